This design comes from an exercise in tuning for small area on the open sky130 flow, not from production work. The RTL was checked by simulation tests, not by an equivalence proof against the original design. Order is by start time. A run may have started before the one above it ended, and the first run may already hold edits. Not every run is shown, and edits may drop behaviour that the tests do not exercise. Power and IR drop assume default switching activity.

$ cat flow/config.mk
export PLATFORM = sky130hd
export DESIGN_NAME = kl10_edp
export DESIGN_NICKNAME = kl10_edp
export VERILOG_FILES = /design/flow/design.v
export SDC_FILE = /design/flow/constraint.sdc
export NUM_CORES = 4
export LEC_CHECK = 0
export CAP_MARGIN = 20
export CORE_MARGIN = 2
export CORE_UTILIZATION = 40
export SLEW_MARGIN = 20
$ cat flow/constraint.sdc
create_clock -name core_clock -period 7.0 [get_ports {clk}]
set_input_delay 1.4000 -clock core_clock [delete_from_list [all_inputs] [get_ports {clk}]]
set_output_delay 1.4000 -clock core_clock [all_outputs]
set_load 0.01 [all_outputs]
$ cat flow/design.v
module delay_line(input bit in, output bit out);
  always_comb out = in;
endmodule  
module mc10101(input bit a1, b1, c1, d1, abcd2,
	       output bit nqa, qa,
	       output bit nqb, qb,
	       output bit nqc, qc,
	       output bit nqd, qd);
always_comb begin
   {qa, qb, qc, qd} = {a1, b1, c1, d1} | {4{abcd2}};
   nqa = !qa;
   nqb = !qb;
   nqc = !qc;
   nqd = !qd;
end
endmodule  
module mc10105(input bit a1,a2, b1,b2,b3, c1,c2,
	       output bit qa, nqa,
	       output bit qb, nqb,
	       output bit qc, nqc);
  always_comb begin
    qa = a1 | a2;
    nqa = !qa;
    qb = b1 | b2 | b3;
    nqb = !qb;
    qc = c1 | c2;
    nqc = !qc;
  end
endmodule  
module mc10107(input bit a1, a2, b1, b2, c1, c2,
	       output bit qa, nqa,
	       output bit qb, nqb,
	       output bit qc, nqc);
  always_comb begin
    qa = a1 ^ a2;
    nqa = !qa;
    qb = b1 ^ b2;
    nqb = !qb;
    qc = c1 ^ c2;
    nqc = !qc;
  end
endmodule  
module mc10109(input bit a1, a2, a3, a4, b1, b2, b3, b4, b5,
	       output bit qa, nqa,
	       output bit qb, nqb);
  always_comb begin
    qa = a1 | a2 | a3 | a4;
    nqa = !qa;
    qb = b1 | b2 | b3 | b4 | b5;
    nqb = !qb;
  end
endmodule  
module mc10110(input bit a1, a2, a3, b1, b2, b3,
	       output bit qa1, qa2, qa3,
	       output bit qb1, qb2, qb3);
  always_comb begin
    qa1 = a1 | a2 | a3;
    qa2 = qa1;
    qa3 = qa1;
    qb1 = b1 | b2 | b3;
    qb2 = qb1;
    qb3 = qb1;
  end
endmodule  
module mc10141(input bit shft0in,
               input bit d0, d1, d2, d3,
               input bit shft3in,
               input bit op2, op1,
               input bit clk,
               output bit q0, q1, q2, q3);
  bit [0:3] value;
  always_comb {q0,q1,q2,q3} = value;
  always_ff @(posedge clk) begin
    unique case ({op2, op1})
      2'd0:     
        value <= {d0,d1,d2,d3};
      2'd2:   
      value <= {value[1:3], shft3in};
      2'd1:   
      value <= {shft0in, value[0:2]};
      2'd3:     
        ;
    endcase
  end
endmodule
module mc10158(input bit d00,d01, d10,d11, d20,d21, d30,d31,
	       sel,
	       output bit b0, b1, b2, b3);
  always_comb {b0,b1,b2,b3} = sel ? {d01,d11,d21,d31} : {d00,d10,d20,d30};
endmodule
module mc10160(input bit d0,d1,d2,d3,d4,d5,d6,d7,d8,d9,d10,d11,
	       output bit odd);
  always_comb odd = ^{d0,d1,d2,d3,d4,d5,d6,d7,d8,d9,d10,d11};
endmodule
module mc10164(input bit d0,d1,d2,d3,d4,d5,d6,d7,
	       sel4, sel2, sel1,
	       nen,
	       output bit b);
  always_comb
    unique case ({nen, sel4, sel2, sel1})
      4'b0000: b = d0;
      4'b0001: b = d1;
      4'b0010: b = d2;
      4'b0011: b = d3;
      4'b0100: b = d4;
      4'b0101: b = d5;
      4'b0110: b = d6;
      4'b0111: b = d7;
      default: b = '0;
    endcase
endmodule
module mc10174(input bit d00,d01,d02,d03, d10,d11,d12,d13,
	       sel2,sel1, nen,
	       output bit b0,b1);
  always_comb begin
    if (!nen) begin
      unique case ({sel2, sel1})
	2'b00: b0 = d00;
	2'b01: b0 = d01;
	2'b10: b0 = d02;
	2'b11: b0 = d03;
      endcase
      unique case ({sel2, sel1})
	2'b00: b1 = d10;
	2'b01: b1 = d11;
	2'b10: b1 = d12;
	2'b11: b1 = d13;
      endcase
    end else
      {b0,b1} = 0;
  end
endmodule
module mc10181(input bit s8,s4,s2,s1, boole, cin,
               input bit a8,a4,a2,a1, b8,b4,b2,b1,
               output bit f8,f4,f2,f1, cg, cp, cout);
  bit [3:0] G, P;
  bit notGG;
  bit [3:0] A;
  bit [3:0] B;
  always_comb begin
    A = {a8,a4,a2,a1};
    B = {b8,b4,b2,b1};
    G = ~(~({4{s8}} | B | A) | ~({4{s4}} | A | ~B));
    P = ~(~(~B | {4{s2}}) | ~({4{s1}} | B) | ~A);
    f8 = ~(G[3] ^ P[3] ^ (~(boole | G[2]) |
			  ~(boole | P[2] | G[1]) |
			  ~(boole | P[2] | P[1] | G[0]) |
			  ~(boole | P[2] | P[1] | P[0] | cin)));
    f4 = ~(G[2] ^ P[2] ^ (~(boole | G[1]) |
			  ~(boole | P[1] | G[0]) |
			  ~(boole | P[1] | P[0] | cin)));
    f2 = ~(G[1] ^ P[1] ^ (~(boole | G[0]) |
			  ~(boole | P[0] | cin)));
    f1 = ~(G[0] ^ P[0] ^ (~(boole | cin)));
    notGG = ~G[3]  |
            ~(P[3] | G[2]) |
            ~(P[3] | P[2]  | G[1]) |
            ~(P[3] | P[2]  | P[1]  | G[0]);
    cg = ~notGG;
    cp = P[3] | P[2] | P[1] | P[0];
    cout = ~(notGG | ~(P[3] | P[2] | P[1] | P[0] | cin));  
  end
endmodule  
module kl10_edp (
  input clk,
  input ad_cry_06_h,
  input ad_cry_12_h,
  input ad_cry_18_h,
  input ad_cry_24_h,
  input ad_cry_30_h,
  input ad_cry_36_b_h,
  input ad_cry_m02_a_h,
  input adx_cry_06_h,
  input adx_cry_12_h,
  input adx_cry_18_h,
  input adx_cry_24_h,
  input adx_cry_30_h,
  input apr_fm_adr_10_h,
  input apr_fm_adr_1_h,
  input apr_fm_adr_2_h,
  input apr_fm_adr_4_h,
  input apr_fm_block_1_h,
  input apr_fm_block_2_h,
  input apr_fm_block_4_h,
  input armm_00_h,
  input armm_01_h,
  input armm_02_h,
  input armm_03_h,
  input armm_04_h,
  input armm_05_h,
  input armm_06_h,
  input armm_07_h,
  input armm_08_h,
  input armm_09_h,
  input armm_10_h,
  input armm_11_h,
  input armm_12_h,
  input armm_13_h,
  input armm_14_h,
  input armm_15_h,
  input armm_16_h,
  input armm_17_h,
  input armm_18_h,
  input armm_19_h,
  input armm_20_h,
  input armm_21_h,
  input armm_22_h,
  input armm_23_h,
  input armm_24_h,
  input armm_25_h,
  input armm_26_h,
  input armm_27_h,
  input armm_28_h,
  input armm_29_h,
  input armm_30_h,
  input armm_31_h,
  input armm_32_h,
  input armm_33_h,
  input armm_34_h,
  input armm_35_h,
  input arx_36_h,
  input arx_37_h,
  input brx_36_h,
  input cache_data_00_b_h,
  input cache_data_01_b_h,
  input cache_data_02_b_h,
  input cache_data_03_b_h,
  input cache_data_04_b_h,
  input cache_data_05_b_h,
  input cache_data_06_b_h,
  input cache_data_07_b_h,
  input cache_data_08_b_h,
  input cache_data_09_b_h,
  input cache_data_10_b_h,
  input cache_data_11_b_h,
  input cache_data_12_b_h,
  input cache_data_13_b_h,
  input cache_data_14_b_h,
  input cache_data_15_b_h,
  input cache_data_16_b_h,
  input cache_data_17_b_h,
  input cache_data_18_b_h,
  input cache_data_19_b_h,
  input cache_data_20_b_h,
  input cache_data_21_b_h,
  input cache_data_22_b_h,
  input cache_data_23_b_h,
  input cache_data_24_b_h,
  input cache_data_25_b_h,
  input cache_data_26_b_h,
  input cache_data_27_b_h,
  input cache_data_28_b_h,
  input cache_data_29_b_h,
  input cache_data_30_b_h,
  input cache_data_31_b_h,
  input cache_data_32_b_h,
  input cache_data_33_b_h,
  input cache_data_34_b_h,
  input cache_data_35_b_h,
  input con_fm_write_00_17_l,
  input con_fm_write_18_35_l,
  input cram_ad_boole_00_h,
  input cram_ad_boole_06_h,
  input cram_ad_boole_12_h,
  input cram_ad_boole_18_h,
  input cram_ad_boole_24_h,
  input cram_ad_boole_30_h,
  input cram_ad_sel_1_00_h,
  input cram_ad_sel_1_06_h,
  input cram_ad_sel_1_12_h,
  input cram_ad_sel_1_18_h,
  input cram_ad_sel_1_24_h,
  input cram_ad_sel_1_30_h,
  input cram_ad_sel_2_00_h,
  input cram_ad_sel_2_06_h,
  input cram_ad_sel_2_12_h,
  input cram_ad_sel_2_18_h,
  input cram_ad_sel_2_24_h,
  input cram_ad_sel_2_30_h,
  input cram_ad_sel_4_00_h,
  input cram_ad_sel_4_06_h,
  input cram_ad_sel_4_12_h,
  input cram_ad_sel_4_18_h,
  input cram_ad_sel_4_24_h,
  input cram_ad_sel_4_30_h,
  input cram_ad_sel_8_00_h,
  input cram_ad_sel_8_06_h,
  input cram_ad_sel_8_12_h,
  input cram_ad_sel_8_18_h,
  input cram_ad_sel_8_24_h,
  input cram_ad_sel_8_30_h,
  input cram_ada_sel_1_00_h,
  input cram_ada_sel_1_06_h,
  input cram_ada_sel_1_12_h,
  input cram_ada_sel_1_18_h,
  input cram_ada_sel_1_24_h,
  input cram_ada_sel_1_30_h,
  input cram_ada_sel_2_00_h,
  input cram_ada_sel_2_06_h,
  input cram_ada_sel_2_12_h,
  input cram_ada_sel_2_18_h,
  input cram_ada_sel_2_24_h,
  input cram_ada_sel_2_30_h,
  input cram_adb_sel_1_00_h,
  input cram_adb_sel_1_06_h,
  input cram_adb_sel_1_12_h,
  input cram_adb_sel_1_18_h,
  input cram_adb_sel_1_24_h,
  input cram_adb_sel_1_30_h,
  input cram_adb_sel_2_00_h,
  input cram_adb_sel_2_06_h,
  input cram_adb_sel_2_12_h,
  input cram_adb_sel_2_18_h,
  input cram_adb_sel_2_24_h,
  input cram_adb_sel_2_30_h,
  input cram_arm_sel_4_a_h,
  input cram_arxm_sel_4_00_h,
  input cram_arxm_sel_4_06_h,
  input cram_br_load_a_h,
  input cram_brx_load_a_h,
  input cram_num_00_h,
  input cram_num_01_h,
  input cram_num_02_h,
  input cram_num_03_h,
  input cram_num_04_h,
  input cram_num_05_h,
  input cram_num_06_h,
  input cram_num_07_h,
  input cram_num_08_h,
  input cram_num_09_h,
  input cram_num_10_h,
  input cram_num_11_h,
  input cram_num_12_h,
  input cram_num_13_h,
  input cram_num_14_h,
  input cram_num_15_h,
  input cram_num_16_h,
  input cram_num_17_h,
  input cram_num_18_h,
  input cram_num_19_h,
  input cram_num_20_h,
  input cram_num_21_h,
  input cram_num_22_h,
  input cram_num_23_h,
  input cram_num_24_h,
  input cram_num_25_h,
  input cram_num_26_h,
  input cram_num_27_h,
  input cram_num_28_h,
  input cram_num_29_h,
  input cram_num_30_h,
  input cram_num_31_h,
  input cram_num_32_h,
  input cram_num_33_h,
  input cram_num_34_h,
  input cram_num_35_h,
  input ctl_ad_to_ebus_l_h,
  input ctl_ad_to_ebus_r_h,
  input ctl_adx_cry_36_h,
  input ctl_ar_00_08_load_l,
  input ctl_ar_00_11_clr_h,
  input ctl_ar_09_17_load_l,
  input ctl_ar_12_17_clr_h,
  input ctl_arl_sel_1_h,
  input ctl_arl_sel_2_h,
  input ctl_arl_sel_4_h,
  input ctl_arr_clr_h,
  input ctl_arr_load_a_l,
  input ctl_arr_load_b_l,
  input ctl_arr_sel_1_h,
  input ctl_arr_sel_2_h,
  input ctl_arx_load_h,
  input ctl_arxl_sel_1_h,
  input ctl_arxl_sel_2_h,
  input ctl_arxr_sel_1_h,
  input ctl_arxr_sel_2_h,
  input ctl_mq_sel_1_h,
  input ctl_mq_sel_2_h,
  input ctl_mqm_en_h,
  input ctl_mqm_sel_1_h,
  input ctl_mqm_sel_2_h,
  input diag_04_a_h,
  input diag_05_a_h,
  input diag_06_a_h,
  input diag_read_func_12x_h,
  input ebus_d00_e_h,
  input ebus_d01_e_h,
  input ebus_d02_e_h,
  input ebus_d03_e_h,
  input ebus_d04_e_h,
  input ebus_d05_e_h,
  input ebus_d06_e_h,
  input ebus_d07_e_h,
  input ebus_d08_e_h,
  input ebus_d09_e_h,
  input ebus_d10_e_h,
  input ebus_d11_e_h,
  input ebus_d12_e_h,
  input ebus_d13_e_h,
  input ebus_d14_e_h,
  input ebus_d15_e_h,
  input ebus_d16_e_h,
  input ebus_d17_e_h,
  input ebus_d18_e_h,
  input ebus_d19_e_h,
  input ebus_d20_e_h,
  input ebus_d21_e_h,
  input ebus_d22_e_h,
  input ebus_d23_e_h,
  input ebus_d24_e_h,
  input ebus_d25_e_h,
  input ebus_d26_e_h,
  input ebus_d27_e_h,
  input ebus_d28_e_h,
  input ebus_d29_e_h,
  input ebus_d30_e_h,
  input ebus_d31_e_h,
  input ebus_d32_e_h,
  input ebus_d33_e_h,
  input ebus_d34_e_h,
  input ebus_d35_e_h,
  input fm_00_h,
  input fm_01_h,
  input fm_02_h,
  input fm_03_h,
  input fm_04_h,
  input fm_05_h,
  input fm_06_h,
  input fm_07_h,
  input fm_08_h,
  input fm_09_h,
  input fm_10_h,
  input fm_11_h,
  input fm_12_h,
  input fm_13_h,
  input fm_14_h,
  input fm_15_h,
  input fm_16_h,
  input fm_17_h,
  input fm_18_h,
  input fm_19_h,
  input fm_20_h,
  input fm_21_h,
  input fm_22_h,
  input fm_23_h,
  input fm_24_h,
  input fm_25_h,
  input fm_26_h,
  input fm_27_h,
  input fm_28_h,
  input fm_29_h,
  input fm_30_h,
  input fm_31_h,
  input fm_32_h,
  input fm_33_h,
  input fm_34_h,
  input fm_35_h,
  input hi,
  input n_cram_ada_dis_00_l,
  input n_cram_ada_dis_06_l,
  input n_cram_ada_dis_12_l,
  input n_cram_ada_dis_18_l,
  input n_cram_ada_dis_24_l,
  input n_cram_ada_dis_30_l,
  input sh_00_h,
  input sh_01_h,
  input sh_02_h,
  input sh_03_h,
  input sh_04_h,
  input sh_05_h,
  input sh_06_h,
  input sh_07_h,
  input sh_08_h,
  input sh_09_h,
  input sh_10_h,
  input sh_11_h,
  input sh_12_h,
  input sh_13_h,
  input sh_14_h,
  input sh_15_h,
  input sh_16_h,
  input sh_17_h,
  input sh_18_h,
  input sh_19_h,
  input sh_20_h,
  input sh_21_h,
  input sh_22_h,
  input sh_23_h,
  input sh_24_h,
  input sh_25_h,
  input sh_26_h,
  input sh_27_h,
  input sh_28_h,
  input sh_29_h,
  input sh_30_h,
  input sh_31_h,
  input sh_32_h,
  input sh_33_h,
  input sh_34_h,
  input sh_35_h,
  input vma_held_or_pc_00_h,
  input vma_held_or_pc_01_h,
  input vma_held_or_pc_02_h,
  input vma_held_or_pc_03_h,
  input vma_held_or_pc_04_h,
  input vma_held_or_pc_05_h,
  input vma_held_or_pc_06_h,
  input vma_held_or_pc_07_h,
  input vma_held_or_pc_08_h,
  input vma_held_or_pc_09_h,
  input vma_held_or_pc_10_h,
  input vma_held_or_pc_11_h,
  input vma_held_or_pc_12_h,
  input vma_held_or_pc_13_h,
  input vma_held_or_pc_14_h,
  input vma_held_or_pc_15_h,
  input vma_held_or_pc_16_h,
  input vma_held_or_pc_17_h,
  input vma_held_or_pc_18_h,
  input vma_held_or_pc_19_h,
  input vma_held_or_pc_20_h,
  input vma_held_or_pc_21_h,
  input vma_held_or_pc_22_h,
  input vma_held_or_pc_23_h,
  input vma_held_or_pc_24_h,
  input vma_held_or_pc_25_h,
  input vma_held_or_pc_26_h,
  input vma_held_or_pc_27_h,
  input vma_held_or_pc_28_h,
  input vma_held_or_pc_29_h,
  input vma_held_or_pc_30_h,
  input vma_held_or_pc_31_h,
  input vma_held_or_pc_32_h,
  input vma_held_or_pc_33_h,
  input vma_held_or_pc_34_h,
  input vma_held_or_pc_35_h,
  output ad_00_a_h,
  output ad_00_a_l,
  output ad_00_h,
  output ad_01_h,
  output ad_02_h,
  output ad_03_h,
  output ad_04_a_h,
  output ad_04_h,
  output ad_05_a_h,
  output ad_05_h,
  output ad_06_a_h,
  output ad_06_a_l,
  output ad_06_h,
  output ad_07_h,
  output ad_08_h,
  output ad_09_h,
  output ad_10_a_h,
  output ad_10_h,
  output ad_11_a_h,
  output ad_11_h,
  output ad_12_a_h,
  output ad_12_a_l,
  output ad_12_h,
  output ad_13_h,
  output ad_14_h,
  output ad_15_h,
  output ad_16_a_h,
  output ad_16_h,
  output ad_17_a_h,
  output ad_17_h,
  output ad_18_a_h,
  output ad_18_a_l,
  output ad_18_h,
  output ad_19_h,
  output ad_20_h,
  output ad_21_h,
  output ad_22_a_h,
  output ad_22_h,
  output ad_23_a_h,
  output ad_23_h,
  output ad_24_a_h,
  output ad_24_a_l,
  output ad_24_h,
  output ad_25_h,
  output ad_26_h,
  output ad_27_h,
  output ad_28_a_h,
  output ad_28_h,
  output ad_29_a_h,
  output ad_29_h,
  output ad_30_a_h,
  output ad_30_a_l,
  output ad_30_h,
  output ad_31_h,
  output ad_32_h,
  output ad_33_h,
  output ad_34_a_h,
  output ad_34_h,
  output ad_35_a_h,
  output ad_35_h,
  output ad_cg_00_h,
  output ad_cg_02_h,
  output ad_cg_06_h,
  output ad_cg_08_h,
  output ad_cg_12_h,
  output ad_cg_14_h,
  output ad_cg_18_h,
  output ad_cg_20_h,
  output ad_cg_24_h,
  output ad_cg_26_h,
  output ad_cg_30_h,
  output ad_cg_32_h,
  output ad_cp_00_h,
  output ad_cp_02_h,
  output ad_cp_06_h,
  output ad_cp_08_h,
  output ad_cp_12_h,
  output ad_cp_14_h,
  output ad_cp_18_h,
  output ad_cp_20_h,
  output ad_cp_24_h,
  output ad_cp_26_h,
  output ad_cp_30_h,
  output ad_cp_32_h,
  output ad_cry_01_h,
  output ad_cry_01_l,
  output ad_cry_07_h,
  output ad_cry_07_l,
  output ad_cry_13_h,
  output ad_cry_13_l,
  output ad_cry_19_h,
  output ad_cry_19_l,
  output ad_cry_25_h,
  output ad_cry_25_l,
  output ad_cry_31_h,
  output ad_cry_31_l,
  output ad_ex_04_h,
  output ad_ex_05_h,
  output ad_ex_10_h,
  output ad_ex_11_h,
  output ad_ex_16_h,
  output ad_ex_17_h,
  output ad_ex_22_h,
  output ad_ex_23_h,
  output ad_ex_28_h,
  output ad_ex_29_h,
  output ad_ex_m01_h,
  output ad_ex_m02_h,
  output ad_overflow_00_l,
  output ad_overflow_06_l,
  output ad_overflow_12_l,
  output ad_overflow_18_l,
  output ad_overflow_24_l,
  output ad_overflow_30_l,
  output adx_00_a_h,
  output adx_00_h,
  output adx_04_h,
  output adx_05_h,
  output adx_06_a_h,
  output adx_06_h,
  output adx_10_h,
  output adx_11_h,
  output adx_12_a_h,
  output adx_12_h,
  output adx_16_h,
  output adx_17_h,
  output adx_18_a_h,
  output adx_18_h,
  output adx_22_h,
  output adx_23_h,
  output adx_24_a_h,
  output adx_24_h,
  output adx_28_h,
  output adx_29_h,
  output adx_30_a_h,
  output adx_30_h,
  output adx_34_h,
  output adx_35_h,
  output adx_cg_00_h,
  output adx_cg_03_h,
  output adx_cg_06_h,
  output adx_cg_09_h,
  output adx_cg_12_h,
  output adx_cg_15_h,
  output adx_cg_18_h,
  output adx_cg_21_h,
  output adx_cg_24_h,
  output adx_cg_27_h,
  output adx_cg_30_h,
  output adx_cg_33_h,
  output adx_cp_00_h,
  output adx_cp_03_h,
  output adx_cp_06_h,
  output adx_cp_09_h,
  output adx_cp_12_h,
  output adx_cp_15_h,
  output adx_cp_18_h,
  output adx_cp_21_h,
  output adx_cp_24_h,
  output adx_cp_27_h,
  output adx_cp_30_h,
  output adx_cp_33_h,
  output ar_00_a_h,
  output ar_00_b_h,
  output ar_00_c_h,
  output ar_00_d_h,
  output ar_00_h,
  output ar_01_a_h,
  output ar_01_b_h,
  output ar_01_c_h,
  output ar_01_h,
  output ar_02_a_h,
  output ar_02_b_h,
  output ar_02_c_h,
  output ar_03_a_h,
  output ar_03_b_h,
  output ar_03_c_h,
  output ar_04_a_h,
  output ar_04_b_h,
  output ar_04_c_h,
  output ar_05_a_h,
  output ar_05_b_h,
  output ar_05_c_h,
  output ar_06_a_h,
  output ar_06_b_h,
  output ar_06_c_h,
  output ar_06_d_h,
  output ar_06_h,
  output ar_07_a_h,
  output ar_07_b_h,
  output ar_07_c_h,
  output ar_07_h,
  output ar_08_a_h,
  output ar_08_b_h,
  output ar_08_c_h,
  output ar_09_a_h,
  output ar_09_b_h,
  output ar_09_c_h,
  output ar_10_a_h,
  output ar_10_b_h,
  output ar_10_c_h,
  output ar_11_a_h,
  output ar_11_b_h,
  output ar_11_c_h,
  output ar_12_a_h,
  output ar_12_b_h,
  output ar_12_c_h,
  output ar_12_d_h,
  output ar_12_h,
  output ar_13_a_h,
  output ar_13_b_h,
  output ar_13_c_h,
  output ar_13_h,
  output ar_14_a_h,
  output ar_14_b_h,
  output ar_14_c_h,
  output ar_15_a_h,
  output ar_15_b_h,
  output ar_15_c_h,
  output ar_16_a_h,
  output ar_16_b_h,
  output ar_16_c_h,
  output ar_17_a_h,
  output ar_17_b_h,
  output ar_17_c_h,
  output ar_18_a_h,
  output ar_18_b_h,
  output ar_18_c_h,
  output ar_18_d_h,
  output ar_18_h,
  output ar_19_a_h,
  output ar_19_b_h,
  output ar_19_c_h,
  output ar_19_h,
  output ar_20_a_h,
  output ar_20_b_h,
  output ar_20_c_h,
  output ar_21_a_h,
  output ar_21_b_h,
  output ar_21_c_h,
  output ar_22_a_h,
  output ar_22_b_h,
  output ar_22_c_h,
  output ar_23_a_h,
  output ar_23_b_h,
  output ar_23_c_h,
  output ar_24_a_h,
  output ar_24_b_h,
  output ar_24_c_h,
  output ar_24_d_h,
  output ar_24_h,
  output ar_25_a_h,
  output ar_25_b_h,
  output ar_25_c_h,
  output ar_25_h,
  output ar_26_a_h,
  output ar_26_b_h,
  output ar_26_c_h,
  output ar_27_a_h,
  output ar_27_b_h,
  output ar_27_c_h,
  output ar_28_a_h,
  output ar_28_b_h,
  output ar_28_c_h,
  output ar_29_a_h,
  output ar_29_b_h,
  output ar_29_c_h,
  output ar_30_a_h,
  output ar_30_b_h,
  output ar_30_c_h,
  output ar_30_d_h,
  output ar_30_h,
  output ar_31_a_h,
  output ar_31_b_h,
  output ar_31_c_h,
  output ar_31_h,
  output ar_32_a_h,
  output ar_32_b_h,
  output ar_32_c_h,
  output ar_33_a_h,
  output ar_33_b_h,
  output ar_33_c_h,
  output ar_34_a_h,
  output ar_34_b_h,
  output ar_34_c_h,
  output ar_35_a_h,
  output ar_35_b_h,
  output ar_35_c_h,
  output arx_00_a_h,
  output arx_00_b_h,
  output arx_00_h,
  output arx_01_a_h,
  output arx_01_b_h,
  output arx_01_h,
  output arx_02_h,
  output arx_03_h,
  output arx_04_h,
  output arx_05_h,
  output arx_06_a_h,
  output arx_06_b_h,
  output arx_06_h,
  output arx_07_a_h,
  output arx_07_b_h,
  output arx_07_h,
  output arx_08_h,
  output arx_09_h,
  output arx_10_h,
  output arx_11_h,
  output arx_12_a_h,
  output arx_12_b_h,
  output arx_12_h,
  output arx_13_a_h,
  output arx_13_b_h,
  output arx_13_h,
  output arx_14_h,
  output arx_15_h,
  output arx_16_h,
  output arx_17_h,
  output arx_18_a_h,
  output arx_18_b_h,
  output arx_18_h,
  output arx_19_a_h,
  output arx_19_b_h,
  output arx_19_h,
  output arx_20_h,
  output arx_21_h,
  output arx_22_h,
  output arx_23_h,
  output arx_24_a_h,
  output arx_24_b_h,
  output arx_24_h,
  output arx_25_a_h,
  output arx_25_b_h,
  output arx_25_h,
  output arx_26_h,
  output arx_27_h,
  output arx_28_h,
  output arx_29_h,
  output arx_30_a_h,
  output arx_30_b_h,
  output arx_30_h,
  output arx_31_a_h,
  output arx_31_b_h,
  output arx_31_h,
  output arx_32_h,
  output arx_33_h,
  output arx_34_h,
  output arx_35_h,
  output br_00_a_h,
  output br_06_a_h,
  output br_12_a_h,
  output br_18_a_h,
  output br_24_a_h,
  output br_30_a_h,
  output brx_00_h,
  output brx_06_h,
  output brx_12_h,
  output brx_18_h,
  output brx_24_h,
  output brx_30_h,
  output ebus_d00,
  output ebus_d01,
  output ebus_d02,
  output ebus_d03,
  output ebus_d04,
  output ebus_d05,
  output ebus_d06,
  output ebus_d07,
  output ebus_d08,
  output ebus_d09,
  output ebus_d10,
  output ebus_d11,
  output ebus_d12,
  output ebus_d13,
  output ebus_d14,
  output ebus_d15,
  output ebus_d16,
  output ebus_d17,
  output ebus_d18,
  output ebus_d19,
  output ebus_d20,
  output ebus_d21,
  output ebus_d22,
  output ebus_d23,
  output ebus_d24,
  output ebus_d25,
  output ebus_d26,
  output ebus_d27,
  output ebus_d28,
  output ebus_d29,
  output ebus_d30,
  output ebus_d31,
  output ebus_d32,
  output ebus_d33,
  output ebus_d34,
  output ebus_d35,
  output edp_fm_parity_00_05_h,
  output edp_fm_parity_06_11_h,
  output edp_fm_parity_12_17_h,
  output edp_fm_parity_18_23_h,
  output edp_fm_parity_24_29_h,
  output edp_fm_parity_30_35_h,
  output mq_00_h,
  output mq_04_h,
  output mq_05_h,
  output mq_06_h,
  output mq_10_h,
  output mq_11_h,
  output mq_12_h,
  output mq_16_h,
  output mq_17_h,
  output mq_18_h,
  output mq_22_h,
  output mq_23_h,
  output mq_24_h,
  output mq_28_h,
  output mq_29_h,
  output mq_30_h,
  output mq_34_h,
  output mq_35_h,
  output n_ad_00_05_eq_0_h,
  output n_ad_06_11_eq_0_h,
  output n_ad_12_17_eq_0_h,
  output n_ad_18_23_eq_0_h,
  output n_ad_24_29_eq_0_h,
  output n_ad_30_35_eq_0_h
);
  wire ad_cry_02_h;
  wire ad_cry_04_h;
  wire ad_cry_08_h;
  wire ad_cry_10_h;
  wire ad_cry_14_h;
  wire ad_cry_16_h;
  wire ad_cry_20_h;
  wire ad_cry_22_h;
  wire ad_cry_26_h;
  wire ad_cry_28_h;
  wire ad_cry_32_h;
  wire ad_cry_m02_h;
  wire ada_00_h;
  wire ada_01_h;
  wire ada_02_h;
  wire ada_03_h;
  wire ada_04_h;
  wire ada_05_h;
  wire ada_06_h;
  wire ada_07_h;
  wire ada_08_h;
  wire ada_09_h;
  wire ada_10_h;
  wire ada_11_h;
  wire ada_12_h;
  wire ada_13_h;
  wire ada_14_h;
  wire ada_15_h;
  wire ada_16_h;
  wire ada_17_h;
  wire ada_18_h;
  wire ada_19_h;
  wire ada_20_h;
  wire ada_21_h;
  wire ada_22_h;
  wire ada_23_h;
  wire ada_24_h;
  wire ada_25_h;
  wire ada_26_h;
  wire ada_27_h;
  wire ada_28_h;
  wire ada_29_h;
  wire ada_30_h;
  wire ada_31_h;
  wire ada_32_h;
  wire ada_33_h;
  wire ada_34_h;
  wire ada_35_h;
  wire adb_00_h;
  wire adb_01_h;
  wire adb_02_h;
  wire adb_03_h;
  wire adb_06_h;
  wire adb_07_h;
  wire adb_08_h;
  wire adb_09_h;
  wire adb_12_h;
  wire adb_13_h;
  wire adb_14_h;
  wire adb_15_h;
  wire adb_18_h;
  wire adb_19_h;
  wire adb_20_h;
  wire adb_21_h;
  wire adb_24_h;
  wire adb_25_h;
  wire adb_26_h;
  wire adb_27_h;
  wire adb_30_h;
  wire adb_31_h;
  wire adb_32_h;
  wire adb_33_h;
  wire adb_34_h;
  wire adb_35_h;
  wire adb_m01_h;
  wire adb_m02_h;
  wire adx_01_h;
  wire adx_02_h;
  wire adx_03_h;
  wire adx_07_h;
  wire adx_08_h;
  wire adx_09_h;
  wire adx_13_h;
  wire adx_14_h;
  wire adx_15_h;
  wire adx_19_h;
  wire adx_20_h;
  wire adx_21_h;
  wire adx_25_h;
  wire adx_26_h;
  wire adx_27_h;
  wire adx_31_h;
  wire adx_32_h;
  wire adx_33_h;
  wire adx_cry_03_h;
  wire adx_cry_09_h;
  wire adx_cry_15_h;
  wire adx_cry_21_h;
  wire adx_cry_27_h;
  wire adx_cry_33_h;
  wire adxa_00_h;
  wire adxa_01_h;
  wire adxa_02_h;
  wire adxa_03_h;
  wire adxa_04_h;
  wire adxa_05_h;
  wire adxa_06_h;
  wire adxa_07_h;
  wire adxa_08_h;
  wire adxa_09_h;
  wire adxa_10_h;
  wire adxa_11_h;
  wire adxa_12_h;
  wire adxa_13_h;
  wire adxa_14_h;
  wire adxa_15_h;
  wire adxa_16_h;
  wire adxa_17_h;
  wire adxa_18_h;
  wire adxa_19_h;
  wire adxa_20_h;
  wire adxa_21_h;
  wire adxa_22_h;
  wire adxa_23_h;
  wire adxa_24_h;
  wire adxa_25_h;
  wire adxa_26_h;
  wire adxa_27_h;
  wire adxa_28_h;
  wire adxa_29_h;
  wire adxa_30_h;
  wire adxa_31_h;
  wire adxa_32_h;
  wire adxa_33_h;
  wire adxa_34_h;
  wire adxa_35_h;
  wire adxb_00_h;
  wire adxb_01_h;
  wire adxb_02_h;
  wire adxb_03_h;
  wire adxb_04_h;
  wire adxb_05_h;
  wire adxb_06_h;
  wire adxb_07_h;
  wire adxb_08_h;
  wire adxb_09_h;
  wire adxb_10_h;
  wire adxb_11_h;
  wire adxb_12_h;
  wire adxb_13_h;
  wire adxb_14_h;
  wire adxb_15_h;
  wire adxb_16_h;
  wire adxb_17_h;
  wire adxb_18_h;
  wire adxb_19_h;
  wire adxb_20_h;
  wire adxb_21_h;
  wire adxb_22_h;
  wire adxb_23_h;
  wire adxb_24_h;
  wire adxb_25_h;
  wire adxb_26_h;
  wire adxb_27_h;
  wire adxb_28_h;
  wire adxb_29_h;
  wire adxb_30_h;
  wire adxb_31_h;
  wire adxb_32_h;
  wire adxb_33_h;
  wire adxb_34_h;
  wire adxb_35_h;
  wire ar_02_h;
  wire ar_03_h;
  wire ar_04_h;
  wire ar_05_h;
  wire ar_08_h;
  wire ar_09_h;
  wire ar_10_h;
  wire ar_11_h;
  wire ar_14_h;
  wire ar_15_h;
  wire ar_16_h;
  wire ar_17_h;
  wire ar_20_h;
  wire ar_21_h;
  wire ar_22_h;
  wire ar_23_h;
  wire ar_26_h;
  wire ar_27_h;
  wire ar_28_h;
  wire ar_29_h;
  wire ar_32_h;
  wire ar_33_h;
  wire ar_34_h;
  wire ar_35_h;
  wire arm_00_h;
  wire arm_01_h;
  wire arm_02_h;
  wire arm_03_h;
  wire arm_04_h;
  wire arm_05_h;
  wire arm_06_h;
  wire arm_07_h;
  wire arm_08_h;
  wire arm_09_h;
  wire arm_10_h;
  wire arm_11_h;
  wire arm_12_h;
  wire arm_13_h;
  wire arm_14_h;
  wire arm_15_h;
  wire arm_16_h;
  wire arm_17_h;
  wire arm_18_h;
  wire arm_19_h;
  wire arm_20_h;
  wire arm_21_h;
  wire arm_22_h;
  wire arm_23_h;
  wire arm_24_h;
  wire arm_25_h;
  wire arm_26_h;
  wire arm_27_h;
  wire arm_28_h;
  wire arm_29_h;
  wire arm_30_h;
  wire arm_31_h;
  wire arm_32_h;
  wire arm_33_h;
  wire arm_34_h;
  wire arm_35_h;
  wire arx_02_a_h;
  wire arx_03_a_h;
  wire arx_04_a_h;
  wire arx_05_a_h;
  wire arx_08_a_h;
  wire arx_09_a_h;
  wire arx_10_a_h;
  wire arx_11_a_h;
  wire arx_14_a_h;
  wire arx_15_a_h;
  wire arx_16_a_h;
  wire arx_17_a_h;
  wire arx_20_a_h;
  wire arx_21_a_h;
  wire arx_22_a_h;
  wire arx_23_a_h;
  wire arx_26_a_h;
  wire arx_27_a_h;
  wire arx_28_a_h;
  wire arx_29_a_h;
  wire arx_32_a_h;
  wire arx_33_a_h;
  wire arx_34_a_h;
  wire arx_35_a_h;
  wire arxm_00_h;
  wire arxm_01_h;
  wire arxm_02_h;
  wire arxm_03_h;
  wire arxm_04_h;
  wire arxm_05_h;
  wire arxm_06_h;
  wire arxm_07_h;
  wire arxm_08_h;
  wire arxm_09_h;
  wire arxm_10_h;
  wire arxm_11_h;
  wire arxm_12_h;
  wire arxm_13_h;
  wire arxm_14_h;
  wire arxm_15_h;
  wire arxm_16_h;
  wire arxm_17_h;
  wire arxm_18_h;
  wire arxm_19_h;
  wire arxm_20_h;
  wire arxm_21_h;
  wire arxm_22_h;
  wire arxm_23_h;
  wire arxm_24_h;
  wire arxm_25_h;
  wire arxm_26_h;
  wire arxm_27_h;
  wire arxm_28_h;
  wire arxm_29_h;
  wire arxm_30_h;
  wire arxm_31_h;
  wire arxm_32_h;
  wire arxm_33_h;
  wire arxm_34_h;
  wire arxm_35_h;
  wire br_00_h;
  wire br_01_h;
  wire br_02_h;
  wire br_03_h;
  wire br_04_h;
  wire br_05_h;
  wire br_06_h;
  wire br_07_h;
  wire br_08_h;
  wire br_09_h;
  wire br_10_h;
  wire br_11_h;
  wire br_12_h;
  wire br_13_h;
  wire br_14_h;
  wire br_15_h;
  wire br_16_h;
  wire br_17_h;
  wire br_18_h;
  wire br_19_h;
  wire br_20_h;
  wire br_21_h;
  wire br_22_h;
  wire br_23_h;
  wire br_24_h;
  wire br_25_h;
  wire br_26_h;
  wire br_27_h;
  wire br_28_h;
  wire br_29_h;
  wire br_30_h;
  wire br_31_h;
  wire br_32_h;
  wire br_33_h;
  wire br_34_h;
  wire br_35_h;
  wire brx_01_h;
  wire brx_02_h;
  wire brx_03_h;
  wire brx_04_h;
  wire brx_05_h;
  wire brx_07_h;
  wire brx_08_h;
  wire brx_09_h;
  wire brx_10_h;
  wire brx_11_h;
  wire brx_13_h;
  wire brx_14_h;
  wire brx_15_h;
  wire brx_16_h;
  wire brx_17_h;
  wire brx_19_h;
  wire brx_20_h;
  wire brx_21_h;
  wire brx_22_h;
  wire brx_23_h;
  wire brx_25_h;
  wire brx_26_h;
  wire brx_27_h;
  wire brx_28_h;
  wire brx_29_h;
  wire brx_31_h;
  wire brx_32_h;
  wire brx_33_h;
  wire brx_34_h;
  wire brx_35_h;
  wire edp_00_apr_fm_adr_10_h;
  wire edp_00_apr_fm_adr_1_h;
  wire edp_00_apr_fm_adr_2_h;
  wire edp_00_apr_fm_adr_4_h;
  wire edp_00_apr_fm_block_1_h;
  wire edp_00_apr_fm_block_2_h;
  wire edp_00_apr_fm_block_4_h;
  wire edp_06_apr_fm_adr_10_h;
  wire edp_06_apr_fm_adr_1_h;
  wire edp_06_apr_fm_adr_2_h;
  wire edp_06_apr_fm_adr_4_h;
  wire edp_06_apr_fm_block_1_h;
  wire edp_06_apr_fm_block_2_h;
  wire edp_06_apr_fm_block_4_h;
  wire edp_12_apr_fm_adr_10_h;
  wire edp_12_apr_fm_adr_1_h;
  wire edp_12_apr_fm_adr_2_h;
  wire edp_12_apr_fm_adr_4_h;
  wire edp_12_apr_fm_block_1_h;
  wire edp_12_apr_fm_block_2_h;
  wire edp_12_apr_fm_block_4_h;
  wire edp_18_apr_fm_adr_10_h;
  wire edp_18_apr_fm_adr_1_h;
  wire edp_18_apr_fm_adr_2_h;
  wire edp_18_apr_fm_adr_4_h;
  wire edp_18_apr_fm_block_1_h;
  wire edp_18_apr_fm_block_2_h;
  wire edp_18_apr_fm_block_4_h;
  wire edp_24_apr_fm_adr_10_h;
  wire edp_24_apr_fm_adr_1_h;
  wire edp_24_apr_fm_adr_2_h;
  wire edp_24_apr_fm_adr_4_h;
  wire edp_24_apr_fm_block_1_h;
  wire edp_24_apr_fm_block_2_h;
  wire edp_24_apr_fm_block_4_h;
  wire edp_30_apr_fm_adr_10_h;
  wire edp_30_apr_fm_adr_1_h;
  wire edp_30_apr_fm_adr_2_h;
  wire edp_30_apr_fm_adr_4_h;
  wire edp_30_apr_fm_block_1_h;
  wire edp_30_apr_fm_block_2_h;
  wire edp_30_apr_fm_block_4_h;
  wire mq_01_h;
  wire mq_02_h;
  wire mq_03_h;
  wire mq_07_h;
  wire mq_08_h;
  wire mq_09_h;
  wire mq_13_h;
  wire mq_14_h;
  wire mq_15_h;
  wire mq_19_h;
  wire mq_20_h;
  wire mq_21_h;
  wire mq_25_h;
  wire mq_26_h;
  wire mq_27_h;
  wire mq_31_h;
  wire mq_32_h;
  wire mq_33_h;
  wire mqm_00_h;
  wire mqm_01_h;
  wire mqm_02_h;
  wire mqm_03_h;
  wire mqm_04_h;
  wire mqm_05_h;
  wire mqm_06_h;
  wire mqm_07_h;
  wire mqm_08_h;
  wire mqm_09_h;
  wire mqm_10_h;
  wire mqm_11_h;
  wire mqm_12_h;
  wire mqm_13_h;
  wire mqm_14_h;
  wire mqm_15_h;
  wire mqm_16_h;
  wire mqm_17_h;
  wire mqm_18_h;
  wire mqm_19_h;
  wire mqm_20_h;
  wire mqm_21_h;
  wire mqm_22_h;
  wire mqm_23_h;
  wire mqm_24_h;
  wire mqm_25_h;
  wire mqm_26_h;
  wire mqm_27_h;
  wire mqm_28_h;
  wire mqm_29_h;
  wire mqm_30_h;
  wire mqm_31_h;
  wire mqm_32_h;
  wire mqm_33_h;
  wire mqm_34_h;
  wire mqm_35_h;
  wire s00_adb_04_h;
  wire s00_adb_05_h;
  wire s00_dp04_fm_write_l;
  wire s00_edp1_e52_11;
  wire s00_edp1_e52_5;
  wire s00_edp1_e52_6;
  wire s00_edp1_e52_9;
  wire s00_edp2_e20_11;
  wire s00_edp2_e20_5;
  wire s00_edp2_e20_6;
  wire s00_edp2_e20_9;
  wire s00_edp2_e24_14;
  wire s00_edp2_e38_15;
  wire s00_edp2_e38_5;
  wire s00_edp2_e38_6;
  wire s00_edp2_e38_9;
  wire s00_edp2_e60_5;
  wire s00_edp2_e60_6;
  wire s00_edp2_e60_9;
  wire s00_edp3_e33_10;
  wire s00_edp3_e33_3;
  wire s00_edp3_e7_2;
  wire s00_edp4_dl1_1;
  wire s00_edp4_dl1_2;
  wire s00_edp4_e11_14;
  wire s00_edp4_e29_2;
  wire s00_edp4_e38_14;
  wire s00_edp4_e59_14;
  wire s00_edp4_e59_5;
  wire s00_edp4_e59_6;
  wire s00_edp4_e59_9;
  wire s06_adb_04_h;
  wire s06_adb_05_h;
  wire s06_adb_10_h;
  wire s06_adb_11_h;
  wire s06_dp04_fm_write_l;
  wire s06_edp1_e52_11;
  wire s06_edp1_e52_5;
  wire s06_edp1_e52_6;
  wire s06_edp1_e52_9;
  wire s06_edp2_e20_11;
  wire s06_edp2_e20_5;
  wire s06_edp2_e20_6;
  wire s06_edp2_e20_9;
  wire s06_edp2_e24_14;
  wire s06_edp2_e38_15;
  wire s06_edp2_e38_5;
  wire s06_edp2_e38_6;
  wire s06_edp2_e38_9;
  wire s06_edp2_e60_5;
  wire s06_edp2_e60_6;
  wire s06_edp2_e60_9;
  wire s06_edp3_e33_10;
  wire s06_edp3_e33_3;
  wire s06_edp3_e7_2;
  wire s06_edp4_dl1_1;
  wire s06_edp4_dl1_2;
  wire s06_edp4_e11_14;
  wire s06_edp4_e29_2;
  wire s06_edp4_e38_14;
  wire s06_edp4_e59_14;
  wire s06_edp4_e59_5;
  wire s06_edp4_e59_6;
  wire s06_edp4_e59_9;
  wire s12_adb_10_h;
  wire s12_adb_11_h;
  wire s12_adb_16_h;
  wire s12_adb_17_h;
  wire s12_dp04_fm_write_l;
  wire s12_edp1_e52_11;
  wire s12_edp1_e52_5;
  wire s12_edp1_e52_6;
  wire s12_edp1_e52_9;
  wire s12_edp2_e20_11;
  wire s12_edp2_e20_5;
  wire s12_edp2_e20_6;
  wire s12_edp2_e20_9;
  wire s12_edp2_e24_14;
  wire s12_edp2_e38_15;
  wire s12_edp2_e38_5;
  wire s12_edp2_e38_6;
  wire s12_edp2_e38_9;
  wire s12_edp2_e60_5;
  wire s12_edp2_e60_6;
  wire s12_edp2_e60_9;
  wire s12_edp3_e33_10;
  wire s12_edp3_e33_3;
  wire s12_edp3_e7_2;
  wire s12_edp4_dl1_1;
  wire s12_edp4_dl1_2;
  wire s12_edp4_e11_14;
  wire s12_edp4_e29_2;
  wire s12_edp4_e38_14;
  wire s12_edp4_e59_14;
  wire s12_edp4_e59_5;
  wire s12_edp4_e59_6;
  wire s12_edp4_e59_9;
  wire s18_adb_16_h;
  wire s18_adb_17_h;
  wire s18_adb_22_h;
  wire s18_adb_23_h;
  wire s18_dp04_fm_write_l;
  wire s18_edp1_e52_11;
  wire s18_edp1_e52_5;
  wire s18_edp1_e52_6;
  wire s18_edp1_e52_9;
  wire s18_edp2_e20_11;
  wire s18_edp2_e20_5;
  wire s18_edp2_e20_6;
  wire s18_edp2_e20_9;
  wire s18_edp2_e24_14;
  wire s18_edp2_e38_15;
  wire s18_edp2_e38_5;
  wire s18_edp2_e38_6;
  wire s18_edp2_e38_9;
  wire s18_edp2_e60_5;
  wire s18_edp2_e60_6;
  wire s18_edp2_e60_9;
  wire s18_edp3_e33_10;
  wire s18_edp3_e33_3;
  wire s18_edp3_e7_2;
  wire s18_edp4_dl1_1;
  wire s18_edp4_dl1_2;
  wire s18_edp4_e11_14;
  wire s18_edp4_e29_2;
  wire s18_edp4_e38_14;
  wire s18_edp4_e59_14;
  wire s18_edp4_e59_5;
  wire s18_edp4_e59_6;
  wire s18_edp4_e59_9;
  wire s24_adb_22_h;
  wire s24_adb_23_h;
  wire s24_adb_28_h;
  wire s24_adb_29_h;
  wire s24_dp04_fm_write_l;
  wire s24_edp1_e52_11;
  wire s24_edp1_e52_5;
  wire s24_edp1_e52_6;
  wire s24_edp1_e52_9;
  wire s24_edp2_e20_11;
  wire s24_edp2_e20_5;
  wire s24_edp2_e20_6;
  wire s24_edp2_e20_9;
  wire s24_edp2_e24_14;
  wire s24_edp2_e38_15;
  wire s24_edp2_e38_5;
  wire s24_edp2_e38_6;
  wire s24_edp2_e38_9;
  wire s24_edp2_e60_5;
  wire s24_edp2_e60_6;
  wire s24_edp2_e60_9;
  wire s24_edp3_e33_10;
  wire s24_edp3_e33_3;
  wire s24_edp3_e7_2;
  wire s24_edp4_dl1_1;
  wire s24_edp4_dl1_2;
  wire s24_edp4_e11_14;
  wire s24_edp4_e29_2;
  wire s24_edp4_e38_14;
  wire s24_edp4_e59_14;
  wire s24_edp4_e59_5;
  wire s24_edp4_e59_6;
  wire s24_edp4_e59_9;
  wire s30_adb_28_h;
  wire s30_adb_29_h;
  wire s30_dp04_fm_write_l;
  wire s30_edp1_e52_11;
  wire s30_edp1_e52_5;
  wire s30_edp1_e52_6;
  wire s30_edp1_e52_9;
  wire s30_edp2_e20_11;
  wire s30_edp2_e20_5;
  wire s30_edp2_e20_6;
  wire s30_edp2_e20_9;
  wire s30_edp2_e24_14;
  wire s30_edp2_e38_15;
  wire s30_edp2_e38_5;
  wire s30_edp2_e38_6;
  wire s30_edp2_e38_9;
  wire s30_edp2_e60_5;
  wire s30_edp2_e60_6;
  wire s30_edp2_e60_9;
  wire s30_edp3_e33_10;
  wire s30_edp3_e33_3;
  wire s30_edp3_e7_2;
  wire s30_edp4_dl1_1;
  wire s30_edp4_dl1_2;
  wire s30_edp4_e11_14;
  wire s30_edp4_e29_2;
  wire s30_edp4_e38_14;
  wire s30_edp4_e59_14;
  wire s30_edp4_e59_5;
  wire s30_edp4_e59_6;
  wire s30_edp4_e59_9;
  mc10101 e52_00 (.a1(ctl_arl_sel_4_h), .abcd2(1'b0), .qa(s00_edp1_e52_5), .nqa(), .b1(ctl_arl_sel_2_h), .nqb(), .qb(s00_edp1_e52_6), .d1(ctl_arl_sel_1_h), .nqd(), .qd(s00_edp1_e52_9), .c1(ctl_ar_00_11_clr_h), .nqc(), .qc(s00_edp1_e52_11));
  mc10164 e53_00 (.d0(armm_00_h), .d1(cache_data_00_b_h), .d2(ad_00_h), .d3(ebus_d00_e_h), .d4(sh_00_h), .d5(ad_01_h), .d6(adx_00_h), .d7(ad_ex_m02_h), .sel4(s00_edp1_e52_5), .sel2(s00_edp1_e52_6), .sel1(s00_edp1_e52_9), .nen(s00_edp1_e52_11), .b(arm_00_h));
  mc10164 e46_00 (.d0(armm_01_h), .d1(cache_data_01_b_h), .d2(ad_01_h), .d3(ebus_d01_e_h), .d4(sh_01_h), .d5(ad_02_h), .d6(adx_01_h), .d7(ad_ex_m01_h), .sel4(s00_edp1_e52_5), .sel2(s00_edp1_e52_6), .sel1(s00_edp1_e52_9), .nen(s00_edp1_e52_11), .b(arm_01_h));
  mc10164 e47_00 (.d0(armm_02_h), .d1(cache_data_02_b_h), .d2(ad_02_h), .d3(ebus_d02_e_h), .d4(sh_02_h), .d5(ad_03_h), .d6(adx_02_h), .d7(ad_00_h), .sel4(s00_edp1_e52_5), .sel2(s00_edp1_e52_6), .sel1(s00_edp1_e52_9), .nen(s00_edp1_e52_11), .b(arm_02_h));
  mc10164 e41_00 (.d0(armm_03_h), .d1(cache_data_03_b_h), .d2(ad_03_h), .d3(ebus_d03_e_h), .d4(sh_03_h), .d5(ad_04_h), .d6(adx_03_h), .d7(ad_01_h), .sel4(s00_edp1_e52_5), .sel2(s00_edp1_e52_6), .sel1(s00_edp1_e52_9), .nen(s00_edp1_e52_11), .b(arm_03_h));
  mc10164 e40_00 (.d0(armm_04_h), .d1(cache_data_04_b_h), .d2(ad_04_h), .d3(ebus_d04_e_h), .d4(sh_04_h), .d5(ad_05_h), .d6(adx_04_h), .d7(ad_02_h), .sel4(s00_edp1_e52_5), .sel2(s00_edp1_e52_6), .sel1(s00_edp1_e52_9), .nen(s00_edp1_e52_11), .b(arm_04_h));
  mc10164 e54_00 (.d0(armm_05_h), .d1(cache_data_05_b_h), .d2(ad_05_h), .d3(ebus_d05_e_h), .d4(sh_05_h), .d5(ad_06_h), .d6(adx_05_h), .d7(ad_03_h), .sel4(s00_edp1_e52_5), .sel2(s00_edp1_e52_6), .sel1(s00_edp1_e52_9), .nen(s00_edp1_e52_11), .b(arm_05_h));
  mc10141 e51_00 (.shft0in(1'b0), .d0(1'b0), .d1(arm_03_h), .d2(arm_04_h), .d3(arm_05_h), .shft3in(1'b0), .op2(ctl_ar_00_08_load_l), .op1(ctl_ar_00_08_load_l), .clk(clk), .q0(), .q1(ar_03_h), .q2(ar_04_h), .q3(ar_05_h));
  mc10110 e28_00 (.a1(1'b0), .a2(1'b0), .a3(ar_02_h), .qa1(ar_02_a_h), .qa2(ar_02_b_h), .qa3(ar_02_c_h), .b1(1'b0), .b2(1'b0), .b3(ar_03_h), .qb1(ar_03_a_h), .qb2(ar_03_b_h), .qb3(ar_03_c_h));
  mc10141 e39_00 (.shft0in(1'b0), .d0(arm_00_h), .d1(arm_00_h), .d2(arm_01_h), .d3(arm_02_h), .shft3in(1'b0), .op2(ctl_ar_00_08_load_l), .op1(ctl_ar_00_08_load_l), .clk(clk), .q0(ar_00_d_h), .q1(ar_00_h), .q2(ar_01_h), .q3(ar_02_h));
  mc10110 e68_00 (.a1(1'b0), .a2(1'b0), .a3(ar_00_h), .qa1(ar_00_a_h), .qa2(ar_00_b_h), .qa3(ar_00_c_h), .b1(1'b0), .b2(1'b0), .b3(ar_01_h), .qb1(ar_01_a_h), .qb2(ar_01_b_h), .qb3(ar_01_c_h));
  mc10110 e62_00 (.a1(1'b0), .a2(1'b0), .a3(ar_04_h), .qa1(ar_04_a_h), .qa2(ar_04_b_h), .qa3(ar_04_c_h), .b1(1'b0), .b2(1'b0), .b3(ar_05_h), .qb1(ar_05_a_h), .qb2(ar_05_b_h), .qb3(ar_05_c_h));
  mc10101 e60_00 (.a1(cram_arxm_sel_4_00_h), .abcd2(1'b0), .qa(s00_edp2_e60_5), .nqa(), .b1(ctl_arxl_sel_2_h), .nqb(), .qb(s00_edp2_e60_6), .d1(ctl_arxl_sel_1_h), .nqd(), .qd(s00_edp2_e60_9), .c1(1'b0), .nqc(), .qc());
  mc10164 e55_00 (.d0(1'b0), .d1(cache_data_00_b_h), .d2(ad_00_h), .d3(mq_00_h), .d4(sh_00_h), .d5(adx_01_h), .d6(adx_00_h), .d7(ad_34_h), .sel4(s00_edp2_e60_5), .sel2(s00_edp2_e60_6), .sel1(s00_edp2_e60_9), .nen(1'b0), .b(arxm_00_h));
  mc10164 e56_00 (.d0(1'b0), .d1(cache_data_01_b_h), .d2(ad_01_h), .d3(mq_01_h), .d4(sh_01_h), .d5(adx_02_h), .d6(adx_01_h), .d7(ad_35_h), .sel4(s00_edp2_e60_5), .sel2(s00_edp2_e60_6), .sel1(s00_edp2_e60_9), .nen(1'b0), .b(arxm_01_h));
  mc10164 e49_00 (.d0(1'b0), .d1(cache_data_02_b_h), .d2(ad_02_h), .d3(mq_02_h), .d4(sh_02_h), .d5(adx_03_h), .d6(adx_02_h), .d7(adx_00_h), .sel4(s00_edp2_e60_5), .sel2(s00_edp2_e60_6), .sel1(s00_edp2_e60_9), .nen(1'b0), .b(arxm_02_h));
  mc10164 e42_00 (.d0(1'b0), .d1(cache_data_03_b_h), .d2(ad_03_h), .d3(mq_03_h), .d4(sh_03_h), .d5(adx_04_h), .d6(adx_03_h), .d7(adx_01_h), .sel4(s00_edp2_e60_5), .sel2(s00_edp2_e60_6), .sel1(s00_edp2_e60_9), .nen(1'b0), .b(arxm_03_h));
  mc10164 e31_00 (.d0(1'b0), .d1(cache_data_04_b_h), .d2(ad_04_h), .d3(mq_04_h), .d4(sh_04_h), .d5(adx_05_h), .d6(adx_04_h), .d7(adx_02_h), .sel4(s00_edp2_e60_5), .sel2(s00_edp2_e60_6), .sel1(s00_edp2_e60_9), .nen(1'b0), .b(arxm_04_h));
  mc10164 e30_00 (.d0(1'b0), .d1(cache_data_05_b_h), .d2(ad_05_h), .d3(mq_05_h), .d4(sh_05_h), .d5(adx_06_h), .d6(adx_05_h), .d7(adx_03_h), .sel4(s00_edp2_e60_5), .sel2(s00_edp2_e60_6), .sel1(s00_edp2_e60_9), .nen(1'b0), .b(arxm_05_h));
  mc10101 e38_00 (.a1(ctl_mqm_sel_2_h), .abcd2(1'b0), .nqa(), .qa(s00_edp2_e38_5), .b1(ctl_mqm_sel_1_h), .nqb(), .qb(s00_edp2_e38_6), .d1(ctl_mqm_en_h), .nqd(s00_edp2_e38_15), .qd(s00_edp2_e38_9), .c1(cram_br_load_a_h), .nqc(s00_edp4_e38_14), .qc());
  mc10174 e45_00 (.d00(adx_34_h), .d01(sh_00_h), .d02(ad_00_h), .d03(s00_edp2_e38_9), .d10(adx_35_h), .d11(sh_01_h), .d12(ad_01_h), .d13(s00_edp2_e38_9), .sel2(s00_edp2_e38_5), .sel1(s00_edp2_e38_6), .nen(s00_edp2_e38_15), .b0(mqm_00_h), .b1(mqm_01_h));
  mc10174 e48_00 (.d00(mq_00_h), .d01(sh_02_h), .d02(ad_02_h), .d03(s00_edp2_e38_9), .d10(mq_01_h), .d11(sh_03_h), .d12(ad_03_h), .d13(s00_edp2_e38_9), .sel2(s00_edp2_e38_5), .sel1(s00_edp2_e38_6), .nen(s00_edp2_e38_15), .b0(mqm_02_h), .b1(mqm_03_h));
  mc10174 e35_00 (.d00(mq_02_h), .d01(sh_04_h), .d02(ad_04_h), .d03(s00_edp2_e38_9), .d10(mq_03_h), .d11(sh_05_h), .d12(ad_05_h), .d13(s00_edp2_e38_9), .sel2(s00_edp2_e38_5), .sel1(s00_edp2_e38_6), .nen(s00_edp2_e38_15), .b0(mqm_04_h), .b1(mqm_05_h));
  mc10101 e20_00 (.a1(ctl_mq_sel_2_h), .abcd2(1'b0), .qa(s00_edp2_e20_5), .nqa(), .b1(ctl_mq_sel_1_h), .nqb(), .qb(s00_edp2_e20_6), .d1(mq_04_h), .nqd(), .qd(s00_edp2_e20_9), .c1(mq_06_h), .nqc(), .qc(s00_edp2_e20_11));
  mc10141 e13_00 (.shft0in(mqm_01_h), .d0(mqm_00_h), .d1(mqm_01_h), .d2(mqm_02_h), .d3(mqm_03_h), .shft3in(s00_edp2_e20_9), .op2(s00_edp2_e20_5), .op1(s00_edp2_e20_6), .q0(mq_00_h), .q1(mq_01_h), .q2(mq_02_h), .q3(), .clk(clk));
  mc10141 e15_00 (.shft0in(mqm_03_h), .d0(mqm_02_h), .d1(mqm_03_h), .d2(mqm_04_h), .d3(mqm_05_h), .shft3in(s00_edp2_e20_11), .op2(s00_edp2_e20_5), .op1(s00_edp2_e20_6), .q0(), .q1(mq_03_h), .q2(mq_04_h), .q3(mq_05_h), .clk(clk));
  mc10141 e25_00 (.shft0in(1'b0), .d0(arxm_00_h), .d1(arxm_00_h), .d2(arxm_01_h), .d3(arxm_02_h), .shft3in(1'b0), .op2(s00_edp2_e24_14), .op1(s00_edp2_e24_14), .q0(arx_00_b_h), .q1(arx_00_h), .q2(arx_01_h), .q3(arx_02_h), .clk(clk));
  mc10101 e24_00 (.a1(arx_00_h), .abcd2(1'b0), .nqa(), .qa(arx_00_a_h), .b1(arx_01_h), .nqb(), .qb(arx_01_a_h), .d1(arx_02_h), .nqd(), .qd(arx_02_a_h), .c1(ctl_arx_load_h), .nqc(s00_edp2_e24_14), .qc());
  mc10141 e32_00 (.shft0in(1'b0), .d0(arxm_01_h), .d1(arxm_03_h), .d2(arxm_04_h), .d3(arxm_05_h), .shft3in(1'b0), .op2(s00_edp2_e24_14), .op1(s00_edp2_e24_14), .q0(arx_01_b_h), .q1(arx_03_h), .q2(arx_04_h), .q3(arx_05_h), .clk(clk));
  mc10101 e11_00 (.a1(arx_03_h), .abcd2(1'b0), .nqa(), .qa(arx_03_a_h), .b1(arx_04_h), .nqb(), .qb(arx_04_a_h), .d1(arx_05_h), .nqd(), .qd(arx_05_a_h), .c1(cram_brx_load_a_h), .nqc(s00_edp4_e11_14), .qc());
  mc10101 e27_00 (.a1(ad_00_h), .abcd2(1'b0), .nqa(ad_00_a_l), .qa(ad_00_a_h), .c1(ad_04_h), .nqc(), .qc(ad_04_a_h), .d1(ad_05_h), .nqd(), .qd(ad_05_a_h), .b1(adx_00_h), .nqb(), .qb(adx_00_a_h));
  mc10107 e33_00 (.a1(ad_ex_m02_h), .a2(ad_ex_m01_h), .nqa(), .qa(s00_edp3_e33_3), .b1(ad_ex_m01_h), .b2(ad_00_h), .nqb(), .qb(s00_edp3_e33_10), .c1(s00_edp3_e33_10), .c2(ad_cry_m02_h), .nqc(ad_cry_01_l), .qc(ad_cry_01_h));
  mc10105 e29_00 (.c2(s00_edp3_e33_3), .c1(s00_edp3_e33_10), .nqc(ad_overflow_00_l), .qc(), .b1(s00_edp4_dl1_2), .b2(s00_edp4_e29_2), .b3(con_fm_write_00_17_l), .nqb(), .qb(s00_dp04_fm_write_l), .a1(1'b0), .a2(1'b0), .nqa(s00_edp4_dl1_1), .qa(s00_edp4_e29_2));
  mc10109 e7_00 (.b1(1'b0), .b2(ad_00_h), .b3(ad_01_h), .b4(ad_02_h), .b5(s00_edp3_e7_2), .nqb(), .qb(n_ad_00_05_eq_0_h), .a1(1'b0), .a2(ad_03_h), .a3(ad_04_h), .a4(ad_05_h), .qa(s00_edp3_e7_2), .nqa());
  mc10181 e1_00 (.a8(ada_00_h), .b8(adb_m02_h), .a4(ada_00_h), .b4(adb_m01_h), .a2(ada_00_h), .b2(adb_00_h), .a1(ada_01_h), .b1(adb_01_h), .cin(ad_cry_02_h), .s8(cram_ad_sel_8_00_h), .s4(cram_ad_sel_4_00_h), .s2(cram_ad_sel_2_00_h), .s1(cram_ad_sel_1_00_h), .boole(cram_ad_boole_00_h), .cout(ad_cry_m02_h), .f8(ad_ex_m02_h), .f4(ad_ex_m01_h), .f2(ad_00_h), .f1(ad_01_h), .cg(ad_cg_00_h), .cp(ad_cp_00_h));
  mc10181 e2_00 (.a8(ada_02_h), .b8(adb_02_h), .a4(ada_03_h), .b4(adb_03_h), .a2(ada_04_h), .b2(s00_adb_04_h), .a1(ada_05_h), .b1(s00_adb_05_h), .cin(ad_cry_06_h), .s8(cram_ad_sel_8_00_h), .s4(cram_ad_sel_4_00_h), .s2(cram_ad_sel_2_00_h), .s1(cram_ad_sel_1_00_h), .boole(cram_ad_boole_00_h), .cout(ad_cry_02_h), .f8(ad_02_h), .f4(ad_03_h), .f2(ad_04_h), .f1(ad_05_h), .cg(ad_cg_02_h), .cp(ad_cp_02_h));
  mc10181 e3_00 (.a8(adxa_00_h), .b8(adxb_00_h), .a4(adxa_00_h), .b4(adxb_00_h), .a2(adxa_01_h), .b2(adxb_01_h), .a1(adxa_02_h), .b1(adxb_02_h), .cin(adx_cry_03_h), .s8(cram_ad_sel_8_00_h), .s4(cram_ad_sel_4_00_h), .s2(cram_ad_sel_2_00_h), .s1(cram_ad_sel_1_00_h), .boole(cram_ad_boole_00_h), .cout(), .f8(), .f4(adx_00_h), .f2(adx_01_h), .f1(adx_02_h), .cg(adx_cg_00_h), .cp(adx_cp_00_h));
  mc10181 e4_00 (.a8(adxa_03_h), .b8(adxb_03_h), .a4(adxa_03_h), .b4(adxb_03_h), .a2(adxa_04_h), .b2(adxb_04_h), .a1(adxa_05_h), .b1(adxb_05_h), .cin(adx_cry_06_h), .s8(cram_ad_sel_8_00_h), .s4(cram_ad_sel_4_00_h), .s2(cram_ad_sel_2_00_h), .s1(cram_ad_sel_1_00_h), .boole(cram_ad_boole_00_h), .cout(adx_cry_03_h), .f8(), .f4(adx_03_h), .f2(adx_04_h), .f1(adx_05_h), .cg(adx_cg_03_h), .cp(adx_cp_03_h));
  mc10164 e22_00 (.d0(fm_00_h), .d1(br_01_h), .d2(br_00_h), .d3(ar_02_h), .d4(fm_00_h), .d5(br_00_h), .d6(br_00_h), .d7(ar_00_h), .sel4(hi), .sel2(cram_adb_sel_2_00_h), .sel1(cram_adb_sel_1_00_h), .nen(1'b0), .b(adb_m02_h));
  mc10164 e21_00 (.d0(fm_00_h), .d1(br_01_h), .d2(br_00_h), .d3(ar_02_h), .d4(fm_00_h), .d5(br_00_h), .d6(br_00_h), .d7(ar_01_h), .sel4(hi), .sel2(cram_adb_sel_2_00_h), .sel1(cram_adb_sel_1_00_h), .nen(1'b0), .b(adb_m01_h));
  mc10174 e14_00 (.d00(ar_00_h), .d01(arx_00_h), .d02(mq_00_h), .d03(vma_held_or_pc_00_h), .d10(ar_01_h), .d11(arx_01_h), .d12(mq_01_h), .d13(vma_held_or_pc_01_h), .sel2(cram_ada_sel_2_00_h), .sel1(cram_ada_sel_1_00_h), .nen(n_cram_ada_dis_00_l), .b0(ada_00_h), .b1(ada_01_h));
  mc10174 e16_00 (.d00(ar_02_h), .d01(arx_02_h), .d02(mq_02_h), .d03(vma_held_or_pc_02_h), .d10(ar_03_h), .d11(arx_03_h), .d12(mq_03_h), .d13(vma_held_or_pc_03_h), .sel2(cram_ada_sel_2_00_h), .sel1(cram_ada_sel_1_00_h), .nen(n_cram_ada_dis_00_l), .b0(ada_02_h), .b1(ada_03_h));
  mc10174 e18_00 (.d00(ar_04_h), .d01(arx_04_h), .d02(mq_04_h), .d03(vma_held_or_pc_04_h), .d10(ar_05_h), .d11(arx_05_h), .d12(mq_05_h), .d13(vma_held_or_pc_05_h), .sel2(cram_ada_sel_2_00_h), .sel1(cram_ada_sel_1_00_h), .nen(n_cram_ada_dis_00_l), .b0(ada_04_h), .b1(ada_05_h));
  mc10158 e17_00 (.d01(1'b0), .d00(1'b0), .d11(1'b0), .d10(arx_00_h), .d21(1'b0), .d20(arx_01_h), .d31(1'b0), .d30(arx_02_h), .sel(n_cram_ada_dis_00_l), .b0(), .b1(adxa_00_h), .b2(adxa_01_h), .b3(adxa_02_h));
  mc10158 e5_00 (.d01(1'b0), .d00(1'b0), .d11(1'b0), .d10(arx_03_h), .d21(1'b0), .d20(arx_04_h), .d31(1'b0), .d30(arx_05_h), .sel(n_cram_ada_dis_00_l), .b0(), .b1(adxa_03_h), .b2(adxa_04_h), .b3(adxa_05_h));
  mc10174 e23_00 (.d00(fm_00_h), .d01(br_01_h), .d02(br_00_h), .d03(ar_02_h), .d10(fm_01_h), .d11(fm_02_h), .d12(br_01_h), .d13(ar_03_h), .sel2(cram_adb_sel_2_00_h), .sel1(cram_adb_sel_1_00_h), .nen(1'b0), .b0(adb_00_h), .b1(adb_01_h));
  mc10174 e26_00 (.d00(fm_02_h), .d01(br_03_h), .d02(br_02_h), .d03(ar_04_h), .d10(fm_03_h), .d11(fm_04_h), .d12(br_03_h), .d13(ar_05_h), .sel2(cram_adb_sel_2_00_h), .sel1(cram_adb_sel_1_00_h), .nen(1'b0), .b0(adb_02_h), .b1(adb_03_h));
  mc10174 e19_00 (.d00(fm_04_h), .d01(br_05_h), .d02(br_04_h), .d03(ar_06_h), .d10(fm_05_h), .d11(br_06_a_h), .d12(br_05_h), .d13(ar_07_h), .sel2(cram_adb_sel_2_00_h), .sel1(cram_adb_sel_1_00_h), .nen(1'b0), .b0(s00_adb_04_h), .b1(s00_adb_05_h));
  mc10174 e9_00 (.d00(cram_num_00_h), .d01(brx_01_h), .d02(brx_00_h), .d03(arx_02_h), .d10(cram_num_01_h), .d11(brx_02_h), .d12(brx_01_h), .d13(arx_03_h), .sel2(cram_adb_sel_2_00_h), .sel1(cram_adb_sel_1_00_h), .nen(1'b0), .b0(adxb_00_h), .b1(adxb_01_h));
  mc10174 e12_00 (.d00(cram_num_02_h), .d01(brx_03_h), .d02(brx_02_h), .d03(arx_04_h), .d10(cram_num_03_h), .d11(brx_04_h), .d12(brx_03_h), .d13(arx_05_h), .sel2(cram_adb_sel_2_00_h), .sel1(cram_adb_sel_1_00_h), .nen(1'b0), .b0(adxb_02_h), .b1(adxb_03_h));
  mc10174 e6_00 (.d00(cram_num_04_h), .d01(brx_05_h), .d02(brx_04_h), .d03(arx_06_h), .d10(cram_num_05_h), .d11(brx_06_h), .d12(brx_05_h), .d13(arx_07_h), .sel2(cram_adb_sel_2_00_h), .sel1(cram_adb_sel_1_00_h), .nen(1'b0), .b0(adxb_04_h), .b1(adxb_05_h));
  delay_line dl1_00 (.in(s00_edp4_dl1_1), .out(s00_edp4_dl1_2));
  mc10101 e59_00 (.c1(diag_read_func_12x_h), .abcd2(ctl_ad_to_ebus_l_h), .nqc(s00_edp4_e59_14), .qc(), .a1(diag_04_a_h), .nqa(), .qa(s00_edp4_e59_5), .b1(diag_05_a_h), .nqb(), .qb(s00_edp4_e59_6), .d1(diag_06_a_h), .nqd(), .qd(s00_edp4_e59_9));
  mc10164 e57_00 (.d0(ar_00_h), .d1(br_00_h), .d2(mq_00_h), .d3(fm_00_h), .d4(brx_00_h), .d5(arx_00_h), .d6(adx_00_h), .d7(ad_00_h), .sel4(s00_edp4_e59_5), .sel2(s00_edp4_e59_6), .sel1(s00_edp4_e59_9), .nen(s00_edp4_e59_14), .b(ebus_d00));
  mc10164 e50_00 (.d0(ar_01_h), .d1(br_01_h), .d2(mq_01_h), .d3(fm_01_h), .d4(brx_01_h), .d5(arx_01_h), .d6(adx_01_h), .d7(ad_01_h), .sel4(s00_edp4_e59_5), .sel2(s00_edp4_e59_6), .sel1(s00_edp4_e59_9), .nen(s00_edp4_e59_14), .b(ebus_d01));
  mc10164 e43_00 (.d0(ar_02_h), .d1(br_02_h), .d2(mq_02_h), .d3(fm_02_h), .d4(brx_02_h), .d5(arx_02_h), .d6(adx_02_h), .d7(ad_02_h), .sel4(s00_edp4_e59_5), .sel2(s00_edp4_e59_6), .sel1(s00_edp4_e59_9), .nen(s00_edp4_e59_14), .b(ebus_d02));
  mc10164 e44_00 (.d0(ar_03_h), .d1(br_03_h), .d2(mq_03_h), .d3(fm_03_h), .d4(brx_03_h), .d5(arx_03_h), .d6(adx_03_h), .d7(ad_03_h), .sel4(s00_edp4_e59_5), .sel2(s00_edp4_e59_6), .sel1(s00_edp4_e59_9), .nen(s00_edp4_e59_14), .b(ebus_d03));
  mc10164 e36_00 (.d0(ar_04_h), .d1(br_04_h), .d2(mq_04_h), .d3(fm_04_h), .d4(brx_04_h), .d5(arx_04_h), .d6(adx_04_h), .d7(ad_04_h), .sel4(s00_edp4_e59_5), .sel2(s00_edp4_e59_6), .sel1(s00_edp4_e59_9), .nen(s00_edp4_e59_14), .b(ebus_d04));
  mc10164 e37_00 (.d0(ar_05_h), .d1(br_05_h), .d2(mq_05_h), .d3(fm_05_h), .d4(brx_05_h), .d5(arx_05_h), .d6(adx_05_h), .d7(ad_05_h), .sel4(s00_edp4_e59_5), .sel2(s00_edp4_e59_6), .sel1(s00_edp4_e59_9), .nen(s00_edp4_e59_14), .b(ebus_d05));
  mc10101 e66_00 (.a1(apr_fm_block_4_h), .abcd2(1'b0), .nqa(), .qa(edp_00_apr_fm_block_4_h), .b1(apr_fm_block_2_h), .nqb(), .qb(edp_00_apr_fm_block_2_h), .d1(apr_fm_block_1_h), .nqd(), .qd(edp_00_apr_fm_block_1_h), .c1(1'b0), .nqc(), .qc());
  mc10101 e67_00 (.a1(apr_fm_adr_10_h), .abcd2(1'b0), .nqa(), .qa(edp_00_apr_fm_adr_10_h), .b1(apr_fm_adr_4_h), .nqb(), .qb(edp_00_apr_fm_adr_4_h), .d1(apr_fm_adr_2_h), .nqd(), .qd(edp_00_apr_fm_adr_2_h), .c1(apr_fm_adr_1_h), .nqc(), .qc(edp_00_apr_fm_adr_1_h));
  mc10160 e64_00 (.d0(fm_00_h), .d1(fm_01_h), .d2(fm_02_h), .d3(fm_03_h), .d4(fm_04_h), .d5(fm_05_h), .d6(1'b0), .d7(1'b0), .d8(1'b0), .d9(1'b0), .d10(1'b0), .d11(1'b0), .odd(edp_fm_parity_00_05_h));
  mc10141 e61_00 (.shft0in(1'b0), .d0(ar_00_a_h), .d1(ar_00_a_h), .d2(ar_01_a_h), .d3(ar_02_a_h), .shft3in(1'b0), .op2(s00_edp4_e38_14), .op1(s00_edp4_e38_14), .q0(br_00_a_h), .q1(br_00_h), .q2(br_01_h), .q3(br_02_h), .clk(clk));
  mc10141 e63_00 (.shft0in(1'b0), .d0(ar_03_a_h), .d1(ar_04_a_h), .d2(ar_05_a_h), .d3(1'b0), .shft3in(1'b0), .op2(s00_edp4_e38_14), .op1(s00_edp4_e38_14), .q0(br_03_h), .q1(br_04_h), .q2(br_05_h), .q3(), .clk(clk));
  mc10141 e8_00 (.shft0in(1'b0), .d0(arx_00_a_h), .d1(arx_01_a_h), .d2(arx_02_a_h), .d3(1'b0), .shft3in(1'b0), .op2(s00_edp4_e11_14), .op1(s00_edp4_e11_14), .q0(brx_00_h), .q1(brx_01_h), .q2(brx_02_h), .q3(), .clk(clk));
  mc10141 e10_00 (.shft0in(1'b0), .d0(arx_03_a_h), .d1(arx_04_a_h), .d2(arx_05_a_h), .d3(1'b0), .shft3in(1'b0), .op2(s00_edp4_e11_14), .op1(s00_edp4_e11_14), .q0(brx_03_h), .q1(brx_04_h), .q2(brx_05_h), .q3(), .clk(clk));
  mc10101 e52_06 (.a1(ctl_arl_sel_4_h), .abcd2(1'b0), .qa(s06_edp1_e52_5), .nqa(), .b1(ctl_arl_sel_2_h), .nqb(), .qb(s06_edp1_e52_6), .d1(ctl_arl_sel_1_h), .nqd(), .qd(s06_edp1_e52_9), .c1(ctl_ar_00_11_clr_h), .nqc(), .qc(s06_edp1_e52_11));
  mc10164 e53_06 (.d0(armm_06_h), .d1(cache_data_06_b_h), .d2(ad_06_h), .d3(ebus_d06_e_h), .d4(sh_06_h), .d5(ad_07_h), .d6(adx_06_h), .d7(ad_ex_04_h), .sel4(s06_edp1_e52_5), .sel2(s06_edp1_e52_6), .sel1(s06_edp1_e52_9), .nen(s06_edp1_e52_11), .b(arm_06_h));
  mc10164 e46_06 (.d0(armm_07_h), .d1(cache_data_07_b_h), .d2(ad_07_h), .d3(ebus_d07_e_h), .d4(sh_07_h), .d5(ad_08_h), .d6(adx_07_h), .d7(ad_ex_05_h), .sel4(s06_edp1_e52_5), .sel2(s06_edp1_e52_6), .sel1(s06_edp1_e52_9), .nen(s06_edp1_e52_11), .b(arm_07_h));
  mc10164 e47_06 (.d0(armm_08_h), .d1(cache_data_08_b_h), .d2(ad_08_h), .d3(ebus_d08_e_h), .d4(sh_08_h), .d5(ad_09_h), .d6(adx_08_h), .d7(ad_06_h), .sel4(s06_edp1_e52_5), .sel2(s06_edp1_e52_6), .sel1(s06_edp1_e52_9), .nen(s06_edp1_e52_11), .b(arm_08_h));
  mc10164 e41_06 (.d0(armm_09_h), .d1(cache_data_09_b_h), .d2(ad_09_h), .d3(ebus_d09_e_h), .d4(sh_09_h), .d5(ad_10_h), .d6(adx_09_h), .d7(ad_07_h), .sel4(s06_edp1_e52_5), .sel2(s06_edp1_e52_6), .sel1(s06_edp1_e52_9), .nen(s06_edp1_e52_11), .b(arm_09_h));
  mc10164 e40_06 (.d0(armm_10_h), .d1(cache_data_10_b_h), .d2(ad_10_h), .d3(ebus_d10_e_h), .d4(sh_10_h), .d5(ad_11_h), .d6(adx_10_h), .d7(ad_08_h), .sel4(s06_edp1_e52_5), .sel2(s06_edp1_e52_6), .sel1(s06_edp1_e52_9), .nen(s06_edp1_e52_11), .b(arm_10_h));
  mc10164 e54_06 (.d0(armm_11_h), .d1(cache_data_11_b_h), .d2(ad_11_h), .d3(ebus_d11_e_h), .d4(sh_11_h), .d5(ad_12_h), .d6(adx_11_h), .d7(ad_09_h), .sel4(s06_edp1_e52_5), .sel2(s06_edp1_e52_6), .sel1(s06_edp1_e52_9), .nen(s06_edp1_e52_11), .b(arm_11_h));
  mc10141 e51_06 (.shft0in(1'b0), .d0(1'b0), .d1(arm_09_h), .d2(arm_10_h), .d3(arm_11_h), .shft3in(1'b0), .op2(ctl_ar_09_17_load_l), .op1(ctl_ar_09_17_load_l), .clk(clk), .q0(), .q1(ar_09_h), .q2(ar_10_h), .q3(ar_11_h));
  mc10110 e28_06 (.a1(1'b0), .a2(1'b0), .a3(ar_08_h), .qa1(ar_08_a_h), .qa2(ar_08_b_h), .qa3(ar_08_c_h), .b1(1'b0), .b2(1'b0), .b3(ar_09_h), .qb1(ar_09_a_h), .qb2(ar_09_b_h), .qb3(ar_09_c_h));
  mc10141 e39_06 (.shft0in(1'b0), .d0(arm_06_h), .d1(arm_06_h), .d2(arm_07_h), .d3(arm_08_h), .shft3in(1'b0), .op2(ctl_ar_00_08_load_l), .op1(ctl_ar_00_08_load_l), .clk(clk), .q0(ar_06_d_h), .q1(ar_06_h), .q2(ar_07_h), .q3(ar_08_h));
  mc10110 e68_06 (.a1(1'b0), .a2(1'b0), .a3(ar_06_h), .qa1(ar_06_a_h), .qa2(ar_06_b_h), .qa3(ar_06_c_h), .b1(1'b0), .b2(1'b0), .b3(ar_07_h), .qb1(ar_07_a_h), .qb2(ar_07_b_h), .qb3(ar_07_c_h));
  mc10110 e62_06 (.a1(1'b0), .a2(1'b0), .a3(ar_10_h), .qa1(ar_10_a_h), .qa2(ar_10_b_h), .qa3(ar_10_c_h), .b1(1'b0), .b2(1'b0), .b3(ar_11_h), .qb1(ar_11_a_h), .qb2(ar_11_b_h), .qb3(ar_11_c_h));
  mc10101 e60_06 (.a1(cram_arxm_sel_4_00_h), .abcd2(1'b0), .qa(s06_edp2_e60_5), .nqa(), .b1(ctl_arxl_sel_2_h), .nqb(), .qb(s06_edp2_e60_6), .d1(ctl_arxl_sel_1_h), .nqd(), .qd(s06_edp2_e60_9), .c1(1'b0), .nqc(), .qc());
  mc10164 e55_06 (.d0(1'b0), .d1(cache_data_06_b_h), .d2(ad_06_h), .d3(mq_06_h), .d4(sh_06_h), .d5(adx_07_h), .d6(adx_06_h), .d7(adx_04_h), .sel4(s06_edp2_e60_5), .sel2(s06_edp2_e60_6), .sel1(s06_edp2_e60_9), .nen(1'b0), .b(arxm_06_h));
  mc10164 e56_06 (.d0(1'b0), .d1(cache_data_07_b_h), .d2(ad_07_h), .d3(mq_07_h), .d4(sh_07_h), .d5(adx_08_h), .d6(adx_07_h), .d7(adx_05_h), .sel4(s06_edp2_e60_5), .sel2(s06_edp2_e60_6), .sel1(s06_edp2_e60_9), .nen(1'b0), .b(arxm_07_h));
  mc10164 e49_06 (.d0(1'b0), .d1(cache_data_08_b_h), .d2(ad_08_h), .d3(mq_08_h), .d4(sh_08_h), .d5(adx_09_h), .d6(adx_08_h), .d7(adx_06_h), .sel4(s06_edp2_e60_5), .sel2(s06_edp2_e60_6), .sel1(s06_edp2_e60_9), .nen(1'b0), .b(arxm_08_h));
  mc10164 e42_06 (.d0(1'b0), .d1(cache_data_09_b_h), .d2(ad_09_h), .d3(mq_09_h), .d4(sh_09_h), .d5(adx_10_h), .d6(adx_09_h), .d7(adx_07_h), .sel4(s06_edp2_e60_5), .sel2(s06_edp2_e60_6), .sel1(s06_edp2_e60_9), .nen(1'b0), .b(arxm_09_h));
  mc10164 e31_06 (.d0(1'b0), .d1(cache_data_10_b_h), .d2(ad_10_h), .d3(mq_10_h), .d4(sh_10_h), .d5(adx_11_h), .d6(adx_10_h), .d7(adx_08_h), .sel4(s06_edp2_e60_5), .sel2(s06_edp2_e60_6), .sel1(s06_edp2_e60_9), .nen(1'b0), .b(arxm_10_h));
  mc10164 e30_06 (.d0(1'b0), .d1(cache_data_11_b_h), .d2(ad_11_h), .d3(mq_11_h), .d4(sh_11_h), .d5(adx_12_h), .d6(adx_11_h), .d7(adx_09_h), .sel4(s06_edp2_e60_5), .sel2(s06_edp2_e60_6), .sel1(s06_edp2_e60_9), .nen(1'b0), .b(arxm_11_h));
  mc10101 e38_06 (.a1(ctl_mqm_sel_2_h), .abcd2(1'b0), .nqa(), .qa(s06_edp2_e38_5), .b1(ctl_mqm_sel_1_h), .nqb(), .qb(s06_edp2_e38_6), .d1(ctl_mqm_en_h), .nqd(s06_edp2_e38_15), .qd(s06_edp2_e38_9), .c1(cram_br_load_a_h), .nqc(s06_edp4_e38_14), .qc());
  mc10174 e45_06 (.d00(mq_04_h), .d01(sh_06_h), .d02(ad_06_h), .d03(s06_edp2_e38_9), .d10(mq_05_h), .d11(sh_07_h), .d12(ad_07_h), .d13(s06_edp2_e38_9), .sel2(s06_edp2_e38_5), .sel1(s06_edp2_e38_6), .nen(s06_edp2_e38_15), .b0(mqm_06_h), .b1(mqm_07_h));
  mc10174 e48_06 (.d00(mq_06_h), .d01(sh_08_h), .d02(ad_08_h), .d03(s06_edp2_e38_9), .d10(mq_07_h), .d11(sh_09_h), .d12(ad_09_h), .d13(s06_edp2_e38_9), .sel2(s06_edp2_e38_5), .sel1(s06_edp2_e38_6), .nen(s06_edp2_e38_15), .b0(mqm_08_h), .b1(mqm_09_h));
  mc10174 e35_06 (.d00(mq_08_h), .d01(sh_10_h), .d02(ad_10_h), .d03(s06_edp2_e38_9), .d10(mq_09_h), .d11(sh_11_h), .d12(ad_11_h), .d13(s06_edp2_e38_9), .sel2(s06_edp2_e38_5), .sel1(s06_edp2_e38_6), .nen(s06_edp2_e38_15), .b0(mqm_10_h), .b1(mqm_11_h));
  mc10101 e20_06 (.a1(ctl_mq_sel_2_h), .abcd2(1'b0), .qa(s06_edp2_e20_5), .nqa(), .b1(ctl_mq_sel_1_h), .nqb(), .qb(s06_edp2_e20_6), .d1(mq_10_h), .nqd(), .qd(s06_edp2_e20_9), .c1(mq_12_h), .nqc(), .qc(s06_edp2_e20_11));
  mc10141 e13_06 (.shft0in(mqm_07_h), .d0(mqm_06_h), .d1(mqm_07_h), .d2(mqm_08_h), .d3(mqm_09_h), .shft3in(s06_edp2_e20_9), .op2(s06_edp2_e20_5), .op1(s06_edp2_e20_6), .q0(mq_06_h), .q1(mq_07_h), .q2(mq_08_h), .q3(), .clk(clk));
  mc10141 e15_06 (.shft0in(mqm_09_h), .d0(mqm_08_h), .d1(mqm_09_h), .d2(mqm_10_h), .d3(mqm_11_h), .shft3in(s06_edp2_e20_11), .op2(s06_edp2_e20_5), .op1(s06_edp2_e20_6), .q0(), .q1(mq_09_h), .q2(mq_10_h), .q3(mq_11_h), .clk(clk));
  mc10141 e25_06 (.shft0in(1'b0), .d0(arxm_06_h), .d1(arxm_06_h), .d2(arxm_07_h), .d3(arxm_08_h), .shft3in(1'b0), .op2(s06_edp2_e24_14), .op1(s06_edp2_e24_14), .q0(arx_06_b_h), .q1(arx_06_h), .q2(arx_07_h), .q3(arx_08_h), .clk(clk));
  mc10101 e24_06 (.a1(arx_06_h), .abcd2(1'b0), .nqa(), .qa(arx_06_a_h), .b1(arx_07_h), .nqb(), .qb(arx_07_a_h), .d1(arx_08_h), .nqd(), .qd(arx_08_a_h), .c1(ctl_arx_load_h), .nqc(s06_edp2_e24_14), .qc());
  mc10141 e32_06 (.shft0in(1'b0), .d0(arxm_07_h), .d1(arxm_09_h), .d2(arxm_10_h), .d3(arxm_11_h), .shft3in(1'b0), .op2(s06_edp2_e24_14), .op1(s06_edp2_e24_14), .q0(arx_07_b_h), .q1(arx_09_h), .q2(arx_10_h), .q3(arx_11_h), .clk(clk));
  mc10101 e11_06 (.a1(arx_09_h), .abcd2(1'b0), .nqa(), .qa(arx_09_a_h), .b1(arx_10_h), .nqb(), .qb(arx_10_a_h), .d1(arx_11_h), .nqd(), .qd(arx_11_a_h), .c1(cram_brx_load_a_h), .nqc(s06_edp4_e11_14), .qc());
  mc10101 e27_06 (.a1(ad_06_h), .abcd2(1'b0), .nqa(ad_06_a_l), .qa(ad_06_a_h), .c1(ad_10_h), .nqc(), .qc(ad_10_a_h), .d1(ad_11_h), .nqd(), .qd(ad_11_a_h), .b1(adx_06_h), .nqb(), .qb(adx_06_a_h));
  mc10107 e33_06 (.a1(ad_ex_04_h), .a2(ad_ex_05_h), .nqa(), .qa(s06_edp3_e33_3), .b1(ad_ex_05_h), .b2(ad_06_h), .nqb(), .qb(s06_edp3_e33_10), .c1(s06_edp3_e33_10), .c2(ad_cry_04_h), .nqc(ad_cry_07_l), .qc(ad_cry_07_h));
  mc10105 e29_06 (.c2(s06_edp3_e33_3), .c1(s06_edp3_e33_10), .nqc(ad_overflow_06_l), .qc(), .b1(s06_edp4_dl1_2), .b2(s06_edp4_e29_2), .b3(con_fm_write_00_17_l), .nqb(), .qb(s06_dp04_fm_write_l), .a1(1'b0), .a2(1'b0), .nqa(s06_edp4_dl1_1), .qa(s06_edp4_e29_2));
  mc10109 e7_06 (.b1(1'b0), .b2(ad_06_h), .b3(ad_07_h), .b4(ad_08_h), .b5(s06_edp3_e7_2), .nqb(), .qb(n_ad_06_11_eq_0_h), .a1(1'b0), .a2(ad_09_h), .a3(ad_10_h), .a4(ad_11_h), .qa(s06_edp3_e7_2), .nqa());
  mc10181 e1_06 (.a8(ada_06_h), .b8(s06_adb_04_h), .a4(ada_06_h), .b4(s06_adb_05_h), .a2(ada_06_h), .b2(adb_06_h), .a1(ada_07_h), .b1(adb_07_h), .cin(ad_cry_08_h), .s8(cram_ad_sel_8_06_h), .s4(cram_ad_sel_4_06_h), .s2(cram_ad_sel_2_06_h), .s1(cram_ad_sel_1_06_h), .boole(cram_ad_boole_06_h), .cout(ad_cry_04_h), .f8(ad_ex_04_h), .f4(ad_ex_05_h), .f2(ad_06_h), .f1(ad_07_h), .cg(ad_cg_06_h), .cp(ad_cp_06_h));
  mc10181 e2_06 (.a8(ada_08_h), .b8(adb_08_h), .a4(ada_09_h), .b4(adb_09_h), .a2(ada_10_h), .b2(s06_adb_10_h), .a1(ada_11_h), .b1(s06_adb_11_h), .cin(ad_cry_12_h), .s8(cram_ad_sel_8_06_h), .s4(cram_ad_sel_4_06_h), .s2(cram_ad_sel_2_06_h), .s1(cram_ad_sel_1_06_h), .boole(cram_ad_boole_06_h), .cout(ad_cry_08_h), .f8(ad_08_h), .f4(ad_09_h), .f2(ad_10_h), .f1(ad_11_h), .cg(ad_cg_08_h), .cp(ad_cp_08_h));
  mc10181 e3_06 (.a8(adxa_06_h), .b8(adxb_06_h), .a4(adxa_06_h), .b4(adxb_06_h), .a2(adxa_07_h), .b2(adxb_07_h), .a1(adxa_08_h), .b1(adxb_08_h), .cin(adx_cry_09_h), .s8(cram_ad_sel_8_06_h), .s4(cram_ad_sel_4_06_h), .s2(cram_ad_sel_2_06_h), .s1(cram_ad_sel_1_06_h), .boole(cram_ad_boole_06_h), .cout(), .f8(), .f4(adx_06_h), .f2(adx_07_h), .f1(adx_08_h), .cg(adx_cg_06_h), .cp(adx_cp_06_h));
  mc10181 e4_06 (.a8(adxa_09_h), .b8(adxb_09_h), .a4(adxa_09_h), .b4(adxb_09_h), .a2(adxa_10_h), .b2(adxb_10_h), .a1(adxa_11_h), .b1(adxb_11_h), .cin(adx_cry_12_h), .s8(cram_ad_sel_8_06_h), .s4(cram_ad_sel_4_06_h), .s2(cram_ad_sel_2_06_h), .s1(cram_ad_sel_1_06_h), .boole(cram_ad_boole_06_h), .cout(adx_cry_09_h), .f8(), .f4(adx_09_h), .f2(adx_10_h), .f1(adx_11_h), .cg(adx_cg_09_h), .cp(adx_cp_09_h));
  mc10164 e22_06 (.d0(fm_06_h), .d1(br_07_h), .d2(br_06_h), .d3(ar_08_h), .d4(fm_06_h), .d5(br_06_h), .d6(br_06_h), .d7(ar_06_h), .sel4(1'b0), .sel2(cram_adb_sel_2_06_h), .sel1(cram_adb_sel_1_06_h), .nen(1'b0), .b(s06_adb_04_h));
  mc10164 e21_06 (.d0(fm_06_h), .d1(br_07_h), .d2(br_06_h), .d3(ar_08_h), .d4(fm_06_h), .d5(br_06_h), .d6(br_06_h), .d7(ar_07_h), .sel4(1'b0), .sel2(cram_adb_sel_2_06_h), .sel1(cram_adb_sel_1_06_h), .nen(1'b0), .b(s06_adb_05_h));
  mc10174 e14_06 (.d00(ar_06_h), .d01(arx_06_h), .d02(mq_06_h), .d03(vma_held_or_pc_06_h), .d10(ar_07_h), .d11(arx_07_h), .d12(mq_07_h), .d13(vma_held_or_pc_07_h), .sel2(cram_ada_sel_2_06_h), .sel1(cram_ada_sel_1_06_h), .nen(n_cram_ada_dis_06_l), .b0(ada_06_h), .b1(ada_07_h));
  mc10174 e16_06 (.d00(ar_08_h), .d01(arx_08_h), .d02(mq_08_h), .d03(vma_held_or_pc_08_h), .d10(ar_09_h), .d11(arx_09_h), .d12(mq_09_h), .d13(vma_held_or_pc_09_h), .sel2(cram_ada_sel_2_06_h), .sel1(cram_ada_sel_1_06_h), .nen(n_cram_ada_dis_06_l), .b0(ada_08_h), .b1(ada_09_h));
  mc10174 e18_06 (.d00(ar_10_h), .d01(arx_10_h), .d02(mq_10_h), .d03(vma_held_or_pc_10_h), .d10(ar_11_h), .d11(arx_11_h), .d12(mq_11_h), .d13(vma_held_or_pc_11_h), .sel2(cram_ada_sel_2_06_h), .sel1(cram_ada_sel_1_06_h), .nen(n_cram_ada_dis_06_l), .b0(ada_10_h), .b1(ada_11_h));
  mc10158 e17_06 (.d01(1'b0), .d00(1'b0), .d11(1'b0), .d10(arx_06_h), .d21(1'b0), .d20(arx_07_h), .d31(1'b0), .d30(arx_08_h), .sel(n_cram_ada_dis_06_l), .b0(), .b1(adxa_06_h), .b2(adxa_07_h), .b3(adxa_08_h));
  mc10158 e5_06 (.d01(1'b0), .d00(1'b0), .d11(1'b0), .d10(arx_09_h), .d21(1'b0), .d20(arx_10_h), .d31(1'b0), .d30(arx_11_h), .sel(n_cram_ada_dis_06_l), .b0(), .b1(adxa_09_h), .b2(adxa_10_h), .b3(adxa_11_h));
  mc10174 e23_06 (.d00(fm_06_h), .d01(br_07_h), .d02(br_06_h), .d03(ar_08_h), .d10(fm_07_h), .d11(fm_08_h), .d12(br_07_h), .d13(ar_09_h), .sel2(cram_adb_sel_2_06_h), .sel1(cram_adb_sel_1_06_h), .nen(1'b0), .b0(adb_06_h), .b1(adb_07_h));
  mc10174 e26_06 (.d00(fm_08_h), .d01(br_09_h), .d02(br_08_h), .d03(ar_10_h), .d10(fm_09_h), .d11(fm_10_h), .d12(br_09_h), .d13(ar_11_h), .sel2(cram_adb_sel_2_06_h), .sel1(cram_adb_sel_1_06_h), .nen(1'b0), .b0(adb_08_h), .b1(adb_09_h));
  mc10174 e19_06 (.d00(fm_10_h), .d01(br_11_h), .d02(br_10_h), .d03(ar_12_h), .d10(fm_11_h), .d11(br_12_a_h), .d12(br_11_h), .d13(ar_13_h), .sel2(cram_adb_sel_2_06_h), .sel1(cram_adb_sel_1_06_h), .nen(1'b0), .b0(s06_adb_10_h), .b1(s06_adb_11_h));
  mc10174 e9_06 (.d00(cram_num_06_h), .d01(brx_07_h), .d02(brx_06_h), .d03(arx_08_h), .d10(cram_num_07_h), .d11(brx_08_h), .d12(brx_07_h), .d13(arx_09_h), .sel2(cram_adb_sel_2_06_h), .sel1(cram_adb_sel_1_06_h), .nen(1'b0), .b0(adxb_06_h), .b1(adxb_07_h));
  mc10174 e12_06 (.d00(cram_num_08_h), .d01(brx_09_h), .d02(brx_08_h), .d03(arx_10_h), .d10(cram_num_09_h), .d11(brx_10_h), .d12(brx_09_h), .d13(arx_11_h), .sel2(cram_adb_sel_2_06_h), .sel1(cram_adb_sel_1_06_h), .nen(1'b0), .b0(adxb_08_h), .b1(adxb_09_h));
  mc10174 e6_06 (.d00(cram_num_10_h), .d01(brx_11_h), .d02(brx_10_h), .d03(arx_12_h), .d10(cram_num_11_h), .d11(brx_12_h), .d12(brx_11_h), .d13(arx_13_h), .sel2(cram_adb_sel_2_06_h), .sel1(cram_adb_sel_1_06_h), .nen(1'b0), .b0(adxb_10_h), .b1(adxb_11_h));
  delay_line dl1_06 (.in(s06_edp4_dl1_1), .out(s06_edp4_dl1_2));
  mc10101 e59_06 (.c1(diag_read_func_12x_h), .abcd2(ctl_ad_to_ebus_l_h), .nqc(s06_edp4_e59_14), .qc(), .a1(diag_04_a_h), .nqa(), .qa(s06_edp4_e59_5), .b1(diag_05_a_h), .nqb(), .qb(s06_edp4_e59_6), .d1(diag_06_a_h), .nqd(), .qd(s06_edp4_e59_9));
  mc10164 e57_06 (.d0(ar_06_h), .d1(br_06_h), .d2(mq_06_h), .d3(fm_06_h), .d4(brx_06_h), .d5(arx_06_h), .d6(adx_06_h), .d7(ad_06_h), .sel4(s06_edp4_e59_5), .sel2(s06_edp4_e59_6), .sel1(s06_edp4_e59_9), .nen(s06_edp4_e59_14), .b(ebus_d06));
  mc10164 e50_06 (.d0(ar_07_h), .d1(br_07_h), .d2(mq_07_h), .d3(fm_07_h), .d4(brx_07_h), .d5(arx_07_h), .d6(adx_07_h), .d7(ad_07_h), .sel4(s06_edp4_e59_5), .sel2(s06_edp4_e59_6), .sel1(s06_edp4_e59_9), .nen(s06_edp4_e59_14), .b(ebus_d07));
  mc10164 e43_06 (.d0(ar_08_h), .d1(br_08_h), .d2(mq_08_h), .d3(fm_08_h), .d4(brx_08_h), .d5(arx_08_h), .d6(adx_08_h), .d7(ad_08_h), .sel4(s06_edp4_e59_5), .sel2(s06_edp4_e59_6), .sel1(s06_edp4_e59_9), .nen(s06_edp4_e59_14), .b(ebus_d08));
  mc10164 e44_06 (.d0(ar_09_h), .d1(br_09_h), .d2(mq_09_h), .d3(fm_09_h), .d4(brx_09_h), .d5(arx_09_h), .d6(adx_09_h), .d7(ad_09_h), .sel4(s06_edp4_e59_5), .sel2(s06_edp4_e59_6), .sel1(s06_edp4_e59_9), .nen(s06_edp4_e59_14), .b(ebus_d09));
  mc10164 e36_06 (.d0(ar_10_h), .d1(br_10_h), .d2(mq_10_h), .d3(fm_10_h), .d4(brx_10_h), .d5(arx_10_h), .d6(adx_10_h), .d7(ad_10_h), .sel4(s06_edp4_e59_5), .sel2(s06_edp4_e59_6), .sel1(s06_edp4_e59_9), .nen(s06_edp4_e59_14), .b(ebus_d10));
  mc10164 e37_06 (.d0(ar_11_h), .d1(br_11_h), .d2(mq_11_h), .d3(fm_11_h), .d4(brx_11_h), .d5(arx_11_h), .d6(adx_11_h), .d7(ad_11_h), .sel4(s06_edp4_e59_5), .sel2(s06_edp4_e59_6), .sel1(s06_edp4_e59_9), .nen(s06_edp4_e59_14), .b(ebus_d11));
  mc10101 e66_06 (.a1(apr_fm_block_4_h), .abcd2(1'b0), .nqa(), .qa(edp_06_apr_fm_block_4_h), .b1(apr_fm_block_2_h), .nqb(), .qb(edp_06_apr_fm_block_2_h), .d1(apr_fm_block_1_h), .nqd(), .qd(edp_06_apr_fm_block_1_h), .c1(1'b0), .nqc(), .qc());
  mc10101 e67_06 (.a1(apr_fm_adr_10_h), .abcd2(1'b0), .nqa(), .qa(edp_06_apr_fm_adr_10_h), .b1(apr_fm_adr_4_h), .nqb(), .qb(edp_06_apr_fm_adr_4_h), .d1(apr_fm_adr_2_h), .nqd(), .qd(edp_06_apr_fm_adr_2_h), .c1(apr_fm_adr_1_h), .nqc(), .qc(edp_06_apr_fm_adr_1_h));
  mc10160 e64_06 (.d0(fm_06_h), .d1(fm_07_h), .d2(fm_08_h), .d3(fm_09_h), .d4(fm_10_h), .d5(fm_11_h), .d6(1'b0), .d7(1'b0), .d8(1'b0), .d9(1'b0), .d10(1'b0), .d11(1'b0), .odd(edp_fm_parity_06_11_h));
  mc10141 e61_06 (.shft0in(1'b0), .d0(ar_06_a_h), .d1(ar_06_a_h), .d2(ar_07_a_h), .d3(ar_08_a_h), .shft3in(1'b0), .op2(s06_edp4_e38_14), .op1(s06_edp4_e38_14), .q0(br_06_a_h), .q1(br_06_h), .q2(br_07_h), .q3(br_08_h), .clk(clk));
  mc10141 e63_06 (.shft0in(1'b0), .d0(ar_09_a_h), .d1(ar_10_a_h), .d2(ar_11_a_h), .d3(1'b0), .shft3in(1'b0), .op2(s06_edp4_e38_14), .op1(s06_edp4_e38_14), .q0(br_09_h), .q1(br_10_h), .q2(br_11_h), .q3(), .clk(clk));
  mc10141 e8_06 (.shft0in(1'b0), .d0(arx_06_a_h), .d1(arx_07_a_h), .d2(arx_08_a_h), .d3(1'b0), .shft3in(1'b0), .op2(s06_edp4_e11_14), .op1(s06_edp4_e11_14), .q0(brx_06_h), .q1(brx_07_h), .q2(brx_08_h), .q3(), .clk(clk));
  mc10141 e10_06 (.shft0in(1'b0), .d0(arx_09_a_h), .d1(arx_10_a_h), .d2(arx_11_a_h), .d3(1'b0), .shft3in(1'b0), .op2(s06_edp4_e11_14), .op1(s06_edp4_e11_14), .q0(brx_09_h), .q1(brx_10_h), .q2(brx_11_h), .q3(), .clk(clk));
  mc10101 e52_12 (.a1(ctl_arl_sel_4_h), .abcd2(1'b0), .qa(s12_edp1_e52_5), .nqa(), .b1(ctl_arl_sel_2_h), .nqb(), .qb(s12_edp1_e52_6), .d1(ctl_arl_sel_1_h), .nqd(), .qd(s12_edp1_e52_9), .c1(ctl_ar_12_17_clr_h), .nqc(), .qc(s12_edp1_e52_11));
  mc10164 e53_12 (.d0(armm_12_h), .d1(cache_data_12_b_h), .d2(ad_12_h), .d3(ebus_d12_e_h), .d4(sh_12_h), .d5(ad_13_h), .d6(adx_12_h), .d7(ad_ex_10_h), .sel4(s12_edp1_e52_5), .sel2(s12_edp1_e52_6), .sel1(s12_edp1_e52_9), .nen(s12_edp1_e52_11), .b(arm_12_h));
  mc10164 e46_12 (.d0(armm_13_h), .d1(cache_data_13_b_h), .d2(ad_13_h), .d3(ebus_d13_e_h), .d4(sh_13_h), .d5(ad_14_h), .d6(adx_13_h), .d7(ad_ex_11_h), .sel4(s12_edp1_e52_5), .sel2(s12_edp1_e52_6), .sel1(s12_edp1_e52_9), .nen(s12_edp1_e52_11), .b(arm_13_h));
  mc10164 e47_12 (.d0(armm_14_h), .d1(cache_data_14_b_h), .d2(ad_14_h), .d3(ebus_d14_e_h), .d4(sh_14_h), .d5(ad_15_h), .d6(adx_14_h), .d7(ad_12_h), .sel4(s12_edp1_e52_5), .sel2(s12_edp1_e52_6), .sel1(s12_edp1_e52_9), .nen(s12_edp1_e52_11), .b(arm_14_h));
  mc10164 e41_12 (.d0(armm_15_h), .d1(cache_data_15_b_h), .d2(ad_15_h), .d3(ebus_d15_e_h), .d4(sh_15_h), .d5(ad_16_h), .d6(adx_15_h), .d7(ad_13_h), .sel4(s12_edp1_e52_5), .sel2(s12_edp1_e52_6), .sel1(s12_edp1_e52_9), .nen(s12_edp1_e52_11), .b(arm_15_h));
  mc10164 e40_12 (.d0(armm_16_h), .d1(cache_data_16_b_h), .d2(ad_16_h), .d3(ebus_d16_e_h), .d4(sh_16_h), .d5(ad_17_h), .d6(adx_16_h), .d7(ad_14_h), .sel4(s12_edp1_e52_5), .sel2(s12_edp1_e52_6), .sel1(s12_edp1_e52_9), .nen(s12_edp1_e52_11), .b(arm_16_h));
  mc10164 e54_12 (.d0(armm_17_h), .d1(cache_data_17_b_h), .d2(ad_17_h), .d3(ebus_d17_e_h), .d4(sh_17_h), .d5(ad_18_h), .d6(adx_17_h), .d7(ad_15_h), .sel4(s12_edp1_e52_5), .sel2(s12_edp1_e52_6), .sel1(s12_edp1_e52_9), .nen(s12_edp1_e52_11), .b(arm_17_h));
  mc10141 e51_12 (.shft0in(1'b0), .d0(1'b0), .d1(arm_15_h), .d2(arm_16_h), .d3(arm_17_h), .shft3in(1'b0), .op2(ctl_ar_09_17_load_l), .op1(ctl_ar_09_17_load_l), .clk(clk), .q0(), .q1(ar_15_h), .q2(ar_16_h), .q3(ar_17_h));
  mc10110 e28_12 (.a1(1'b0), .a2(1'b0), .a3(ar_14_h), .qa1(ar_14_a_h), .qa2(ar_14_b_h), .qa3(ar_14_c_h), .b1(1'b0), .b2(1'b0), .b3(ar_15_h), .qb1(ar_15_a_h), .qb2(ar_15_b_h), .qb3(ar_15_c_h));
  mc10141 e39_12 (.shft0in(1'b0), .d0(arm_12_h), .d1(arm_12_h), .d2(arm_13_h), .d3(arm_14_h), .shft3in(1'b0), .op2(ctl_ar_09_17_load_l), .op1(ctl_ar_09_17_load_l), .clk(clk), .q0(ar_12_d_h), .q1(ar_12_h), .q2(ar_13_h), .q3(ar_14_h));
  mc10110 e68_12 (.a1(1'b0), .a2(1'b0), .a3(ar_12_h), .qa1(ar_12_a_h), .qa2(ar_12_b_h), .qa3(ar_12_c_h), .b1(1'b0), .b2(1'b0), .b3(ar_13_h), .qb1(ar_13_a_h), .qb2(ar_13_b_h), .qb3(ar_13_c_h));
  mc10110 e62_12 (.a1(1'b0), .a2(1'b0), .a3(ar_16_h), .qa1(ar_16_a_h), .qa2(ar_16_b_h), .qa3(ar_16_c_h), .b1(1'b0), .b2(1'b0), .b3(ar_17_h), .qb1(ar_17_a_h), .qb2(ar_17_b_h), .qb3(ar_17_c_h));
  mc10101 e60_12 (.a1(cram_arxm_sel_4_00_h), .abcd2(1'b0), .qa(s12_edp2_e60_5), .nqa(), .b1(ctl_arxl_sel_2_h), .nqb(), .qb(s12_edp2_e60_6), .d1(ctl_arxl_sel_1_h), .nqd(), .qd(s12_edp2_e60_9), .c1(1'b0), .nqc(), .qc());
  mc10164 e55_12 (.d0(1'b0), .d1(cache_data_12_b_h), .d2(ad_12_h), .d3(mq_12_h), .d4(sh_12_h), .d5(adx_13_h), .d6(adx_12_h), .d7(adx_10_h), .sel4(s12_edp2_e60_5), .sel2(s12_edp2_e60_6), .sel1(s12_edp2_e60_9), .nen(1'b0), .b(arxm_12_h));
  mc10164 e56_12 (.d0(1'b0), .d1(cache_data_13_b_h), .d2(ad_13_h), .d3(mq_13_h), .d4(sh_13_h), .d5(adx_14_h), .d6(adx_13_h), .d7(adx_11_h), .sel4(s12_edp2_e60_5), .sel2(s12_edp2_e60_6), .sel1(s12_edp2_e60_9), .nen(1'b0), .b(arxm_13_h));
  mc10164 e49_12 (.d0(1'b0), .d1(cache_data_14_b_h), .d2(ad_14_h), .d3(mq_14_h), .d4(sh_14_h), .d5(adx_15_h), .d6(adx_14_h), .d7(adx_12_h), .sel4(s12_edp2_e60_5), .sel2(s12_edp2_e60_6), .sel1(s12_edp2_e60_9), .nen(1'b0), .b(arxm_14_h));
  mc10164 e42_12 (.d0(1'b0), .d1(cache_data_15_b_h), .d2(ad_15_h), .d3(mq_15_h), .d4(sh_15_h), .d5(adx_16_h), .d6(adx_15_h), .d7(adx_13_h), .sel4(s12_edp2_e60_5), .sel2(s12_edp2_e60_6), .sel1(s12_edp2_e60_9), .nen(1'b0), .b(arxm_15_h));
  mc10164 e31_12 (.d0(1'b0), .d1(cache_data_16_b_h), .d2(ad_16_h), .d3(mq_16_h), .d4(sh_16_h), .d5(adx_17_h), .d6(adx_16_h), .d7(adx_14_h), .sel4(s12_edp2_e60_5), .sel2(s12_edp2_e60_6), .sel1(s12_edp2_e60_9), .nen(1'b0), .b(arxm_16_h));
  mc10164 e30_12 (.d0(1'b0), .d1(cache_data_17_b_h), .d2(ad_17_h), .d3(mq_17_h), .d4(sh_17_h), .d5(adx_18_h), .d6(adx_17_h), .d7(adx_15_h), .sel4(s12_edp2_e60_5), .sel2(s12_edp2_e60_6), .sel1(s12_edp2_e60_9), .nen(1'b0), .b(arxm_17_h));
  mc10101 e38_12 (.a1(ctl_mqm_sel_2_h), .abcd2(1'b0), .nqa(), .qa(s12_edp2_e38_5), .b1(ctl_mqm_sel_1_h), .nqb(), .qb(s12_edp2_e38_6), .d1(ctl_mqm_en_h), .nqd(s12_edp2_e38_15), .qd(s12_edp2_e38_9), .c1(cram_br_load_a_h), .nqc(s12_edp4_e38_14), .qc());
  mc10174 e45_12 (.d00(mq_10_h), .d01(sh_12_h), .d02(ad_12_h), .d03(s12_edp2_e38_9), .d10(mq_11_h), .d11(sh_13_h), .d12(ad_13_h), .d13(s12_edp2_e38_9), .sel2(s12_edp2_e38_5), .sel1(s12_edp2_e38_6), .nen(s12_edp2_e38_15), .b0(mqm_12_h), .b1(mqm_13_h));
  mc10174 e48_12 (.d00(mq_12_h), .d01(sh_14_h), .d02(ad_14_h), .d03(s12_edp2_e38_9), .d10(mq_13_h), .d11(sh_15_h), .d12(ad_15_h), .d13(s12_edp2_e38_9), .sel2(s12_edp2_e38_5), .sel1(s12_edp2_e38_6), .nen(s12_edp2_e38_15), .b0(mqm_14_h), .b1(mqm_15_h));
  mc10174 e35_12 (.d00(mq_14_h), .d01(sh_16_h), .d02(ad_16_h), .d03(s12_edp2_e38_9), .d10(mq_15_h), .d11(sh_17_h), .d12(ad_17_h), .d13(s12_edp2_e38_9), .sel2(s12_edp2_e38_5), .sel1(s12_edp2_e38_6), .nen(s12_edp2_e38_15), .b0(mqm_16_h), .b1(mqm_17_h));
  mc10101 e20_12 (.a1(ctl_mq_sel_2_h), .abcd2(1'b0), .qa(s12_edp2_e20_5), .nqa(), .b1(ctl_mq_sel_1_h), .nqb(), .qb(s12_edp2_e20_6), .d1(mq_16_h), .nqd(), .qd(s12_edp2_e20_9), .c1(mq_18_h), .nqc(), .qc(s12_edp2_e20_11));
  mc10141 e13_12 (.shft0in(mqm_13_h), .d0(mqm_12_h), .d1(mqm_13_h), .d2(mqm_14_h), .d3(mqm_15_h), .shft3in(s12_edp2_e20_9), .op2(s12_edp2_e20_5), .op1(s12_edp2_e20_6), .q0(mq_12_h), .q1(mq_13_h), .q2(mq_14_h), .q3(), .clk(clk));
  mc10141 e15_12 (.shft0in(mqm_15_h), .d0(mqm_14_h), .d1(mqm_15_h), .d2(mqm_16_h), .d3(mqm_17_h), .shft3in(s12_edp2_e20_11), .op2(s12_edp2_e20_5), .op1(s12_edp2_e20_6), .q0(), .q1(mq_15_h), .q2(mq_16_h), .q3(mq_17_h), .clk(clk));
  mc10141 e25_12 (.shft0in(1'b0), .d0(arxm_12_h), .d1(arxm_12_h), .d2(arxm_13_h), .d3(arxm_14_h), .shft3in(1'b0), .op2(s12_edp2_e24_14), .op1(s12_edp2_e24_14), .q0(arx_12_b_h), .q1(arx_12_h), .q2(arx_13_h), .q3(arx_14_h), .clk(clk));
  mc10101 e24_12 (.a1(arx_12_h), .abcd2(1'b0), .nqa(), .qa(arx_12_a_h), .b1(arx_13_h), .nqb(), .qb(arx_13_a_h), .d1(arx_14_h), .nqd(), .qd(arx_14_a_h), .c1(ctl_arx_load_h), .nqc(s12_edp2_e24_14), .qc());
  mc10141 e32_12 (.shft0in(1'b0), .d0(arxm_13_h), .d1(arxm_15_h), .d2(arxm_16_h), .d3(arxm_17_h), .shft3in(1'b0), .op2(s12_edp2_e24_14), .op1(s12_edp2_e24_14), .q0(arx_13_b_h), .q1(arx_15_h), .q2(arx_16_h), .q3(arx_17_h), .clk(clk));
  mc10101 e11_12 (.a1(arx_15_h), .abcd2(1'b0), .nqa(), .qa(arx_15_a_h), .b1(arx_16_h), .nqb(), .qb(arx_16_a_h), .d1(arx_17_h), .nqd(), .qd(arx_17_a_h), .c1(cram_brx_load_a_h), .nqc(s12_edp4_e11_14), .qc());
  mc10101 e27_12 (.a1(ad_12_h), .abcd2(1'b0), .nqa(ad_12_a_l), .qa(ad_12_a_h), .c1(ad_16_h), .nqc(), .qc(ad_16_a_h), .d1(ad_17_h), .nqd(), .qd(ad_17_a_h), .b1(adx_12_h), .nqb(), .qb(adx_12_a_h));
  mc10107 e33_12 (.a1(ad_ex_10_h), .a2(ad_ex_11_h), .nqa(), .qa(s12_edp3_e33_3), .b1(ad_ex_11_h), .b2(ad_12_h), .nqb(), .qb(s12_edp3_e33_10), .c1(s12_edp3_e33_10), .c2(ad_cry_10_h), .nqc(ad_cry_13_l), .qc(ad_cry_13_h));
  mc10105 e29_12 (.c2(s12_edp3_e33_3), .c1(s12_edp3_e33_10), .nqc(ad_overflow_12_l), .qc(), .b1(s12_edp4_dl1_2), .b2(s12_edp4_e29_2), .b3(con_fm_write_00_17_l), .nqb(), .qb(s12_dp04_fm_write_l), .a1(1'b0), .a2(1'b0), .nqa(s12_edp4_dl1_1), .qa(s12_edp4_e29_2));
  mc10109 e7_12 (.b1(1'b0), .b2(ad_12_h), .b3(ad_13_h), .b4(ad_14_h), .b5(s12_edp3_e7_2), .nqb(), .qb(n_ad_12_17_eq_0_h), .a1(1'b0), .a2(ad_15_h), .a3(ad_16_h), .a4(ad_17_h), .qa(s12_edp3_e7_2), .nqa());
  mc10181 e1_12 (.a8(ada_12_h), .b8(s12_adb_10_h), .a4(ada_12_h), .b4(s12_adb_11_h), .a2(ada_12_h), .b2(adb_12_h), .a1(ada_13_h), .b1(adb_13_h), .cin(ad_cry_14_h), .s8(cram_ad_sel_8_12_h), .s4(cram_ad_sel_4_12_h), .s2(cram_ad_sel_2_12_h), .s1(cram_ad_sel_1_12_h), .boole(cram_ad_boole_12_h), .cout(ad_cry_10_h), .f8(ad_ex_10_h), .f4(ad_ex_11_h), .f2(ad_12_h), .f1(ad_13_h), .cg(ad_cg_12_h), .cp(ad_cp_12_h));
  mc10181 e2_12 (.a8(ada_14_h), .b8(adb_14_h), .a4(ada_15_h), .b4(adb_15_h), .a2(ada_16_h), .b2(s12_adb_16_h), .a1(ada_17_h), .b1(s12_adb_17_h), .cin(ad_cry_18_h), .s8(cram_ad_sel_8_12_h), .s4(cram_ad_sel_4_12_h), .s2(cram_ad_sel_2_12_h), .s1(cram_ad_sel_1_12_h), .boole(cram_ad_boole_12_h), .cout(ad_cry_14_h), .f8(ad_14_h), .f4(ad_15_h), .f2(ad_16_h), .f1(ad_17_h), .cg(ad_cg_14_h), .cp(ad_cp_14_h));
  mc10181 e3_12 (.a8(adxa_12_h), .b8(adxb_12_h), .a4(adxa_12_h), .b4(adxb_12_h), .a2(adxa_13_h), .b2(adxb_13_h), .a1(adxa_14_h), .b1(adxb_14_h), .cin(adx_cry_15_h), .s8(cram_ad_sel_8_12_h), .s4(cram_ad_sel_4_12_h), .s2(cram_ad_sel_2_12_h), .s1(cram_ad_sel_1_12_h), .boole(cram_ad_boole_12_h), .cout(), .f8(), .f4(adx_12_h), .f2(adx_13_h), .f1(adx_14_h), .cg(adx_cg_12_h), .cp(adx_cp_12_h));
  mc10181 e4_12 (.a8(adxa_15_h), .b8(adxb_15_h), .a4(adxa_15_h), .b4(adxb_15_h), .a2(adxa_16_h), .b2(adxb_16_h), .a1(adxa_17_h), .b1(adxb_17_h), .cin(adx_cry_18_h), .s8(cram_ad_sel_8_12_h), .s4(cram_ad_sel_4_12_h), .s2(cram_ad_sel_2_12_h), .s1(cram_ad_sel_1_12_h), .boole(cram_ad_boole_12_h), .cout(adx_cry_15_h), .f8(), .f4(adx_15_h), .f2(adx_16_h), .f1(adx_17_h), .cg(adx_cg_15_h), .cp(adx_cp_15_h));
  mc10164 e22_12 (.d0(fm_12_h), .d1(br_13_h), .d2(br_12_h), .d3(ar_14_h), .d4(fm_12_h), .d5(br_12_h), .d6(br_12_h), .d7(ar_12_h), .sel4(1'b0), .sel2(cram_adb_sel_2_12_h), .sel1(cram_adb_sel_1_12_h), .nen(1'b0), .b(s12_adb_10_h));
  mc10164 e21_12 (.d0(fm_12_h), .d1(br_13_h), .d2(br_12_h), .d3(ar_14_h), .d4(fm_12_h), .d5(br_12_h), .d6(br_12_h), .d7(ar_13_h), .sel4(1'b0), .sel2(cram_adb_sel_2_12_h), .sel1(cram_adb_sel_1_12_h), .nen(1'b0), .b(s12_adb_11_h));
  mc10174 e14_12 (.d00(ar_12_h), .d01(arx_12_h), .d02(mq_12_h), .d03(vma_held_or_pc_12_h), .d10(ar_13_h), .d11(arx_13_h), .d12(mq_13_h), .d13(vma_held_or_pc_13_h), .sel2(cram_ada_sel_2_12_h), .sel1(cram_ada_sel_1_12_h), .nen(n_cram_ada_dis_12_l), .b0(ada_12_h), .b1(ada_13_h));
  mc10174 e16_12 (.d00(ar_14_h), .d01(arx_14_h), .d02(mq_14_h), .d03(vma_held_or_pc_14_h), .d10(ar_15_h), .d11(arx_15_h), .d12(mq_15_h), .d13(vma_held_or_pc_15_h), .sel2(cram_ada_sel_2_12_h), .sel1(cram_ada_sel_1_12_h), .nen(n_cram_ada_dis_12_l), .b0(ada_14_h), .b1(ada_15_h));
  mc10174 e18_12 (.d00(ar_16_h), .d01(arx_16_h), .d02(mq_16_h), .d03(vma_held_or_pc_16_h), .d10(ar_17_h), .d11(arx_17_h), .d12(mq_17_h), .d13(vma_held_or_pc_17_h), .sel2(cram_ada_sel_2_12_h), .sel1(cram_ada_sel_1_12_h), .nen(n_cram_ada_dis_12_l), .b0(ada_16_h), .b1(ada_17_h));
  mc10158 e17_12 (.d01(1'b0), .d00(1'b0), .d11(1'b0), .d10(arx_12_h), .d21(1'b0), .d20(arx_13_h), .d31(1'b0), .d30(arx_14_h), .sel(n_cram_ada_dis_12_l), .b0(), .b1(adxa_12_h), .b2(adxa_13_h), .b3(adxa_14_h));
  mc10158 e5_12 (.d01(1'b0), .d00(1'b0), .d11(1'b0), .d10(arx_15_h), .d21(1'b0), .d20(arx_16_h), .d31(1'b0), .d30(arx_17_h), .sel(n_cram_ada_dis_12_l), .b0(), .b1(adxa_15_h), .b2(adxa_16_h), .b3(adxa_17_h));
  mc10174 e23_12 (.d00(fm_12_h), .d01(br_13_h), .d02(br_12_h), .d03(ar_14_h), .d10(fm_13_h), .d11(fm_14_h), .d12(br_13_h), .d13(ar_15_h), .sel2(cram_adb_sel_2_12_h), .sel1(cram_adb_sel_1_12_h), .nen(1'b0), .b0(adb_12_h), .b1(adb_13_h));
  mc10174 e26_12 (.d00(fm_14_h), .d01(br_15_h), .d02(br_14_h), .d03(ar_16_h), .d10(fm_15_h), .d11(fm_16_h), .d12(br_15_h), .d13(ar_17_h), .sel2(cram_adb_sel_2_12_h), .sel1(cram_adb_sel_1_12_h), .nen(1'b0), .b0(adb_14_h), .b1(adb_15_h));
  mc10174 e19_12 (.d00(fm_16_h), .d01(br_17_h), .d02(br_16_h), .d03(ar_18_h), .d10(fm_17_h), .d11(br_18_a_h), .d12(br_17_h), .d13(ar_19_h), .sel2(cram_adb_sel_2_12_h), .sel1(cram_adb_sel_1_12_h), .nen(1'b0), .b0(s12_adb_16_h), .b1(s12_adb_17_h));
  mc10174 e9_12 (.d00(cram_num_12_h), .d01(brx_13_h), .d02(brx_12_h), .d03(arx_14_h), .d10(cram_num_13_h), .d11(brx_14_h), .d12(brx_13_h), .d13(arx_15_h), .sel2(cram_adb_sel_2_12_h), .sel1(cram_adb_sel_1_12_h), .nen(1'b0), .b0(adxb_12_h), .b1(adxb_13_h));
  mc10174 e12_12 (.d00(cram_num_14_h), .d01(brx_15_h), .d02(brx_14_h), .d03(arx_16_h), .d10(cram_num_15_h), .d11(brx_16_h), .d12(brx_15_h), .d13(arx_17_h), .sel2(cram_adb_sel_2_12_h), .sel1(cram_adb_sel_1_12_h), .nen(1'b0), .b0(adxb_14_h), .b1(adxb_15_h));
  mc10174 e6_12 (.d00(cram_num_16_h), .d01(brx_17_h), .d02(brx_16_h), .d03(arx_18_h), .d10(cram_num_17_h), .d11(brx_18_h), .d12(brx_17_h), .d13(arx_19_h), .sel2(cram_adb_sel_2_12_h), .sel1(cram_adb_sel_1_12_h), .nen(1'b0), .b0(adxb_16_h), .b1(adxb_17_h));
  delay_line dl1_12 (.in(s12_edp4_dl1_1), .out(s12_edp4_dl1_2));
  mc10101 e59_12 (.c1(diag_read_func_12x_h), .abcd2(ctl_ad_to_ebus_l_h), .nqc(s12_edp4_e59_14), .qc(), .a1(diag_04_a_h), .nqa(), .qa(s12_edp4_e59_5), .b1(diag_05_a_h), .nqb(), .qb(s12_edp4_e59_6), .d1(diag_06_a_h), .nqd(), .qd(s12_edp4_e59_9));
  mc10164 e57_12 (.d0(ar_12_h), .d1(br_12_h), .d2(mq_12_h), .d3(fm_12_h), .d4(brx_12_h), .d5(arx_12_h), .d6(adx_12_h), .d7(ad_12_h), .sel4(s12_edp4_e59_5), .sel2(s12_edp4_e59_6), .sel1(s12_edp4_e59_9), .nen(s12_edp4_e59_14), .b(ebus_d12));
  mc10164 e50_12 (.d0(ar_13_h), .d1(br_13_h), .d2(mq_13_h), .d3(fm_13_h), .d4(brx_13_h), .d5(arx_13_h), .d6(adx_13_h), .d7(ad_13_h), .sel4(s12_edp4_e59_5), .sel2(s12_edp4_e59_6), .sel1(s12_edp4_e59_9), .nen(s12_edp4_e59_14), .b(ebus_d13));
  mc10164 e43_12 (.d0(ar_14_h), .d1(br_14_h), .d2(mq_14_h), .d3(fm_14_h), .d4(brx_14_h), .d5(arx_14_h), .d6(adx_14_h), .d7(ad_14_h), .sel4(s12_edp4_e59_5), .sel2(s12_edp4_e59_6), .sel1(s12_edp4_e59_9), .nen(s12_edp4_e59_14), .b(ebus_d14));
  mc10164 e44_12 (.d0(ar_15_h), .d1(br_15_h), .d2(mq_15_h), .d3(fm_15_h), .d4(brx_15_h), .d5(arx_15_h), .d6(adx_15_h), .d7(ad_15_h), .sel4(s12_edp4_e59_5), .sel2(s12_edp4_e59_6), .sel1(s12_edp4_e59_9), .nen(s12_edp4_e59_14), .b(ebus_d15));
  mc10164 e36_12 (.d0(ar_16_h), .d1(br_16_h), .d2(mq_16_h), .d3(fm_16_h), .d4(brx_16_h), .d5(arx_16_h), .d6(adx_16_h), .d7(ad_16_h), .sel4(s12_edp4_e59_5), .sel2(s12_edp4_e59_6), .sel1(s12_edp4_e59_9), .nen(s12_edp4_e59_14), .b(ebus_d16));
  mc10164 e37_12 (.d0(ar_17_h), .d1(br_17_h), .d2(mq_17_h), .d3(fm_17_h), .d4(brx_17_h), .d5(arx_17_h), .d6(adx_17_h), .d7(ad_17_h), .sel4(s12_edp4_e59_5), .sel2(s12_edp4_e59_6), .sel1(s12_edp4_e59_9), .nen(s12_edp4_e59_14), .b(ebus_d17));
  mc10101 e66_12 (.a1(apr_fm_block_4_h), .abcd2(1'b0), .nqa(), .qa(edp_12_apr_fm_block_4_h), .b1(apr_fm_block_2_h), .nqb(), .qb(edp_12_apr_fm_block_2_h), .d1(apr_fm_block_1_h), .nqd(), .qd(edp_12_apr_fm_block_1_h), .c1(1'b0), .nqc(), .qc());
  mc10101 e67_12 (.a1(apr_fm_adr_10_h), .abcd2(1'b0), .nqa(), .qa(edp_12_apr_fm_adr_10_h), .b1(apr_fm_adr_4_h), .nqb(), .qb(edp_12_apr_fm_adr_4_h), .d1(apr_fm_adr_2_h), .nqd(), .qd(edp_12_apr_fm_adr_2_h), .c1(apr_fm_adr_1_h), .nqc(), .qc(edp_12_apr_fm_adr_1_h));
  mc10160 e64_12 (.d0(fm_12_h), .d1(fm_13_h), .d2(fm_14_h), .d3(fm_15_h), .d4(fm_16_h), .d5(fm_17_h), .d6(1'b0), .d7(1'b0), .d8(1'b0), .d9(1'b0), .d10(1'b0), .d11(1'b0), .odd(edp_fm_parity_12_17_h));
  mc10141 e61_12 (.shft0in(1'b0), .d0(ar_12_a_h), .d1(ar_12_a_h), .d2(ar_13_a_h), .d3(ar_14_a_h), .shft3in(1'b0), .op2(s12_edp4_e38_14), .op1(s12_edp4_e38_14), .q0(br_12_a_h), .q1(br_12_h), .q2(br_13_h), .q3(br_14_h), .clk(clk));
  mc10141 e63_12 (.shft0in(1'b0), .d0(ar_15_a_h), .d1(ar_16_a_h), .d2(ar_17_a_h), .d3(1'b0), .shft3in(1'b0), .op2(s12_edp4_e38_14), .op1(s12_edp4_e38_14), .q0(br_15_h), .q1(br_16_h), .q2(br_17_h), .q3(), .clk(clk));
  mc10141 e8_12 (.shft0in(1'b0), .d0(arx_12_a_h), .d1(arx_13_a_h), .d2(arx_14_a_h), .d3(1'b0), .shft3in(1'b0), .op2(s12_edp4_e11_14), .op1(s12_edp4_e11_14), .q0(brx_12_h), .q1(brx_13_h), .q2(brx_14_h), .q3(), .clk(clk));
  mc10141 e10_12 (.shft0in(1'b0), .d0(arx_15_a_h), .d1(arx_16_a_h), .d2(arx_17_a_h), .d3(1'b0), .shft3in(1'b0), .op2(s12_edp4_e11_14), .op1(s12_edp4_e11_14), .q0(brx_15_h), .q1(brx_16_h), .q2(brx_17_h), .q3(), .clk(clk));
  mc10101 e52_18 (.a1(cram_arm_sel_4_a_h), .abcd2(1'b0), .qa(s18_edp1_e52_5), .nqa(), .b1(ctl_arr_sel_2_h), .nqb(), .qb(s18_edp1_e52_6), .d1(ctl_arr_sel_1_h), .nqd(), .qd(s18_edp1_e52_9), .c1(ctl_arr_clr_h), .nqc(), .qc(s18_edp1_e52_11));
  mc10164 e53_18 (.d0(armm_18_h), .d1(cache_data_18_b_h), .d2(ad_18_h), .d3(ebus_d18_e_h), .d4(sh_18_h), .d5(ad_19_h), .d6(adx_18_h), .d7(ad_ex_16_h), .sel4(s18_edp1_e52_5), .sel2(s18_edp1_e52_6), .sel1(s18_edp1_e52_9), .nen(s18_edp1_e52_11), .b(arm_18_h));
  mc10164 e46_18 (.d0(armm_19_h), .d1(cache_data_19_b_h), .d2(ad_19_h), .d3(ebus_d19_e_h), .d4(sh_19_h), .d5(ad_20_h), .d6(adx_19_h), .d7(ad_ex_17_h), .sel4(s18_edp1_e52_5), .sel2(s18_edp1_e52_6), .sel1(s18_edp1_e52_9), .nen(s18_edp1_e52_11), .b(arm_19_h));
  mc10164 e47_18 (.d0(armm_20_h), .d1(cache_data_20_b_h), .d2(ad_20_h), .d3(ebus_d20_e_h), .d4(sh_20_h), .d5(ad_21_h), .d6(adx_20_h), .d7(ad_18_h), .sel4(s18_edp1_e52_5), .sel2(s18_edp1_e52_6), .sel1(s18_edp1_e52_9), .nen(s18_edp1_e52_11), .b(arm_20_h));
  mc10164 e41_18 (.d0(armm_21_h), .d1(cache_data_21_b_h), .d2(ad_21_h), .d3(ebus_d21_e_h), .d4(sh_21_h), .d5(ad_22_h), .d6(adx_21_h), .d7(ad_19_h), .sel4(s18_edp1_e52_5), .sel2(s18_edp1_e52_6), .sel1(s18_edp1_e52_9), .nen(s18_edp1_e52_11), .b(arm_21_h));
  mc10164 e40_18 (.d0(armm_22_h), .d1(cache_data_22_b_h), .d2(ad_22_h), .d3(ebus_d22_e_h), .d4(sh_22_h), .d5(ad_23_h), .d6(adx_22_h), .d7(ad_20_h), .sel4(s18_edp1_e52_5), .sel2(s18_edp1_e52_6), .sel1(s18_edp1_e52_9), .nen(s18_edp1_e52_11), .b(arm_22_h));
  mc10164 e54_18 (.d0(armm_23_h), .d1(cache_data_23_b_h), .d2(ad_23_h), .d3(ebus_d23_e_h), .d4(sh_23_h), .d5(ad_24_h), .d6(adx_23_h), .d7(ad_21_h), .sel4(s18_edp1_e52_5), .sel2(s18_edp1_e52_6), .sel1(s18_edp1_e52_9), .nen(s18_edp1_e52_11), .b(arm_23_h));
  mc10141 e51_18 (.shft0in(1'b0), .d0(1'b0), .d1(arm_21_h), .d2(arm_22_h), .d3(arm_23_h), .shft3in(1'b0), .op2(ctl_arr_load_a_l), .op1(ctl_arr_load_a_l), .clk(clk), .q0(), .q1(ar_21_h), .q2(ar_22_h), .q3(ar_23_h));
  mc10110 e28_18 (.a1(1'b0), .a2(1'b0), .a3(ar_20_h), .qa1(ar_20_a_h), .qa2(ar_20_b_h), .qa3(ar_20_c_h), .b1(1'b0), .b2(1'b0), .b3(ar_21_h), .qb1(ar_21_a_h), .qb2(ar_21_b_h), .qb3(ar_21_c_h));
  mc10141 e39_18 (.shft0in(1'b0), .d0(arm_18_h), .d1(arm_18_h), .d2(arm_19_h), .d3(arm_20_h), .shft3in(1'b0), .op2(ctl_arr_load_b_l), .op1(ctl_arr_load_b_l), .clk(clk), .q0(ar_18_d_h), .q1(ar_18_h), .q2(ar_19_h), .q3(ar_20_h));
  mc10110 e68_18 (.a1(1'b0), .a2(1'b0), .a3(ar_18_h), .qa1(ar_18_a_h), .qa2(ar_18_b_h), .qa3(ar_18_c_h), .b1(1'b0), .b2(1'b0), .b3(ar_19_h), .qb1(ar_19_a_h), .qb2(ar_19_b_h), .qb3(ar_19_c_h));
  mc10110 e62_18 (.a1(1'b0), .a2(1'b0), .a3(ar_22_h), .qa1(ar_22_a_h), .qa2(ar_22_b_h), .qa3(ar_22_c_h), .b1(1'b0), .b2(1'b0), .b3(ar_23_h), .qb1(ar_23_a_h), .qb2(ar_23_b_h), .qb3(ar_23_c_h));
  mc10101 e60_18 (.a1(cram_arxm_sel_4_06_h), .abcd2(1'b0), .qa(s18_edp2_e60_5), .nqa(), .b1(ctl_arxr_sel_2_h), .nqb(), .qb(s18_edp2_e60_6), .d1(ctl_arxr_sel_1_h), .nqd(), .qd(s18_edp2_e60_9), .c1(1'b0), .nqc(), .qc());
  mc10164 e55_18 (.d0(1'b0), .d1(cache_data_18_b_h), .d2(ad_18_h), .d3(mq_18_h), .d4(sh_18_h), .d5(adx_19_h), .d6(adx_18_h), .d7(adx_16_h), .sel4(s18_edp2_e60_5), .sel2(s18_edp2_e60_6), .sel1(s18_edp2_e60_9), .nen(1'b0), .b(arxm_18_h));
  mc10164 e56_18 (.d0(1'b0), .d1(cache_data_19_b_h), .d2(ad_19_h), .d3(mq_19_h), .d4(sh_19_h), .d5(adx_20_h), .d6(adx_19_h), .d7(adx_17_h), .sel4(s18_edp2_e60_5), .sel2(s18_edp2_e60_6), .sel1(s18_edp2_e60_9), .nen(1'b0), .b(arxm_19_h));
  mc10164 e49_18 (.d0(1'b0), .d1(cache_data_20_b_h), .d2(ad_20_h), .d3(mq_20_h), .d4(sh_20_h), .d5(adx_21_h), .d6(adx_20_h), .d7(adx_18_h), .sel4(s18_edp2_e60_5), .sel2(s18_edp2_e60_6), .sel1(s18_edp2_e60_9), .nen(1'b0), .b(arxm_20_h));
  mc10164 e42_18 (.d0(1'b0), .d1(cache_data_21_b_h), .d2(ad_21_h), .d3(mq_21_h), .d4(sh_21_h), .d5(adx_22_h), .d6(adx_21_h), .d7(adx_19_h), .sel4(s18_edp2_e60_5), .sel2(s18_edp2_e60_6), .sel1(s18_edp2_e60_9), .nen(1'b0), .b(arxm_21_h));
  mc10164 e31_18 (.d0(1'b0), .d1(cache_data_22_b_h), .d2(ad_22_h), .d3(mq_22_h), .d4(sh_22_h), .d5(adx_23_h), .d6(adx_22_h), .d7(adx_20_h), .sel4(s18_edp2_e60_5), .sel2(s18_edp2_e60_6), .sel1(s18_edp2_e60_9), .nen(1'b0), .b(arxm_22_h));
  mc10164 e30_18 (.d0(1'b0), .d1(cache_data_23_b_h), .d2(ad_23_h), .d3(mq_23_h), .d4(sh_23_h), .d5(adx_24_h), .d6(adx_23_h), .d7(adx_21_h), .sel4(s18_edp2_e60_5), .sel2(s18_edp2_e60_6), .sel1(s18_edp2_e60_9), .nen(1'b0), .b(arxm_23_h));
  mc10101 e38_18 (.a1(ctl_mqm_sel_2_h), .abcd2(1'b0), .nqa(), .qa(s18_edp2_e38_5), .b1(ctl_mqm_sel_1_h), .nqb(), .qb(s18_edp2_e38_6), .d1(ctl_mqm_en_h), .nqd(s18_edp2_e38_15), .qd(s18_edp2_e38_9), .c1(cram_br_load_a_h), .nqc(s18_edp4_e38_14), .qc());
  mc10174 e45_18 (.d00(mq_16_h), .d01(sh_18_h), .d02(ad_18_h), .d03(s18_edp2_e38_9), .d10(mq_17_h), .d11(sh_19_h), .d12(ad_19_h), .d13(s18_edp2_e38_9), .sel2(s18_edp2_e38_5), .sel1(s18_edp2_e38_6), .nen(s18_edp2_e38_15), .b0(mqm_18_h), .b1(mqm_19_h));
  mc10174 e48_18 (.d00(mq_18_h), .d01(sh_20_h), .d02(ad_20_h), .d03(s18_edp2_e38_9), .d10(mq_19_h), .d11(sh_21_h), .d12(ad_21_h), .d13(s18_edp2_e38_9), .sel2(s18_edp2_e38_5), .sel1(s18_edp2_e38_6), .nen(s18_edp2_e38_15), .b0(mqm_20_h), .b1(mqm_21_h));
  mc10174 e35_18 (.d00(mq_20_h), .d01(sh_22_h), .d02(ad_22_h), .d03(s18_edp2_e38_9), .d10(mq_21_h), .d11(sh_23_h), .d12(ad_23_h), .d13(s18_edp2_e38_9), .sel2(s18_edp2_e38_5), .sel1(s18_edp2_e38_6), .nen(s18_edp2_e38_15), .b0(mqm_22_h), .b1(mqm_23_h));
  mc10101 e20_18 (.a1(ctl_mq_sel_2_h), .abcd2(1'b0), .qa(s18_edp2_e20_5), .nqa(), .b1(ctl_mq_sel_1_h), .nqb(), .qb(s18_edp2_e20_6), .d1(mq_22_h), .nqd(), .qd(s18_edp2_e20_9), .c1(mq_24_h), .nqc(), .qc(s18_edp2_e20_11));
  mc10141 e13_18 (.shft0in(mqm_19_h), .d0(mqm_18_h), .d1(mqm_19_h), .d2(mqm_20_h), .d3(mqm_21_h), .shft3in(s18_edp2_e20_9), .op2(s18_edp2_e20_5), .op1(s18_edp2_e20_6), .q0(mq_18_h), .q1(mq_19_h), .q2(mq_20_h), .q3(), .clk(clk));
  mc10141 e15_18 (.shft0in(mqm_21_h), .d0(mqm_20_h), .d1(mqm_21_h), .d2(mqm_22_h), .d3(mqm_23_h), .shft3in(s18_edp2_e20_11), .op2(s18_edp2_e20_5), .op1(s18_edp2_e20_6), .q0(), .q1(mq_21_h), .q2(mq_22_h), .q3(mq_23_h), .clk(clk));
  mc10141 e25_18 (.shft0in(1'b0), .d0(arxm_18_h), .d1(arxm_18_h), .d2(arxm_19_h), .d3(arxm_20_h), .shft3in(1'b0), .op2(s18_edp2_e24_14), .op1(s18_edp2_e24_14), .q0(arx_18_b_h), .q1(arx_18_h), .q2(arx_19_h), .q3(arx_20_h), .clk(clk));
  mc10101 e24_18 (.a1(arx_18_h), .abcd2(1'b0), .nqa(), .qa(arx_18_a_h), .b1(arx_19_h), .nqb(), .qb(arx_19_a_h), .d1(arx_20_h), .nqd(), .qd(arx_20_a_h), .c1(ctl_arx_load_h), .nqc(s18_edp2_e24_14), .qc());
  mc10141 e32_18 (.shft0in(1'b0), .d0(arxm_19_h), .d1(arxm_21_h), .d2(arxm_22_h), .d3(arxm_23_h), .shft3in(1'b0), .op2(s18_edp2_e24_14), .op1(s18_edp2_e24_14), .q0(arx_19_b_h), .q1(arx_21_h), .q2(arx_22_h), .q3(arx_23_h), .clk(clk));
  mc10101 e11_18 (.a1(arx_21_h), .abcd2(1'b0), .nqa(), .qa(arx_21_a_h), .b1(arx_22_h), .nqb(), .qb(arx_22_a_h), .d1(arx_23_h), .nqd(), .qd(arx_23_a_h), .c1(cram_brx_load_a_h), .nqc(s18_edp4_e11_14), .qc());
  mc10101 e27_18 (.a1(ad_18_h), .abcd2(1'b0), .nqa(ad_18_a_l), .qa(ad_18_a_h), .c1(ad_22_h), .nqc(), .qc(ad_22_a_h), .d1(ad_23_h), .nqd(), .qd(ad_23_a_h), .b1(adx_18_h), .nqb(), .qb(adx_18_a_h));
  mc10107 e33_18 (.a1(ad_ex_16_h), .a2(ad_ex_17_h), .nqa(), .qa(s18_edp3_e33_3), .b1(ad_ex_17_h), .b2(ad_18_h), .nqb(), .qb(s18_edp3_e33_10), .c1(s18_edp3_e33_10), .c2(ad_cry_16_h), .nqc(ad_cry_19_l), .qc(ad_cry_19_h));
  mc10105 e29_18 (.c2(s18_edp3_e33_3), .c1(s18_edp3_e33_10), .nqc(ad_overflow_18_l), .qc(), .b1(s18_edp4_dl1_2), .b2(s18_edp4_e29_2), .b3(con_fm_write_18_35_l), .nqb(), .qb(s18_dp04_fm_write_l), .a1(1'b0), .a2(1'b0), .nqa(s18_edp4_dl1_1), .qa(s18_edp4_e29_2));
  mc10109 e7_18 (.b1(1'b0), .b2(ad_18_h), .b3(ad_19_h), .b4(ad_20_h), .b5(s18_edp3_e7_2), .nqb(), .qb(n_ad_18_23_eq_0_h), .a1(1'b0), .a2(ad_21_h), .a3(ad_22_h), .a4(ad_23_h), .qa(s18_edp3_e7_2), .nqa());
  mc10181 e1_18 (.a8(ada_18_h), .b8(s18_adb_16_h), .a4(ada_18_h), .b4(s18_adb_17_h), .a2(ada_18_h), .b2(adb_18_h), .a1(ada_19_h), .b1(adb_19_h), .cin(ad_cry_20_h), .s8(cram_ad_sel_8_18_h), .s4(cram_ad_sel_4_18_h), .s2(cram_ad_sel_2_18_h), .s1(cram_ad_sel_1_18_h), .boole(cram_ad_boole_18_h), .cout(ad_cry_16_h), .f8(ad_ex_16_h), .f4(ad_ex_17_h), .f2(ad_18_h), .f1(ad_19_h), .cg(ad_cg_18_h), .cp(ad_cp_18_h));
  mc10181 e2_18 (.a8(ada_20_h), .b8(adb_20_h), .a4(ada_21_h), .b4(adb_21_h), .a2(ada_22_h), .b2(s18_adb_22_h), .a1(ada_23_h), .b1(s18_adb_23_h), .cin(ad_cry_24_h), .s8(cram_ad_sel_8_18_h), .s4(cram_ad_sel_4_18_h), .s2(cram_ad_sel_2_18_h), .s1(cram_ad_sel_1_18_h), .boole(cram_ad_boole_18_h), .cout(ad_cry_20_h), .f8(ad_20_h), .f4(ad_21_h), .f2(ad_22_h), .f1(ad_23_h), .cg(ad_cg_20_h), .cp(ad_cp_20_h));
  mc10181 e3_18 (.a8(adxa_18_h), .b8(adxb_18_h), .a4(adxa_18_h), .b4(adxb_18_h), .a2(adxa_19_h), .b2(adxb_19_h), .a1(adxa_20_h), .b1(adxb_20_h), .cin(adx_cry_21_h), .s8(cram_ad_sel_8_18_h), .s4(cram_ad_sel_4_18_h), .s2(cram_ad_sel_2_18_h), .s1(cram_ad_sel_1_18_h), .boole(cram_ad_boole_18_h), .cout(), .f8(), .f4(adx_18_h), .f2(adx_19_h), .f1(adx_20_h), .cg(adx_cg_18_h), .cp(adx_cp_18_h));
  mc10181 e4_18 (.a8(adxa_21_h), .b8(adxb_21_h), .a4(adxa_21_h), .b4(adxb_21_h), .a2(adxa_22_h), .b2(adxb_22_h), .a1(adxa_23_h), .b1(adxb_23_h), .cin(adx_cry_24_h), .s8(cram_ad_sel_8_18_h), .s4(cram_ad_sel_4_18_h), .s2(cram_ad_sel_2_18_h), .s1(cram_ad_sel_1_18_h), .boole(cram_ad_boole_18_h), .cout(adx_cry_21_h), .f8(), .f4(adx_21_h), .f2(adx_22_h), .f1(adx_23_h), .cg(adx_cg_21_h), .cp(adx_cp_21_h));
  mc10164 e22_18 (.d0(fm_18_h), .d1(br_19_h), .d2(br_18_h), .d3(ar_20_h), .d4(fm_18_h), .d5(br_18_h), .d6(br_18_h), .d7(ar_18_h), .sel4(1'b0), .sel2(cram_adb_sel_2_18_h), .sel1(cram_adb_sel_1_18_h), .nen(1'b0), .b(s18_adb_16_h));
  mc10164 e21_18 (.d0(fm_18_h), .d1(br_19_h), .d2(br_18_h), .d3(ar_20_h), .d4(fm_18_h), .d5(br_18_h), .d6(br_18_h), .d7(ar_19_h), .sel4(1'b0), .sel2(cram_adb_sel_2_18_h), .sel1(cram_adb_sel_1_18_h), .nen(1'b0), .b(s18_adb_17_h));
  mc10174 e14_18 (.d00(ar_18_h), .d01(arx_18_h), .d02(mq_18_h), .d03(vma_held_or_pc_18_h), .d10(ar_19_h), .d11(arx_19_h), .d12(mq_19_h), .d13(vma_held_or_pc_19_h), .sel2(cram_ada_sel_2_18_h), .sel1(cram_ada_sel_1_18_h), .nen(n_cram_ada_dis_18_l), .b0(ada_18_h), .b1(ada_19_h));
  mc10174 e16_18 (.d00(ar_20_h), .d01(arx_20_h), .d02(mq_20_h), .d03(vma_held_or_pc_20_h), .d10(ar_21_h), .d11(arx_21_h), .d12(mq_21_h), .d13(vma_held_or_pc_21_h), .sel2(cram_ada_sel_2_18_h), .sel1(cram_ada_sel_1_18_h), .nen(n_cram_ada_dis_18_l), .b0(ada_20_h), .b1(ada_21_h));
  mc10174 e18_18 (.d00(ar_22_h), .d01(arx_22_h), .d02(mq_22_h), .d03(vma_held_or_pc_22_h), .d10(ar_23_h), .d11(arx_23_h), .d12(mq_23_h), .d13(vma_held_or_pc_23_h), .sel2(cram_ada_sel_2_18_h), .sel1(cram_ada_sel_1_18_h), .nen(n_cram_ada_dis_18_l), .b0(ada_22_h), .b1(ada_23_h));
  mc10158 e17_18 (.d01(1'b0), .d00(1'b0), .d11(1'b0), .d10(arx_18_h), .d21(1'b0), .d20(arx_19_h), .d31(1'b0), .d30(arx_20_h), .sel(n_cram_ada_dis_18_l), .b0(), .b1(adxa_18_h), .b2(adxa_19_h), .b3(adxa_20_h));
  mc10158 e5_18 (.d01(1'b0), .d00(1'b0), .d11(1'b0), .d10(arx_21_h), .d21(1'b0), .d20(arx_22_h), .d31(1'b0), .d30(arx_23_h), .sel(n_cram_ada_dis_18_l), .b0(), .b1(adxa_21_h), .b2(adxa_22_h), .b3(adxa_23_h));
  mc10174 e23_18 (.d00(fm_18_h), .d01(br_19_h), .d02(br_18_h), .d03(ar_20_h), .d10(fm_19_h), .d11(fm_20_h), .d12(br_19_h), .d13(ar_21_h), .sel2(cram_adb_sel_2_18_h), .sel1(cram_adb_sel_1_18_h), .nen(1'b0), .b0(adb_18_h), .b1(adb_19_h));
  mc10174 e26_18 (.d00(fm_20_h), .d01(br_21_h), .d02(br_20_h), .d03(ar_22_h), .d10(fm_21_h), .d11(fm_22_h), .d12(br_21_h), .d13(ar_23_h), .sel2(cram_adb_sel_2_18_h), .sel1(cram_adb_sel_1_18_h), .nen(1'b0), .b0(adb_20_h), .b1(adb_21_h));
  mc10174 e19_18 (.d00(fm_22_h), .d01(br_23_h), .d02(br_22_h), .d03(ar_24_h), .d10(fm_23_h), .d11(br_24_a_h), .d12(br_23_h), .d13(ar_25_h), .sel2(cram_adb_sel_2_18_h), .sel1(cram_adb_sel_1_18_h), .nen(1'b0), .b0(s18_adb_22_h), .b1(s18_adb_23_h));
  mc10174 e9_18 (.d00(cram_num_18_h), .d01(brx_19_h), .d02(brx_18_h), .d03(arx_20_h), .d10(cram_num_19_h), .d11(brx_20_h), .d12(brx_19_h), .d13(arx_21_h), .sel2(cram_adb_sel_2_18_h), .sel1(cram_adb_sel_1_18_h), .nen(1'b0), .b0(adxb_18_h), .b1(adxb_19_h));
  mc10174 e12_18 (.d00(cram_num_20_h), .d01(brx_21_h), .d02(brx_20_h), .d03(arx_22_h), .d10(cram_num_21_h), .d11(brx_22_h), .d12(brx_21_h), .d13(arx_23_h), .sel2(cram_adb_sel_2_18_h), .sel1(cram_adb_sel_1_18_h), .nen(1'b0), .b0(adxb_20_h), .b1(adxb_21_h));
  mc10174 e6_18 (.d00(cram_num_22_h), .d01(brx_23_h), .d02(brx_22_h), .d03(arx_24_h), .d10(cram_num_23_h), .d11(brx_24_h), .d12(brx_23_h), .d13(arx_25_h), .sel2(cram_adb_sel_2_18_h), .sel1(cram_adb_sel_1_18_h), .nen(1'b0), .b0(adxb_22_h), .b1(adxb_23_h));
  delay_line dl1_18 (.in(s18_edp4_dl1_1), .out(s18_edp4_dl1_2));
  mc10101 e59_18 (.c1(diag_read_func_12x_h), .abcd2(ctl_ad_to_ebus_r_h), .nqc(s18_edp4_e59_14), .qc(), .a1(diag_04_a_h), .nqa(), .qa(s18_edp4_e59_5), .b1(diag_05_a_h), .nqb(), .qb(s18_edp4_e59_6), .d1(diag_06_a_h), .nqd(), .qd(s18_edp4_e59_9));
  mc10164 e57_18 (.d0(ar_18_h), .d1(br_18_h), .d2(mq_18_h), .d3(fm_18_h), .d4(brx_18_h), .d5(arx_18_h), .d6(adx_18_h), .d7(ad_18_h), .sel4(s18_edp4_e59_5), .sel2(s18_edp4_e59_6), .sel1(s18_edp4_e59_9), .nen(s18_edp4_e59_14), .b(ebus_d18));
  mc10164 e50_18 (.d0(ar_19_h), .d1(br_19_h), .d2(mq_19_h), .d3(fm_19_h), .d4(brx_19_h), .d5(arx_19_h), .d6(adx_19_h), .d7(ad_19_h), .sel4(s18_edp4_e59_5), .sel2(s18_edp4_e59_6), .sel1(s18_edp4_e59_9), .nen(s18_edp4_e59_14), .b(ebus_d19));
  mc10164 e43_18 (.d0(ar_20_h), .d1(br_20_h), .d2(mq_20_h), .d3(fm_20_h), .d4(brx_20_h), .d5(arx_20_h), .d6(adx_20_h), .d7(ad_20_h), .sel4(s18_edp4_e59_5), .sel2(s18_edp4_e59_6), .sel1(s18_edp4_e59_9), .nen(s18_edp4_e59_14), .b(ebus_d20));
  mc10164 e44_18 (.d0(ar_21_h), .d1(br_21_h), .d2(mq_21_h), .d3(fm_21_h), .d4(brx_21_h), .d5(arx_21_h), .d6(adx_21_h), .d7(ad_21_h), .sel4(s18_edp4_e59_5), .sel2(s18_edp4_e59_6), .sel1(s18_edp4_e59_9), .nen(s18_edp4_e59_14), .b(ebus_d21));
  mc10164 e36_18 (.d0(ar_22_h), .d1(br_22_h), .d2(mq_22_h), .d3(fm_22_h), .d4(brx_22_h), .d5(arx_22_h), .d6(adx_22_h), .d7(ad_22_h), .sel4(s18_edp4_e59_5), .sel2(s18_edp4_e59_6), .sel1(s18_edp4_e59_9), .nen(s18_edp4_e59_14), .b(ebus_d22));
  mc10164 e37_18 (.d0(ar_23_h), .d1(br_23_h), .d2(mq_23_h), .d3(fm_23_h), .d4(brx_23_h), .d5(arx_23_h), .d6(adx_23_h), .d7(ad_23_h), .sel4(s18_edp4_e59_5), .sel2(s18_edp4_e59_6), .sel1(s18_edp4_e59_9), .nen(s18_edp4_e59_14), .b(ebus_d23));
  mc10101 e66_18 (.a1(apr_fm_block_4_h), .abcd2(1'b0), .nqa(), .qa(edp_18_apr_fm_block_4_h), .b1(apr_fm_block_2_h), .nqb(), .qb(edp_18_apr_fm_block_2_h), .d1(apr_fm_block_1_h), .nqd(), .qd(edp_18_apr_fm_block_1_h), .c1(1'b0), .nqc(), .qc());
  mc10101 e67_18 (.a1(apr_fm_adr_10_h), .abcd2(1'b0), .nqa(), .qa(edp_18_apr_fm_adr_10_h), .b1(apr_fm_adr_4_h), .nqb(), .qb(edp_18_apr_fm_adr_4_h), .d1(apr_fm_adr_2_h), .nqd(), .qd(edp_18_apr_fm_adr_2_h), .c1(apr_fm_adr_1_h), .nqc(), .qc(edp_18_apr_fm_adr_1_h));
  mc10160 e64_18 (.d0(fm_18_h), .d1(fm_19_h), .d2(fm_20_h), .d3(fm_21_h), .d4(fm_22_h), .d5(fm_23_h), .d6(1'b0), .d7(1'b0), .d8(1'b0), .d9(1'b0), .d10(1'b0), .d11(1'b0), .odd(edp_fm_parity_18_23_h));
  mc10141 e61_18 (.shft0in(1'b0), .d0(ar_18_a_h), .d1(ar_18_a_h), .d2(ar_19_a_h), .d3(ar_20_a_h), .shft3in(1'b0), .op2(s18_edp4_e38_14), .op1(s18_edp4_e38_14), .q0(br_18_a_h), .q1(br_18_h), .q2(br_19_h), .q3(br_20_h), .clk(clk));
  mc10141 e63_18 (.shft0in(1'b0), .d0(ar_21_a_h), .d1(ar_22_a_h), .d2(ar_23_a_h), .d3(1'b0), .shft3in(1'b0), .op2(s18_edp4_e38_14), .op1(s18_edp4_e38_14), .q0(br_21_h), .q1(br_22_h), .q2(br_23_h), .q3(), .clk(clk));
  mc10141 e8_18 (.shft0in(1'b0), .d0(arx_18_a_h), .d1(arx_19_a_h), .d2(arx_20_a_h), .d3(1'b0), .shft3in(1'b0), .op2(s18_edp4_e11_14), .op1(s18_edp4_e11_14), .q0(brx_18_h), .q1(brx_19_h), .q2(brx_20_h), .q3(), .clk(clk));
  mc10141 e10_18 (.shft0in(1'b0), .d0(arx_21_a_h), .d1(arx_22_a_h), .d2(arx_23_a_h), .d3(1'b0), .shft3in(1'b0), .op2(s18_edp4_e11_14), .op1(s18_edp4_e11_14), .q0(brx_21_h), .q1(brx_22_h), .q2(brx_23_h), .q3(), .clk(clk));
  mc10101 e52_24 (.a1(cram_arm_sel_4_a_h), .abcd2(1'b0), .qa(s24_edp1_e52_5), .nqa(), .b1(ctl_arr_sel_2_h), .nqb(), .qb(s24_edp1_e52_6), .d1(ctl_arr_sel_1_h), .nqd(), .qd(s24_edp1_e52_9), .c1(ctl_arr_clr_h), .nqc(), .qc(s24_edp1_e52_11));
  mc10164 e53_24 (.d0(armm_24_h), .d1(cache_data_24_b_h), .d2(ad_24_h), .d3(ebus_d24_e_h), .d4(sh_24_h), .d5(ad_25_h), .d6(adx_24_h), .d7(ad_ex_22_h), .sel4(s24_edp1_e52_5), .sel2(s24_edp1_e52_6), .sel1(s24_edp1_e52_9), .nen(s24_edp1_e52_11), .b(arm_24_h));
  mc10164 e46_24 (.d0(armm_25_h), .d1(cache_data_25_b_h), .d2(ad_25_h), .d3(ebus_d25_e_h), .d4(sh_25_h), .d5(ad_26_h), .d6(adx_25_h), .d7(ad_ex_23_h), .sel4(s24_edp1_e52_5), .sel2(s24_edp1_e52_6), .sel1(s24_edp1_e52_9), .nen(s24_edp1_e52_11), .b(arm_25_h));
  mc10164 e47_24 (.d0(armm_26_h), .d1(cache_data_26_b_h), .d2(ad_26_h), .d3(ebus_d26_e_h), .d4(sh_26_h), .d5(ad_27_h), .d6(adx_26_h), .d7(ad_24_h), .sel4(s24_edp1_e52_5), .sel2(s24_edp1_e52_6), .sel1(s24_edp1_e52_9), .nen(s24_edp1_e52_11), .b(arm_26_h));
  mc10164 e41_24 (.d0(armm_27_h), .d1(cache_data_27_b_h), .d2(ad_27_h), .d3(ebus_d27_e_h), .d4(sh_27_h), .d5(ad_28_h), .d6(adx_27_h), .d7(ad_25_h), .sel4(s24_edp1_e52_5), .sel2(s24_edp1_e52_6), .sel1(s24_edp1_e52_9), .nen(s24_edp1_e52_11), .b(arm_27_h));
  mc10164 e40_24 (.d0(armm_28_h), .d1(cache_data_28_b_h), .d2(ad_28_h), .d3(ebus_d28_e_h), .d4(sh_28_h), .d5(ad_29_h), .d6(adx_28_h), .d7(ad_26_h), .sel4(s24_edp1_e52_5), .sel2(s24_edp1_e52_6), .sel1(s24_edp1_e52_9), .nen(s24_edp1_e52_11), .b(arm_28_h));
  mc10164 e54_24 (.d0(armm_29_h), .d1(cache_data_29_b_h), .d2(ad_29_h), .d3(ebus_d29_e_h), .d4(sh_29_h), .d5(ad_30_h), .d6(adx_29_h), .d7(ad_27_h), .sel4(s24_edp1_e52_5), .sel2(s24_edp1_e52_6), .sel1(s24_edp1_e52_9), .nen(s24_edp1_e52_11), .b(arm_29_h));
  mc10141 e51_24 (.shft0in(1'b0), .d0(1'b0), .d1(arm_27_h), .d2(arm_28_h), .d3(arm_29_h), .shft3in(1'b0), .op2(ctl_arr_load_a_l), .op1(ctl_arr_load_a_l), .clk(clk), .q0(), .q1(ar_27_h), .q2(ar_28_h), .q3(ar_29_h));
  mc10110 e28_24 (.a1(1'b0), .a2(1'b0), .a3(ar_26_h), .qa1(ar_26_a_h), .qa2(ar_26_b_h), .qa3(ar_26_c_h), .b1(1'b0), .b2(1'b0), .b3(ar_27_h), .qb1(ar_27_a_h), .qb2(ar_27_b_h), .qb3(ar_27_c_h));
  mc10141 e39_24 (.shft0in(1'b0), .d0(arm_24_h), .d1(arm_24_h), .d2(arm_25_h), .d3(arm_26_h), .shft3in(1'b0), .op2(ctl_arr_load_b_l), .op1(ctl_arr_load_b_l), .clk(clk), .q0(ar_24_d_h), .q1(ar_24_h), .q2(ar_25_h), .q3(ar_26_h));
  mc10110 e68_24 (.a1(1'b0), .a2(1'b0), .a3(ar_24_h), .qa1(ar_24_a_h), .qa2(ar_24_b_h), .qa3(ar_24_c_h), .b1(1'b0), .b2(1'b0), .b3(ar_25_h), .qb1(ar_25_a_h), .qb2(ar_25_b_h), .qb3(ar_25_c_h));
  mc10110 e62_24 (.a1(1'b0), .a2(1'b0), .a3(ar_28_h), .qa1(ar_28_a_h), .qa2(ar_28_b_h), .qa3(ar_28_c_h), .b1(1'b0), .b2(1'b0), .b3(ar_29_h), .qb1(ar_29_a_h), .qb2(ar_29_b_h), .qb3(ar_29_c_h));
  mc10101 e60_24 (.a1(cram_arxm_sel_4_06_h), .abcd2(1'b0), .qa(s24_edp2_e60_5), .nqa(), .b1(ctl_arxr_sel_2_h), .nqb(), .qb(s24_edp2_e60_6), .d1(ctl_arxr_sel_1_h), .nqd(), .qd(s24_edp2_e60_9), .c1(1'b0), .nqc(), .qc());
  mc10164 e55_24 (.d0(1'b0), .d1(cache_data_24_b_h), .d2(ad_24_h), .d3(mq_24_h), .d4(sh_24_h), .d5(adx_25_h), .d6(adx_24_h), .d7(adx_22_h), .sel4(s24_edp2_e60_5), .sel2(s24_edp2_e60_6), .sel1(s24_edp2_e60_9), .nen(1'b0), .b(arxm_24_h));
  mc10164 e56_24 (.d0(1'b0), .d1(cache_data_25_b_h), .d2(ad_25_h), .d3(mq_25_h), .d4(sh_25_h), .d5(adx_26_h), .d6(adx_25_h), .d7(adx_23_h), .sel4(s24_edp2_e60_5), .sel2(s24_edp2_e60_6), .sel1(s24_edp2_e60_9), .nen(1'b0), .b(arxm_25_h));
  mc10164 e49_24 (.d0(1'b0), .d1(cache_data_26_b_h), .d2(ad_26_h), .d3(mq_26_h), .d4(sh_26_h), .d5(adx_27_h), .d6(adx_26_h), .d7(adx_24_h), .sel4(s24_edp2_e60_5), .sel2(s24_edp2_e60_6), .sel1(s24_edp2_e60_9), .nen(1'b0), .b(arxm_26_h));
  mc10164 e42_24 (.d0(1'b0), .d1(cache_data_27_b_h), .d2(ad_27_h), .d3(mq_27_h), .d4(sh_27_h), .d5(adx_28_h), .d6(adx_27_h), .d7(adx_25_h), .sel4(s24_edp2_e60_5), .sel2(s24_edp2_e60_6), .sel1(s24_edp2_e60_9), .nen(1'b0), .b(arxm_27_h));
  mc10164 e31_24 (.d0(1'b0), .d1(cache_data_28_b_h), .d2(ad_28_h), .d3(mq_28_h), .d4(sh_28_h), .d5(adx_29_h), .d6(adx_28_h), .d7(adx_26_h), .sel4(s24_edp2_e60_5), .sel2(s24_edp2_e60_6), .sel1(s24_edp2_e60_9), .nen(1'b0), .b(arxm_28_h));
  mc10164 e30_24 (.d0(1'b0), .d1(cache_data_29_b_h), .d2(ad_29_h), .d3(mq_29_h), .d4(sh_29_h), .d5(adx_30_h), .d6(adx_29_h), .d7(adx_27_h), .sel4(s24_edp2_e60_5), .sel2(s24_edp2_e60_6), .sel1(s24_edp2_e60_9), .nen(1'b0), .b(arxm_29_h));
  mc10101 e38_24 (.a1(ctl_mqm_sel_2_h), .abcd2(1'b0), .nqa(), .qa(s24_edp2_e38_5), .b1(ctl_mqm_sel_1_h), .nqb(), .qb(s24_edp2_e38_6), .d1(ctl_mqm_en_h), .nqd(s24_edp2_e38_15), .qd(s24_edp2_e38_9), .c1(cram_br_load_a_h), .nqc(s24_edp4_e38_14), .qc());
  mc10174 e45_24 (.d00(mq_22_h), .d01(sh_24_h), .d02(ad_24_h), .d03(s24_edp2_e38_9), .d10(mq_23_h), .d11(sh_25_h), .d12(ad_25_h), .d13(s24_edp2_e38_9), .sel2(s24_edp2_e38_5), .sel1(s24_edp2_e38_6), .nen(s24_edp2_e38_15), .b0(mqm_24_h), .b1(mqm_25_h));
  mc10174 e48_24 (.d00(mq_24_h), .d01(sh_26_h), .d02(ad_26_h), .d03(s24_edp2_e38_9), .d10(mq_25_h), .d11(sh_27_h), .d12(ad_27_h), .d13(s24_edp2_e38_9), .sel2(s24_edp2_e38_5), .sel1(s24_edp2_e38_6), .nen(s24_edp2_e38_15), .b0(mqm_26_h), .b1(mqm_27_h));
  mc10174 e35_24 (.d00(mq_26_h), .d01(sh_28_h), .d02(ad_28_h), .d03(s24_edp2_e38_9), .d10(mq_27_h), .d11(sh_29_h), .d12(ad_29_h), .d13(s24_edp2_e38_9), .sel2(s24_edp2_e38_5), .sel1(s24_edp2_e38_6), .nen(s24_edp2_e38_15), .b0(mqm_28_h), .b1(mqm_29_h));
  mc10101 e20_24 (.a1(ctl_mq_sel_2_h), .abcd2(1'b0), .qa(s24_edp2_e20_5), .nqa(), .b1(ctl_mq_sel_1_h), .nqb(), .qb(s24_edp2_e20_6), .d1(mq_28_h), .nqd(), .qd(s24_edp2_e20_9), .c1(mq_30_h), .nqc(), .qc(s24_edp2_e20_11));
  mc10141 e13_24 (.shft0in(mqm_25_h), .d0(mqm_24_h), .d1(mqm_25_h), .d2(mqm_26_h), .d3(mqm_27_h), .shft3in(s24_edp2_e20_9), .op2(s24_edp2_e20_5), .op1(s24_edp2_e20_6), .q0(mq_24_h), .q1(mq_25_h), .q2(mq_26_h), .q3(), .clk(clk));
  mc10141 e15_24 (.shft0in(mqm_27_h), .d0(mqm_26_h), .d1(mqm_27_h), .d2(mqm_28_h), .d3(mqm_29_h), .shft3in(s24_edp2_e20_11), .op2(s24_edp2_e20_5), .op1(s24_edp2_e20_6), .q0(), .q1(mq_27_h), .q2(mq_28_h), .q3(mq_29_h), .clk(clk));
  mc10141 e25_24 (.shft0in(1'b0), .d0(arxm_24_h), .d1(arxm_24_h), .d2(arxm_25_h), .d3(arxm_26_h), .shft3in(1'b0), .op2(s24_edp2_e24_14), .op1(s24_edp2_e24_14), .q0(arx_24_b_h), .q1(arx_24_h), .q2(arx_25_h), .q3(arx_26_h), .clk(clk));
  mc10101 e24_24 (.a1(arx_24_h), .abcd2(1'b0), .nqa(), .qa(arx_24_a_h), .b1(arx_25_h), .nqb(), .qb(arx_25_a_h), .d1(arx_26_h), .nqd(), .qd(arx_26_a_h), .c1(ctl_arx_load_h), .nqc(s24_edp2_e24_14), .qc());
  mc10141 e32_24 (.shft0in(1'b0), .d0(arxm_25_h), .d1(arxm_27_h), .d2(arxm_28_h), .d3(arxm_29_h), .shft3in(1'b0), .op2(s24_edp2_e24_14), .op1(s24_edp2_e24_14), .q0(arx_25_b_h), .q1(arx_27_h), .q2(arx_28_h), .q3(arx_29_h), .clk(clk));
  mc10101 e11_24 (.a1(arx_27_h), .abcd2(1'b0), .nqa(), .qa(arx_27_a_h), .b1(arx_28_h), .nqb(), .qb(arx_28_a_h), .d1(arx_29_h), .nqd(), .qd(arx_29_a_h), .c1(cram_brx_load_a_h), .nqc(s24_edp4_e11_14), .qc());
  mc10101 e27_24 (.a1(ad_24_h), .abcd2(1'b0), .nqa(ad_24_a_l), .qa(ad_24_a_h), .c1(ad_28_h), .nqc(), .qc(ad_28_a_h), .d1(ad_29_h), .nqd(), .qd(ad_29_a_h), .b1(adx_24_h), .nqb(), .qb(adx_24_a_h));
  mc10107 e33_24 (.a1(ad_ex_22_h), .a2(ad_ex_23_h), .nqa(), .qa(s24_edp3_e33_3), .b1(ad_ex_23_h), .b2(ad_24_h), .nqb(), .qb(s24_edp3_e33_10), .c1(s24_edp3_e33_10), .c2(ad_cry_22_h), .nqc(ad_cry_25_l), .qc(ad_cry_25_h));
  mc10105 e29_24 (.c2(s24_edp3_e33_3), .c1(s24_edp3_e33_10), .nqc(ad_overflow_24_l), .qc(), .b1(s24_edp4_dl1_2), .b2(s24_edp4_e29_2), .b3(con_fm_write_18_35_l), .nqb(), .qb(s24_dp04_fm_write_l), .a1(1'b0), .a2(1'b0), .nqa(s24_edp4_dl1_1), .qa(s24_edp4_e29_2));
  mc10109 e7_24 (.b1(1'b0), .b2(ad_24_h), .b3(ad_25_h), .b4(ad_26_h), .b5(s24_edp3_e7_2), .nqb(), .qb(n_ad_24_29_eq_0_h), .a1(1'b0), .a2(ad_27_h), .a3(ad_28_h), .a4(ad_29_h), .qa(s24_edp3_e7_2), .nqa());
  mc10181 e1_24 (.a8(ada_24_h), .b8(s24_adb_22_h), .a4(ada_24_h), .b4(s24_adb_23_h), .a2(ada_24_h), .b2(adb_24_h), .a1(ada_25_h), .b1(adb_25_h), .cin(ad_cry_26_h), .s8(cram_ad_sel_8_24_h), .s4(cram_ad_sel_4_24_h), .s2(cram_ad_sel_2_24_h), .s1(cram_ad_sel_1_24_h), .boole(cram_ad_boole_24_h), .cout(ad_cry_22_h), .f8(ad_ex_22_h), .f4(ad_ex_23_h), .f2(ad_24_h), .f1(ad_25_h), .cg(ad_cg_24_h), .cp(ad_cp_24_h));
  mc10181 e2_24 (.a8(ada_26_h), .b8(adb_26_h), .a4(ada_27_h), .b4(adb_27_h), .a2(ada_28_h), .b2(s24_adb_28_h), .a1(ada_29_h), .b1(s24_adb_29_h), .cin(ad_cry_30_h), .s8(cram_ad_sel_8_24_h), .s4(cram_ad_sel_4_24_h), .s2(cram_ad_sel_2_24_h), .s1(cram_ad_sel_1_24_h), .boole(cram_ad_boole_24_h), .cout(ad_cry_26_h), .f8(ad_26_h), .f4(ad_27_h), .f2(ad_28_h), .f1(ad_29_h), .cg(ad_cg_26_h), .cp(ad_cp_26_h));
  mc10181 e3_24 (.a8(adxa_24_h), .b8(adxb_24_h), .a4(adxa_24_h), .b4(adxb_24_h), .a2(adxa_25_h), .b2(adxb_25_h), .a1(adxa_26_h), .b1(adxb_26_h), .cin(adx_cry_27_h), .s8(cram_ad_sel_8_24_h), .s4(cram_ad_sel_4_24_h), .s2(cram_ad_sel_2_24_h), .s1(cram_ad_sel_1_24_h), .boole(cram_ad_boole_24_h), .cout(), .f8(), .f4(adx_24_h), .f2(adx_25_h), .f1(adx_26_h), .cg(adx_cg_24_h), .cp(adx_cp_24_h));
  mc10181 e4_24 (.a8(adxa_27_h), .b8(adxb_27_h), .a4(adxa_27_h), .b4(adxb_27_h), .a2(adxa_28_h), .b2(adxb_28_h), .a1(adxa_29_h), .b1(adxb_29_h), .cin(adx_cry_30_h), .s8(cram_ad_sel_8_24_h), .s4(cram_ad_sel_4_24_h), .s2(cram_ad_sel_2_24_h), .s1(cram_ad_sel_1_24_h), .boole(cram_ad_boole_24_h), .cout(adx_cry_27_h), .f8(), .f4(adx_27_h), .f2(adx_28_h), .f1(adx_29_h), .cg(adx_cg_27_h), .cp(adx_cp_27_h));
  mc10164 e22_24 (.d0(fm_24_h), .d1(br_25_h), .d2(br_24_h), .d3(ar_26_h), .d4(fm_24_h), .d5(br_24_h), .d6(br_24_h), .d7(ar_24_h), .sel4(1'b0), .sel2(cram_adb_sel_2_24_h), .sel1(cram_adb_sel_1_24_h), .nen(1'b0), .b(s24_adb_22_h));
  mc10164 e21_24 (.d0(fm_24_h), .d1(br_25_h), .d2(br_24_h), .d3(ar_26_h), .d4(fm_24_h), .d5(br_24_h), .d6(br_24_h), .d7(ar_25_h), .sel4(1'b0), .sel2(cram_adb_sel_2_24_h), .sel1(cram_adb_sel_1_24_h), .nen(1'b0), .b(s24_adb_23_h));
  mc10174 e14_24 (.d00(ar_24_h), .d01(arx_24_h), .d02(mq_24_h), .d03(vma_held_or_pc_24_h), .d10(ar_25_h), .d11(arx_25_h), .d12(mq_25_h), .d13(vma_held_or_pc_25_h), .sel2(cram_ada_sel_2_24_h), .sel1(cram_ada_sel_1_24_h), .nen(n_cram_ada_dis_24_l), .b0(ada_24_h), .b1(ada_25_h));
  mc10174 e16_24 (.d00(ar_26_h), .d01(arx_26_h), .d02(mq_26_h), .d03(vma_held_or_pc_26_h), .d10(ar_27_h), .d11(arx_27_h), .d12(mq_27_h), .d13(vma_held_or_pc_27_h), .sel2(cram_ada_sel_2_24_h), .sel1(cram_ada_sel_1_24_h), .nen(n_cram_ada_dis_24_l), .b0(ada_26_h), .b1(ada_27_h));
  mc10174 e18_24 (.d00(ar_28_h), .d01(arx_28_h), .d02(mq_28_h), .d03(vma_held_or_pc_28_h), .d10(ar_29_h), .d11(arx_29_h), .d12(mq_29_h), .d13(vma_held_or_pc_29_h), .sel2(cram_ada_sel_2_24_h), .sel1(cram_ada_sel_1_24_h), .nen(n_cram_ada_dis_24_l), .b0(ada_28_h), .b1(ada_29_h));
  mc10158 e17_24 (.d01(1'b0), .d00(1'b0), .d11(1'b0), .d10(arx_24_h), .d21(1'b0), .d20(arx_25_h), .d31(1'b0), .d30(arx_26_h), .sel(n_cram_ada_dis_24_l), .b0(), .b1(adxa_24_h), .b2(adxa_25_h), .b3(adxa_26_h));
  mc10158 e5_24 (.d01(1'b0), .d00(1'b0), .d11(1'b0), .d10(arx_27_h), .d21(1'b0), .d20(arx_28_h), .d31(1'b0), .d30(arx_29_h), .sel(n_cram_ada_dis_24_l), .b0(), .b1(adxa_27_h), .b2(adxa_28_h), .b3(adxa_29_h));
  mc10174 e23_24 (.d00(fm_24_h), .d01(br_25_h), .d02(br_24_h), .d03(ar_26_h), .d10(fm_25_h), .d11(fm_26_h), .d12(br_25_h), .d13(ar_27_h), .sel2(cram_adb_sel_2_24_h), .sel1(cram_adb_sel_1_24_h), .nen(1'b0), .b0(adb_24_h), .b1(adb_25_h));
  mc10174 e26_24 (.d00(fm_26_h), .d01(br_27_h), .d02(br_26_h), .d03(ar_28_h), .d10(fm_27_h), .d11(fm_28_h), .d12(br_27_h), .d13(ar_29_h), .sel2(cram_adb_sel_2_24_h), .sel1(cram_adb_sel_1_24_h), .nen(1'b0), .b0(adb_26_h), .b1(adb_27_h));
  mc10174 e19_24 (.d00(fm_28_h), .d01(br_29_h), .d02(br_28_h), .d03(ar_30_h), .d10(fm_29_h), .d11(br_30_a_h), .d12(br_29_h), .d13(ar_31_h), .sel2(cram_adb_sel_2_24_h), .sel1(cram_adb_sel_1_24_h), .nen(1'b0), .b0(s24_adb_28_h), .b1(s24_adb_29_h));
  mc10174 e9_24 (.d00(cram_num_24_h), .d01(brx_25_h), .d02(brx_24_h), .d03(arx_26_h), .d10(cram_num_25_h), .d11(brx_26_h), .d12(brx_25_h), .d13(arx_27_h), .sel2(cram_adb_sel_2_24_h), .sel1(cram_adb_sel_1_24_h), .nen(1'b0), .b0(adxb_24_h), .b1(adxb_25_h));
  mc10174 e12_24 (.d00(cram_num_26_h), .d01(brx_27_h), .d02(brx_26_h), .d03(arx_28_h), .d10(cram_num_27_h), .d11(brx_28_h), .d12(brx_27_h), .d13(arx_29_h), .sel2(cram_adb_sel_2_24_h), .sel1(cram_adb_sel_1_24_h), .nen(1'b0), .b0(adxb_26_h), .b1(adxb_27_h));
  mc10174 e6_24 (.d00(cram_num_28_h), .d01(brx_29_h), .d02(brx_28_h), .d03(arx_30_h), .d10(cram_num_29_h), .d11(brx_30_h), .d12(brx_29_h), .d13(arx_31_h), .sel2(cram_adb_sel_2_24_h), .sel1(cram_adb_sel_1_24_h), .nen(1'b0), .b0(adxb_28_h), .b1(adxb_29_h));
  delay_line dl1_24 (.in(s24_edp4_dl1_1), .out(s24_edp4_dl1_2));
  mc10101 e59_24 (.c1(diag_read_func_12x_h), .abcd2(ctl_ad_to_ebus_r_h), .nqc(s24_edp4_e59_14), .qc(), .a1(diag_04_a_h), .nqa(), .qa(s24_edp4_e59_5), .b1(diag_05_a_h), .nqb(), .qb(s24_edp4_e59_6), .d1(diag_06_a_h), .nqd(), .qd(s24_edp4_e59_9));
  mc10164 e57_24 (.d0(ar_24_h), .d1(br_24_h), .d2(mq_24_h), .d3(fm_24_h), .d4(brx_24_h), .d5(arx_24_h), .d6(adx_24_h), .d7(ad_24_h), .sel4(s24_edp4_e59_5), .sel2(s24_edp4_e59_6), .sel1(s24_edp4_e59_9), .nen(s24_edp4_e59_14), .b(ebus_d24));
  mc10164 e50_24 (.d0(ar_25_h), .d1(br_25_h), .d2(mq_25_h), .d3(fm_25_h), .d4(brx_25_h), .d5(arx_25_h), .d6(adx_25_h), .d7(ad_25_h), .sel4(s24_edp4_e59_5), .sel2(s24_edp4_e59_6), .sel1(s24_edp4_e59_9), .nen(s24_edp4_e59_14), .b(ebus_d25));
  mc10164 e43_24 (.d0(ar_26_h), .d1(br_26_h), .d2(mq_26_h), .d3(fm_26_h), .d4(brx_26_h), .d5(arx_26_h), .d6(adx_26_h), .d7(ad_26_h), .sel4(s24_edp4_e59_5), .sel2(s24_edp4_e59_6), .sel1(s24_edp4_e59_9), .nen(s24_edp4_e59_14), .b(ebus_d26));
  mc10164 e44_24 (.d0(ar_27_h), .d1(br_27_h), .d2(mq_27_h), .d3(fm_27_h), .d4(brx_27_h), .d5(arx_27_h), .d6(adx_27_h), .d7(ad_27_h), .sel4(s24_edp4_e59_5), .sel2(s24_edp4_e59_6), .sel1(s24_edp4_e59_9), .nen(s24_edp4_e59_14), .b(ebus_d27));
  mc10164 e36_24 (.d0(ar_28_h), .d1(br_28_h), .d2(mq_28_h), .d3(fm_28_h), .d4(brx_28_h), .d5(arx_28_h), .d6(adx_28_h), .d7(ad_28_h), .sel4(s24_edp4_e59_5), .sel2(s24_edp4_e59_6), .sel1(s24_edp4_e59_9), .nen(s24_edp4_e59_14), .b(ebus_d28));
  mc10164 e37_24 (.d0(ar_29_h), .d1(br_29_h), .d2(mq_29_h), .d3(fm_29_h), .d4(brx_29_h), .d5(arx_29_h), .d6(adx_29_h), .d7(ad_29_h), .sel4(s24_edp4_e59_5), .sel2(s24_edp4_e59_6), .sel1(s24_edp4_e59_9), .nen(s24_edp4_e59_14), .b(ebus_d29));
  mc10101 e66_24 (.a1(apr_fm_block_4_h), .abcd2(1'b0), .nqa(), .qa(edp_24_apr_fm_block_4_h), .b1(apr_fm_block_2_h), .nqb(), .qb(edp_24_apr_fm_block_2_h), .d1(apr_fm_block_1_h), .nqd(), .qd(edp_24_apr_fm_block_1_h), .c1(1'b0), .nqc(), .qc());
  mc10101 e67_24 (.a1(apr_fm_adr_10_h), .abcd2(1'b0), .nqa(), .qa(edp_24_apr_fm_adr_10_h), .b1(apr_fm_adr_4_h), .nqb(), .qb(edp_24_apr_fm_adr_4_h), .d1(apr_fm_adr_2_h), .nqd(), .qd(edp_24_apr_fm_adr_2_h), .c1(apr_fm_adr_1_h), .nqc(), .qc(edp_24_apr_fm_adr_1_h));
  mc10160 e64_24 (.d0(fm_24_h), .d1(fm_25_h), .d2(fm_26_h), .d3(fm_27_h), .d4(fm_28_h), .d5(fm_29_h), .d6(1'b0), .d7(1'b0), .d8(1'b0), .d9(1'b0), .d10(1'b0), .d11(1'b0), .odd(edp_fm_parity_24_29_h));
  mc10141 e61_24 (.shft0in(1'b0), .d0(ar_24_a_h), .d1(ar_24_a_h), .d2(ar_25_a_h), .d3(ar_26_a_h), .shft3in(1'b0), .op2(s24_edp4_e38_14), .op1(s24_edp4_e38_14), .q0(br_24_a_h), .q1(br_24_h), .q2(br_25_h), .q3(br_26_h), .clk(clk));
  mc10141 e63_24 (.shft0in(1'b0), .d0(ar_27_a_h), .d1(ar_28_a_h), .d2(ar_29_a_h), .d3(1'b0), .shft3in(1'b0), .op2(s24_edp4_e38_14), .op1(s24_edp4_e38_14), .q0(br_27_h), .q1(br_28_h), .q2(br_29_h), .q3(), .clk(clk));
  mc10141 e8_24 (.shft0in(1'b0), .d0(arx_24_a_h), .d1(arx_25_a_h), .d2(arx_26_a_h), .d3(1'b0), .shft3in(1'b0), .op2(s24_edp4_e11_14), .op1(s24_edp4_e11_14), .q0(brx_24_h), .q1(brx_25_h), .q2(brx_26_h), .q3(), .clk(clk));
  mc10141 e10_24 (.shft0in(1'b0), .d0(arx_27_a_h), .d1(arx_28_a_h), .d2(arx_29_a_h), .d3(1'b0), .shft3in(1'b0), .op2(s24_edp4_e11_14), .op1(s24_edp4_e11_14), .q0(brx_27_h), .q1(brx_28_h), .q2(brx_29_h), .q3(), .clk(clk));
  mc10101 e52_30 (.a1(cram_arm_sel_4_a_h), .abcd2(1'b0), .qa(s30_edp1_e52_5), .nqa(), .b1(ctl_arr_sel_2_h), .nqb(), .qb(s30_edp1_e52_6), .d1(ctl_arr_sel_1_h), .nqd(), .qd(s30_edp1_e52_9), .c1(ctl_arr_clr_h), .nqc(), .qc(s30_edp1_e52_11));
  mc10164 e53_30 (.d0(armm_30_h), .d1(cache_data_30_b_h), .d2(ad_30_h), .d3(ebus_d30_e_h), .d4(sh_30_h), .d5(ad_31_h), .d6(adx_30_h), .d7(ad_ex_28_h), .sel4(s30_edp1_e52_5), .sel2(s30_edp1_e52_6), .sel1(s30_edp1_e52_9), .nen(s30_edp1_e52_11), .b(arm_30_h));
  mc10164 e46_30 (.d0(armm_31_h), .d1(cache_data_31_b_h), .d2(ad_31_h), .d3(ebus_d31_e_h), .d4(sh_31_h), .d5(ad_32_h), .d6(adx_31_h), .d7(ad_ex_29_h), .sel4(s30_edp1_e52_5), .sel2(s30_edp1_e52_6), .sel1(s30_edp1_e52_9), .nen(s30_edp1_e52_11), .b(arm_31_h));
  mc10164 e47_30 (.d0(armm_32_h), .d1(cache_data_32_b_h), .d2(ad_32_h), .d3(ebus_d32_e_h), .d4(sh_32_h), .d5(ad_33_h), .d6(adx_32_h), .d7(ad_30_h), .sel4(s30_edp1_e52_5), .sel2(s30_edp1_e52_6), .sel1(s30_edp1_e52_9), .nen(s30_edp1_e52_11), .b(arm_32_h));
  mc10164 e41_30 (.d0(armm_33_h), .d1(cache_data_33_b_h), .d2(ad_33_h), .d3(ebus_d33_e_h), .d4(sh_33_h), .d5(ad_34_h), .d6(adx_33_h), .d7(ad_31_h), .sel4(s30_edp1_e52_5), .sel2(s30_edp1_e52_6), .sel1(s30_edp1_e52_9), .nen(s30_edp1_e52_11), .b(arm_33_h));
  mc10164 e40_30 (.d0(armm_34_h), .d1(cache_data_34_b_h), .d2(ad_34_h), .d3(ebus_d34_e_h), .d4(sh_34_h), .d5(ad_35_h), .d6(adx_34_h), .d7(ad_32_h), .sel4(s30_edp1_e52_5), .sel2(s30_edp1_e52_6), .sel1(s30_edp1_e52_9), .nen(s30_edp1_e52_11), .b(arm_34_h));
  mc10164 e54_30 (.d0(armm_35_h), .d1(cache_data_35_b_h), .d2(ad_35_h), .d3(ebus_d35_e_h), .d4(sh_35_h), .d5(adx_00_h), .d6(adx_35_h), .d7(ad_33_h), .sel4(s30_edp1_e52_5), .sel2(s30_edp1_e52_6), .sel1(s30_edp1_e52_9), .nen(s30_edp1_e52_11), .b(arm_35_h));
  mc10141 e51_30 (.shft0in(1'b0), .d0(1'b0), .d1(arm_33_h), .d2(arm_34_h), .d3(arm_35_h), .shft3in(1'b0), .op2(ctl_arr_load_a_l), .op1(ctl_arr_load_a_l), .clk(clk), .q0(), .q1(ar_33_h), .q2(ar_34_h), .q3(ar_35_h));
  mc10110 e28_30 (.a1(1'b0), .a2(1'b0), .a3(ar_32_h), .qa1(ar_32_a_h), .qa2(ar_32_b_h), .qa3(ar_32_c_h), .b1(1'b0), .b2(1'b0), .b3(ar_33_h), .qb1(ar_33_a_h), .qb2(ar_33_b_h), .qb3(ar_33_c_h));
  mc10141 e39_30 (.shft0in(1'b0), .d0(arm_30_h), .d1(arm_30_h), .d2(arm_31_h), .d3(arm_32_h), .shft3in(1'b0), .op2(ctl_arr_load_b_l), .op1(ctl_arr_load_b_l), .clk(clk), .q0(ar_30_d_h), .q1(ar_30_h), .q2(ar_31_h), .q3(ar_32_h));
  mc10110 e68_30 (.a1(1'b0), .a2(1'b0), .a3(ar_30_h), .qa1(ar_30_a_h), .qa2(ar_30_b_h), .qa3(ar_30_c_h), .b1(1'b0), .b2(1'b0), .b3(ar_31_h), .qb1(ar_31_a_h), .qb2(ar_31_b_h), .qb3(ar_31_c_h));
  mc10110 e62_30 (.a1(1'b0), .a2(1'b0), .a3(ar_34_h), .qa1(ar_34_a_h), .qa2(ar_34_b_h), .qa3(ar_34_c_h), .b1(1'b0), .b2(1'b0), .b3(ar_35_h), .qb1(ar_35_a_h), .qb2(ar_35_b_h), .qb3(ar_35_c_h));
  mc10101 e60_30 (.a1(cram_arxm_sel_4_06_h), .abcd2(1'b0), .qa(s30_edp2_e60_5), .nqa(), .b1(ctl_arxr_sel_2_h), .nqb(), .qb(s30_edp2_e60_6), .d1(ctl_arxr_sel_1_h), .nqd(), .qd(s30_edp2_e60_9), .c1(1'b0), .nqc(), .qc());
  mc10164 e55_30 (.d0(1'b0), .d1(cache_data_30_b_h), .d2(ad_30_h), .d3(mq_30_h), .d4(sh_30_h), .d5(adx_31_h), .d6(adx_30_h), .d7(adx_28_h), .sel4(s30_edp2_e60_5), .sel2(s30_edp2_e60_6), .sel1(s30_edp2_e60_9), .nen(1'b0), .b(arxm_30_h));
  mc10164 e56_30 (.d0(1'b0), .d1(cache_data_31_b_h), .d2(ad_31_h), .d3(mq_31_h), .d4(sh_31_h), .d5(adx_32_h), .d6(adx_31_h), .d7(adx_29_h), .sel4(s30_edp2_e60_5), .sel2(s30_edp2_e60_6), .sel1(s30_edp2_e60_9), .nen(1'b0), .b(arxm_31_h));
  mc10164 e49_30 (.d0(1'b0), .d1(cache_data_32_b_h), .d2(ad_32_h), .d3(mq_32_h), .d4(sh_32_h), .d5(adx_33_h), .d6(adx_32_h), .d7(adx_30_h), .sel4(s30_edp2_e60_5), .sel2(s30_edp2_e60_6), .sel1(s30_edp2_e60_9), .nen(1'b0), .b(arxm_32_h));
  mc10164 e42_30 (.d0(1'b0), .d1(cache_data_33_b_h), .d2(ad_33_h), .d3(mq_33_h), .d4(sh_33_h), .d5(adx_34_h), .d6(adx_33_h), .d7(adx_31_h), .sel4(s30_edp2_e60_5), .sel2(s30_edp2_e60_6), .sel1(s30_edp2_e60_9), .nen(1'b0), .b(arxm_33_h));
  mc10164 e31_30 (.d0(1'b0), .d1(cache_data_34_b_h), .d2(ad_34_h), .d3(mq_34_h), .d4(sh_34_h), .d5(adx_35_h), .d6(adx_34_h), .d7(adx_32_h), .sel4(s30_edp2_e60_5), .sel2(s30_edp2_e60_6), .sel1(s30_edp2_e60_9), .nen(1'b0), .b(arxm_34_h));
  mc10164 e30_30 (.d0(1'b0), .d1(cache_data_35_b_h), .d2(ad_35_h), .d3(mq_35_h), .d4(sh_35_h), .d5(mq_00_h), .d6(adx_35_h), .d7(adx_33_h), .sel4(s30_edp2_e60_5), .sel2(s30_edp2_e60_6), .sel1(s30_edp2_e60_9), .nen(1'b0), .b(arxm_35_h));
  mc10101 e38_30 (.a1(ctl_mqm_sel_2_h), .abcd2(1'b0), .nqa(), .qa(s30_edp2_e38_5), .b1(ctl_mqm_sel_1_h), .nqb(), .qb(s30_edp2_e38_6), .d1(ctl_mqm_en_h), .nqd(s30_edp2_e38_15), .qd(s30_edp2_e38_9), .c1(cram_br_load_a_h), .nqc(s30_edp4_e38_14), .qc());
  mc10174 e45_30 (.d00(mq_28_h), .d01(sh_30_h), .d02(ad_30_h), .d03(s30_edp2_e38_9), .d10(mq_29_h), .d11(sh_31_h), .d12(ad_31_h), .d13(s30_edp2_e38_9), .sel2(s30_edp2_e38_5), .sel1(s30_edp2_e38_6), .nen(s30_edp2_e38_15), .b0(mqm_30_h), .b1(mqm_31_h));
  mc10174 e48_30 (.d00(mq_30_h), .d01(sh_32_h), .d02(ad_32_h), .d03(s30_edp2_e38_9), .d10(mq_31_h), .d11(sh_33_h), .d12(ad_33_h), .d13(s30_edp2_e38_9), .sel2(s30_edp2_e38_5), .sel1(s30_edp2_e38_6), .nen(s30_edp2_e38_15), .b0(mqm_32_h), .b1(mqm_33_h));
  mc10174 e35_30 (.d00(mq_32_h), .d01(sh_34_h), .d02(ad_34_h), .d03(s30_edp2_e38_9), .d10(mq_33_h), .d11(sh_35_h), .d12(ad_35_h), .d13(s30_edp2_e38_9), .sel2(s30_edp2_e38_5), .sel1(s30_edp2_e38_6), .nen(s30_edp2_e38_15), .b0(mqm_34_h), .b1(mqm_35_h));
  mc10101 e20_30 (.a1(ctl_mq_sel_2_h), .abcd2(1'b0), .qa(s30_edp2_e20_5), .nqa(), .b1(ctl_mq_sel_1_h), .nqb(), .qb(s30_edp2_e20_6), .d1(mq_34_h), .nqd(), .qd(s30_edp2_e20_9), .c1(ad_cry_m02_a_h), .nqc(), .qc(s30_edp2_e20_11));
  mc10141 e13_30 (.shft0in(mqm_31_h), .d0(mqm_30_h), .d1(mqm_31_h), .d2(mqm_32_h), .d3(mqm_33_h), .shft3in(s30_edp2_e20_9), .op2(s30_edp2_e20_5), .op1(s30_edp2_e20_6), .q0(mq_30_h), .q1(mq_31_h), .q2(mq_32_h), .q3(), .clk(clk));
  mc10141 e15_30 (.shft0in(mqm_33_h), .d0(mqm_32_h), .d1(mqm_33_h), .d2(mqm_34_h), .d3(mqm_35_h), .shft3in(s30_edp2_e20_11), .op2(s30_edp2_e20_5), .op1(s30_edp2_e20_6), .q0(), .q1(mq_33_h), .q2(mq_34_h), .q3(mq_35_h), .clk(clk));
  mc10141 e25_30 (.shft0in(1'b0), .d0(arxm_30_h), .d1(arxm_30_h), .d2(arxm_31_h), .d3(arxm_32_h), .shft3in(1'b0), .op2(s30_edp2_e24_14), .op1(s30_edp2_e24_14), .q0(arx_30_b_h), .q1(arx_30_h), .q2(arx_31_h), .q3(arx_32_h), .clk(clk));
  mc10101 e24_30 (.a1(arx_30_h), .abcd2(1'b0), .nqa(), .qa(arx_30_a_h), .b1(arx_31_h), .nqb(), .qb(arx_31_a_h), .d1(arx_32_h), .nqd(), .qd(arx_32_a_h), .c1(ctl_arx_load_h), .nqc(s30_edp2_e24_14), .qc());
  mc10141 e32_30 (.shft0in(1'b0), .d0(arxm_31_h), .d1(arxm_33_h), .d2(arxm_34_h), .d3(arxm_35_h), .shft3in(1'b0), .op2(s30_edp2_e24_14), .op1(s30_edp2_e24_14), .q0(arx_31_b_h), .q1(arx_33_h), .q2(arx_34_h), .q3(arx_35_h), .clk(clk));
  mc10101 e11_30 (.a1(arx_33_h), .abcd2(1'b0), .nqa(), .qa(arx_33_a_h), .b1(arx_34_h), .nqb(), .qb(arx_34_a_h), .d1(arx_35_h), .nqd(), .qd(arx_35_a_h), .c1(cram_brx_load_a_h), .nqc(s30_edp4_e11_14), .qc());
  mc10101 e27_30 (.a1(ad_30_h), .abcd2(1'b0), .nqa(ad_30_a_l), .qa(ad_30_a_h), .c1(ad_34_h), .nqc(), .qc(ad_34_a_h), .d1(ad_35_h), .nqd(), .qd(ad_35_a_h), .b1(adx_30_h), .nqb(), .qb(adx_30_a_h));
  mc10107 e33_30 (.a1(ad_ex_28_h), .a2(ad_ex_29_h), .nqa(), .qa(s30_edp3_e33_3), .b1(ad_ex_29_h), .b2(ad_30_h), .nqb(), .qb(s30_edp3_e33_10), .c1(s30_edp3_e33_10), .c2(ad_cry_28_h), .nqc(ad_cry_31_l), .qc(ad_cry_31_h));
  mc10105 e29_30 (.c2(s30_edp3_e33_3), .c1(s30_edp3_e33_10), .nqc(ad_overflow_30_l), .qc(), .b1(s30_edp4_dl1_2), .b2(s30_edp4_e29_2), .b3(con_fm_write_18_35_l), .nqb(), .qb(s30_dp04_fm_write_l), .a1(1'b0), .a2(1'b0), .nqa(s30_edp4_dl1_1), .qa(s30_edp4_e29_2));
  mc10109 e7_30 (.b1(1'b0), .b2(ad_30_h), .b3(ad_31_h), .b4(ad_32_h), .b5(s30_edp3_e7_2), .nqb(), .qb(n_ad_30_35_eq_0_h), .a1(1'b0), .a2(ad_33_h), .a3(ad_34_h), .a4(ad_35_h), .qa(s30_edp3_e7_2), .nqa());
  mc10181 e1_30 (.a8(ada_30_h), .b8(s30_adb_28_h), .a4(ada_30_h), .b4(s30_adb_29_h), .a2(ada_30_h), .b2(adb_30_h), .a1(ada_31_h), .b1(adb_31_h), .cin(ad_cry_32_h), .s8(cram_ad_sel_8_30_h), .s4(cram_ad_sel_4_30_h), .s2(cram_ad_sel_2_30_h), .s1(cram_ad_sel_1_30_h), .boole(cram_ad_boole_30_h), .cout(ad_cry_28_h), .f8(ad_ex_28_h), .f4(ad_ex_29_h), .f2(ad_30_h), .f1(ad_31_h), .cg(ad_cg_30_h), .cp(ad_cp_30_h));
  mc10181 e2_30 (.a8(ada_32_h), .b8(adb_32_h), .a4(ada_33_h), .b4(adb_33_h), .a2(ada_34_h), .b2(adb_34_h), .a1(ada_35_h), .b1(adb_35_h), .cin(ad_cry_36_b_h), .s8(cram_ad_sel_8_30_h), .s4(cram_ad_sel_4_30_h), .s2(cram_ad_sel_2_30_h), .s1(cram_ad_sel_1_30_h), .boole(cram_ad_boole_30_h), .cout(ad_cry_32_h), .f8(ad_32_h), .f4(ad_33_h), .f2(ad_34_h), .f1(ad_35_h), .cg(ad_cg_32_h), .cp(ad_cp_32_h));
  mc10181 e3_30 (.a8(adxa_30_h), .b8(adxb_30_h), .a4(adxa_30_h), .b4(adxb_30_h), .a2(adxa_31_h), .b2(adxb_31_h), .a1(adxa_32_h), .b1(adxb_32_h), .cin(adx_cry_33_h), .s8(cram_ad_sel_8_30_h), .s4(cram_ad_sel_4_30_h), .s2(cram_ad_sel_2_30_h), .s1(cram_ad_sel_1_30_h), .boole(cram_ad_boole_30_h), .cout(), .f8(), .f4(adx_30_h), .f2(adx_31_h), .f1(adx_32_h), .cg(adx_cg_30_h), .cp(adx_cp_30_h));
  mc10181 e4_30 (.a8(adxa_33_h), .b8(adxb_33_h), .a4(adxa_33_h), .b4(adxb_33_h), .a2(adxa_34_h), .b2(adxb_34_h), .a1(adxa_35_h), .b1(adxb_35_h), .cin(ctl_adx_cry_36_h), .s8(cram_ad_sel_8_30_h), .s4(cram_ad_sel_4_30_h), .s2(cram_ad_sel_2_30_h), .s1(cram_ad_sel_1_30_h), .boole(cram_ad_boole_30_h), .cout(adx_cry_33_h), .f8(), .f4(adx_33_h), .f2(adx_34_h), .f1(adx_35_h), .cg(adx_cg_33_h), .cp(adx_cp_33_h));
  mc10164 e22_30 (.d0(fm_30_h), .d1(br_31_h), .d2(br_30_h), .d3(ar_32_h), .d4(fm_30_h), .d5(br_30_h), .d6(br_30_h), .d7(ar_30_h), .sel4(1'b0), .sel2(cram_adb_sel_2_30_h), .sel1(cram_adb_sel_1_30_h), .nen(1'b0), .b(s30_adb_28_h));
  mc10164 e21_30 (.d0(fm_30_h), .d1(br_31_h), .d2(br_30_h), .d3(ar_32_h), .d4(fm_30_h), .d5(br_30_h), .d6(br_30_h), .d7(ar_31_h), .sel4(1'b0), .sel2(cram_adb_sel_2_30_h), .sel1(cram_adb_sel_1_30_h), .nen(1'b0), .b(s30_adb_29_h));
  mc10174 e14_30 (.d00(ar_30_h), .d01(arx_30_h), .d02(mq_30_h), .d03(vma_held_or_pc_30_h), .d10(ar_31_h), .d11(arx_31_h), .d12(mq_31_h), .d13(vma_held_or_pc_31_h), .sel2(cram_ada_sel_2_30_h), .sel1(cram_ada_sel_1_30_h), .nen(n_cram_ada_dis_30_l), .b0(ada_30_h), .b1(ada_31_h));
  mc10174 e16_30 (.d00(ar_32_h), .d01(arx_32_h), .d02(mq_32_h), .d03(vma_held_or_pc_32_h), .d10(ar_33_h), .d11(arx_33_h), .d12(mq_33_h), .d13(vma_held_or_pc_33_h), .sel2(cram_ada_sel_2_30_h), .sel1(cram_ada_sel_1_30_h), .nen(n_cram_ada_dis_30_l), .b0(ada_32_h), .b1(ada_33_h));
  mc10174 e18_30 (.d00(ar_34_h), .d01(arx_34_h), .d02(mq_34_h), .d03(vma_held_or_pc_34_h), .d10(ar_35_h), .d11(arx_35_h), .d12(mq_35_h), .d13(vma_held_or_pc_35_h), .sel2(cram_ada_sel_2_30_h), .sel1(cram_ada_sel_1_30_h), .nen(n_cram_ada_dis_30_l), .b0(ada_34_h), .b1(ada_35_h));
  mc10158 e17_30 (.d01(1'b0), .d00(1'b0), .d11(1'b0), .d10(arx_30_h), .d21(1'b0), .d20(arx_31_h), .d31(1'b0), .d30(arx_32_h), .sel(n_cram_ada_dis_30_l), .b0(), .b1(adxa_30_h), .b2(adxa_31_h), .b3(adxa_32_h));
  mc10158 e5_30 (.d01(1'b0), .d00(1'b0), .d11(1'b0), .d10(arx_33_h), .d21(1'b0), .d20(arx_34_h), .d31(1'b0), .d30(arx_35_h), .sel(n_cram_ada_dis_30_l), .b0(), .b1(adxa_33_h), .b2(adxa_34_h), .b3(adxa_35_h));
  mc10174 e23_30 (.d00(fm_30_h), .d01(br_31_h), .d02(br_30_h), .d03(ar_32_h), .d10(fm_31_h), .d11(fm_32_h), .d12(br_31_h), .d13(ar_33_h), .sel2(cram_adb_sel_2_30_h), .sel1(cram_adb_sel_1_30_h), .nen(1'b0), .b0(adb_30_h), .b1(adb_31_h));
  mc10174 e26_30 (.d00(fm_32_h), .d01(br_33_h), .d02(br_32_h), .d03(ar_34_h), .d10(fm_33_h), .d11(fm_34_h), .d12(br_33_h), .d13(ar_35_h), .sel2(cram_adb_sel_2_30_h), .sel1(cram_adb_sel_1_30_h), .nen(1'b0), .b0(adb_32_h), .b1(adb_33_h));
  mc10174 e19_30 (.d00(fm_34_h), .d01(br_35_h), .d02(br_34_h), .d03(arx_00_h), .d10(fm_35_h), .d11(brx_00_h), .d12(br_35_h), .d13(arx_01_h), .sel2(cram_adb_sel_2_30_h), .sel1(cram_adb_sel_1_30_h), .nen(1'b0), .b0(adb_34_h), .b1(adb_35_h));
  mc10174 e9_30 (.d00(cram_num_30_h), .d01(brx_31_h), .d02(brx_30_h), .d03(arx_32_h), .d10(cram_num_31_h), .d11(brx_32_h), .d12(brx_31_h), .d13(arx_33_h), .sel2(cram_adb_sel_2_30_h), .sel1(cram_adb_sel_1_30_h), .nen(1'b0), .b0(adxb_30_h), .b1(adxb_31_h));
  mc10174 e12_30 (.d00(cram_num_32_h), .d01(brx_33_h), .d02(brx_32_h), .d03(arx_34_h), .d10(cram_num_33_h), .d11(brx_34_h), .d12(brx_33_h), .d13(arx_35_h), .sel2(cram_adb_sel_2_30_h), .sel1(cram_adb_sel_1_30_h), .nen(1'b0), .b0(adxb_32_h), .b1(adxb_33_h));
  mc10174 e6_30 (.d00(cram_num_34_h), .d01(brx_35_h), .d02(brx_34_h), .d03(arx_36_h), .d10(cram_num_35_h), .d11(brx_36_h), .d12(brx_35_h), .d13(arx_37_h), .sel2(cram_adb_sel_2_30_h), .sel1(cram_adb_sel_1_30_h), .nen(1'b0), .b0(adxb_34_h), .b1(adxb_35_h));
  delay_line dl1_30 (.in(s30_edp4_dl1_1), .out(s30_edp4_dl1_2));
  mc10101 e59_30 (.c1(diag_read_func_12x_h), .abcd2(ctl_ad_to_ebus_r_h), .nqc(s30_edp4_e59_14), .qc(), .a1(diag_04_a_h), .nqa(), .qa(s30_edp4_e59_5), .b1(diag_05_a_h), .nqb(), .qb(s30_edp4_e59_6), .d1(diag_06_a_h), .nqd(), .qd(s30_edp4_e59_9));
  mc10164 e57_30 (.d0(ar_30_h), .d1(br_30_h), .d2(mq_30_h), .d3(fm_30_h), .d4(brx_30_h), .d5(arx_30_h), .d6(adx_30_h), .d7(ad_30_h), .sel4(s30_edp4_e59_5), .sel2(s30_edp4_e59_6), .sel1(s30_edp4_e59_9), .nen(s30_edp4_e59_14), .b(ebus_d30));
  mc10164 e50_30 (.d0(ar_31_h), .d1(br_31_h), .d2(mq_31_h), .d3(fm_31_h), .d4(brx_31_h), .d5(arx_31_h), .d6(adx_31_h), .d7(ad_31_h), .sel4(s30_edp4_e59_5), .sel2(s30_edp4_e59_6), .sel1(s30_edp4_e59_9), .nen(s30_edp4_e59_14), .b(ebus_d31));
  mc10164 e43_30 (.d0(ar_32_h), .d1(br_32_h), .d2(mq_32_h), .d3(fm_32_h), .d4(brx_32_h), .d5(arx_32_h), .d6(adx_32_h), .d7(ad_32_h), .sel4(s30_edp4_e59_5), .sel2(s30_edp4_e59_6), .sel1(s30_edp4_e59_9), .nen(s30_edp4_e59_14), .b(ebus_d32));
  mc10164 e44_30 (.d0(ar_33_h), .d1(br_33_h), .d2(mq_33_h), .d3(fm_33_h), .d4(brx_33_h), .d5(arx_33_h), .d6(adx_33_h), .d7(ad_33_h), .sel4(s30_edp4_e59_5), .sel2(s30_edp4_e59_6), .sel1(s30_edp4_e59_9), .nen(s30_edp4_e59_14), .b(ebus_d33));
  mc10164 e36_30 (.d0(ar_34_h), .d1(br_34_h), .d2(mq_34_h), .d3(fm_34_h), .d4(brx_34_h), .d5(arx_34_h), .d6(adx_34_h), .d7(ad_34_h), .sel4(s30_edp4_e59_5), .sel2(s30_edp4_e59_6), .sel1(s30_edp4_e59_9), .nen(s30_edp4_e59_14), .b(ebus_d34));
  mc10164 e37_30 (.d0(ar_35_h), .d1(br_35_h), .d2(mq_35_h), .d3(fm_35_h), .d4(brx_35_h), .d5(arx_35_h), .d6(adx_35_h), .d7(ad_35_h), .sel4(s30_edp4_e59_5), .sel2(s30_edp4_e59_6), .sel1(s30_edp4_e59_9), .nen(s30_edp4_e59_14), .b(ebus_d35));
  mc10101 e66_30 (.a1(apr_fm_block_4_h), .abcd2(1'b0), .nqa(), .qa(edp_30_apr_fm_block_4_h), .b1(apr_fm_block_2_h), .nqb(), .qb(edp_30_apr_fm_block_2_h), .d1(apr_fm_block_1_h), .nqd(), .qd(edp_30_apr_fm_block_1_h), .c1(1'b0), .nqc(), .qc());
  mc10101 e67_30 (.a1(apr_fm_adr_10_h), .abcd2(1'b0), .nqa(), .qa(edp_30_apr_fm_adr_10_h), .b1(apr_fm_adr_4_h), .nqb(), .qb(edp_30_apr_fm_adr_4_h), .d1(apr_fm_adr_2_h), .nqd(), .qd(edp_30_apr_fm_adr_2_h), .c1(apr_fm_adr_1_h), .nqc(), .qc(edp_30_apr_fm_adr_1_h));
  mc10160 e64_30 (.d0(fm_30_h), .d1(fm_31_h), .d2(fm_32_h), .d3(fm_33_h), .d4(fm_34_h), .d5(fm_35_h), .d6(1'b0), .d7(1'b0), .d8(1'b0), .d9(1'b0), .d10(1'b0), .d11(1'b0), .odd(edp_fm_parity_30_35_h));
  mc10141 e61_30 (.shft0in(1'b0), .d0(ar_30_a_h), .d1(ar_30_a_h), .d2(ar_31_a_h), .d3(ar_32_a_h), .shft3in(1'b0), .op2(s30_edp4_e38_14), .op1(s30_edp4_e38_14), .q0(br_30_a_h), .q1(br_30_h), .q2(br_31_h), .q3(br_32_h), .clk(clk));
  mc10141 e63_30 (.shft0in(1'b0), .d0(ar_33_a_h), .d1(ar_34_a_h), .d2(ar_35_a_h), .d3(1'b0), .shft3in(1'b0), .op2(s30_edp4_e38_14), .op1(s30_edp4_e38_14), .q0(br_33_h), .q1(br_34_h), .q2(br_35_h), .q3(), .clk(clk));
  mc10141 e8_30 (.shft0in(1'b0), .d0(arx_30_a_h), .d1(arx_31_a_h), .d2(arx_32_a_h), .d3(1'b0), .shft3in(1'b0), .op2(s30_edp4_e11_14), .op1(s30_edp4_e11_14), .q0(brx_30_h), .q1(brx_31_h), .q2(brx_32_h), .q3(), .clk(clk));
  mc10141 e10_30 (.shft0in(1'b0), .d0(arx_33_a_h), .d1(arx_34_a_h), .d2(arx_35_a_h), .d3(1'b0), .shft3in(1'b0), .op2(s30_edp4_e11_14), .op1(s30_edp4_e11_14), .q0(brx_33_h), .q1(brx_34_h), .q2(brx_35_h), .q3(), .clk(clk));
endmodule
$ cat flow/run.sh
#!/bin/bash
# synth_recipe.tcl (not shown) runs the flow's synth.tcl, then flattens the netlist and writes it again
# the make line also repeats each setting of config.mk as NAME=value (left out here)
make -C /OpenROAD-flow-scripts/flow DESIGN_CONFIG=/design/flow/config.mk WORK_HOME=/design/flow/orfs CLKGATE_MAP_FILE= SYNTH_SCRIPT=/design/flow/synth_recipe.tcl finish
==> metrics.sh, run 1 <==
CRIT_FANOUT=12
VIAS_PER_CELL=6.75
YS_SEQ_ELEMENTS=192
DRT_DRC_VIOLATIONS_LEFT=0
CTS_SETUP_BUFFERS=0
INITIAL_CORE_UTIL_PCT=40.3
DIE_AREA_UM2=58400
PRE_CTS_SLACK_NS=0.0504
LEAKAGE_nW=11.8
PLACEABLECOREAREA_UM2=56100
HOLD_WS_NS=0.626
CTS_MAX_LEVEL=4
CTS-HOLD-FIX-BUFFERS=0
FINALHOLDVIOLATIONS=0
FINALCRITICALPERIOD_NS=6.82
POWER.IR.VDD_WORST_mV=0.192
MAX_SLEW.WORST_PIN.SLEW_NS=1.18
YOSYSSEQAREASHARE_PCT=25.5
MIN_PATH_TYPE='reg2reg'
PLACE.GP.CONGESTION=1.07
POWER.COMBINATIONAL.FRACTION_PCT=57.6
SYNTH_TOP_FLOP_CELL='edfxtp_1'
CLKSLEWWORSTSETUPHOLDPATHS_NS=0.08
CLOCKROOTBUFFER='clkbuf_16'
NUMBER_OF_SLEW_LIMIT_VIOLATIONS_IN_THE_FINAL_REPORT=0
FLOW.AREA_GROWTH_FROM_SYNTHESIS_PCT=39.5
POWER_DENSITY_OVER_THE_CELLS_nW_PER_UM2=204
PLACED_INSTANCE_AREA_UM2=30900
SYNTH.LIB_CELLS_USED.DISTINCT=89
RSZ0062_AT_GRT='false'
DETAIL_ROUTE.ITER0.VIOLATIONS=4270
TOTAL_WIRE_LENGTH_UM=132000
PERIOD_SHARE_PCT=97.5
SLEW_HEADROOM_PCT=21.2
P_INT_mW=3.67
YS_WARNINGS=12
DRTANTENNAVIOLNETS=0
POST_SYNTH_INST_COUNT=2504
WIRE_LENGTH_OF_THE_FIRST_GLOBAL_ROUTING_PASS_UM=186000
POWER.SHARE.SWITCHING_PCT=43.0
SYNTH_AREA_UM2=22600
ROUTED-VIA-COUNT=26630
WORSTPATHREQUIRED_NS=5.60
ACHIEVABLE-FREQUENCY_MHz=147
STATUS='timing/DRC/antenna clean'
PIN_COUNT_OF_THE_BIGGEST_NET_ENTERING_GLOBAL_ROUTING=57
FLOORPLAN.DIE.HEIGHT_UM=242
PLACEMENT.IO_BUFFERS=788
TOTAL_POWER_mW=6.43
YOSYS-TOP-CELLS-AREA='edfxtp_1 26%, mux2i_1 10%, mux4_2 7.3%'
WORST_EP_ARRIVAL_TIME_NS=5.42
SETUP_VIOL=0
CHIPWIDTH_UM=242
TOTAL_SWITCHING_POWER_mW=2.77
CTS-RESIZED-GATES=0
SYNTH.NET_COUNT=2879
FINISH.NET_COUNT=3534
MAXCAPVIOLATIONS=0
SYNTHARSTFLOPSHARE_PCT=0
SYNTH_AREA_PER_CELL_UM2=9.02
VIAS_IN_THE_FIRST_GLOBAL_ROUTE=25228
FIN_WS_NS=0.178
WL_PER_CELL_UM=33.6
TRITONCTS='yes'
POST_SYNTH_TOP_AREA_CELL='edfxtp_1'
DETAILEDROUTE.FIRSTPASSITERATIONCOUNT=13
GLOBALROUTE.TOTALOVERFLOW=0
CRIT_PATH_START_KIND='input port'
CRITICAL_PATH.ENDPOINT_TYPE='output pin'
SYNTH_TOP_CELL_AREA_SHARE_PCT=25.5
CTS_BUFFERS=17
SHARE_OF_CELLS_ABOVE_DRIVE_STRENGTH_1_PCT=13.3
SYNTH-EDFF-COUNT=192
CTS_NUM_SINKS=192
CLKPWRFRAC_PCT=15.1
GRT.TOTAL_USAGE_PCT=43.2
TNS_NS=0
FP-ROW-COUNT=87
IO-PIN-COUNT=798
WORST-SETUP-PATH-TYPE='in2out'
HALF_PERIMETER_WIRE_LENGTH_AFTER_DETAILED_PLACEMENT_UM=104000
ANTENNA_FOUND_INITIAL=25
CLOCK_INSERTION_DELAY_WORST_SKEW_NS=0.46
SEQ_POWER_SHARE_PCT=27.3
SKEW_NS=0.0145
STDCELL_AREA_UM2=31500
MAX-CLOCK-PATH-BUFFERS=2
routing by layer:
metal | part of all wire, % | track usage (%) | vias up
li1 | - | - | 10909
met1 | 37 | 56.3 | 12897
met2 | 44 | 68.0 | 2347
met3 | 13 | 10.8 | 459
met4 | 5.2 | 18.4 | 18
met5 | 0.088 | 0 | -
per-stage QoR:
stage | utilization [%] | std cells
after floorplan | - | 2504
after global placement | 55.1 | 3895
after detailed placement | 55.1 | 3895
after CTS | 56.1 | 3925
after global routing | 56.2 | 3935
final | 56.2 | 3944
area by class of cell:
type | instances | area (um2)
diodes | 18 | 45.0
clock buffers | 18 | 429
clock inverters | 12 | 113
fillers | 5034 | 24600
inverters | 71 | 269
multi-input cells | 1931 | 14900
flip-flops and latches | 192 | 5770
well taps | 756 | 946
repair buffers | 946 | 9070
power by group through the flow:
stage                     Clock (mW)  Combinational, mW  Sequential [mW]
after floorplan                    0               1.73             1.62
after global placement             0               3.57             1.75
after detailed placement           0               3.59             1.75
after CTS                      0.962               3.61             1.73
after global routing            1.01               3.82             1.75
final                          0.973               3.70             1.76
registers in the layout, summed over array words and instances, names as in the netlist, 4 cells and up:
signal,cells
e15_12.value,4
e13_12.value,4
e15_30.value,4
e13_00.value,4
e13_30.value,4
e15_00.value,4
e13_24.value,4
e13_06.value,4
e15_24.value,4
e15_06.value,4
e13_18.value,4
e15_18.value,4
cell usage in the layout, fill, tap and decap left out, types with 67 or more instances in the layout:
cell type / Yosys / final
nand2_1: 199 / 199
o21ai_0: 138 / 138
mux4_2: 73 / 73
a21oi_1: 100 / 100
mux2_2: 86 / 86
nor2_1: 174 / 174
a22oi_1: 136 / 136
xnor2_1: 68 / 67
edfxtp_1: 192 / 192
mux2i_1: 226 / 226
buf_4: 147 / 156
clkdlybuf4s50_1: 0 / 777
cell families (layout without fill, tap and decap cells):
logic type / Yosys count / after routing / synth area share (%)
adders and majority gates: 5 / 5 / 0.260
AOI/OAI and AO/OA: 748 / 748 / 23.6
xor gates and xnor gates: 112 / 112 / 4.86
DFF: 192 / 192 / 25.5
other: 0 / 18 / 0
buffers and inverters: 381 / 1047 / 8.97
and+or+nand+nor: 672 / 672 / 14.2
muxes: 394 / 394 / 22.6
critical path, stage by stage:
cell	delay [ns]
clkdlybuf4s50_1	0.51
buf_12	0.17
mux4_2	0.55
mux2i_1	0.15
or4_4	0.47
and3_4	0.21
a221oi_2	0.37
o21ai_1	0.13
nor2b_2	0.21
xnor2_4	0.20
inv_4	0.09
o21ai_0	0.32
clkdlybuf4s50_1	0.63
cells in the mapped netlist, types with 8 or more instances:
cell type and number:
edfxtp_1 192, a31oi_1 10, o22ai_1 47, xor2_1 33, and2_1 19, nor4_1 11
a222oi_1 27, a22o_1 11, o211ai_1 25, nor2b_1 31, nand2b_1 60, nand4_1 8
a22oi_1 136, xnor2_1 68, o21ai_0 138, nand3_1 43, o21a_1 28, nand2_1 199
nor2_1 174, nor3_1 56, mux2_2 86, a211oi_1 14, or3_1 19, mux4_2 73
a221oi_1 52, o221a_2 8, clkbuf_1 130, o221ai_1 34, mux2i_1 226, inv_1 65
or2_2 12, buf_4 147, buf_1 19, mux4_1 8, a221o_1 44, buf_2 9
nand3b_1 11, a21oi_1 100, o21ai_1 14
worst paths after layout:
check | cells past startpoint | to | from | slack, ns
max | 13 | ebus_d18 | cram_adb_sel_2_18_h | 0.18
min | 2 | e15_30.value[1] | e15_30.value[0] | 0.63
max reg2reg | 12 | e25_00.value[1] | e15_00.value[2] | 3.19
min reg2reg | 2 | e15_30.value[1] | e15_30.value[0] | 0.63
==> run 2, diff against run 1 <==
==> flow/flow/run.sh (new file) <==
#!/bin/bash
set -euo pipefail
export BUFFER_PORTS_ARGS="-buffer_cell sky130_fd_sc_hd__buf_1"
bash standard.sh > standard_flow.log 2>&1
==> flow/standard.sh (new file) <==
#!/bin/bash
# synth_recipe.tcl (not shown) runs the flow's synth.tcl, then flattens the netlist and writes it again
# the make line also repeats each setting of config.mk as NAME=value (left out here)
make -C /OpenROAD-flow-scripts/flow DESIGN_CONFIG=/design/flow/config.mk WORK_HOME=/design/flow/orfs CLKGATE_MAP_FILE= SYNTH_SCRIPT=/design/flow/synth_recipe.tcl "${@:-finish}"
removed: flow/run.sh
==> run 2 against run 1 <==
Effect of this change:
- still clean
- clock power up about 10%
- sequential power about the same
- first-iteration DRC count shrank 3.0%
- sequential cell count did not move
- cell count is 1.5% lower
- final area shrank 17%
- combinational power down 21%
- global-route usage fell by 2.5 points
- non-clock buffer count fell by 57
- wire length down 5.5%
- clock skew fell by 0.0035 ns
- fmax is 7.2% higher
- critical path type unchanged
- highest routed layer unchanged
==> metrics.sh, run 2 <==
PRE_CTS_SLACK_NS=0.651  # +0.601 ns
SYNTH_TOP_FLOP_CELL='edfxtp_1'
CLOCK_INSERTION_DELAY_WORST_SKEW_NS=0.48  # +0.02 ns
YOSYSSEQAREASHARE_PCT=25.5  # unchanged
SYNTH-EDFF-COUNT=192  # unchanged
CTS-RESIZED-GATES=0  # unchanged
RSZ0062_AT_GRT='false'
GRT.TOTAL_USAGE_PCT=40.7  # -2.5 points
MAXCAPVIOLATIONS=0  # unchanged
TNS_NS=0  # unchanged
WL_PER_CELL_UM=32.2  # -4.1%
CRIT_FANOUT=11  # -1
FINALCRITICALPERIOD_NS=6.37  # -0.456 ns
ANTENNA_FOUND_INITIAL=27  # +8.0%
TRITONCTS='yes'
FINAL_CELL_COUNT_NO_FILL=3885  # -1.5%
DETAILEDROUTE.FIRSTPASSITERATIONCOUNT=10  # -3
CRITPATHSLOWESTCELL='mux4_2'
POWER.IR.VDD_WORST_mV=0.170  # -11%
WORST-SETUP-PATH-TYPE='in2out'
CLKPWRFRAC_PCT=18.6  # +3.5 points
HOLD_WS_NS=0.617  # -0.00894 ns
DIE_AREA_UM2=58400  # unchanged
GLOBALROUTE.TOTALOVERFLOW=0  # unchanged
DRTANTENNAVIOLNETS=0  # unchanged
INITIAL_CORE_UTIL_PCT=40.3  # unchanged
CTS-HOLD-FIX-BUFFERS=0  # unchanged
CTS_BUFFERS=17  # unchanged
SETUP_VIOL=0  # unchanged
SYNTH_AREA_PER_CELL_UM2=9.02  # unchanged
IO-PIN-COUNT=798  # unchanged
PATH_DEPTH=12  # -1
POWER_DENSITY_OVER_THE_CELLS_nW_PER_UM2=218  # +7.0%
AREA_USED_BY_MULTI_INPUT_COMBINATIONAL_LOGIC_UM2=14900  # about the same
PIN_COUNT_OF_THE_BIGGEST_NET_ENTERING_GLOBAL_ROUTING=57  # unchanged
REGISTER_AREA_UM2=5770  # unchanged
WORSTPATHCELLLIST='buf_1 -> buf_4 -> mux4_2 -> mux2i_1 -> or2_2 -> a221oi_2 -> o21ai_2 -> and2_2 -> xor2_4 -> xnor2_1 -> xor2_1 -> buf_1'
NUMBER_OF_SLEW_LIMIT_VIOLATIONS_IN_THE_FINAL_REPORT=0  # unchanged
PLACE.GP.CONGESTION=1.02  # -4.3%
MOST_COMMON_CELL_AFTER_LAYOUT_FILL_AND_TAPS_ASIDE='buf_1'
CRIT_PATH_START_KIND='input port'
TOTAL_WIRE_LENGTH_UM=125000  # -5.5%
PLACED_INSTANCE_AREA_UM2=25600  # -17%
FIN_WS_NS=0.634  # +0.456 ns
MAX-CLOCK-PATH-BUFFERS=2  # unchanged
HALF_PERIMETER_WIRE_LENGTH_AFTER_DETAILED_PLACEMENT_UM=98000  # -5.8%
CLKSLEWWORSTSETUPHOLDPATHS_NS=0.08  # about the same
P_INT_mW=2.97  # -19%
STDCELL_AREA_UM2=26200  # -17%
SKEW_NS=0.0111  # -0.00346 ns
WORST_EP_ARRIVAL_TIME_NS=4.97  # -0.45 ns
SYNTHMOSTINSTANTIATEDCELL='mux2i_1'
POST_SYNTH_INST_COUNT=2504  # unchanged
MOSTFREQUENTLAYOUTCELLS='780 x buf_1, 226 x mux2i_1, 199 x nand2_1, 192 x edfxtp_1, 173 x nor2_1'
MAX_SLEW.WORST_PIN.SLEW_NS=1.19  # +0.0119 ns
SYNTH.NET_COUNT=2879  # unchanged
SYNTH_TOP_CELL_AREA_SHARE_PCT=25.5  # unchanged
WHS_PATH_DEPTH=2  # unchanged
FINISH.NET_COUNT=3477  # -1.6%
FLOORPLAN.DIE.HEIGHT_UM=242  # unchanged
TIMING.CRITICAL_PATH.SLOWEST_CELL_DELAY_NS=0.56  # -0.07 ns
FINALHOLDVIOLATIONS=0  # unchanged
TOTAL_SWITCHING_POWER_mW=2.76  # -0.26%
TOTAL_POWER_mW=5.73  # -11%
YS_SEQ_ELEMENTS=192  # unchanged
POWER.SHARE.SWITCHING_PCT=48.1  # +5.1 points
SHARE_OF_CELLS_ABOVE_DRIVE_STRENGTH_1_PCT=11.8  # -1.4 points
REG2REGPATHDEPTH=11  # -1
CTS_MAX_LEVEL=4  # unchanged
DETAIL_ROUTE.ITER0.VIOLATIONS=4143  # -3.0%
CLOCKROOTBUFFER='clkbuf_16'
NUMPLACEDINSTANCES=3838  # -1.5%
ACHIEVABLE-FREQUENCY_MHz=157  # +7.2%
CRITICAL_PATH.ENDPOINT_TYPE='output pin'
SEQ_POWER_SHARE_PCT=30.4  # +3.1 points
POWER.COMBINATIONAL.FRACTION_PCT=50.9  # -6.7 points
PLACEMENT.IO_BUFFERS=788  # unchanged
LEAKAGE_nW=9.48  # -20%
CP_TOP_FAMILY='XOR/XNOR gates'
POST_SYNTH_TOP_AREA_CELL='edfxtp_1'
PERIOD_SHARE_PCT=90.9  # -6.5 points
STATUS='timing/DRC/antenna clean'
CRITICAL-PATH-TOP-CELL-BY-COUNT='buf_1'
MIN_PATH_TYPE='reg2reg'
CTS_SETUP_BUFFERS=0  # unchanged
SLEW_HEADROOM_PCT=20.1  # -1.1 points
NFILLCELLS=5628  # +12%
YS_WARNINGS=12  # unchanged
SYNTH_AREA_UM2=22600  # unchanged
NETLIST_TOP_CELLS_COUNT='226 x mux2i_1, 199 x nand2_1, 192 x edfxtp_1'
WIRE_LENGTH_OF_THE_FIRST_GLOBAL_ROUTING_PASS_UM=174000  # -6.2%
TIMING.CRITICAL_PATH.BUF_INV=3  # -1
SYNTHARSTFLOPSHARE_PCT=0  # unchanged
VIAS_IN_THE_FIRST_GLOBAL_ROUTE=23933  # -5.1%
CTS_NUM_SINKS=192  # unchanged
PLACEABLECOREAREA_UM2=56100  # unchanged
WORSTPATHREQUIRED_NS=5.60  # about the same
CHIPWIDTH_UM=242  # unchanged
DRT_DRC_VIOLATIONS_LEFT=0  # unchanged
ROUTED-VIA-COUNT=25974  # -2.5%
VIAS_PER_CELL=6.69  # -0.98%
SYNTH.LIB_CELLS_USED.DISTINCT=89  # unchanged
FINAL_CORE_UTILIZATION_PCT=46.8  # -9.4 points
FP-ROW-COUNT=87  # unchanged
FLOW.AREA_GROWTH_FROM_SYNTHESIS_PCT=16.2
YOSYS-TOP-CELLS-AREA='edfxtp_1 26%, mux2i_1 10%, mux4_2 7.3%'
run 2: cell counts after synthesis:
Identical to the previous run, type by type.
run 2: power by group through the flow:
stage / registers, mW / logic [mW] / clock network, mW
after floorplan: 1.62 / 1.73 / 0
after CTS: 1.72 / 2.84 / 1.07
after global routing: 1.74 / 3.05 / 1.11
after global placement: 1.75 / 2.81 / 0
final: 1.74 / 2.92 / 1.07
after detailed placement: 1.75 / 2.82 / 0
run 2: final cells by class:
type / count / area share [%]
Antenna cell: 14 / 0.134
Clock buffer: 17 / 1.62
Clock inverter: 15 / 0.734
Inverter: 71 / 1.03
Multi-Input combinational cell: 1931 / 56.7
Sequential cell: 192 / 22.0
Tap cell: 756 / 3.60
Timing Repair Buffer: 889 / 14.2
run 2: final timing paths:
path,start,to,slack [ns]
worst max-delay path,cram_adb_sel_2_00_h,ad_cry_01_h,0.63
worst min-delay path,e15_24.value[0],e15_24.value[1],0.62
worst max register to register,e51_30.value[3],e13_30.value[0],3.04
worst min register to register,e15_24.value[0],e15_24.value[1],0.62
run 2: cells by family (layout without fill, tap and decap cells):
family	Yosys count	after routing	share of synthesized area [%]
other cells	0	14	0
simple gates	672	672	14.2
flops	192	192	25.5
buf+inv	381	992	8.97
fa+ha+maj	5	5	0.260
mux	394	394	22.6
xor+xnor	112	112	4.86
compound gates	748	748	23.6
run 2: per-layer routing:
layer | track usage, % | share of wire (%)
met1 | 53.4 | 38
met2 | 61.8 | 44
met3 | 11.7 | 13
met4 | 18.6 | 5.1
met5 | 0 | 0.10
run 2: worst register-to-register path, cell delays in order (launching register included):
cell      delay [ns]
edfxtp_1        0.61
mux4_2          0.66
mux2i_1         0.17
nor3_1          0.29
o21ai_0         0.23
a221oi_2        0.43
o21ai_1         0.19
and2_1          0.22
xor2_2          0.39
inv_2           0.17
o22ai_1         0.20
o22ai_1         0.12
==> run 3, diff against run 2 <==
==> flow/flow/run.sh (replaced) <==
#!/bin/bash
set -euo pipefail
export BUFFER_PORTS_ARGS="-buffer_cell sky130_fd_sc_hd__buf_1"
export RECOVER_POWER=100
bash standard.sh > standard_flow.log 2>&1
--- a/flow/config.mk
+++ b/flow/config.mk
@@ -7,5 +7,5 @@
 export LEC_CHECK = 0
 export CAP_MARGIN = 20
 export CORE_MARGIN = 2
-export CORE_UTILIZATION = 40
+export CORE_UTILIZATION = 60
 export SLEW_MARGIN = 20
==> run 3 against run 2 <==
Effect of this change:
- synthesized cell count unchanged
- the flow now stops in I/O pin placement (3_2_place_iop)
- area after synthesis unchanged
==> metrics.sh, run 3 <==
YOSYSSEQAREASHARE_PCT=25.5  # unchanged
FLOORPLAN.DIE.HEIGHT_UM=198  # -18%
SYNTH_AREA_UM2=22600  # unchanged
YS_SEQ_ELEMENTS=192  # unchanged
NETLIST_TOP_CELLS_COUNT='226 x mux2i_1, 199 x nand2_1, 192 x edfxtp_1'
INITIAL_CORE_UTIL_PCT=60.4  # +20 points
YS_WARNINGS=12  # unchanged
SYNTHMOSTINSTANTIATEDCELL='mux2i_1'
SYNTH_AREA_PER_CELL_UM2=9.02  # unchanged
SYNTHARSTFLOPSHARE_PCT=0  # unchanged
SYNTH.LIB_CELLS_USED.DISTINCT=89  # unchanged
POST_SYNTH_INST_COUNT=2504  # unchanged
FIRST-ERROR='[ERROR PPL-0024] Number of IO pins (798) exceeds maximum number of available positions (710). Increase the die perimeter from 792.06um to 1085.28um.'
FP-ROW-COUNT=71  # -18%
FAILING_STEP='I/O pin placement (3_2_place_iop)'
SYNTH_TOP_CELL_AREA_SHARE_PCT=25.5  # unchanged
POST_SYNTH_TOP_AREA_CELL='edfxtp_1'
SYNTH.NET_COUNT=2879  # unchanged
CHIPWIDTH_UM=198  # -18%
YOSYS-TOP-CELLS-AREA='edfxtp_1 26%, mux2i_1 10%, mux4_2 7.3%'
SYNTH_TOP_FLOP_CELL='edfxtp_1'
STATUS='stopped before the end'
SYNTH-EDFF-COUNT=192  # unchanged
run 3: cell families after synthesis:
group | count (synthesis) | synth area share [%]
adders and majority gates | 5 | 0.260
DFF | 192 | 25.5
muxes | 394 | 22.6
xor gates and xnor gates | 112 | 4.86
buffers and inverters | 381 | 8.97
and+or+nand+nor | 672 | 14.2
AOI/OAI and AO/OA | 748 | 23.6
==> run 4, diff against run 3 <==
--- a/flow/config.mk
+++ b/flow/config.mk
@@ -6,6 +6,7 @@
 export NUM_CORES = 4
 export LEC_CHECK = 0
 export CAP_MARGIN = 20
+export CORE_ASPECT_RATIO = 0.5
 export CORE_MARGIN = 2
-export CORE_UTILIZATION = 60
+export CORE_UTILIZATION = 55
 export SLEW_MARGIN = 20
==> run 4 against run 3 <==
Effect of this change:
- now fails the layout checks on max-capacitance violations, max-slew violations
- area after synthesis did not move
- synthesized cell count did not move
==> metrics.sh, run 4 <==
DETAILEDROUTE.FIRSTPASSITERATIONCOUNT=12
SKEW_NS=0.0176
DIE_AREA_UM2=42800
POWER.IR.VDD_WORST_mV=0.188
WL_PER_CELL_UM=30.1
WORST-SETUP-PATH-TYPE='in2out'
FIN_WS_NS=0.225
TOTAL_WIRE_LENGTH_UM=110000
CRITPATHSLOWESTCELL='xor2_1'
RSZ0062_AT_GRT='false'
SYNTHARSTFLOPSHARE_PCT=0  # unchanged
SEQ_POWER_SHARE_PCT=31.8
POWER_DENSITY_OVER_THE_CELLS_nW_PER_UM2=216
WORSTPATHCELLLIST='clkbuf_1 -> mux2i_1 -> mux2_2 -> or3_1 -> nor3b_1 -> a221oi_1 -> or2_0 -> xor2_1 -> a221o_1 -> buf_1'
P_INT_mW=2.86
SYNTH_AREA_PER_CELL_UM2=9.02  # unchanged
GRT_BUSIEST_LAYER='met2'
MOST_COMMON_CELL_AFTER_LAYOUT_FILL_AND_TAPS_ASIDE='buf_1'
POST_SYNTH_TOP_AREA_CELL='edfxtp_1'
DRT_DRC_VIOLATIONS_LEFT=0
WORST_EP_ARRIVAL_TIME_NS=5.38
MAXCAPVIOLATIONS=7
CLKSLEWWORSTSETUPHOLDPATHS_NS=0.08
POWER.COMBINATIONAL.FRACTION_PCT=50.0
MOSTFREQUENTLAYOUTCELLS='765 x buf_1, 226 x mux2i_1, 199 x nand2_1, 192 x edfxtp_1, 173 x nor2_1'
YS_SEQ_ELEMENTS=192  # unchanged
TNS_NS=0
NFILLCELLS=3691
CLKPWRFRAC_PCT=18.2
ANTENNA_FOUND_INITIAL=7
HALF_PERIMETER_WIRE_LENGTH_AFTER_DETAILED_PLACEMENT_UM=83300
SYNTHMOSTINSTANTIATEDCELL='mux2i_1'
POWER.SHARE.SWITCHING_PCT=48.2
SYNTH.LIB_CELLS_USED.DISTINCT=89  # unchanged
NETLIST_TOP_CELLS_COUNT='226 x mux2i_1, 199 x nand2_1, 192 x edfxtp_1'
FINALCRITICALPERIOD_NS=6.78
SETUP_VIOL=0
SYNTH-EDFF-COUNT=192  # unchanged
MIN_PATH_TYPE='reg2reg'
FINAL_CELL_COUNT_NO_FILL=3648
FLOW.AREA_GROWTH_FROM_SYNTHESIS_PCT=12.9
YOSYS-TOP-CELLS-AREA='edfxtp_1 26%, mux2i_1 10%, mux4_2 7.3%'
WORSTPATHREQUIRED_NS=5.60
CHIPWIDTH_UM=291  # +47%
YOSYSSEQAREASHARE_PCT=25.5  # unchanged
GRT.TOTAL_USAGE_PCT=48.9
GR-USAGE-MET1_PCT=65.9
FINALHOLDVIOLATIONS=0
PRE_CTS_SLACK_NS=0.687
PLACEABLECOREAREA_UM2=40500
CTS_MAX_LEVEL=4
POST_SYNTH_INST_COUNT=2504  # unchanged
DRTANTENNAVIOLNETS=0
PIN_COUNT_OF_THE_BIGGEST_NET_ENTERING_GLOBAL_ROUTING=57
VIAS_PER_CELL=7.13
CRIT_PATH_START_KIND='input port'
GLOBALROUTE.TOTALOVERFLOW=0
CRITICAL_PATH.ENDPOINT_TYPE='output pin'
MAX-CLOCK-PATH-BUFFERS=2
DETAIL_ROUTE.ITER0.VIOLATIONS=4405
FINISH.NET_COUNT=3463
PERIOD_SHARE_PCT=96.8
TOTAL_SWITCHING_POWER_mW=2.66
ROUTED-VIA-COUNT=26025
FP-ROW-COUNT=52  # -27%
WIRE_LENGTH_OF_THE_FIRST_GLOBAL_ROUTING_PASS_UM=157000
SLEW_HEADROOM_PCT=-124
CTS-RESIZED-GATES=0
SYNTH_TOP_CELL_AREA_SHARE_PCT=25.5  # unchanged
ACHIEVABLE-FREQUENCY_MHz=148
GLOBALROUTEMET3UTIL_PCT=15.1
YS_WARNINGS=12  # unchanged
CHECKFAILREASONS='max-capacitance violations, max-slew violations'
PLACE.GP.CONGESTION=1.03
SYNTH.NET_COUNT=2879  # unchanged
IO-PIN-COUNT=798
SYNTH_TOP_FLOP_CELL='edfxtp_1'
HOLD_WS_NS=0.616
REGISTER_AREA_UM2=5770
SYNTH_AREA_UM2=22600  # unchanged
CTS_SETUP_BUFFERS=0
VIAS_IN_THE_FIRST_GLOBAL_ROUTE=23675
MET2_ROUTING_RESOURCE_USAGE_AFTER_GLOBAL_ROUTING_PCT=71.6
NUMBER_OF_SLEW_LIMIT_VIOLATIONS_IN_THE_FINAL_REPORT=258
CLOCK_INSERTION_DELAY_WORST_SKEW_NS=0.47
NUMPLACEDINSTANCES=3608
LEAKAGE_nW=9.15
AREA_USED_BY_MULTI_INPUT_COMBINATIONAL_LOGIC_UM2=14800
FLOORPLAN.DIE.HEIGHT_UM=147  # -26%
CTS-HOLD-FIX-BUFFERS=0
TIMING.CRITICAL_PATH.SLOWEST_CELL_DELAY_NS=0.92
CTS_NUM_SINKS=192
TRITONCTS='yes'
STATUS='complete, but fails checks'
TOTAL_POWER_mW=5.52
INITIAL_CORE_UTIL_PCT=55.8  # -4.6 points
MAX_SLEW.WORST_PIN.SLEW_NS=3.36
SHARE_OF_CELLS_ABOVE_DRIVE_STRENGTH_1_PCT=9.09
CTS_BUFFERS=17
CLOCKROOTBUFFER='clkbuf_16'
CRIT_FANOUT=11
PLACEMENT.IO_BUFFERS=788
## run 4: cell counts after synthesis
No cell type changed its count.
## run 4: final cells by class
class                      instances  share of cell area [%]
antenna                            7                  0.0687
timing repair buffer             875                    13.5
sequential                       192                    22.6
inverter                          71                    1.06
clock inverter                    14                   0.496
tap                              540                    2.65
multi-input combinational       1931                    57.9
clock buffer                      18                    1.68
## run 4: worst max-delay path: cells and delay by family
| kind | cells | cell delay (ns) |
|---|---|---|
| xor gates and xnor gates | 1 | 0.92 |
| AOI/OAI and AO/OA | 2 | 0.99 |
| and+or+nand+nor | 3 | 0.87 |
| muxes | 2 | 0.44 |
| buffers and inverters | 2 | 0.74 |
## run 4: kinds of logic (layout without fill, tap and decap cells)
group | Yosys count | in the layout | share of synthesized area [%]
compound gates | 748 | 748 | 23.6
flops | 192 | 192 | 25.5
xor+xnor | 112 | 112 | 4.86
fa+ha+maj | 5 | 5 | 0.260
other cells | 0 | 7 | 0
simple gates | 672 | 672 | 14.2
buf+inv | 381 | 978 | 8.97
mux | 394 | 394 | 22.6
## run 4: final timing paths
check,startpoint,end,slack (ns),cells past startpoint
max reg2reg,e8_00.value[0],e13_30.value[0],2.45,10
max,cram_ada_sel_1_30_h,ebus_d31,0.22,10
min,e15_18.value[0],e15_18.value[1],0.62,2
min reg2reg,e15_18.value[0],e15_18.value[1],0.62,2
## run 4: routing by layer
layer	share of wire, %	up-vias	wire length (um)
li1	-	10761	-
met3	16	470	17900
met1	36	12296	39400
met2	42	2498	46200
met5	0	-	0
met4	5.7	0	6240
## run 4: power groups by stage
stage	clock network, mW	logic, mW	registers (mW)
floorplan	0	1.73	1.62
global placement	0	2.69	1.74
detailed placement	0	2.70	1.74
CTS	0.987	2.72	1.72
global route	1.02	2.88	1.74
finish	1.00	2.76	1.75
## run 4: per-stage QoR
stage | util (%) | instance area, um2
after floorplan | - | 22600
after global placement | 62.2 | 25200
after detailed placement | 62.2 | 25200
after CTS | 63.6 | 25700
after global routing | 63.0 | 25500
final | 63.0 | 25500

[what the ideal ports hide]
How much do the figures lean on ideal ports? The routed layouts below were timed once more, with nothing changed but the port constraints.
Step 1 assumes that a clkbuf_16 drives the clock port and a buf_2 every other input.
Step 2 moves the port delays by t, midway between the first and last clock arrival at a register: inputs arrive t later, outputs are due t later. That takes back most of the time a late clock gives input paths.
Three values: no drivers, after step 1, after step 2; two values: the first two.
run | shift t [ns] | setup slack, ns | worst data-port slew with drivers (ns)
run 1 | 0.519 | 0.178 / 0.125 / 0.125 | 0.16
run 2 | 0.530 | 0.634 / 0.608 / 0.608 | 0.15
run 4 | 0.526 | 0.225 / 0.198 / 0.198 | 0.12
The setup slack of run 1, which loses most, moves by -0.053 ns with the drivers and by -0.053 ns with both steps.
